Source: an optimization exercise on an open RTL-to-GDS flow (aim: small area). Production flows keep margins and buffers that such runs may drop. Where RTL was checked, it was by simulation tests only, not by an equivalence proof against the original. Order is by start time. A run may have started before the one above it ended, and the first run may already hold edits. The series may have gaps, and a smaller design here may also do less where the tests do not look. No functional check of the RTL was part of runs 1, 3 to 5, 7 and 10. No activity file was given, so power comes from the tool's default toggle rates. The clock port is modelled as an ideal driver; clocking choices that lean on that would not hold on a real chip.

[flow/run.sh]
#!/bin/bash
# synth_recipe.tcl (not shown) runs the flow's synth.tcl, then flattens the netlist and writes it again
# the make line also repeats each setting of config.mk as NAME=value (left out here)
make -C /OpenROAD-flow-scripts/flow DESIGN_CONFIG=/design/flow/config.mk WORK_HOME=/design/flow/orfs CLKGATE_MAP_FILE= SYNTH_SCRIPT=/design/flow/synth_recipe.tcl finish
[flow/design.v]
module cic_integrator #(
	parameter WIDTH = 64
) (	
	input logic clk_i,
	input logic rstn_i,
	input  logic en_i,
	input  logic clr_i,
	input  logic [1:0] sel_i,
	input  logic [WIDTH-1:0] data_i,
	output logic [WIDTH-1:0] data_o
);
	logic [3:0] [WIDTH-1:0] r_accumulator;
	logic       [WIDTH-1:0] s_sum;
	logic       [WIDTH-1:0] s_mux;
	assign s_mux = r_accumulator[sel_i];
	assign s_sum = s_mux + data_i;
	assign data_o = s_mux;
	always_ff @(posedge clk_i or negedge rstn_i)
	begin
		if (~rstn_i)
		begin
			r_accumulator[0] <= 'h0;
			r_accumulator[1] <= 'h0;
			r_accumulator[2] <= 'h0;
			r_accumulator[3] <= 'h0;
		end
		else
		begin
			if (clr_i)
			begin
				r_accumulator[0] <= 'h0;
				r_accumulator[1] <= 'h0;
				r_accumulator[2] <= 'h0;
				r_accumulator[3] <= 'h0;
			end
  			else if (en_i) 
  				r_accumulator[sel_i] <= s_sum;
  		end
	end
endmodule
module cic_comb #(
	parameter WIDTH = 64
) (	
	input logic clk_i,
	input logic rstn_i,
	input  logic en_i,
	input  logic clr_i,
	input  logic [1:0] sel_i,
	input  logic [WIDTH-1:0] data_i,
	output logic [WIDTH-1:0] data_o
);
	logic [3:0] [WIDTH-1:0] r_previousdata;
	logic [3:0] [WIDTH-1:0] r_data;
	logic       [WIDTH-1:0] s_sum;
	assign s_sum = data_i - r_previousdata[sel_i];
	assign data_o = r_data[sel_i];
	always_ff @(posedge clk_i or negedge rstn_i)
	begin
		if (~rstn_i)
		begin
			r_previousdata[0] <= 'h0;
			r_previousdata[1] <= 'h0;
			r_previousdata[2] <= 'h0;
			r_previousdata[3] <= 'h0;
			r_data[0]         <= 'h0;
			r_data[1]         <= 'h0;
			r_data[2]         <= 'h0;
			r_data[3]         <= 'h0;
		end
		else
		begin
			if (clr_i)
			begin
				r_previousdata[0] <= 'h0;
				r_previousdata[1] <= 'h0;
				r_previousdata[2] <= 'h0;
				r_previousdata[3] <= 'h0;
				r_data[0]         <= 'h0;
				r_data[1]         <= 'h0;
				r_data[2]         <= 'h0;
				r_data[3]         <= 'h0;
				end
  			else if (en_i) 
    		begin
    			r_data[sel_i]     <= s_sum;
    			r_previousdata[sel_i] <= data_i;
    		end
    	end
    end
endmodule
module varcic #( 
  parameter STAGES = 5,
  parameter ACC_WIDTH = 51
) (
  input  logic             clk_i,
  input  logic             rstn_i,
  input  logic             cfg_en_i,
  input  logic  [1:0]      cfg_ch_num_i,
  input  logic  [9:0]      cfg_decimation_i,
  input  logic  [2:0]      cfg_shift_i,
  input  logic             data_i,
  input  logic             data_valid_i,
  output logic [15:0]      data_o,
  output logic             data_valid_o
);
logic [ACC_WIDTH-1:0] integrator_data [0:STAGES];
logic [ACC_WIDTH-1:0] comb_data [0:STAGES];
logic [9:0] r_sample_nr;
logic [1:0] r_ch_nr;
logic       r_en;
logic       s_clr;
assign s_clr = cfg_en_i & !r_en;
always_ff @(posedge clk_i or negedge rstn_i)
begin
  if(~rstn_i)
    r_en <= 'h0;
  else
    r_en <= cfg_en_i;
end
always_ff @(posedge clk_i or negedge rstn_i)
begin
  if(~rstn_i)
  begin
    r_sample_nr  <=  'h0;
    r_ch_nr      <=  'h0;
  end
  else
  begin
    if (s_clr)
    begin
      r_sample_nr  <= 0;
      r_ch_nr      <= 0;
    end
    else if (data_valid_i)
    begin
      if(r_ch_nr == cfg_ch_num_i)
      begin
        r_ch_nr <= 'h0;
        if (r_sample_nr == cfg_decimation_i)
          r_sample_nr  <= 0;
        else
          r_sample_nr  <= r_sample_nr + 1;
      end
      else
        r_ch_nr <= r_ch_nr + 1;
      end
  end
end
logic  s_out_data_valid;
assign s_out_data_valid = data_valid_i & (r_sample_nr == cfg_decimation_i);
assign data_valid_o     = s_out_data_valid;
assign integrator_data[0] = data_i ? 'h1 : {ACC_WIDTH{1'b1}};
assign comb_data[0] = integrator_data[STAGES];
genvar i;
generate
  for (i=0; i<STAGES; i=i+1)
    begin : cic_stages
    cic_integrator #(ACC_WIDTH) cic_integrator_inst(
      .clk_i(clk_i),
      .rstn_i(rstn_i),
      .clr_i(s_clr),
      .sel_i(r_ch_nr),
      .en_i(data_valid_i),
      .data_i(integrator_data[i]),
      .data_o(integrator_data[i+1])
      );
    cic_comb #(ACC_WIDTH) cic_comb_inst(
      .clk_i(clk_i),
      .rstn_i(rstn_i),
      .clr_i(s_clr),
      .sel_i(r_ch_nr),
      .en_i(s_out_data_valid),
      .data_i(comb_data[i]),
      .data_o(comb_data[i+1])
      );
    end
endgenerate
always_comb begin : proc_data_o
  data_o = 'h0;
  case(cfg_shift_i)
    0:
      data_o = comb_data[STAGES][ACC_WIDTH-1:ACC_WIDTH-16];
    1:
      data_o = comb_data[STAGES][ACC_WIDTH-6:ACC_WIDTH-21];
    2:
      data_o = comb_data[STAGES][ACC_WIDTH-11:ACC_WIDTH-26];
    3:
      data_o = comb_data[STAGES][ACC_WIDTH-16:ACC_WIDTH-31];
    4:
      data_o = comb_data[STAGES][ACC_WIDTH-21:ACC_WIDTH-36];
    5:
      data_o = comb_data[STAGES][ACC_WIDTH-26:ACC_WIDTH-41];
    6:
      data_o = comb_data[STAGES][ACC_WIDTH-31:ACC_WIDTH-46];
    7:
      data_o = comb_data[STAGES][ACC_WIDTH-36:ACC_WIDTH-51];
    default:
      data_o = comb_data[STAGES][ACC_WIDTH-1:ACC_WIDTH-16];
    endcase  
end
endmodule
module pdm_top (
	input  logic          clk_i,
	input  logic          rstn_i,
	output logic          pdm_clk_o,
    input  logic  [1:0]   cfg_pdm_ch_mode_i,
    input  logic  [9:0]   cfg_pdm_decimation_i,
    input  logic  [2:0]   cfg_pdm_shift_i,
    input  logic          cfg_pdm_en_i,
	input  logic          pdm_ch0_i,
	input  logic          pdm_ch1_i,
	output logic   [15:0] pcm_data_o,
	output logic          pcm_data_valid_o,
	input  logic          pcm_data_ready_i
);
	logic [1:0] s_ch_target;
	logic       s_data;
	logic       s_data_valid;
	logic       r_store_ch0;
	logic       r_store_ch1;
	logic       r_store_ch2;
	logic       r_store_ch3;
	logic       r_send_ch0;
	logic       r_send_ch1;
	logic       r_send_ch2;
	logic       r_send_ch3;
	logic       r_data_ch0;
	logic       r_data_ch1;
	logic       r_data_ch2;
	logic       r_data_ch3;
	logic       r_clk;
	logic       r_clk_dly;
	assign pdm_clk_o = r_clk;
	varcic #( 
  		.STAGES(5),
  		.ACC_WIDTH(51)
	) i_varcic (
  		.clk_i            ( clk_i                ),
  		.rstn_i           ( rstn_i               ),
  		.cfg_en_i         ( cfg_pdm_en_i         ),
  		.cfg_ch_num_i     ( s_ch_target          ),
  		.cfg_decimation_i ( cfg_pdm_decimation_i ),
  		.cfg_shift_i      ( cfg_pdm_shift_i      ),
  		.data_i           ( s_data               ),
  		.data_valid_i     ( s_data_valid         ),
  		.data_o           ( pcm_data_o           ),
  		.data_valid_o     ( pcm_data_valid_o     )
	);
	always_comb begin : proc_s_ch_target
		s_ch_target = 0;
		case(cfg_pdm_ch_mode_i)
			2'b00:
				s_ch_target = 0;
			2'b01:
				s_ch_target = 1;
			2'b10:
				s_ch_target = 1;
			2'b11:
				s_ch_target = 3;
		endcase  
	end
	always_ff @(posedge clk_i or negedge rstn_i) begin : proc_r_store
		if(~rstn_i) begin
			r_store_ch0 <= 1;
			r_store_ch1 <= 0;
			r_store_ch2 <= 0;
			r_store_ch3 <= 0;
			r_send_ch0  <= 0;
			r_send_ch1  <= 0;
			r_send_ch2  <= 0;
			r_send_ch3  <= 0;
			r_data_ch0  <= 0;
			r_data_ch1  <= 0;
			r_data_ch2  <= 0;
			r_data_ch3  <= 0;
			r_clk       <= 0;
			r_clk_dly   <= 0;
		end else begin
	  		if(cfg_pdm_en_i)
	  		begin
	        case(cfg_pdm_ch_mode_i)
	        	2'b00:
	        	begin
	        		r_store_ch0 <= ~r_store_ch0;
	        		r_send_ch0  <= ~r_send_ch0;
	        		if(r_store_ch0)
	        			r_data_ch0 <= pdm_ch0_i;
	        		r_clk <= ~r_clk;
	        	end
	        	2'b01:
	        	begin
	        		r_store_ch0 <= ~r_store_ch0;
	        		r_send_ch0  <= ~r_send_ch0;
	        		r_store_ch1 <= ~r_store_ch1;
	        		r_send_ch1  <=  r_send_ch0;
	        		if(r_store_ch0)
	        			r_data_ch0 <= pdm_ch0_i;
	        		if(r_store_ch1)
	        			r_data_ch1 <= pdm_ch0_i;
	        		r_clk <= ~r_clk;
	        	end
	        	2'b10:
	        	begin
	        		r_store_ch0 <= ~r_store_ch0;
	        		r_send_ch0  <= ~r_send_ch0;
	        		r_send_ch1  <=  r_send_ch0;
	        		if(r_store_ch0)
	        		begin
	        			r_data_ch0 <= pdm_ch0_i;
	        			r_data_ch1 <= pdm_ch1_i;
	        		end
	        		r_clk <= ~r_clk;
	        	end
	        	2'b11:
	        	begin
	        		r_store_ch0 <=  r_clk_dly & ~r_clk;
	        		r_store_ch2 <= ~r_clk_dly &  r_clk;
	        		r_send_ch0 <= r_store_ch0;
	        		r_send_ch1 <= r_send_ch0;
	        		r_send_ch2 <= r_send_ch1;
	        		r_send_ch3 <= r_send_ch2;
	        		if(r_store_ch0)
	        		begin
	        			r_data_ch0 <= pdm_ch0_i;
	        			r_data_ch1 <= pdm_ch1_i;
	        		end
	        		if(r_store_ch2)
	        		begin
	        			r_data_ch2 <= pdm_ch0_i;
	        			r_data_ch3 <= pdm_ch1_i;
	        		end
	        		r_clk      <= ~r_clk_dly;
	        		r_clk_dly  <= r_clk;
	        	end
	        endcase  
			end	
			else
			begin
				r_store_ch0 <= 1'b1;
				r_store_ch1 <= 0;
				r_store_ch2 <= 0;
				r_store_ch3 <= 0;
				r_send_ch0  <= 0;
				r_send_ch1  <= 0;
				r_send_ch2  <= 0;
				r_send_ch3  <= 0;
				r_clk       <= 0;
				r_clk_dly   <= 0;
			end
		end
	end
	always_comb begin : proc_s_data
		if(r_send_ch0)
		begin
				s_data = r_data_ch0;
		end
		else if(r_send_ch1)
		begin
				s_data = r_data_ch1;
		end
		else if(r_send_ch2)
		begin
				s_data = r_data_ch2;
		end
		else
		begin
				s_data = r_data_ch3;
		end
	end
	assign s_data_valid = r_send_ch0 | r_send_ch1 | r_send_ch2 | r_send_ch3;
endmodule
[flow/constraint.sdc]
create_clock -name core_clock -period 10.0 [get_ports {clk_i}]
set_input_delay 2.0000 -clock core_clock [delete_from_list [all_inputs] [get_ports {clk_i}]]
set_output_delay 2.0000 -clock core_clock [all_outputs]
set_load 0.01 [all_outputs]
[flow/config.mk]
export PLATFORM = sky130hd
export DESIGN_NAME = pdm_top
export DESIGN_NICKNAME = pdm_top
export VERILOG_FILES = /design/flow/design.v
export SDC_FILE = /design/flow/constraint.sdc
export NUM_CORES = 4
export LEC_CHECK = 0
export CAP_MARGIN = 20
export CORE_MARGIN = 2
export CORE_UTILIZATION = 40
export SLEW_MARGIN = 20
==> results_dict.tcl, run 1 <==
set metrics [dict create \
    globalRouteOverflowTotal 0 \
    clk_path_buf_depth 4 \
    maxSlewHeadroom_pct 22.7 \
    grt_pass1_vias 111000 \
    drc 0 \
    critical_path.max_fanout 69 \
    worst_path_max_delay_cell "sky130_fd_sc_hd__dfrtp_4" \
    timing.rr.start "i_varcic.r_ch_nr[1]$_DFFE_PN0P_" \
    num-fill-cells 35500 \
    tightest_slew_ps 1160 \
    grt_first_pass_wirelength_mm 689 \
    min_delay_path_depth 2 \
    worst-setup-path-type "flip-flop to output port" \
    yosysTopAreaCell "sky130_fd_sc_hd__dfrtp_1" \
    postSynthRegisterBits 3086 \
    die_area_sq_um 395000 \
    tns_ps 0 \
    detail_route.wirelength_mm 437 \
    cp_cell_sequence "buf_12, buf_4, buf_4, mux4_2, mux4_2, mux2_2, clkdlybuf4s50_1" \
    drive_gt1_share_pct 12.3 \
    buffer_ports.inserted 37 \
    multi_input_area_sq_um 73500 \
    final_hold_viol_count 0 \
    yosysSeqAreaShare_pct 49.6 \
    post_cts_resize_count 0 \
    drt_pass1_iterations 6 \
    clock_pin_slew_of_the_registers_on_the_worst_case_setup_and_hold_paths_ps 60 \
    fp.coreArea_sq_um 389000 \
    synth-warning-count 8 \
    detailedPlacementHpwl_mm 250 \
    detail_route.wl_per_cell_um 23.9 \
    average_cell_area_after_synthesis_sq_um 11.8 \
    vdd.ir_drop.worst_uv 159 \
    critical_path.startpoint_type "flip-flop" \
    areaGrowthSynthToFinish_pct 10.8 \
    path_category_of_the_worst_min_delay_check "flip-flop to flip-flop" \
    cts_hold_buffers 0 \
    timing.clock.skew_ps 47.0 \
    finalWorstSetupSlack_ps 2320 \
    hold_path.startpoint "i_varcic.cic_stages[4].cic_comb_inst.r_data[92]$_DFFE_PN0P_" \
    die_h_um 628 \
    cts_root_buffer "sky130_fd_sc_hd__clkbuf_16" \
    placement.setup.worst_slack_ps 2960 \
    top_cell_types_by_occurrence_after_synthesis "sky130_fd_sc_hd__dfrtp_1 (3085), sky130_fd_sc_hd__a22o_1 (2266), sky130_fd_sc_hd__nand2_1 (1101), sky130_fd_sc_hd__clkbuf_1 (893), sky130_fd_sc_hd__mux4_2 (782)" \
    final.period_utilization_pct 76.8 \
    synth_cells 13200 \
    setup_violations 0 \
    yosys.cell_types.count 94 \
    final_cells 18300 \
    cp_slowest_stage_delay_ps 960 \
    fmax_ghz 0.130 \
    mappedNetlistArea_sq_um 156000 \
    vias 112000 \
    status "timing/DRC/antenna clean" \
    tritoncts "yes" \
    first_iter_violations 9900 \
    worst_hold_path.endpoint "i_varcic.cic_stages[4].cic_comb_inst.r_data[92]$_DFFE_PN0P_" \
    netlist.area_leader.share_pct 49.6 \
    synth.net_count 13800 \
    p_per_area_nw_per_um2 191 \
    dp_cells 17700 \
    slew_viol_final 0 \
    rows 229 \
    asyncSetResetFlopFracSynth_pct 100 \
    antenna_found_initial 9 \
    io_pins 39 \
    tritoncts_num_sinks 3086 \
    p_leak_nw 79.0 \
    critPathRequiredTime_ps 8000 \
    num-nets-final 13300 \
    clk_latency_ps 940 \
    cts_bufs_inserted 340 \
    worst_r2r_path_cells 15 \
    antenna_violating_nets_post_route 0 \
    critical_path_arrival_ps 5680 \
    final-seq-area_sq_um 77200 \
    cts_setup_buffers 0 \
    gpl.final_weighted_congestion 0.838 \
    initial_core_util_pct 40.1 \
    end_kind "output port" \
    setup_repair_after_global_routing_missed_its_margin "no" \
    synth_flop_cell "sky130_fd_sc_hd__dfrtp_1" \
    detail_route.vias_per_cell 6.12 \
    synth-edff-count 0 \
    clock_tree.htree_level_count 5 \
    r2r_setup_slack_ps 2660 \
    grt_start_max_net_pins 173 \
    groute.usage.overall_pct 21.6 \
    die_width_um 628 \
    maxCapViolCount 0 \
    worst_r2r_endpoint "i_varcic.cic_stages[3].cic_comb_inst.r_data[151]$_DFFE_PN0P_" \
    yosysMostFrequentCell "sky130_fd_sc_hd__dfrtp_1" \
    final.min_clock_period_ps 7680 \
    synth_top_cells_by_area "sky130_fd_sc_hd__dfrtp_1 (50%), sky130_fd_sc_hd__a22o_1 (13%), sky130_fd_sc_hd__mux4_2 (11%)" \
]
==> state kept, by name, indices dropped and copies added (netlist names), 2 cells and up <==
signal / cells
i_varcic.r_sample_nr: 10
i_varcic.cic_stages.cic_integrator_inst.r_accumulator: 1020
i_varcic.cic_stages.cic_comb_inst.r_previousdata: 1020
i_varcic.cic_stages.cic_comb_inst.r_data: 1020
i_varcic.r_ch_nr: 2
==> cells in the final DEF (no fill, tap or decap), drive strengths merged, types with 79 or more instances in the layout <==
cell / count
clkbuf: 501
a21oi: 764
xor2: 176
dfrtp: 3085
o21ai: 781
a21o: 322
xnor2: 281
nor2: 314
nor2b: 88
o21bai: 82
buf: 198
nand3: 369
o21a: 96
mux4: 786
nand2: 1101
ha: 503
nor3: 83
a22o: 2266
nand2b: 79
inv: 381
==> power breakdown <==
part           internal, W  switching (W)
clock network      0.00778        0.00535
registers           0.0129       0.000280
logic              0.00222        0.00445
total               0.0229         0.0101
==> worst max-delay path by stage <==
stage | start | end | slack (ps) | cells past startpoint
global route | i_varcic.r_ch_nr[1]$_DFFE_PN0P_ | pcm_data_o[11] | 2160 | 7
CTS | i_varcic.r_ch_nr[1]$_DFFE_PN0P_ | pcm_data_o[11] | 2220 | 7
finish | i_varcic.r_ch_nr[1]$_DFFE_PN0P_ | pcm_data_o[11] | 2320 | 7
floorplan | i_varcic.r_ch_nr[0]$_DFFE_PN0P_ | i_varcic.cic_stages[4].cic_comb_inst.r_data[197]$_DFFE_PN0P_ | 3610 | 22
detailed placement | i_varcic.r_ch_nr[0]$_DFFE_PN0P_ | flip-flop | 2960 | 15
global placement | i_varcic.r_ch_nr[1]$_DFFE_PN0P_ | i_varcic.cic_stages[3].cic_comb_inst.r_data[202]$_DFFE_PN0P_ | 2950 | 15
==> cell families (layout without fill, tap and decap cells) <==
| family | Yosys count | after routing | synth area share, % |
|---|---|---|---|
| compound gates | 4677 | 4677 | 22.0 |
| flops | 3086 | 3086 | 49.6 |
| simple gates | 2302 | 2302 | 6.68 |
| buf+inv | 1388 | 1210 | 3.38 |
| mux | 817 | 817 | 11.6 |
| fa+ha+maj | 514 | 514 | 4.17 |
| xor+xnor | 457 | 457 | 2.57 |
| other cells | 0 | 3 | 0 |
==> cell type report <==
class	count	area share (%)
Antenna cell	3	0.00435
Clock buffer	501	5.81
Clock inverter	108	0.884
Inverter	367	0.798
Multi-Input combinational cell	8767	42.6
Sequential cell	3086	44.7
Tap cell	5197	3.77
Timing Repair Buffer	234	1.40
==> worst max-delay path: cells and delay by family (launching register included) <==
| kind | cells | cell delay [ps] |
|---|---|---|
| muxes | 3 | 1280 |
| buffers and inverters | 4 | 2380 |
| DFF | 1 | 960 |
==> layer usage <==
metal / track usage [%] / up-vias / routed length, um
met5: 0 / - / 0
met4: 4.44 / 0 / 7810
met3: 3.03 / 495 / 27100
met2: 32.9 / 3569 / 197000
met1: 32.8 / 58400 / 204000
li1: - / 49300 / -
==> through the flow <==
step | power [W] | cell area [sq um] | util [%] | hold slack, ps
after floorplan | 0.0179 | 156000 | - | 444
after global placement | 0.0201 | 161000 | 41.4 | 455
after detailed placement | 0.0201 | 161000 | 41.4 | 465
after CTS | 0.0333 | 173000 | 44.4 | 477
after global routing | 0.0343 | 173000 | 44.4 | 494
final | 0.0330 | 173000 | 44.4 | 473
==> run 2, diff against run 1 <==
--- a/flow/design.v
+++ b/flow/design.v
@@ -1,92 +1,141 @@
 module cic_integrator #(
-	parameter WIDTH = 64
-) (	
-	input logic clk_i,
-	input logic rstn_i,
-	input  logic en_i,
-	input  logic clr_i,
-	input  logic [1:0] sel_i,
-	input  logic [WIDTH-1:0] data_i,
-	output logic [WIDTH-1:0] data_o
+  parameter WIDTH  = 51,
+  parameter STAGES = 5
+) (
+  input  logic             clk_i,
+  input  logic             long_i,
+  input  logic             clr_i,
+  input  logic             data_i,
+  output logic [WIDTH-1:0] data_o
 );
-	logic [3:0] [WIDTH-1:0] r_accumulator;
-	logic       [WIDTH-1:0] s_sum;
-	logic       [WIDTH-1:0] s_mux;
-	assign s_mux = r_accumulator[sel_i];
-	assign s_sum = s_mux + data_i;
-	assign data_o = s_mux;
-	always_ff @(posedge clk_i or negedge rstn_i)
-	begin
-		if (~rstn_i)
-		begin
-			r_accumulator[0] <= 'h0;
-			r_accumulator[1] <= 'h0;
-			r_accumulator[2] <= 'h0;
-			r_accumulator[3] <= 'h0;
-		end
-		else
-		begin
-			if (clr_i)
-			begin
-				r_accumulator[0] <= 'h0;
-				r_accumulator[1] <= 'h0;
-				r_accumulator[2] <= 'h0;
-				r_accumulator[3] <= 'h0;
-			end
-  			else if (en_i) 
-  				r_accumulator[sel_i] <= s_sum;
-  		end
-	end
+  logic [WIDTH-1:0] r_s0 [STAGES];
+  logic [WIDTH-1:0] r_s1 [STAGES];
+  logic [WIDTH-1:0] r_s2 [STAGES];
+  logic [WIDTH-1:0] r_s3 [STAGES];
+  logic [WIDTH-1:0] s_tap [STAGES];
+  logic [WIDTH-1:0] s_in  [STAGES];
+  logic             s_sel3, s_sel1;
+  assign s_sel3 = ~clr_i &  long_i;
+  assign s_sel1 = ~clr_i & ~long_i;
+  genvar i;
+  generate
+    for (i = 0; i < STAGES; i++) begin : g_st
+      assign s_tap[i] = ({WIDTH{s_sel3}} & r_s3[i]) | ({WIDTH{s_sel1}} & r_s1[i]);
+      if (i == 0) begin : g_in0
+        assign s_in[i] = data_i ? {{(WIDTH-1){1'b0}}, 1'b1} : {WIDTH{1'b1}};
+      end else begin : g_in
+        assign s_in[i] = s_tap[i-1];
+      end
+      always_ff @(posedge clk_i) begin
+        r_s0[i] <= s_tap[i] + s_in[i];
+        r_s1[i] <= r_s0[i];
+        r_s2[i] <= r_s1[i];
+        r_s3[i] <= r_s2[i];
+      end
+    end
+  endgenerate
+  assign data_o = s_tap[STAGES-1];
 endmodule
 module cic_comb #(
-	parameter WIDTH = 64
-) (	
-	input logic clk_i,
-	input logic rstn_i,
-	input  logic en_i,
-	input  logic clr_i,
-	input  logic [1:0] sel_i,
-	input  logic [WIDTH-1:0] data_i,
-	output logic [WIDTH-1:0] data_o
+  parameter WIDTH  = 51,
+  parameter STAGES = 5,
+  parameter NF     = 3
+) (
+  input  logic             clk_i,
+  input  logic             long_i,
+  input  logic             clr_i,
+  input  logic             en_i,
+  input  logic [2:0]       shift_i,
+  input  logic [WIDTH-1:0] data_i,
+  output logic [15:0]      data_o
 );
-	logic [3:0] [WIDTH-1:0] r_previousdata;
-	logic [3:0] [WIDTH-1:0] r_data;
-	logic       [WIDTH-1:0] s_sum;
-	assign s_sum = data_i - r_previousdata[sel_i];
-	assign data_o = r_data[sel_i];
-	always_ff @(posedge clk_i or negedge rstn_i)
-	begin
-		if (~rstn_i)
-		begin
-			r_previousdata[0] <= 'h0;
-			r_previousdata[1] <= 'h0;
-			r_previousdata[2] <= 'h0;
-			r_previousdata[3] <= 'h0;
-			r_data[0]         <= 'h0;
-			r_data[1]         <= 'h0;
-			r_data[2]         <= 'h0;
-			r_data[3]         <= 'h0;
-		end
-		else
-		begin
-			if (clr_i)
-			begin
-				r_previousdata[0] <= 'h0;
-				r_previousdata[1] <= 'h0;
-				r_previousdata[2] <= 'h0;
-				r_previousdata[3] <= 'h0;
-				r_data[0]         <= 'h0;
-				r_data[1]         <= 'h0;
-				r_data[2]         <= 'h0;
-				r_data[3]         <= 'h0;
-				end
-  			else if (en_i) 
-    		begin
-    			r_data[sel_i]     <= s_sum;
-    			r_previousdata[sel_i] <= data_i;
-    		end
-    	end
+  logic [WIDTH-1:0] r_c0 [STAGES];
+  logic [WIDTH-1:0] r_c1 [STAGES];
+  logic [WIDTH-1:0] r_c2 [STAGES];
+  logic [WIDTH-1:0] r_c3 [STAGES];
+  logic [15:0]      r_q0 [STAGES];
+  logic [15:0]      r_q1 [STAGES];
+  logic [15:0]      r_q2 [STAGES];
+  logic [15:0]      r_q3 [STAGES];
+  logic [WIDTH-1:0] r_e;
+  logic             r_en;
+  logic [WIDTH-1:0] s_p [STAGES];
+  logic [15:0]      s_q [STAGES];
+  logic [WIDTH-1:0] s_t [STAGES+1];
+  logic [15:0]      s_win;
+  logic             s_sel3, s_sel1;
+  assign s_sel3 = ~clr_i &  long_i;
+  assign s_sel1 = ~clr_i & ~long_i;
+  genvar i;
+  generate
+    for (i = 0; i < STAGES; i++) begin : g_tap
+      assign s_p[i] = ({WIDTH{s_sel3}} & r_c3[i]) | ({WIDTH{s_sel1}} & r_c1[i]);
+      assign s_q[i] = ({16{s_sel3}} & r_q3[i]) | ({16{s_sel1}} & r_q1[i]);
+    end
+  endgenerate
+  assign s_t[0] = data_i;
+  generate
+    for (i = 0; i < NF; i++) begin : g_f
+      assign s_t[i+1] = s_t[i] - s_p[i];
+      always_ff @(posedge clk_i)
+        r_c0[i] <= en_i ? s_t[i] : s_p[i];
     end
+    for (i = NF; i < STAGES; i++) begin : g_fp
+      always_ff @(posedge clk_i)
+        r_c0[i] <= s_p[i];
+    end
+    for (i = 0; i < STAGES; i++) begin : g_fq
+      always_ff @(posedge clk_i)
+        r_q0[i] <= s_q[i];
+    end
+  endgenerate
+  always_ff @(posedge clk_i) begin
+    r_e  <= s_t[NF];
+    r_en <= en_i;
+  end
+  generate
+    for (i = NF; i < STAGES; i++) begin : g_g
+      if (i == NF) begin : g_g0
+        assign s_t[i+1] = r_e - r_c0[i];
+        always_ff @(posedge clk_i)
+          r_c1[i] <= r_en ? r_e : r_c0[i];
+      end else begin : g_gn
+        assign s_t[i+1] = s_t[i] - r_c0[i];
+        always_ff @(posedge clk_i)
+          r_c1[i] <= r_en ? s_t[i] : r_c0[i];
+      end
+    end
+    for (i = 0; i < NF; i++) begin : g_gp
+      always_ff @(posedge clk_i)
+        r_c1[i] <= r_c0[i];
+    end
+  endgenerate
+  always_comb begin
+    case (shift_i)
+      3'd0: s_win = s_t[STAGES][50:35];
+      3'd1: s_win = s_t[STAGES][45:30];
+      3'd2: s_win = s_t[STAGES][40:25];
+      3'd3: s_win = s_t[STAGES][35:20];
+      3'd4: s_win = s_t[STAGES][30:15];
+      3'd5: s_win = s_t[STAGES][25:10];
+      3'd6: s_win = s_t[STAGES][20:5];
+      default: s_win = s_t[STAGES][15:0];
+    endcase
+  end
+  always_ff @(posedge clk_i) begin
+    r_q1[0] <= r_en ? s_win : r_q0[0];
+    for (int k = 1; k < STAGES; k++)
+      r_q1[k] <= r_en ? r_q0[k-1] : r_q0[k];
+  end
+  always_ff @(posedge clk_i) begin
+    for (int k = 0; k < STAGES; k++) begin
+      r_c2[k] <= r_c1[k];
+      r_c3[k] <= r_c2[k];
+      r_q2[k] <= r_q1[k];
+      r_q3[k] <= r_q2[k];
+    end
+  end
+  assign data_o = s_q[STAGES-1];
 endmodule
-module varcic #( 
+module varcic #(
   parameter STAGES = 5,
@@ -105,4 +154,2 @@
 );
-logic [ACC_WIDTH-1:0] integrator_data [0:STAGES];
-logic [ACC_WIDTH-1:0] comb_data [0:STAGES];
 logic [9:0] r_sample_nr;
@@ -111,3 +158,11 @@
 logic       s_clr;
-assign s_clr = cfg_en_i & !r_en;
+logic       r_int_first;    
+logic       r_comb_first;   
+logic       s_last_ch;
+logic       s_out_data_valid;
+logic       s_long;
+logic [ACC_WIDTH-1:0] s_int_out;
+assign s_clr     = cfg_en_i & !r_en;
+assign s_last_ch = (r_ch_nr == cfg_ch_num_i);
+assign s_long    = (cfg_ch_num_i == 2'd3);
 always_ff @(posedge clk_i or negedge rstn_i)
@@ -125,2 +180,4 @@
     r_ch_nr      <=  'h0;
+    r_int_first  <= 1'b1;
+    r_comb_first <= 1'b1;
   end
@@ -132,2 +189,4 @@
       r_ch_nr      <= 0;
+      r_int_first  <= 1'b1;
+      r_comb_first <= 1'b1;
     end
@@ -135,7 +194,11 @@
     begin
-      if(r_ch_nr == cfg_ch_num_i)
+      if(s_last_ch)
       begin
         r_ch_nr <= 'h0;
+        r_int_first <= 1'b0;
         if (r_sample_nr == cfg_decimation_i)
+        begin
           r_sample_nr  <= 0;
+          r_comb_first <= 1'b0;
+        end
         else
@@ -145,57 +208,23 @@
         r_ch_nr <= r_ch_nr + 1;
-      end
+    end
   end
 end
-logic  s_out_data_valid;
 assign s_out_data_valid = data_valid_i & (r_sample_nr == cfg_decimation_i);
 assign data_valid_o     = s_out_data_valid;
-assign integrator_data[0] = data_i ? 'h1 : {ACC_WIDTH{1'b1}};
-assign comb_data[0] = integrator_data[STAGES];
-genvar i;
-generate
-  for (i=0; i<STAGES; i=i+1)
-    begin : cic_stages
-    cic_integrator #(ACC_WIDTH) cic_integrator_inst(
-      .clk_i(clk_i),
-      .rstn_i(rstn_i),
-      .clr_i(s_clr),
-      .sel_i(r_ch_nr),
-      .en_i(data_valid_i),
-      .data_i(integrator_data[i]),
-      .data_o(integrator_data[i+1])
-      );
-    cic_comb #(ACC_WIDTH) cic_comb_inst(
-      .clk_i(clk_i),
-      .rstn_i(rstn_i),
-      .clr_i(s_clr),
-      .sel_i(r_ch_nr),
-      .en_i(s_out_data_valid),
-      .data_i(comb_data[i]),
-      .data_o(comb_data[i+1])
-      );
-    end
-endgenerate
-always_comb begin : proc_data_o
-  data_o = 'h0;
-  case(cfg_shift_i)
-    0:
-      data_o = comb_data[STAGES][ACC_WIDTH-1:ACC_WIDTH-16];
-    1:
-      data_o = comb_data[STAGES][ACC_WIDTH-6:ACC_WIDTH-21];
-    2:
-      data_o = comb_data[STAGES][ACC_WIDTH-11:ACC_WIDTH-26];
-    3:
-      data_o = comb_data[STAGES][ACC_WIDTH-16:ACC_WIDTH-31];
-    4:
-      data_o = comb_data[STAGES][ACC_WIDTH-21:ACC_WIDTH-36];
-    5:
-      data_o = comb_data[STAGES][ACC_WIDTH-26:ACC_WIDTH-41];
-    6:
-      data_o = comb_data[STAGES][ACC_WIDTH-31:ACC_WIDTH-46];
-    7:
-      data_o = comb_data[STAGES][ACC_WIDTH-36:ACC_WIDTH-51];
-    default:
-      data_o = comb_data[STAGES][ACC_WIDTH-1:ACC_WIDTH-16];
-    endcase  
-end
+cic_integrator #(.WIDTH(ACC_WIDTH), .STAGES(STAGES)) i_int (
+  .clk_i   ( clk_i       ),
+  .long_i  ( s_long      ),
+  .clr_i   ( r_int_first ),
+  .data_i  ( data_i      ),
+  .data_o  ( s_int_out   )
+);
+cic_comb #(.WIDTH(ACC_WIDTH), .STAGES(STAGES)) i_comb (
+  .clk_i   ( clk_i            ),
+  .long_i  ( s_long           ),
+  .clr_i   ( r_comb_first     ),
+  .en_i    ( s_out_data_valid ),
+  .shift_i ( cfg_shift_i      ),
+  .data_i  ( s_int_out        ),
+  .data_o  ( data_o           )
+);
 endmodule
==> run 2 against run 1 <==
Sequential share of layout area grew 2.4 points; routed wire length shrank 58%; utilization is 2.9 points higher; critical path type is now input port to flip-flop.
==> results_dict.tcl, run 2 <==
set metrics [dict create \
    setup_repair_after_global_routing_missed_its_margin "no" \
    final.period_utilization_pct 94.5 \
    timing.rr.start "i_varcic.r_comb_first$_DFFE_PN1P_" \
    drc 0 \
    groute.usage.overall_pct 16.4 \
    cts_root_buffer "sky130_fd_sc_hd__clkbuf_16" \
    xor_xnor_portion_of_the_synthesized_cell_area_pct 5.27 \
    synth_mux_area_share_pct 1.39 \
    num-nets-final 10100 \
    synth_cells 9064 \
    grt_pass1_vias 62000 \
    timing.clock.skew_ps 106 \
    detailedPlacementHpwl_mm 127 \
    crit_family "compound AO/OA/AOI/OAI gates" \
    antenna_violating_nets_post_route 0 \
    rows 172 \
    setup_violations 0 \
    synth_simple_gate_area_share_pct 13.5 \
    path_category_of_the_worst_min_delay_check "flip-flop to flip-flop" \
    tritoncts_num_sinks 2440 \
    detail_route.wl_per_cell_um 14.7 \
    drive_gt1_share_pct 12.0 \
    worst_path_max_delay_cell "sky130_fd_sc_hd__or4_1" \
    drt_pass1_iterations 5 \
    globalRouteOverflowTotal 0 \
    yosysSeqAreaShare_pct 55.5 \
    critical_path.max_fanout 19 \
    maxSlewHeadroom_pct 27.7 \
    tritoncts "yes" \
    critical_path.startpoint_type "input port" \
    end_kind "flip-flop" \
    mappedNetlistArea_sq_um 88300 \
    synth_flop_cell "sky130_fd_sc_hd__dfxtp_1" \
    clock_pin_slew_of_the_registers_on_the_worst_case_setup_and_hold_paths_ps 60 \
    postSynthRegisterBits 2440 \
    worst-setup-path-type "input port to flip-flop" \
    insertedDiodeCount 0 \
    placed_area_sq_um 95200 \
    average_cell_area_after_synthesis_sq_um 9.74 \
    yosys.cell_types.count 126 \
    first_iter_violations 2827 \
    dominant_combinational_cell_family_by_area_after_synthesis "compound AO/OA/AOI/OAI gates" \
    final.min_clock_period_ps 9450 \
    fmax_ghz 0.106 \
    die_width_um 474 \
    status "timing/DRC/antenna clean" \
    clk_latency_ps 890 \
    dp_cells 12200 \
    mostFrequentLayoutCell "sky130_fd_sc_hd__dfxtp_1" \
    critical_path_arrival_ps 10210 \
    antenna_found_initial 3 \
    slew_viol_final 0 \
    yosysTopAreaCell "sky130_fd_sc_hd__dfxtp_1" \
    gpl.final_weighted_congestion 0.826 \
    fp.coreArea_sq_um 220000 \
    hold_path.startpoint "i_varcic.i_comb.r_c2[3][10]$_DFF_P_" \
    synth-compound-area-share_pct 14.7 \
    cts_hold_buffers 0 \
    cp_slowest_stage_delay_ps 510 \
    grt_first_pass_wirelength_mm 306 \
    num-fill-cells 20200 \
    detail_route.vias_per_cell 4.86 \
    path_common_cell "sky130_fd_sc_hd__buf_4" \
    buffer_ports.inserted 37 \
    clock_tree.htree_level_count 4 \
    detail_route.wirelength_mm 185 \
    cp_num_buf_inv 6 \
    critPathRequiredTime_ps 10760 \
    layout_common_cells "sky130_fd_sc_hd__dfxtp_1 (2411), sky130_fd_sc_hd__nand2_1 (1901), sky130_fd_sc_hd__a21oi_1 (815)" \
    synth-edff-count 0 \
    vias 61400 \
    die_area_sq_um 225000 \
    yosysMostFrequentCell "sky130_fd_sc_hd__dfxtp_1" \
    die_h_um 474 \
    top_cell_types_by_occurrence_after_synthesis "sky130_fd_sc_hd__dfxtp_1 (2412), sky130_fd_sc_hd__nand2_1 (1902), sky130_fd_sc_hd__a21oi_1 (830), sky130_fd_sc_hd__o21ai_0 (496), sky130_fd_sc_hd__ha_1 (471)" \
    io_pins 39 \
    asyncSetResetFlopFracSynth_pct 1.15 \
    final_area_sq_um 104000 \
    initial_core_util_pct 40.2 \
    startpoint_of_the_most_critical_setup_path "cfg_pdm_ch_mode_i[1]" \
    synth.net_count 9566 \
    tightest_slew_ps 1080 \
    areaGrowthSynthToFinish_pct 17.7 \
    synth_top_cells_by_area "sky130_fd_sc_hd__dfxtp_1 (55%), sky130_fd_sc_hd__nand2_1 (8.1%), sky130_fd_sc_hd__ha_1 (6.7%)" \
    synth-warning-count 21 \
    grt_start_max_net_pins 194 \
    netlist.area_leader.share_pct 54.7 \
    cts_bufs_inserted 237 \
    final_hold_viol_count 0 \
    final_cells 12600 \
    area_share_of_fa_ha_maj_cells_after_synthesis_pct 7.08 \
    maxCapViolCount 0 \
    clk_path_buf_depth 3 \
    hold_slack_final_ps 237 \
]
run 2: changes by cell type in the layout (fill, tap and decap cells not counted), moves of 64 or more:
cell                        delta
sky130_fd_sc_hd__a21o_1      -125
sky130_fd_sc_hd__a22o_1     -2263
sky130_fd_sc_hd__buf_4       +368
sky130_fd_sc_hd__clkbuf_16   -111
sky130_fd_sc_hd__dfrtp_1    -3058
sky130_fd_sc_hd__dfxtp_1    +2411
sky130_fd_sc_hd__inv_1        -88
sky130_fd_sc_hd__mux2_2       +71
sky130_fd_sc_hd__mux4_2      -782
sky130_fd_sc_hd__nand2_1     +804
sky130_fd_sc_hd__nand3_1     -264
sky130_fd_sc_hd__o21ai_0     -273
sky130_fd_sc_hd__xnor2_1      +64
run 2: path summary, 6_finish.rpt:
| kind | end | slack, ps | cells past startpoint |
|---|---|---|---|
| setup / recovery | i_varcic.i_comb.r_e[50]$_DFF_P_ | 550 | 40 |
| hold / removal | i_varcic.i_comb.r_c3[3][10]$_DFF_P_ | 240 | 0 |
| setup reg to reg | i_varcic.i_comb.r_e[50]$_DFF_P_ | 1190 | 37 |
| hold reg to reg | i_varcic.i_comb.r_c3[3][10]$_DFF_P_ | 240 | 0 |
| max in group asynchronous | r_clk$_DFF_PN0_ | 8360 | 1 |
| min in group asynchronous | i_varcic.r_sample_nr[5]$_DFFE_PN0P_ | 1190 | 1 |
run 2: repair_timing:
action,in CTS,in global routing
gates resized for setup,0,23
setup endpoints to repair,0,7
setup buffers,0,4
run 2: routing by layer:
metal,vias up,share of wire [%],GRT usage (%)
li1,31800,-,-
met2,703,47,28.3
met1,28500,47,21.0
met3,308,2.9,2.35
met4,0,2.6,5.12
met5,-,0,0
run 2: logic make-up after synthesis:
group                      Yosys count
AOI/OAI and AO/OA                 2106
xor gates and xnor gates           512
adders and majority gates          496
buffers and inverters              602
DFF                               2440
muxes                              112
and+or+nand+nor                   2796
run 2: area by class of cell:
| class | count | area, sq um | share of cell area, % |
|---|---|---|---|
| repair buffers | 564 | 4380 | 4.22 |
| well taps | 2871 | 3590 | 3.46 |
| multi-input cells | 6023 | 37300 | 35.9 |
| clock inverters | 105 | 1710 | 1.65 |
| clock buffers | 339 | 6840 | 6.59 |
| inverters | 282 | 1070 | 1.03 |
| flip-flops and latches | 2440 | 49000 | 47.2 |
run 2: stage by stage:
stage	setup slack (ps)	utilization, %	setup TNS, ps
after floorplan	-624	-	-2470
after global placement	-757	43.4	-4140
after detailed placement	-800	43.4	-4920
after CTS	129	47.3	0
after global routing	129	47.3	0
final	545	47.3	0
Power of run 2 is not shown: default switching activity piles up to over one toggle a cycle in this logic, so the estimate is an artifact.
==> run 3, diff against run 2 <==
--- a/flow/design.v
+++ b/flow/design.v
@@ -1,4 +1,68 @@
+module cic_add #(
+  parameter W    = 51,
+  parameter ARCH = 1,
+  parameter K    = 13
+) (
+  input  logic [W-1:0] a,
+  input  logic [W-1:0] b,
+  input  logic         ci,
+  output logic [W-1:0] s
+);
+  generate
+    if (ARCH == 0) begin : g_plain
+      assign s = a + b + W'(ci);
+    end else if (ARCH == 1) begin : g_chunk
+      localparam NC = (W + K - 1) / K;
+      logic [NC:0] c;
+      assign c[0] = ci;
+      for (genvar j = 0; j < NC; j++) begin : g_c
+        localparam LO = j * K;
+        localparam HI = (j * K + K > W) ? W - 1 : j * K + K - 1;
+        assign {c[j+1], s[HI:LO]} = {1'b0, a[HI:LO]} + {1'b0, b[HI:LO]} + (HI-LO+2)'(c[j]);
+      end
+    end else begin : g_bk
+      localparam L = $clog2(W);
+      logic [W-1:0] g [2*L];
+      logic [W-1:0] p [2*L];
+      logic [W-1:0] gf, pf;
+      logic [W:0]   c;
+      assign g[0] = a & b;
+      assign p[0] = a ^ b;
+      for (genvar d = 0; d < L; d++) begin : g_up
+        for (genvar i = 0; i < W; i++) begin : g_b
+          if ((i % (2 << d)) == (2 << d) - 1) begin : g_op
+            assign g[d+1][i] = g[d][i] | (p[d][i] & g[d][i - (1 << d)]);
+            assign p[d+1][i] = p[d][i] & p[d][i - (1 << d)];
+          end else begin : g_pass
+            assign g[d+1][i] = g[d][i];
+            assign p[d+1][i] = p[d][i];
+          end
+        end
+      end
+      for (genvar d = L - 2; d >= 0; d--) begin : g_dn
+        for (genvar i = 0; i < W; i++) begin : g_b
+          if (i >= (3 << d) - 1 && ((i + 1 - (1 << d)) % (2 << d)) == 0) begin : g_op
+            assign g[2*L-1-d][i] = g[2*L-2-d][i] | (p[2*L-2-d][i] & g[2*L-2-d][i - (1 << d)]);
+            assign p[2*L-1-d][i] = p[2*L-2-d][i] & p[2*L-2-d][i - (1 << d)];
+          end else begin : g_pass
+            assign g[2*L-1-d][i] = g[2*L-2-d][i];
+            assign p[2*L-1-d][i] = p[2*L-2-d][i];
+          end
+        end
+      end
+      assign gf = g[2*L-1];
+      assign pf = p[2*L-1];
+      assign c[0] = ci;
+      for (genvar i = 0; i < W; i++) begin : g_cc
+        assign c[i+1] = gf[i] | (pf[i] & ci);
+      end
+      assign s = p[0] ^ c[W-1:0];
+    end
+  endgenerate
+endmodule
 module cic_integrator #(
   parameter WIDTH  = 51,
-  parameter STAGES = 5
+  parameter STAGES = 5,
+  parameter ARCH   = 1,
+  parameter K      = 13
 ) (
@@ -16,2 +80,3 @@
   logic [WIDTH-1:0] s_in  [STAGES];
+  logic [WIDTH-1:0] s_sum [STAGES];
   logic             s_sel3, s_sel1;
@@ -24,3 +89,3 @@
       if (i == 0) begin : g_in0
-        assign s_in[i] = data_i ? {{(WIDTH-1){1'b0}}, 1'b1} : {WIDTH{1'b1}};
+        assign s_in[i] = {{(WIDTH-1){~data_i}}, 1'b1};
       end else begin : g_in
@@ -28,4 +93,6 @@
       end
+      cic_add #(.W(WIDTH), .ARCH(ARCH), .K(K)) i_add (
+        .a(s_tap[i]), .b(s_in[i]), .ci(1'b0), .s(s_sum[i]));
       always_ff @(posedge clk_i) begin
-        r_s0[i] <= s_tap[i] + s_in[i];
+        r_s0[i] <= s_sum[i];
         r_s1[i] <= r_s0[i];
@@ -41,3 +108,5 @@
   parameter STAGES = 5,
-  parameter NF     = 3
+  parameter NF     = 3,
+  parameter ARCH   = 1,
+  parameter K      = 13
 ) (
@@ -78,3 +147,4 @@
     for (i = 0; i < NF; i++) begin : g_f
-      assign s_t[i+1] = s_t[i] - s_p[i];
+      cic_add #(.W(WIDTH), .ARCH(ARCH), .K(K)) i_sub (
+        .a(s_t[i]), .b(~s_p[i]), .ci(1'b1), .s(s_t[i+1]));
       always_ff @(posedge clk_i)
@@ -98,3 +168,4 @@
       if (i == NF) begin : g_g0
-        assign s_t[i+1] = r_e - r_c0[i];
+        cic_add #(.W(WIDTH), .ARCH(ARCH), .K(K)) i_sub (
+          .a(r_e), .b(~r_c0[i]), .ci(1'b1), .s(s_t[i+1]));
         always_ff @(posedge clk_i)
@@ -102,3 +173,4 @@
       end else begin : g_gn
-        assign s_t[i+1] = s_t[i] - r_c0[i];
+        cic_add #(.W(WIDTH), .ARCH(ARCH), .K(K)) i_sub (
+          .a(s_t[i]), .b(~r_c0[i]), .ci(1'b1), .s(s_t[i+1]));
         always_ff @(posedge clk_i)
@@ -141,3 +213,5 @@
   parameter STAGES = 5,
-  parameter ACC_WIDTH = 51
+  parameter ACC_WIDTH = 51,
+  parameter ARCH = 2,
+  parameter K = 13
 ) (
@@ -155,3 +229,5 @@
 logic [9:0] r_sample_nr;
+logic [9:0] s_sample_nr;
 logic [1:0] r_ch_nr;
+logic [1:0] s_ch_nr;
 logic       r_en;
@@ -160,9 +236,15 @@
 logic       r_comb_first;   
+logic       r_hit;          
+logic       r_long;         
+logic [2:0] r_shift;
 logic       s_last_ch;
 logic       s_out_data_valid;
-logic       s_long;
 logic [ACC_WIDTH-1:0] s_int_out;
+always_ff @(posedge clk_i)
+begin
+  r_long  <= (cfg_ch_num_i == 2'd3);
+  r_shift <= cfg_shift_i;
+end
 assign s_clr     = cfg_en_i & !r_en;
 assign s_last_ch = (r_ch_nr == cfg_ch_num_i);
-assign s_long    = (cfg_ch_num_i == 2'd3);
 always_ff @(posedge clk_i or negedge rstn_i)
@@ -174,2 +256,40 @@
 end
+always_comb
+begin
+  s_sample_nr = r_sample_nr;
+  s_ch_nr     = r_ch_nr;
+  if (s_clr)
+  begin
+    s_sample_nr = 0;
+    s_ch_nr     = 0;
+  end
+  else if (data_valid_i)
+  begin
+    if (s_last_ch)
+    begin
+      s_ch_nr = 'h0;
+      if (r_hit)
+        s_sample_nr = 0;
+      else
+        s_sample_nr = r_sample_nr + 1;
+    end
+    else
+      s_ch_nr = r_ch_nr + 1;
+  end
+end
+always_ff @(posedge clk_i or negedge rstn_i)
+begin
+  if(~rstn_i)
+  begin
+    r_sample_nr  <= 'h0;
+    r_ch_nr      <= 'h0;
+  end
+  else
+  begin
+    r_sample_nr  <= s_sample_nr;
+    r_ch_nr      <= s_ch_nr;
+  end
+end
+always_ff @(posedge clk_i)
+  r_hit <= (s_sample_nr == cfg_decimation_i);
 always_ff @(posedge clk_i or negedge rstn_i)
@@ -178,4 +298,2 @@
   begin
-    r_sample_nr  <=  'h0;
-    r_ch_nr      <=  'h0;
     r_int_first  <= 1'b1;
@@ -187,4 +305,2 @@
     begin
-      r_sample_nr  <= 0;
-      r_ch_nr      <= 0;
       r_int_first  <= 1'b1;
@@ -192,18 +308,7 @@
     end
-    else if (data_valid_i)
+    else if (data_valid_i & s_last_ch)
     begin
-      if(s_last_ch)
-      begin
-        r_ch_nr <= 'h0;
-        r_int_first <= 1'b0;
-        if (r_sample_nr == cfg_decimation_i)
-        begin
-          r_sample_nr  <= 0;
-          r_comb_first <= 1'b0;
-        end
-        else
-          r_sample_nr  <= r_sample_nr + 1;
-      end
-      else
-        r_ch_nr <= r_ch_nr + 1;
+      r_int_first <= 1'b0;
+      if (r_hit)
+        r_comb_first <= 1'b0;
     end
@@ -211,7 +316,7 @@
 end
-assign s_out_data_valid = data_valid_i & (r_sample_nr == cfg_decimation_i);
+assign s_out_data_valid = data_valid_i & r_hit;
 assign data_valid_o     = s_out_data_valid;
-cic_integrator #(.WIDTH(ACC_WIDTH), .STAGES(STAGES)) i_int (
+cic_integrator #(.WIDTH(ACC_WIDTH), .STAGES(STAGES), .ARCH(ARCH), .K(K)) i_int (
   .clk_i   ( clk_i       ),
-  .long_i  ( s_long      ),
+  .long_i  ( r_long      ),
   .clr_i   ( r_int_first ),
@@ -220,8 +325,8 @@
 );
-cic_comb #(.WIDTH(ACC_WIDTH), .STAGES(STAGES)) i_comb (
+cic_comb #(.WIDTH(ACC_WIDTH), .STAGES(STAGES), .ARCH(ARCH), .K(K)) i_comb (
   .clk_i   ( clk_i            ),
-  .long_i  ( s_long           ),
+  .long_i  ( r_long           ),
   .clr_i   ( r_comb_first     ),
   .en_i    ( s_out_data_valid ),
-  .shift_i ( cfg_shift_i      ),
+  .shift_i ( r_shift          ),
   .data_i  ( s_int_out        ),
--- a/flow/config.mk
+++ b/flow/config.mk
@@ -9,3 +9,7 @@
 export CORE_MARGIN = 2
-export CORE_UTILIZATION = 40
+export CORE_UTILIZATION = 65
+export CTS_BUF_LIST = sky130_fd_sc_hd__clkbuf_8
+export CTS_CLUSTER_DIAMETER = 60
+export CTS_CLUSTER_SIZE = 18
+export PLACE_DENSITY = 0.75
 export SLEW_MARGIN = 20
==> run 3 against run 2 <==
Clock skew fell by 55 ps; sequential share of layout area rose by 8.3 points; via count fell by 21%; cell area fell by 15%; utilization rose by 22 points; largest cell class unchanged.
==> results_dict.tcl, run 3 <==
set metrics [dict create \
    r2r_setup_slack_ps 970 \
    drive_gt1_share_pct 7.19 \
    critPathRequiredTime_ps 10820 \
    path_category_of_the_worst_min_delay_check "flip-flop to flip-flop" \
    tritoncts_num_sinks 2445 \
    layout_common_cells "sky130_fd_sc_hd__dfxtp_1 (2415), sky130_fd_sc_hd__nor2_1 (695), sky130_fd_sc_hd__mux2i_1 (593)" \
    cts_hold_buffers 0 \
    grt_pass1_vias 48900 \
    die_area_sq_um 131000 \
    worst-setup-path-type "flip-flop to flip-flop" \
    critical_path.startpoint_type "flip-flop" \
    cts_bufs_inserted 161 \
    post-route-util_pct 69.4 \
    drt_pass1_iterations 5 \
    num-nets-final 7913 \
    cp_num_buf_inv 1 \
    clk_latency_ps 910 \
    grt_start_max_net_pins 183 \
    final.min_clock_period_ps 9030 \
    placement.setup.worst_slack_ps 1000 \
    mappedNetlistArea_sq_um 83600 \
    yosysTopAreaCell "sky130_fd_sc_hd__dfxtp_1" \
    tightest_slew_ps 1090 \
    detailedPlacementHpwl_mm 96.6 \
    drc 0 \
    synth_cells 7242 \
    detail_route.wl_per_cell_um 15.6 \
    setup_violations 0 \
    first_iter_violations 2398 \
    final.period_utilization_pct 90.3 \
    fp.coreArea_sq_um 128000 \
    timing.clock.skew_ps 51.5 \
    yosys.cell_types.count 90 \
    critical_path_arrival_ps 9850 \
    cp_slowest_stage_delay_ps 660 \
    final_area_sq_um 88500 \
    maxSlewHeadroom_pct 27.4 \
    worst_r2r_path_cells 35 \
    yosysSeqAreaShare_pct 58.7 \
    cts_setup_buffers 0 \
    grt_first_pass_wirelength_mm 237 \
    cts_root_buffer "sky130_fd_sc_hd__clkbuf_8" \
    rows 131 \
    tns_ps 0 \
    startpoint_of_the_most_critical_setup_path "i_varcic.r_long$_DFF_P_" \
    tritoncts "yes" \
    worst_path_max_delay_cell "sky130_fd_sc_hd__dfxtp_4" \
    crit_family "compound AO/OA/AOI/OAI gates" \
    postSynthRegisterBits 2445 \
    die_width_um 363 \
    netlist.area_leader.share_pct 57.9 \
    timing.rr.start "i_varcic.r_long$_DFF_P_" \
    clock_tree.htree_level_count 4 \
    average_cell_area_after_synthesis_sq_um 11.5 \
    num-fill-cells 9490 \
    fmax_ghz 0.111 \
    end_kind "flip-flop" \
    setup_repair_after_global_routing_missed_its_margin "no" \
    final_hold_viol_count 0 \
    clk_path_buf_depth 3 \
    worst_hold_path.endpoint "i_varcic.i_int.r_s3[3][39]$_DFF_P_" \
    yosysMostFrequentCell "sky130_fd_sc_hd__dfxtp_1" \
    maxCapViolCount 0 \
    slew_viol_final 0 \
    post_cts_resize_count 0 \
    critical_path.max_fanout 29 \
    initial_core_util_pct 65.5 \
    synth_flop_cell "sky130_fd_sc_hd__dfxtp_1" \
    die_h_um 363 \
    placed_area_sq_um 85600 \
    groute.usage.overall_pct 21.7 \
    synth_top_cells_by_area "sky130_fd_sc_hd__dfxtp_1 (58%), sky130_fd_sc_hd__ha_1 (7.5%), sky130_fd_sc_hd__mux2i_1 (7.1%)" \
    globalRouteOverflowTotal 0 \
    io_pins 39 \
    worst_r2r_endpoint "i_varcic.i_comb.r_e[50]$_DFF_P_" \
    asyncSetResetFlopFracSynth_pct 1.15 \
    top_cell_types_by_occurrence_after_synthesis "sky130_fd_sc_hd__dfxtp_1 (2417), sky130_fd_sc_hd__nor2_1 (695), sky130_fd_sc_hd__mux2i_1 (593), sky130_fd_sc_hd__ha_1 (500), sky130_fd_sc_hd__nand2_1 (415)" \
    clock_pin_slew_of_the_registers_on_the_worst_case_setup_and_hold_paths_ps 100 \
    detail_route.wirelength_mm 140 \
    synth-edff-count 0 \
    gpl.final_weighted_congestion 0.885 \
    mostFrequentLayoutCell "sky130_fd_sc_hd__dfxtp_1" \
    synth.net_count 7888 \
    finalWorstSetupSlack_ps 974 \
    min_delay_path_depth 0 \
    detail_route.vias_per_cell 5.38 \
    vias 48300 \
    hold_path.startpoint "i_varcic.i_int.r_s2[3][39]$_DFF_P_" \
    antenna_found_initial 2 \
    buffer_ports.inserted 37 \
    antenna_violating_nets_post_route 0 \
    status "timing/DRC/antenna clean" \
    areaGrowthSynthToFinish_pct 5.83 \
    synth-warning-count 42 \
]
==> run 3: area by class of cell <==
type / count / area [sq um] / area share [%]
multi-input cells: 4384 / 33000 / 37.3
flip-flops and latches: 2445 / 49100 / 55.5
inverters: 196 / 743 / 0.840
clock inverters: 38 / 389 / 0.440
repair buffers: 79 / 748 / 0.846
diodes: 1 / 2.50 / 0.00283
well taps: 1662 / 2080 / 2.35
clock buffers: 177 / 2440 / 2.75
==> run 3: stage by stage <==
step,hold WS (ps),std cells
after floorplan,310,7242
after global placement,310,8766
after detailed placement,312,8766
after CTS,304,8981
after global routing,309,8982
final,308,8982
==> run 3: logic make-up after synthesis <==
family,Yosys count,synth area share (%)
compound gates,1109,8.40
xor+xnor,329,3.45
fa+ha+maj,625,10.5
buf+inv,413,1.86
flops,2445,58.7
mux,674,8.19
simple gates,1647,8.89
==> run 3: layer usage <==
metal  track usage [%]  vias to the layer above  routed length, um
li1                  -                    24600                  -
met1              29.2                    23000              67500
met2              36.3                      528              65300
met3              3.05                      233               3960
met4              6.69                        0               3450
met5                 0                        -                  0
==> run 3: worst max path at each step <==
| stage | to | slack, ps | cells past startpoint |
|---|---|---|---|
| after floorplan | i_varcic.i_int.r_s0[0][49]$_DFF_P_ | 870 | 19 |
| after global placement | i_varcic.i_comb.r_e[50]$_DFF_P_ | 1190 | 35 |
| after detailed placement | i_varcic.i_comb.r_e[50]$_DFF_P_ | 1000 | 35 |
| after CTS | i_varcic.i_comb.r_e[50]$_DFF_P_ | 920 | 35 |
| after global routing | i_varcic.i_comb.r_e[50]$_DFF_P_ | 200 | 35 |
| final | i_varcic.i_comb.r_e[50]$_DFF_P_ | 970 | 35 |
==> run 3: worst register-to-register path, delay by kind of cell, from the launching register on <==
kind	cells	cell delay (ps)
buffers and inverters	1	310
DFF	1	660
xor gates and xnor gates	4	710
adders and majority gates	3	950
AOI/OAI and AO/OA	21	5260
and+or+nand+nor	5	960
muxes	1	120
Power of run 3 is not shown: the default activity estimate is doubtful for this run.
==> run 4, diff against run 3 <==
--- a/flow/design.v
+++ b/flow/design.v
@@ -23,3 +23,3 @@
     end else begin : g_bk
-      localparam L = $clog2(W);
+      localparam L = (W > 64) ? 7 : (W > 32) ? 6 : (W > 16) ? 5 : (W > 8) ? 4 : (W > 4) ? 3 : (W > 2) ? 2 : 1;
       logic [W-1:0] g [2*L];
@@ -69,4 +69,4 @@
   input  logic             clk_i,
-  input  logic             long_i,
-  input  logic             clr_i,
+  input  logic             sel3_i,
+  input  logic             sel1_i,
   input  logic             data_i,
@@ -81,5 +81,2 @@
   logic [WIDTH-1:0] s_sum [STAGES];
-  logic             s_sel3, s_sel1;
-  assign s_sel3 = ~clr_i &  long_i;
-  assign s_sel1 = ~clr_i & ~long_i;
   genvar i;
@@ -87,3 +84,3 @@
     for (i = 0; i < STAGES; i++) begin : g_st
-      assign s_tap[i] = ({WIDTH{s_sel3}} & r_s3[i]) | ({WIDTH{s_sel1}} & r_s1[i]);
+      assign s_tap[i] = ({WIDTH{sel3_i}} & r_s3[i]) | ({WIDTH{sel1_i}} & r_s1[i]);
       if (i == 0) begin : g_in0
@@ -113,4 +110,4 @@
   input  logic             clk_i,
-  input  logic             long_i,
-  input  logic             clr_i,
+  input  logic             sel3_i,
+  input  logic             sel1_i,
   input  logic             en_i,
@@ -134,5 +131,2 @@
   logic [15:0]      s_win;
-  logic             s_sel3, s_sel1;
-  assign s_sel3 = ~clr_i &  long_i;
-  assign s_sel1 = ~clr_i & ~long_i;
   genvar i;
@@ -140,4 +134,4 @@
     for (i = 0; i < STAGES; i++) begin : g_tap
-      assign s_p[i] = ({WIDTH{s_sel3}} & r_c3[i]) | ({WIDTH{s_sel1}} & r_c1[i]);
-      assign s_q[i] = ({16{s_sel3}} & r_q3[i]) | ({16{s_sel1}} & r_q1[i]);
+      assign s_p[i] = ({WIDTH{sel3_i}} & r_c3[i]) | ({WIDTH{sel1_i}} & r_c1[i]);
+      assign s_q[i] = ({16{sel3_i}} & r_q3[i]) | ({16{sel1_i}} & r_q1[i]);
     end
@@ -234,6 +228,9 @@
 logic       s_clr;
-logic       r_int_first;    
-logic       r_comb_first;   
+logic       s_int_first;    
+logic       s_comb_first;   
+logic       s_int_first_nxt, s_comb_first_nxt;
+logic       r_int_sel3, r_int_sel1;     
+logic       r_comb_sel3, r_comb_sel1;   
+logic       s_long;         
 logic       r_hit;          
-logic       r_long;         
 logic [2:0] r_shift;
@@ -243,6 +240,4 @@
 always_ff @(posedge clk_i)
-begin
-  r_long  <= (cfg_ch_num_i == 2'd3);
   r_shift <= cfg_shift_i;
-end
+assign s_long = (cfg_ch_num_i == 2'd3);
 assign s_clr     = cfg_en_i & !r_en;
@@ -294,2 +289,20 @@
   r_hit <= (s_sample_nr == cfg_decimation_i);
+assign s_int_first  = ~(r_int_sel3 | r_int_sel1);
+assign s_comb_first = ~(r_comb_sel3 | r_comb_sel1);
+always_comb
+begin
+  s_int_first_nxt  = s_int_first;
+  s_comb_first_nxt = s_comb_first;
+  if (s_clr)
+  begin
+    s_int_first_nxt  = 1'b1;
+    s_comb_first_nxt = 1'b1;
+  end
+  else if (data_valid_i & s_last_ch)
+  begin
+    s_int_first_nxt = 1'b0;
+    if (r_hit)
+      s_comb_first_nxt = 1'b0;
+  end
+end
 always_ff @(posedge clk_i or negedge rstn_i)
@@ -298,4 +311,6 @@
   begin
-    r_int_first  <= 1'b1;
-    r_comb_first <= 1'b1;
+    r_int_sel3  <= 1'b0;
+    r_int_sel1  <= 1'b0;
+    r_comb_sel3 <= 1'b0;
+    r_comb_sel1 <= 1'b0;
   end
@@ -303,13 +318,6 @@
   begin
-    if (s_clr)
-    begin
-      r_int_first  <= 1'b1;
-      r_comb_first <= 1'b1;
-    end
-    else if (data_valid_i & s_last_ch)
-    begin
-      r_int_first <= 1'b0;
-      if (r_hit)
-        r_comb_first <= 1'b0;
-    end
+    r_int_sel3  <= ~s_int_first_nxt  &  s_long;
+    r_int_sel1  <= ~s_int_first_nxt  & ~s_long;
+    r_comb_sel3 <= ~s_comb_first_nxt &  s_long;
+    r_comb_sel1 <= ~s_comb_first_nxt & ~s_long;
   end
@@ -320,4 +328,4 @@
   .clk_i   ( clk_i       ),
-  .long_i  ( r_long      ),
-  .clr_i   ( r_int_first ),
+  .sel3_i  ( r_int_sel3  ),
+  .sel1_i  ( r_int_sel1  ),
   .data_i  ( data_i      ),
@@ -327,4 +335,4 @@
   .clk_i   ( clk_i            ),
-  .long_i  ( r_long           ),
-  .clr_i   ( r_comb_first     ),
+  .sel3_i  ( r_comb_sel3      ),
+  .sel1_i  ( r_comb_sel1      ),
   .en_i    ( s_out_data_valid ),
==> run 4 against run 3 <==
Non-clock buffer count shrank 18; maximum frequency grew 2.6%; worst setup slack gained 220 ps; critical path depth shrank 2; count of clock-buffer cells in the layout shrank 11; highest routed layer unchanged; final cell count shrank 7.6%; utilization shrank 0.11 points; still clean.
==> results_dict.tcl, run 4 <==
set metrics [dict create \
    initial_core_util_pct 65.6 \
    yosysMostFrequentCell "sky130_fd_sc_hd__dfxtp_1" \
    asyncSetResetFlopFracSynth_pct 1.23 \
    critical_path.max_fanout 74 \
    critical_path.startpoint_type "flip-flop" \
    synth_top_cells_by_area "sky130_fd_sc_hd__dfxtp_1 (60%), sky130_fd_sc_hd__ha_1 (7.8%), sky130_fd_sc_hd__a22o_1 (4.8%)" \
    tritoncts "yes" \
    num-fill-cells 8796 \
    yosysSeqAreaShare_pct 61.3 \
    grt_first_pass_wirelength_mm 228 \
    final-seq-area_sq_um 49100 \
    postSynthRegisterBits 2446 \
    setup_violations 0 \
    die_h_um 355 \
    worst_path_max_delay_cell "sky130_fd_sc_hd__dfrtp_4" \
    maxSlewHeadroom_pct 28.5 \
    status "timing/DRC/antenna clean" \
    groute.usage.overall_pct 21.7 \
    startpoint_of_the_most_critical_setup_path "i_varcic.r_comb_sel3$_DFF_PN0_" \
    fmax_ghz 0.114 \
    buffer_ports.inserted 37 \
    final.min_clock_period_ps 8800 \
    netlist.area_leader.share_pct 60.4 \
    synth.net_count 7272 \
    setup_repair_after_global_routing_missed_its_margin "no" \
    clock_tree.htree_level_count 4 \
    drt_pass1_iterations 7 \
    yosys.cell_types.count 82 \
    rows 128 \
    maxCapViolCount 0 \
    detail_route.vias_per_cell 5.55 \
    vias 46100 \
    detailedPlacementHpwl_mm 92.2 \
    path_category_of_the_worst_min_delay_check "flip-flop to flip-flop" \
    top_cell_types_by_occurrence_after_synthesis "sky130_fd_sc_hd__dfxtp_1 (2416), sky130_fd_sc_hd__ha_1 (500), sky130_fd_sc_hd__a22o_1 (442), sky130_fd_sc_hd__a21oi_1 (383), sky130_fd_sc_hd__nor2_1 (352)" \
    areaGrowthSynthToFinish_pct 5.54 \
    clock_pin_slew_of_the_registers_on_the_worst_case_setup_and_hold_paths_ps 110 \
    antenna_found_initial 1 \
    post-route-util_pct 69.3 \
    antenna_violating_nets_post_route 0 \
    tritoncts_num_sinks 2446 \
    path_common_cell "sky130_fd_sc_hd__a21oi_1" \
    detail_route.wl_per_cell_um 16.2 \
    globalRouteOverflowTotal 0 \
    gpl.final_weighted_congestion 0.889 \
    grt_pass1_vias 46500 \
    dp_cells 8093 \
    synth_flop_cell "sky130_fd_sc_hd__dfxtp_1" \
    critPathRequiredTime_ps 10770 \
    cts_hold_buffers 0 \
    synth-edff-count 0 \
    final_hold_viol_count 0 \
    worst-setup-path-type "flip-flop to flip-flop" \
    drc 0 \
    tightest_slew_ps 1070 \
    r2r_setup_slack_ps 1200 \
    fp.coreArea_sq_um 122000 \
    layout_common_cells "sky130_fd_sc_hd__dfxtp_1 (2414), sky130_fd_sc_hd__ha_1 (500), sky130_fd_sc_hd__a22o_1 (442)" \
    post_cts_resize_count 0 \
    cts_setup_buffers 0 \
    critical_path_arrival_ps 9580 \
    final.period_utilization_pct 88.0 \
    multi_input_area_sq_um 29400 \
    clk_latency_ps 900 \
    num-nets-final 7276 \
    final_cells 8303 \
    die_width_um 355 \
    grt_start_max_net_pins 226 \
    tns_ps 0 \
    placed_area_sq_um 81900 \
    cts_root_buffer "sky130_fd_sc_hd__clkbuf_8" \
    end_kind "flip-flop" \
    die_area_sq_um 126000 \
    cp_slowest_stage_delay_ps 1040 \
    timing.clock.skew_ps 39.3 \
    cts_bufs_inserted 160 \
    io_pins 39 \
    drive_gt1_share_pct 5.29 \
    yosysTopAreaCell "sky130_fd_sc_hd__dfxtp_1" \
    slew_viol_final 0 \
    hold_path.startpoint "i_varcic.i_int.r_s2[2][12]$_DFF_P_" \
    average_cell_area_after_synthesis_sq_um 12.1 \
    synth_cells 6626 \
    synth-warning-count 42 \
    mappedNetlistArea_sq_um 80100 \
    final_area_sq_um 84500 \
    timing.rr.start "i_varcic.r_comb_sel3$_DFF_PN0_" \
    detail_route.wirelength_mm 135 \
    first_iter_violations 2286 \
    mostFrequentLayoutCell "sky130_fd_sc_hd__dfxtp_1" \
    clk_path_buf_depth 3 \
]
[run 4: through the flow]
stage                     setup WS (ps)  hold WS [ps]
after floorplan                     919           310
after global placement             1340           309
after detailed placement           1230           312
after CTS                          1170           301
after global routing                487           308
final                              1200           303
[run 4: critical path: cells and delay by family (launching register included)]
| family | cells | cell delay [ps] |
|---|---|---|
| AO/OA/AOI/OAI | 18 | 4440 |
| AND/OR/NAND/NOR | 10 | 1850 |
| adder cells (fa/ha/maj) | 3 | 1060 |
| flip-flops | 1 | 1040 |
| XOR/XNOR | 2 | 270 |
[run 4: area by class of cell]
| class | instances | area share (%) |
|---|---|---|
| multi-input combinational | 3752 | 34.8 |
| clock buffer | 166 | 2.70 |
| sequential | 2446 | 58.1 |
| clock inverter | 43 | 0.354 |
| tap | 1625 | 2.41 |
| timing repair buffer | 61 | 0.696 |
| inverter | 209 | 0.928 |
| antenna | 1 | 0.00296 |
[run 4: final timing paths]
kind | to | cells past startpoint
max | i_varcic.i_comb.r_e[49]$_DFF_P_ | 33
max in group asynchronous | r_store_ch0$_DFF_PN1_ | 2
min in group asynchronous | r_data_ch1$_DFFE_PN0P_ | 2
min reg2reg | i_varcic.i_int.r_s3[2][12]$_DFF_P_ | 0
min | i_varcic.i_int.r_s3[2][12]$_DFF_P_ | 0
max reg2reg | i_varcic.i_comb.r_e[49]$_DFF_P_ | 33
[run 4: metal layers]
layer | global-route usage [%] | up-vias | part of all wire, %
met5 | 0 | - | 0
met4 | 8.40 | 0 | 3.4
li1 | - | 23300 | -
met3 | 3.03 | 248 | 2.9
met1 | 28.9 | 22000 | 47
met2 | 35.8 | 578 | 46
[run 4: kinds of logic (layout without fill, tap and decap cells)]
group,count (synthesis),after routing,synth area share (%)
flip-flops,2446,2446,61.3
AO/OA/AOI/OAI,1709,1709,15.0
adder cells (fa/ha/maj),625,625,10.9
other,0,1,0
buffers and inverters,428,479,2.01
AND/OR/NAND/NOR,991,991,5.73
XOR/XNOR,338,338,3.73
multiplexers,89,89,1.24
Power of run 4 is not shown: the default activity estimate is doubtful for this run.
==> run 5, diff against run 4 <==
--- a/flow/design.v
+++ b/flow/design.v
@@ -71,2 +71,3 @@
   input  logic             sel1_i,
+  input  logic             dump_i,
   input  logic             data_i,
@@ -81,2 +82,3 @@
   logic [WIDTH-1:0] s_sum [STAGES];
+  logic [WIDTH-1:0] s_acc [STAGES];
   genvar i;
@@ -90,4 +92,9 @@
       end
+      if (i == STAGES-1) begin : g_dump
+        assign s_acc[i] = s_tap[i] & {WIDTH{~dump_i}};
+      end else begin : g_keep
+        assign s_acc[i] = s_tap[i];
+      end
       cic_add #(.W(WIDTH), .ARCH(ARCH), .K(K)) i_add (
-        .a(s_tap[i]), .b(s_in[i]), .ci(1'b0), .s(s_sum[i]));
+        .a(s_acc[i]), .b(s_in[i]), .ci(1'b0), .s(s_sum[i]));
       always_ff @(posedge clk_i) begin
@@ -105,3 +112,2 @@
   parameter STAGES = 5,
-  parameter NF     = 3,
   parameter ARCH   = 1,
@@ -117,6 +123,7 @@
 );
-  logic [WIDTH-1:0] r_c0 [STAGES];
-  logic [WIDTH-1:0] r_c1 [STAGES];
-  logic [WIDTH-1:0] r_c2 [STAGES];
-  logic [WIDTH-1:0] r_c3 [STAGES];
+  localparam NP = STAGES - 1;   
+  logic [WIDTH-1:0] r_c0 [NP];
+  logic [WIDTH-1:0] r_c1 [NP];
+  logic [WIDTH-1:0] r_c2 [NP];
+  logic [WIDTH-1:0] r_c3 [NP];
   logic [15:0]      r_q0 [STAGES];
@@ -125,7 +132,5 @@
   logic [15:0]      r_q3 [STAGES];
-  logic [WIDTH-1:0] r_e;
-  logic             r_en;
-  logic [WIDTH-1:0] s_p [STAGES];
+  logic [WIDTH-1:0] s_p [NP];
   logic [15:0]      s_q [STAGES];
-  logic [WIDTH-1:0] s_t [STAGES+1];
+  logic [WIDTH-1:0] s_t [NP+1];
   logic [15:0]      s_win;
@@ -133,4 +138,6 @@
   generate
-    for (i = 0; i < STAGES; i++) begin : g_tap
+    for (i = 0; i < NP; i++) begin : g_tap
       assign s_p[i] = ({WIDTH{sel3_i}} & r_c3[i]) | ({WIDTH{sel1_i}} & r_c1[i]);
+    end
+    for (i = 0; i < STAGES; i++) begin : g_tapq
       assign s_q[i] = ({16{sel3_i}} & r_q3[i]) | ({16{sel1_i}} & r_q1[i]);
@@ -140,3 +147,3 @@
   generate
-    for (i = 0; i < NF; i++) begin : g_f
+    for (i = 0; i < NP; i++) begin : g_f
       cic_add #(.W(WIDTH), .ARCH(ARCH), .K(K)) i_sub (
@@ -146,33 +153,2 @@
     end
-    for (i = NF; i < STAGES; i++) begin : g_fp
-      always_ff @(posedge clk_i)
-        r_c0[i] <= s_p[i];
-    end
-    for (i = 0; i < STAGES; i++) begin : g_fq
-      always_ff @(posedge clk_i)
-        r_q0[i] <= s_q[i];
-    end
-  endgenerate
-  always_ff @(posedge clk_i) begin
-    r_e  <= s_t[NF];
-    r_en <= en_i;
-  end
-  generate
-    for (i = NF; i < STAGES; i++) begin : g_g
-      if (i == NF) begin : g_g0
-        cic_add #(.W(WIDTH), .ARCH(ARCH), .K(K)) i_sub (
-          .a(r_e), .b(~r_c0[i]), .ci(1'b1), .s(s_t[i+1]));
-        always_ff @(posedge clk_i)
-          r_c1[i] <= r_en ? r_e : r_c0[i];
-      end else begin : g_gn
-        cic_add #(.W(WIDTH), .ARCH(ARCH), .K(K)) i_sub (
-          .a(s_t[i]), .b(~r_c0[i]), .ci(1'b1), .s(s_t[i+1]));
-        always_ff @(posedge clk_i)
-          r_c1[i] <= r_en ? s_t[i] : r_c0[i];
-      end
-    end
-    for (i = 0; i < NF; i++) begin : g_gp
-      always_ff @(posedge clk_i)
-        r_c1[i] <= r_c0[i];
-    end
   endgenerate
@@ -180,10 +156,10 @@
     case (shift_i)
-      3'd0: s_win = s_t[STAGES][50:35];
-      3'd1: s_win = s_t[STAGES][45:30];
-      3'd2: s_win = s_t[STAGES][40:25];
-      3'd3: s_win = s_t[STAGES][35:20];
-      3'd4: s_win = s_t[STAGES][30:15];
-      3'd5: s_win = s_t[STAGES][25:10];
-      3'd6: s_win = s_t[STAGES][20:5];
-      default: s_win = s_t[STAGES][15:0];
+      3'd0: s_win = s_t[NP][50:35];
+      3'd1: s_win = s_t[NP][45:30];
+      3'd2: s_win = s_t[NP][40:25];
+      3'd3: s_win = s_t[NP][35:20];
+      3'd4: s_win = s_t[NP][30:15];
+      3'd5: s_win = s_t[NP][25:10];
+      3'd6: s_win = s_t[NP][20:5];
+      default: s_win = s_t[NP][15:0];
     endcase
@@ -191,14 +167,26 @@
   always_ff @(posedge clk_i) begin
-    r_q1[0] <= r_en ? s_win : r_q0[0];
-    for (int k = 1; k < STAGES; k++)
-      r_q1[k] <= r_en ? r_q0[k-1] : r_q0[k];
+    r_q0[0] <= en_i ? s_win : s_q[0];
   end
-  always_ff @(posedge clk_i) begin
-    for (int k = 0; k < STAGES; k++) begin
-      r_c2[k] <= r_c1[k];
-      r_c3[k] <= r_c2[k];
-      r_q2[k] <= r_q1[k];
-      r_q3[k] <= r_q2[k];
+  generate
+    for (i = 1; i < STAGES; i++) begin : g_fq
+      always_ff @(posedge clk_i)
+        r_q0[i] <= en_i ? s_q[i-1] : s_q[i];
     end
-  end
+  endgenerate
+  generate
+    for (i = 0; i < NP; i++) begin : g_rc
+      always_ff @(posedge clk_i) begin
+        r_c1[i] <= r_c0[i];
+        r_c2[i] <= r_c1[i];
+        r_c3[i] <= r_c2[i];
+      end
+    end
+    for (i = 0; i < STAGES; i++) begin : g_rq
+      always_ff @(posedge clk_i) begin
+        r_q1[i] <= r_q0[i];
+        r_q2[i] <= r_q1[i];
+        r_q3[i] <= r_q2[i];
+      end
+    end
+  endgenerate
   assign data_o = s_q[STAGES-1];
@@ -330,2 +318,3 @@
   .sel1_i  ( r_int_sel1  ),
+  .dump_i  ( s_out_data_valid ),
   .data_i  ( data_i      ),
==> run 5 against run 4 <==
Sequential share of layout area fell by 1.9 points; worst setup slack got worse by 1100 ps; cell area is 7.4% lower; final cell count decreased by 7.0%; still clean on timing, DRC and antenna.
==> results_dict.tcl, run 5 <==
set metrics [dict create \
    cts_bufs_inserted 146 \
    rows 121 \
    areaGrowthSynthToFinish_pct 9.03 \
    fmax_ghz 0.101 \
    first_iter_violations 2020 \
    antenna_violating_nets_post_route 0 \
    tns_ps 0 \
    maxSlewHeadroom_pct 28.9 \
    slew_viol_final 0 \
    tightest_slew_ps 1070 \
    final.period_utilization_pct 98.5 \
    groute.layer.met1.usage_pct 29.4 \
    final.min_clock_period_ps 9850 \
    mappedNetlistArea_sq_um 71800 \
    critical_path.max_fanout 5 \
    worst_r2r_path_cells 51 \
    worst_r2r_endpoint "i_varcic.i_comb.r_q0[0][15]$_DFF_P_" \
    setup_violations 0 \
    tritoncts_num_sinks 2190 \
    groute.layer.met2.usage_pct 36.2 \
    critical_path_arrival_ps 10580 \
    die_width_um 336 \
    die_h_um 336 \
    top_cell_types_by_occurrence_after_synthesis "sky130_fd_sc_hd__dfxtp_1 (2160), sky130_fd_sc_hd__a21oi_1 (453), sky130_fd_sc_hd__ha_1 (449), sky130_fd_sc_hd__nor2_1 (423), sky130_fd_sc_hd__a22o_1 (283)" \
    detailedPlacementHpwl_mm 82.5 \
    end_kind "flip-flop" \
    asyncSetResetFlopFracSynth_pct 1.37 \
    r2r_setup_slack_ps 150 \
    cp_slowest_stage_delay_ps 520 \
    initial_core_util_pct 65.8 \
    gpl.final_weighted_congestion 0.857 \
    maxCapViolCount 0 \
    synth_cells 5983 \
    grt.busiest_layer "met2" \
    num-nets-final 6781 \
    synth-warning-count 44 \
    fp.coreArea_sq_um 109000 \
    detail_route.wirelength_mm 123 \
    grt_first_pass_wirelength_mm 205 \
    drc 0 \
    buffer_ports.inserted 37 \
    timing.clock.skew_ps 39.5 \
    tritoncts "yes" \
    groute.usage.overall_pct 21.8 \
    cts_root_buffer "sky130_fd_sc_hd__clkbuf_8" \
    yosysSeqAreaShare_pct 61.3 \
    netlist.area_leader.share_pct 60.2 \
    worst_hold_path.endpoint "i_varcic.i_comb.r_c3[1][10]$_DFF_P_" \
    path_category_of_the_worst_min_delay_check "flip-flop to flip-flop" \
    cts_hold_buffers 0 \
    final_hold_viol_count 0 \
    globalRouteOverflowTotal 0 \
    timing.rr.start "i_varcic.r_int_sel3$_DFF_PN0_" \
    placement.setup.worst_slack_ps -275 \
    critPathRequiredTime_ps 10720 \
    yosysMostFrequentCell "sky130_fd_sc_hd__dfxtp_1" \
    clock_pin_slew_of_the_registers_on_the_worst_case_setup_and_hold_paths_ps 110 \
    io_pins 39 \
    status "timing/DRC/antenna clean" \
    synth-edff-count 0 \
    yosysTopAreaCell "sky130_fd_sc_hd__dfxtp_1" \
    antenna_found_initial 1 \
    drt_pass1_iterations 7 \
    drive_gt1_share_pct 9.36 \
    worst-setup-path-type "flip-flop to flip-flop" \
    path_common_cell "sky130_fd_sc_hd__o21a_1" \
    clk_latency_ps 870 \
    die_area_sq_um 113000 \
    finalWorstSetupSlack_ps 146 \
    globalRouteMet3Util_pct 2.99 \
    yosys.cell_types.count 84 \
    postSynthRegisterBits 2190 \
    synth.net_count 6578 \
    multi_input_area_sq_um 27200 \
    synth_flop_cell "sky130_fd_sc_hd__dfxtp_1" \
    hold_path.startpoint "i_varcic.i_comb.r_c2[1][10]$_DFF_P_" \
    synth_top_cells_by_area "sky130_fd_sc_hd__dfxtp_1 (60%), sky130_fd_sc_hd__ha_1 (7.8%), sky130_fd_sc_hd__fa_1 (3.5%)" \
    critical_path.startpoint_type "flip-flop" \
    vias 42400 \
    min_delay_path_depth 0 \
    average_cell_area_after_synthesis_sq_um 12.0 \
    grt_pass1_vias 42300 \
    clock_tree.htree_level_count 4 \
    setup_repair_after_global_routing_missed_its_margin "yes" \
    layout_common_cells "sky130_fd_sc_hd__dfxtp_1 (2160), sky130_fd_sc_hd__ha_1 (442), sky130_fd_sc_hd__a21oi_1 (424)" \
    mostFrequentLayoutCell "sky130_fd_sc_hd__dfxtp_1" \
    detail_route.vias_per_cell 5.50 \
    num-fill-cells 7611 \
    final-seq-area_sq_um 44000 \
    detail_route.wl_per_cell_um 15.9 \
    grt_start_max_net_pins 218 \
    clk_path_buf_depth 3 \
    worst_path_max_delay_cell "sky130_fd_sc_hd__dfrtp_4" \
]
==> run 5: cell types whose count changed in the layout (fill, tap and decap cells not counted), sizes merged, moves of 71 or more <==
cell,previous run,this run
mux2,79,8
nor2,352,423
o21ai,229,133
a22oi,160,260
a21oi,383,455
a22o,442,283
buf,24,225
dfxtp,2416,2160
nand2,265,156
==> run 5: cell type report <==
| type | count | share of cell area [%] |
|---|---|---|
| Clock inverter | 48 | 0.479 |
| Multi-Input combinational cell | 3423 | 34.7 |
| Timing Repair Buffer | 262 | 2.80 |
| Inverter | 163 | 0.785 |
| Antenna cell | 5 | 0.0160 |
| Tap cell | 1476 | 2.36 |
| Clock buffer | 151 | 2.65 |
| Sequential cell | 2190 | 56.2 |
==> run 5: kinds of logic (layout without fill, tap and decap cells) <==
| logic type | Yosys count | after routing | share of synthesized area [%] |
|---|---|---|---|
| adders and majority gates | 574 | 574 | 11.3 |
| and+or+nand+nor | 941 | 941 | 6.08 |
| DFF | 2190 | 2190 | 61.3 |
| buffers and inverters | 370 | 624 | 1.93 |
| other | 0 | 5 | 0 |
| AOI/OAI and AO/OA | 1568 | 1568 | 15.1 |
| muxes | 54 | 54 | 0.784 |
| xor gates and xnor gates | 286 | 286 | 3.52 |
==> run 5: metal layers <==
| layer | part of all wire [%] | up-vias |
|---|---|---|
| met3 | 2.6 | 216 |
| met2 | 47 | 496 |
| met5 | 0 | - |
| met1 | 48 | 20300 |
| li1 | - | 21400 |
| met4 | 2.8 | 0 |
==> run 5: worst max path at each step <==
stage | start | endpoint | cells after the start
floorplan | i_varcic.r_int_sel1$_DFF_PN0_ | i_varcic.i_comb.r_q0[0][15]$_DFF_P_ | 56
global placement | i_varcic.r_int_sel3$_DFF_PN0_ | i_varcic.i_comb.r_q0[0][15]$_DFF_P_ | 54
detailed placement | i_varcic.r_int_sel3$_DFF_PN0_ | i_varcic.i_comb.r_q0[0][15]$_DFF_P_ | 54
CTS | i_varcic.r_int_sel3$_DFF_PN0_ | i_varcic.i_comb.r_q0[0][15]$_DFF_P_ | 55
global route | i_varcic.r_comb_sel3$_DFF_PN0_ | i_varcic.i_comb.r_q0[0][15]$_DFF_P_ | 54
finish | i_varcic.r_int_sel3$_DFF_PN0_ | i_varcic.i_comb.r_q0[0][15]$_DFF_P_ | 51
==> run 5: worst max-delay path, delay by kind of cell, from the launching register on <==
family / cells / cell delay, ps
muxes: 2 / 360
DFF: 1 / 520
adders and majority gates: 4 / 1190
AOI/OAI and AO/OA: 25 / 4290
and+or+nand+nor: 15 / 2710
xor gates and xnor gates: 3 / 430
buffers and inverters: 2 / 210
==> run 5: stage by stage <==
step	cell area, sq um	instances	util (%)	hold slack, ps
4_1_cts	77500	7693	71.0	308
6_report	78300	7718	71.7	307
3_5_place_dp	74900	7490	68.6	312
3_3_place_gp	74900	7490	68.6	309
2_1_floorplan	71900	5983	-	310
5_1_grt	78300	7718	71.7	308
==> run 5: what timing repair did <==
action | 4_1_cts | 5_1_grt
pin swaps | 16 | 81
resized for setup | 21 | 136
endpoints found under the setup margin | 10 | 16
setup buffers | 4 | 23
Power of run 5 is not shown: default switching activity piles up to over one toggle a cycle in this logic, so the estimate is an artifact.
==> run 6, diff against run 5 <==
--- a/flow/design.v
+++ b/flow/design.v
@@ -112,2 +112,3 @@
   parameter STAGES = 5,
+  parameter NF     = 2,
   parameter ARCH   = 1,
@@ -132,2 +133,4 @@
   logic [15:0]      r_q3 [STAGES];
+  logic [WIDTH-1:0] r_e;
+  logic             r_en;
   logic [WIDTH-1:0] s_p [NP];
@@ -147,3 +150,3 @@
   generate
-    for (i = 0; i < NP; i++) begin : g_f
+    for (i = 0; i < NF; i++) begin : g_f
       cic_add #(.W(WIDTH), .ARCH(ARCH), .K(K)) i_sub (
@@ -153,2 +156,33 @@
     end
+    for (i = NF; i < NP; i++) begin : g_fp
+      always_ff @(posedge clk_i)
+        r_c0[i] <= s_p[i];
+    end
+    for (i = 0; i < STAGES; i++) begin : g_fq
+      always_ff @(posedge clk_i)
+        r_q0[i] <= s_q[i];
+    end
+  endgenerate
+  always_ff @(posedge clk_i) begin
+    r_e  <= s_t[NF];
+    r_en <= en_i;
+  end
+  generate
+    for (i = NF; i < NP; i++) begin : g_g
+      if (i == NF) begin : g_g0
+        cic_add #(.W(WIDTH), .ARCH(ARCH), .K(K)) i_sub (
+          .a(r_e), .b(~r_c0[i]), .ci(1'b1), .s(s_t[i+1]));
+        always_ff @(posedge clk_i)
+          r_c1[i] <= r_en ? r_e : r_c0[i];
+      end else begin : g_gn
+        cic_add #(.W(WIDTH), .ARCH(ARCH), .K(K)) i_sub (
+          .a(s_t[i]), .b(~r_c0[i]), .ci(1'b1), .s(s_t[i+1]));
+        always_ff @(posedge clk_i)
+          r_c1[i] <= r_en ? s_t[i] : r_c0[i];
+      end
+    end
+    for (i = 0; i < NF; i++) begin : g_gp
+      always_ff @(posedge clk_i)
+        r_c1[i] <= r_c0[i];
+    end
   endgenerate
@@ -167,14 +201,9 @@
   always_ff @(posedge clk_i) begin
-    r_q0[0] <= en_i ? s_win : s_q[0];
+    r_q1[0] <= r_en ? s_win : r_q0[0];
+    for (int k = 1; k < STAGES; k++)
+      r_q1[k] <= r_en ? r_q0[k-1] : r_q0[k];
   end
   generate
-    for (i = 1; i < STAGES; i++) begin : g_fq
-      always_ff @(posedge clk_i)
-        r_q0[i] <= en_i ? s_q[i-1] : s_q[i];
-    end
-  endgenerate
-  generate
     for (i = 0; i < NP; i++) begin : g_rc
       always_ff @(posedge clk_i) begin
-        r_c1[i] <= r_c0[i];
         r_c2[i] <= r_c1[i];
@@ -185,3 +214,2 @@
       always_ff @(posedge clk_i) begin
-        r_q1[i] <= r_q0[i];
         r_q2[i] <= r_q1[i];
==> run 6 against run 5 <==
Still clean; via count fell by 1.2%; die area is 2.4% higher; critical path depth is 26 lower; synthesized area up 2.4%; synthesized cell count increased by 1.6%; count of clock-buffer cells in the layout is 4 higher; first-iteration DRC count shrank 0.20%; largest cell class unchanged; highest routed layer unchanged.
==> results_dict.tcl, run 6 <==
set metrics [dict create \
    final_hold_viol_count 0 \
    num-nets-final 6676 \
    areaGrowthSynthToFinish_pct 5.64 \
    top_cell_types_by_occurrence_after_synthesis "sky130_fd_sc_hd__dfxtp_1 (2212), sky130_fd_sc_hd__ha_1 (449), sky130_fd_sc_hd__a22o_1 (441), sky130_fd_sc_hd__a21oi_1 (305), sky130_fd_sc_hd__nor2_1 (272)" \
    groute.layer.met2.usage_pct 34.6 \
    num-fill-cells 8236 \
    mostFrequentLayoutCell "sky130_fd_sc_hd__dfxtp_1" \
    antenna_violating_nets_post_route 0 \
    grt_start_max_net_pins 230 \
    average_cell_area_after_synthesis_sq_um 12.1 \
    postSynthRegisterBits 2242 \
    grt_pass1_vias 42000 \
    path_category_of_the_worst_min_delay_check "flip-flop to flip-flop" \
    fmax_ghz 0.136 \
    antenna_found_initial 2 \
    hold_path.startpoint "i_varcic.i_comb.r_c2[3][49]$_DFF_P_" \
    cts_setup_buffers 0 \
    synth.net_count 6671 \
    vias 41900 \
    asyncSetResetFlopFracSynth_pct 1.34 \
    critical_path.startpoint_type "flip-flop" \
    slew_viol_final 0 \
    p_per_area_nw_per_um2 285 \
    tightest_slew_ps 1060 \
    io_pins 39 \
    synth_flop_cell "sky130_fd_sc_hd__dfxtp_1" \
    drive_gt1_share_pct 5.36 \
    synth_cells 6076 \
    timing.rr.start "i_varcic.r_int_sel3$_DFF_PN0_" \
    yosys.cell_types.count 81 \
    maxSlewHeadroom_pct 29.5 \
    status "timing/DRC/antenna clean" \
    critPathRequiredTime_ps 10800 \
    groute.usage.overall_pct 21.1 \
    rows 123 \
    critical_path.max_fanout 94 \
    die_width_um 340 \
    grt.busiest_layer "met2" \
    layout_common_cells "sky130_fd_sc_hd__dfxtp_1 (2211), sky130_fd_sc_hd__ha_1 (449), sky130_fd_sc_hd__a22o_1 (441)" \
    finalWorstSetupSlack_ps 2660 \
    tritoncts "yes" \
    fp.coreArea_sq_um 112000 \
    worst-setup-path-type "flip-flop to flip-flop" \
    end_kind "flip-flop" \
    detail_route.vias_per_cell 5.50 \
    die_h_um 340 \
    yosysTopAreaCell "sky130_fd_sc_hd__dfxtp_1" \
    globalRouteMet3Util_pct 3.04 \
    mappedNetlistArea_sq_um 73500 \
    initial_core_util_pct 65.5 \
    netlist.area_leader.share_pct 60.2 \
    first_iter_violations 2016 \
    detail_route.wl_per_cell_um 15.9 \
    globalRouteOverflowTotal 0 \
    detailedPlacementHpwl_mm 83.7 \
    yosysMostFrequentCell "sky130_fd_sc_hd__dfxtp_1" \
    post_cts_resize_count 0 \
    startpoint_of_the_most_critical_setup_path "i_varcic.r_int_sel3$_DFF_PN0_" \
    drc 0 \
    yosysSeqAreaShare_pct 61.2 \
    final.period_utilization_pct 73.4 \
    clk_latency_ps 880 \
    gpl.final_weighted_congestion 0.874 \
    p_leak_nw 34.2 \
    critical_path_arrival_ps 8130 \
    drt_pass1_iterations 5 \
    detail_route.wirelength_mm 121 \
    tritoncts_num_sinks 2242 \
    placement.setup.worst_slack_ps 2660 \
    clock_tree.htree_level_count 4 \
    cts_hold_buffers 0 \
    maxCapViolCount 0 \
    synth_top_cells_by_area "sky130_fd_sc_hd__dfxtp_1 (60%), sky130_fd_sc_hd__ha_1 (7.6%), sky130_fd_sc_hd__a22o_1 (5.3%)" \
    die_area_sq_um 116000 \
    tns_ps 0 \
    clock_pin_slew_of_the_registers_on_the_worst_case_setup_and_hold_paths_ps 100 \
    vdd.ir_drop.worst_uv 197 \
    cts_root_buffer "sky130_fd_sc_hd__clkbuf_8" \
    grt_first_pass_wirelength_mm 205 \
    groute.layer.met1.usage_pct 28.7 \
    buffer_ports.inserted 37 \
    setup_violations 0 \
    setup_repair_after_global_routing_missed_its_margin "no" \
    synth-warning-count 44 \
    clk_path_buf_depth 3 \
    cts_bufs_inserted 146 \
    synth-edff-count 0 \
    final.min_clock_period_ps 7340 \
    timing.clock.skew_ps 24.9 \
]
run 6: area by class of cell:
class / count / area (sq um) / area share [%]
sequential: 2242 / 45100 / 58.0
multi-input combinational: 3380 / 26800 / 34.5
clock buffer: 155 / 2130 / 2.75
tap: 1500 / 1880 / 2.42
inverter: 251 / 942 / 1.21
timing repair buffer: 60 / 568 / 0.731
clock inverter: 33 / 289 / 0.372
antenna: 3 / 7.51 / 0.00966
run 6: path summary, 6_finish.rpt:
| kind | slack, ps | depth (start not counted) | to |
|---|---|---|---|
| worst max register to register | 2660 | 25 | i_varcic.i_comb.r_e[50]$_DFF_P_ |
| worst min register to register | 320 | 0 | i_varcic.i_comb.r_c3[3][49]$_DFF_P_ |
| min in group asynchronous | 1500 | 2 | r_clk$_DFF_PN0_ |
| worst min-delay path | 320 | 0 | i_varcic.i_comb.r_c3[3][49]$_DFF_P_ |
| max in group asynchronous | 8160 | 2 | i_varcic.r_comb_sel3$_DFF_PN0_ |
| worst max-delay path | 2660 | 25 | i_varcic.i_comb.r_e[50]$_DFF_P_ |
run 6: cell families after synthesis:
family | Yosys count | synth area share [%]
adders and majority gates | 574 | 11.0
xor gates and xnor gates | 300 | 3.57
muxes | 84 | 1.27
and+or+nand+nor | 882 | 5.59
DFF | 2242 | 61.2
AOI/OAI and AO/OA | 1540 | 15.0
buffers and inverters | 454 | 2.32
run 6: through the flow:
stage / std cells / total power, W / hold WS [ps] / instance area [sq um] / utilization (%)
global placement: 7433 / 0.0179 / 309 / 75300 / 67.0
floorplan: 6076 / 0.0163 / 310 / 73500 / -
CTS: 7621 / 0.0222 / 313 / 77700 / 69.2
global route: 7624 / 0.0235 / 321 / 77700 / 69.2
detailed placement: 7433 / 0.0182 / 312 / 75300 / 67.0
finish: 7624 / 0.0221 / 319 / 77700 / 69.2
run 6: critical path, stage by stage, from the launching register on:
cell,delay (ps)
sky130_fd_sc_hd__dfrtp_4,1120
sky130_fd_sc_hd__a22o_1,350
sky130_fd_sc_hd__ha_1,310
sky130_fd_sc_hd__o21ai_0,380
sky130_fd_sc_hd__a221oi_2,160
sky130_fd_sc_hd__a22oi_1,320
sky130_fd_sc_hd__a211oi_1,180
sky130_fd_sc_hd__o2111a_1,330
sky130_fd_sc_hd__o21ai_0,330
sky130_fd_sc_hd__nand2_1,200
sky130_fd_sc_hd__a22o_1,270
sky130_fd_sc_hd__o21a_1,190
sky130_fd_sc_hd__o21bai_1,130
sky130_fd_sc_hd__a21oi_1,120
sky130_fd_sc_hd__ha_1,370
sky130_fd_sc_hd__o21a_1,130
sky130_fd_sc_hd__o211ai_1,150
sky130_fd_sc_hd__a21oi_1,60
sky130_fd_sc_hd__a2111o_1,440
sky130_fd_sc_hd__a2111oi_2,350
sky130_fd_sc_hd__nor2_1,160
sky130_fd_sc_hd__a41o_1,310
sky130_fd_sc_hd__a41o_1,300
sky130_fd_sc_hd__o41ai_2,240
sky130_fd_sc_hd__xor2_1,200
sky130_fd_sc_hd__xnor2_1,130
run 6: metal layers:
layer	up-vias	wire, um
met5	-	0
met4	0	3780
met3	226	3130
met2	445	55500
met1	20000	59000
li1	21300	-
run 6: where the power goes:
part	internal (W)	total (W)	switching, W	leakage [nW]
Combinational	0.00293	0.00734	0.00441	14.6
Sequential	0.0102	0.0107	0.000437	18.4
Clock	0.00151	0.00409	0.00259	1.25
==> run 7, diff against run 6 <==
--- a/flow/design.v
+++ b/flow/design.v
@@ -1,5 +1,4 @@
 module cic_add #(
-  parameter W    = 51,
-  parameter ARCH = 1,
-  parameter K    = 13
+  parameter W    = 26,
+  parameter ARCH = 2
 ) (
@@ -8,3 +7,4 @@
   input  logic         ci,
-  output logic [W-1:0] s
+  output logic [W-1:0] s,
+  output logic         co
 );
@@ -12,12 +12,3 @@
     if (ARCH == 0) begin : g_plain
-      assign s = a + b + W'(ci);
-    end else if (ARCH == 1) begin : g_chunk
-      localparam NC = (W + K - 1) / K;
-      logic [NC:0] c;
-      assign c[0] = ci;
-      for (genvar j = 0; j < NC; j++) begin : g_c
-        localparam LO = j * K;
-        localparam HI = (j * K + K > W) ? W - 1 : j * K + K - 1;
-        assign {c[j+1], s[HI:LO]} = {1'b0, a[HI:LO]} + {1'b0, b[HI:LO]} + (HI-LO+2)'(c[j]);
-      end
+      assign {co, s} = {1'b0, a} + {1'b0, b} + {{W{1'b0}}, ci};
     end else begin : g_bk
@@ -58,3 +49,4 @@
       end
-      assign s = p[0] ^ c[W-1:0];
+      assign s  = p[0] ^ c[W-1:0];
+      assign co = c[W];
     end
@@ -64,13 +56,15 @@
   parameter WIDTH  = 51,
+  parameter LO     = 26,
   parameter STAGES = 5,
-  parameter ARCH   = 1,
-  parameter K      = 13
+  parameter ARCH   = 2
 ) (
-  input  logic             clk_i,
-  input  logic             sel3_i,
-  input  logic             sel1_i,
-  input  logic             dump_i,
-  input  logic             data_i,
-  output logic [WIDTH-1:0] data_o
+  input  logic                  clk_i,
+  input  logic                  sel3_i,
+  input  logic                  sel1_i,
+  input  logic                  dump_i,
+  input  logic                  data_i,
+  output logic [LO-1:0]         lo_o,    
+  output logic [WIDTH-LO-1:0]   hi_o     
 );
+  localparam HI = WIDTH - LO;
   logic [WIDTH-1:0] r_s0 [STAGES];
@@ -79,6 +73,10 @@
   logic [WIDTH-1:0] r_s3 [STAGES];
+  logic             r_c  [STAGES];
+  logic             r_dump;
+  logic             r_data;
   logic [WIDTH-1:0] s_tap [STAGES];
-  logic [WIDTH-1:0] s_in  [STAGES];
-  logic [WIDTH-1:0] s_sum [STAGES];
-  logic [WIDTH-1:0] s_acc [STAGES];
+  always_ff @(posedge clk_i) begin
+    r_dump <= dump_i;
+    r_data <= data_i;
+  end
   genvar i;
@@ -86,18 +84,28 @@
     for (i = 0; i < STAGES; i++) begin : g_st
+      logic [LO-1:0] s_acc_lo, s_in_lo, s_sum_lo;
+      logic [HI-1:0] s_acc_hi, s_in_hi, s_sum_hi;
+      logic          s_co, s_co_hi;
       assign s_tap[i] = ({WIDTH{sel3_i}} & r_s3[i]) | ({WIDTH{sel1_i}} & r_s1[i]);
       if (i == 0) begin : g_in0
-        assign s_in[i] = {{(WIDTH-1){~data_i}}, 1'b1};
+        assign s_in_lo = {{(LO-1){~data_i}}, 1'b1};
+        assign s_in_hi = {HI{~r_data}};
       end else begin : g_in
-        assign s_in[i] = s_tap[i-1];
+        assign s_in_lo = s_tap[i-1][LO-1:0];
+        assign s_in_hi = r_s0[i-1][WIDTH-1:LO];
       end
       if (i == STAGES-1) begin : g_dump
-        assign s_acc[i] = s_tap[i] & {WIDTH{~dump_i}};
+        assign s_acc_lo = s_tap[i][LO-1:0] & {LO{~dump_i}};
+        assign s_acc_hi = r_s0[i][WIDTH-1:LO] & {HI{~r_dump}};
       end else begin : g_keep
-        assign s_acc[i] = s_tap[i];
+        assign s_acc_lo = s_tap[i][LO-1:0];
+        assign s_acc_hi = r_s0[i][WIDTH-1:LO];
       end
-      cic_add #(.W(WIDTH), .ARCH(ARCH), .K(K)) i_add (
-        .a(s_acc[i]), .b(s_in[i]), .ci(1'b0), .s(s_sum[i]));
+      cic_add #(.W(LO), .ARCH(ARCH)) i_add_lo (
+        .a(s_acc_lo), .b(s_in_lo), .ci(1'b0), .s(s_sum_lo), .co(s_co));
+      cic_add #(.W(HI), .ARCH(ARCH)) i_add_hi (
+        .a(s_acc_hi), .b(s_in_hi), .ci(r_c[i]), .s(s_sum_hi), .co(s_co_hi));
       always_ff @(posedge clk_i) begin
-        r_s0[i] <= s_sum[i];
-        r_s1[i] <= r_s0[i];
+        r_s0[i] <= {s_tap[i][WIDTH-1:LO], s_sum_lo};
+        r_c[i]  <= s_co;
+        r_s1[i] <= {s_sum_hi, r_s0[i][LO-1:0]};
         r_s2[i] <= r_s1[i];
@@ -107,3 +115,4 @@
   endgenerate
-  assign data_o = s_tap[STAGES-1];
+  assign lo_o = s_tap[STAGES-1][LO-1:0];
+  assign hi_o = r_s0[STAGES-1][WIDTH-1:LO];
 endmodule
@@ -111,15 +120,16 @@
   parameter WIDTH  = 51,
+  parameter LO     = 26,
   parameter STAGES = 5,
-  parameter NF     = 2,
-  parameter ARCH   = 1,
-  parameter K      = 13
+  parameter ARCH   = 2
 ) (
-  input  logic             clk_i,
-  input  logic             sel3_i,
-  input  logic             sel1_i,
-  input  logic             en_i,
-  input  logic [2:0]       shift_i,
-  input  logic [WIDTH-1:0] data_i,
-  output logic [15:0]      data_o
+  input  logic                clk_i,
+  input  logic                sel3_i,
+  input  logic                sel1_i,
+  input  logic                en_i,
+  input  logic [2:0]          shift_i,
+  input  logic [LO-1:0]       lo_i,
+  input  logic [WIDTH-LO-1:0] hi_i,
+  output logic [15:0]         data_o
 );
+  localparam HI = WIDTH - LO;
   localparam NP = STAGES - 1;   
@@ -133,3 +143,3 @@
   logic [15:0]      r_q3 [STAGES];
-  logic [WIDTH-1:0] r_e;
+  logic             r_b  [NP];
   logic             r_en;
@@ -137,4 +147,5 @@
   logic [15:0]      s_q [STAGES];
-  logic [WIDTH-1:0] s_t [NP+1];
-  logic [15:0]      s_win;
+  logic [LO-1:0]    s_tlo [NP+1];
+  logic [HI-1:0]    s_thi [NP+1];
+  logic [15:0]      s_win_lo, s_win_hi, s_hi_mask;
   genvar i;
@@ -148,60 +159,61 @@
   endgenerate
-  assign s_t[0] = data_i;
+  function automatic logic [15:0] window(input logic [WIDTH-1:0] v, input logic [2:0] s);
+    case (s)
+      3'd0: window = v[50:35];
+      3'd1: window = v[45:30];
+      3'd2: window = v[40:25];
+      3'd3: window = v[35:20];
+      3'd4: window = v[30:15];
+      3'd5: window = v[25:10];
+      3'd6: window = v[20:5];
+      default: window = v[15:0];
+    endcase
+  endfunction
   generate
-    for (i = 0; i < NF; i++) begin : g_f
-      cic_add #(.W(WIDTH), .ARCH(ARCH), .K(K)) i_sub (
-        .a(s_t[i]), .b(~s_p[i]), .ci(1'b1), .s(s_t[i+1]));
-      always_ff @(posedge clk_i)
-        r_c0[i] <= en_i ? s_t[i] : s_p[i];
-    end
-    for (i = NF; i < NP; i++) begin : g_fp
-      always_ff @(posedge clk_i)
-        r_c0[i] <= s_p[i];
+    for (i = 0; i < 16; i++) begin : g_mask
+      assign s_hi_mask[i] = (35 + i) >= (5 * shift_i + LO);
     end
-    for (i = 0; i < STAGES; i++) begin : g_fq
-      always_ff @(posedge clk_i)
-        r_q0[i] <= s_q[i];
+  endgenerate
+  assign s_tlo[0] = lo_i;
+  generate
+    for (i = 0; i < NP; i++) begin : g_f
+      logic s_b;
+      cic_add #(.W(LO), .ARCH(ARCH)) i_sub_lo (
+        .a(s_tlo[i]), .b(~s_p[i][LO-1:0]), .ci(1'b1), .s(s_tlo[i+1]), .co(s_b));
+      always_ff @(posedge clk_i) begin
+        r_c0[i] <= {s_p[i][WIDTH-1:LO], en_i ? s_tlo[i] : s_p[i][LO-1:0]};
+        r_b[i]  <= s_b;
+      end
     end
   endgenerate
+  assign s_win_lo = window({{HI{1'b0}}, s_tlo[NP]}, shift_i);
   always_ff @(posedge clk_i) begin
-    r_e  <= s_t[NF];
-    r_en <= en_i;
+    r_en    <= en_i;
+    r_q0[0] <= en_i ? s_win_lo : s_q[0];
   end
   generate
-    for (i = NF; i < NP; i++) begin : g_g
-      if (i == NF) begin : g_g0
-        cic_add #(.W(WIDTH), .ARCH(ARCH), .K(K)) i_sub (
-          .a(r_e), .b(~r_c0[i]), .ci(1'b1), .s(s_t[i+1]));
-        always_ff @(posedge clk_i)
-          r_c1[i] <= r_en ? r_e : r_c0[i];
-      end else begin : g_gn
-        cic_add #(.W(WIDTH), .ARCH(ARCH), .K(K)) i_sub (
-          .a(s_t[i]), .b(~r_c0[i]), .ci(1'b1), .s(s_t[i+1]));
-        always_ff @(posedge clk_i)
-          r_c1[i] <= r_en ? s_t[i] : r_c0[i];
-      end
+    for (i = 1; i < STAGES; i++) begin : g_fq
+      always_ff @(posedge clk_i)
+        r_q0[i] <= en_i ? s_q[i-1] : s_q[i];
     end
-    for (i = 0; i < NF; i++) begin : g_gp
+  endgenerate
+  assign s_thi[0] = hi_i;
+  generate
+    for (i = 0; i < NP; i++) begin : g_g
+      logic s_b_hi;
+      cic_add #(.W(HI), .ARCH(ARCH)) i_sub_hi (
+        .a(s_thi[i]), .b(~r_c0[i][WIDTH-1:LO]), .ci(r_b[i]), .s(s_thi[i+1]), .co(s_b_hi));
       always_ff @(posedge clk_i)
-        r_c1[i] <= r_c0[i];
+        r_c1[i] <= {r_en ? s_thi[i] : r_c0[i][WIDTH-1:LO], r_c0[i][LO-1:0]};
     end
   endgenerate
-  always_comb begin
-    case (shift_i)
-      3'd0: s_win = s_t[NP][50:35];
-      3'd1: s_win = s_t[NP][45:30];
-      3'd2: s_win = s_t[NP][40:25];
-      3'd3: s_win = s_t[NP][35:20];
-      3'd4: s_win = s_t[NP][30:15];
-      3'd5: s_win = s_t[NP][25:10];
-      3'd6: s_win = s_t[NP][20:5];
-      default: s_win = s_t[NP][15:0];
-    endcase
-  end
+  assign s_win_hi = window({s_thi[NP], {LO{1'b0}}}, shift_i);
   always_ff @(posedge clk_i) begin
-    r_q1[0] <= r_en ? s_win : r_q0[0];
-    for (int k = 1; k < STAGES; k++)
-      r_q1[k] <= r_en ? r_q0[k-1] : r_q0[k];
+    r_q1[0] <= (r_en ? (s_hi_mask & s_win_hi) | (~s_hi_mask & r_q0[0]) : r_q0[0]);
   end
   generate
+    for (i = 1; i < STAGES; i++) begin : g_gq
+      always_ff @(posedge clk_i)
+        r_q1[i] <= r_q0[i];
+    end
     for (i = 0; i < NP; i++) begin : g_rc
@@ -224,4 +236,4 @@
   parameter ACC_WIDTH = 51,
-  parameter ARCH = 2,
-  parameter K = 13
+  parameter LO = 26,
+  parameter ARCH = 2
 ) (
@@ -254,3 +266,4 @@
 logic       s_out_data_valid;
-logic [ACC_WIDTH-1:0] s_int_out;
+logic [LO-1:0] s_int_lo;
+logic [ACC_WIDTH-LO-1:0] s_int_hi;
 always_ff @(posedge clk_i)
@@ -342,11 +355,12 @@
 assign data_valid_o     = s_out_data_valid;
-cic_integrator #(.WIDTH(ACC_WIDTH), .STAGES(STAGES), .ARCH(ARCH), .K(K)) i_int (
-  .clk_i   ( clk_i       ),
-  .sel3_i  ( r_int_sel3  ),
-  .sel1_i  ( r_int_sel1  ),
+cic_integrator #(.WIDTH(ACC_WIDTH), .LO(LO), .STAGES(STAGES), .ARCH(ARCH)) i_int (
+  .clk_i   ( clk_i            ),
+  .sel3_i  ( r_int_sel3       ),
+  .sel1_i  ( r_int_sel1       ),
   .dump_i  ( s_out_data_valid ),
-  .data_i  ( data_i      ),
-  .data_o  ( s_int_out   )
+  .data_i  ( data_i           ),
+  .lo_o    ( s_int_lo         ),
+  .hi_o    ( s_int_hi         )
 );
-cic_comb #(.WIDTH(ACC_WIDTH), .STAGES(STAGES), .ARCH(ARCH), .K(K)) i_comb (
+cic_comb #(.WIDTH(ACC_WIDTH), .LO(LO), .STAGES(STAGES), .ARCH(ARCH)) i_comb (
   .clk_i   ( clk_i            ),
@@ -356,3 +370,4 @@
   .shift_i ( r_shift          ),
-  .data_i  ( s_int_out        ),
+  .lo_i    ( s_int_lo         ),
+  .hi_i    ( s_int_hi         ),
   .data_o  ( data_o           )
==> run 7 against run 6 <==
Worst setup slack got worse by 1500 ps; sequential cell count decreased by 41; clock skew increased by 6.1 ps; die area decreased by 2.0%; count of clock-buffer cells in the layout increased by 3; final cell count increased by 0.16%; critical endpoint is now i_varcic.i_comb.r_q0[0][15]$_DFF_P_; largest cell class unchanged.
==> results_dict.tcl, run 7 <==
set metrics [dict create \
    vias 41700 \
    antenna_violating_nets_post_route 0 \
    yosysSeqAreaShare_pct 61.3 \
    io_pins 39 \
    drc 0 \
    final_hold_viol_count 0 \
    tritoncts "yes" \
    path_category_of_the_worst_min_delay_check "flip-flop to flip-flop" \
    cts_bufs_inserted 147 \
    drive_gt1_share_pct 4.52 \
    yosys.cell_types.count 84 \
    crit_family "compound AO/OA/AOI/OAI gates" \
    worstSetupEndpoint "i_varcic.i_comb.r_q0[0][15]$_DFF_P_" \
    fp.coreArea_sq_um 110000 \
    timing.rr.start "i_varcic.r_int_sel3$_DFF_PN0_" \
    cts_setup_buffers 0 \
    num-nets-final 6656 \
    placed_area_sq_um 73800 \
    setup_repair_after_global_routing_missed_its_margin "no" \
    path_common_cell "sky130_fd_sc_hd__a21oi_1" \
    drt_pass1_iterations 5 \
    tritoncts_num_sinks 2201 \
    synth-warning-count 48 \
    cp_num_buf_inv 0 \
    detail_route.wirelength_mm 119 \
    die_h_um 337 \
    status "timing/DRC/antenna clean" \
    die_width_um 337 \
    grt_pass1_vias 41600 \
    detail_route.vias_per_cell 5.46 \
    yosysTopAreaCell "sky130_fd_sc_hd__dfxtp_1" \
    groute.usage.overall_pct 21.1 \
    initial_core_util_pct 65.3 \
    clk_latency_ps 850 \
    clock_tree.htree_level_count 4 \
    met2_wirelength_mm 54.3 \
    setup_violations 0 \
    end_kind "flip-flop" \
    critical_path_arrival_ps 9500 \
    antenna_found_initial 1 \
    mostFrequentLayoutCell "sky130_fd_sc_hd__dfxtp_1" \
    post_cts_resize_count 0 \
    layout_common_cells "sky130_fd_sc_hd__dfxtp_1 (2170), sky130_fd_sc_hd__ha_1 (458), sky130_fd_sc_hd__a22o_1 (383)" \
    slew_viol_final 0 \
    worst_path_max_delay_cell "sky130_fd_sc_hd__dfrtp_4" \
    synth_flop_cell "sky130_fd_sc_hd__dfxtp_1" \
    timing.clock.skew_ps 31.0 \
    asyncSetResetFlopFracSynth_pct 1.36 \
    tns_ps 0 \
    average_cell_area_after_synthesis_sq_um 11.8 \
    grt_first_pass_wirelength_mm 200 \
    areaGrowthSynthToFinish_pct 5.86 \
    detail_route.wirelength.met1_mm 58.4 \
    gpl.final_weighted_congestion 0.868 \
    critical_path.startpoint_type "flip-flop" \
    synth-edff-count 0 \
    worst-path-stages 36 \
    cts_hold_buffers 0 \
    clock_pin_slew_of_the_registers_on_the_worst_case_setup_and_hold_paths_ps 100 \
    final.period_utilization_pct 88.2 \
    yosysMostFrequentCell "sky130_fd_sc_hd__dfxtp_1" \
    grt_start_max_net_pins 162 \
    tightest_slew_ps 1160 \
    r2r_setup_slack_ps 1180 \
    final_area_sq_um 76300 \
    fmax_ghz 0.113 \
    top_cell_types_by_occurrence_after_synthesis "sky130_fd_sc_hd__dfxtp_1 (2171), sky130_fd_sc_hd__ha_1 (458), sky130_fd_sc_hd__a22o_1 (383), sky130_fd_sc_hd__nor2_1 (363), sky130_fd_sc_hd__a21oi_1 (309)" \
    placement.setup.worst_slack_ps 1300 \
    min_delay_path_depth 0 \
    synth_top_cells_by_area "sky130_fd_sc_hd__dfxtp_1 (60%), sky130_fd_sc_hd__ha_1 (7.9%), sky130_fd_sc_hd__a22o_1 (4.7%)" \
    critical_path.max_fanout 43 \
    cp_slowest_stage_delay_ps 710 \
    die_area_sq_um 114000 \
    postSynthRegisterBits 2201 \
    synth.net_count 6652 \
    worst_r2r_path_cells 36 \
    clk_path_buf_depth 3 \
    globalRouteOverflowTotal 0 \
    first_iter_violations 1947 \
    hold_slack_final_ps 315 \
    maxSlewHeadroom_pct 22.8 \
    synth_cells 6098 \
    final.min_clock_period_ps 8820 \
    cts_root_buffer "sky130_fd_sc_hd__clkbuf_8" \
    rows 122 \
    worst_r2r_endpoint "i_varcic.i_comb.r_q0[0][15]$_DFF_P_" \
    startpoint_of_the_most_critical_setup_path "i_varcic.r_int_sel3$_DFF_PN0_" \
    wl_met3_mm 3.22 \
    detailedPlacementHpwl_mm 80.6 \
    critPathRequiredTime_ps 10680 \
    detail_route.wl_per_cell_um 15.5 \
    netlist.area_leader.share_pct 60.3 \
    top_layer "met4" \
    maxCapViolCount 0 \
    mappedNetlistArea_sq_um 72100 \
    hold_path.startpoint "i_varcic.i_int.r_s0[1][5]$_DFF_P_" \
    buffer_ports.inserted 37 \
    worst-setup-path-type "flip-flop to flip-flop" \
    finalWorstSetupSlack_ps 1180 \
]
run 7: changes by cell type after synthesis, sizes merged, moves of 38 or more:
cell | previous run | this run
nor2 | 272 | 363
a22o | 441 | 383
mux2 | 76 | 20
a21o | 194 | 140
a22oi | 118 | 171
fa | 125 | 75
xnor2 | 138 | 188
nor3 | 66 | 110
dfxtp | 2212 | 2171
mux2i | 8 | 46
run 7: worst min-delay path by stage:
| stage | endpoint |
|---|---|
| 6_report | i_varcic.i_int.r_s1[1][5]$_DFF_P_ |
| 5_1_grt | i_varcic.i_int.r_s1[1][5]$_DFF_P_ |
| 4_1_cts | i_varcic.i_comb.r_c3[3][50]$_DFF_P_ |
| 3_5_place_dp | i_varcic.i_comb.r_c3[0][17]$_DFF_P_ |
| 3_3_place_gp | i_varcic.i_int.r_s1[3][23]$_DFF_P_ |
| 2_1_floorplan | i_varcic.i_comb.r_c1[0][0]$_DFF_P_ |
run 7: cell families (layout without fill, tap and decap cells):
group / after synthesis / count (layout) / share of synthesized area, %
AO/OA/AOI/OAI: 1503 / 1503 / 14.8
other: 0 / 1 / 0
multiplexers: 69 / 69 / 1.04
buffers and inverters: 454 / 503 / 2.37
XOR/XNOR: 316 / 316 / 3.88
AND/OR/NAND/NOR: 1021 / 1021 / 6.52
adder cells (fa/ha/maj): 534 / 534 / 10.0
flip-flops: 2201 / 2201 / 61.3
run 7: metal layers:
layer | vias to the layer above | GRT usage (%)
li1 | 21300 | -
met1 | 19800 | 28.9
met2 | 449 | 34.8
met3 | 190 | 3.02
met4 | 0 | 6.54
met5 | - | 0
run 7: worst reg2reg max path, delay by kind of cell, from the launching register on:
kind	cells	cell delay (ps)
flip-flops	1	710
AO/OA/AOI/OAI	20	4100
adder cells (fa/ha/maj)	5	1700
XOR/XNOR	3	770
AND/OR/NAND/NOR	8	1380
run 7: cell type report:
class / instances / area [sq um]
inverter: 248 / 933
clock buffer: 158 / 2170
timing repair buffer: 61 / 563
tap: 1488 / 1860
multi-input combinational: 3443 / 26200
fill: 8021 / 34100
antenna: 1 / 2.50
sequential: 2201 / 44200
clock inverter: 36 / 365
run 7: per-stage QoR:
step | instances | utilization, %
finish | 7636 | 69.1
global route | 7636 | 69.1
CTS | 7635 | 69.1
detailed placement | 7441 | 66.8
global placement | 7441 | 66.8
floorplan | 6098 | -
Power of run 7 is not shown: default switching activity piles up to over one toggle a cycle in this logic, so the estimate is an artifact.
==> run 8, diff against run 7 <==
--- a/flow/design.v
+++ b/flow/design.v
@@ -13,2 +13,26 @@
       assign {co, s} = {1'b0, a} + {1'b0, b} + {{W{1'b0}}, ci};
+    end else if (ARCH == 3) begin : g_cinc
+      localparam K  = 9;
+      localparam NB = (W + K - 1) / K;
+      logic [W-1:0] r;
+      logic [W-1:0] s0;
+      logic [W-1:0] k;
+      logic [NB:0] c;
+      assign c[0] = ci;
+      for (genvar j = 0; j < NB; j++) begin : g_blk
+        localparam BL = j * K;
+        localparam BH = (j * K + K > W) ? W - 1 : j * K + K - 1;
+        assign r[BL] = 1'b0;
+        assign k[BL] = c[j];
+        for (genvar i = BL; i <= BH; i++) begin : g_bt
+          assign s0[i] = a[i] ^ b[i] ^ r[i];
+          if (i < BH) begin : g_k
+            assign r[i+1] = (a[i] & b[i]) | (r[i] & (a[i] ^ b[i]));
+            assign k[i+1] = s0[i] & k[i];
+          end
+          assign s[i] = s0[i] ^ k[i];
+        end
+        assign c[j+1] = (a[BH] & b[BH]) | (r[BH] & (a[BH] ^ b[BH])) | (&s0[BH:BL] & c[j]);
+      end
+      assign co = c[NB];
     end else begin : g_bk
@@ -237,3 +261,3 @@
   parameter LO = 26,
-  parameter ARCH = 2
+  parameter ARCH = 3
 ) (
@@ -364,3 +388,3 @@
 );
-cic_comb #(.WIDTH(ACC_WIDTH), .LO(LO), .STAGES(STAGES), .ARCH(ARCH)) i_comb (
+cic_comb #(.WIDTH(ACC_WIDTH), .LO(LO), .STAGES(STAGES), .ARCH(2)) i_comb (
   .clk_i   ( clk_i            ),
==> run 8 against run 7 <==
Register-to-register slack gained 170 ps; worst setup slack gained 170 ps; final cell count shrank 4.8%; cell area shrank 0.94%; highest routed layer unchanged.
==> results_dict.tcl, run 8 <==
set metrics [dict create \
    status "timing/DRC/antenna clean" \
    dp_cells 7080 \
    xor_xnor_portion_of_the_synthesized_cell_area_pct 2.32 \
    final_cells 7269 \
    detailedPlacementHpwl_mm 78.8 \
    setup_repair_after_global_routing_missed_its_margin "no" \
    maxCapViolCount 0 \
    netlist.area_leader.share_pct 60.8 \
    end_kind "flip-flop" \
    gpl.final_weighted_congestion 0.883 \
    initial_core_util_pct 65.6 \
    timing.rr.start "i_varcic.r_int_sel1$_DFF_PN0_" \
    clk_path_buf_depth 3 \
    drt_pass1_iterations 5 \
    rows 121 \
    grt_start_max_net_pins 192 \
    clock_pin_slew_of_the_registers_on_the_worst_case_setup_and_hold_paths_ps 110 \
    mostFrequentLayoutCell "sky130_fd_sc_hd__dfxtp_1" \
    tritoncts "yes" \
    yosys.cell_types.count 88 \
    final.period_utilization_pct 86.5 \
    synth_top_cells_by_area "sky130_fd_sc_hd__dfxtp_1 (61%), sky130_fd_sc_hd__ha_1 (7.5%), sky130_fd_sc_hd__fa_1 (6.3%)" \
    yosysMostFrequentCell "sky130_fd_sc_hd__dfxtp_1" \
    cts_setup_buffers 0 \
    synth-edff-count 0 \
    yosysTopAreaCell "sky130_fd_sc_hd__dfxtp_1" \
    worst-setup-path-type "flip-flop to flip-flop" \
    cts_hold_buffers 0 \
    postSynthRegisterBits 2201 \
    detail_route.vias_per_cell 5.46 \
    layout_common_cells "sky130_fd_sc_hd__dfxtp_1 (2170), sky130_fd_sc_hd__ha_1 (428), sky130_fd_sc_hd__inv_1 (409)" \
    slew_viol_final 0 \
    final.min_clock_period_ps 8650 \
    critical_path_arrival_ps 9420 \
    area_share_of_fa_ha_maj_cells_after_synthesis_pct 13.8 \
    die_width_um 336 \
    die_h_um 336 \
    detail_route.wl_per_cell_um 16.1 \
    path_category_of_the_worst_min_delay_check "flip-flop to flip-flop" \
    synth-warning-count 48 \
    fp.coreArea_sq_um 109000 \
    clk_latency_ps 870 \
    critical_path.max_fanout 48 \
    synth_mux_area_share_pct 0.902 \
    fmax_ghz 0.116 \
    clock_tree.htree_level_count 4 \
    groute.usage.overall_pct 21.3 \
    cts_bufs_inserted 146 \
    top_cell_types_by_occurrence_after_synthesis "sky130_fd_sc_hd__dfxtp_1 (2171), sky130_fd_sc_hd__ha_1 (428), sky130_fd_sc_hd__inv_1 (404), sky130_fd_sc_hd__a22o_1 (364), sky130_fd_sc_hd__nor2_1 (288)" \
    average_cell_area_after_synthesis_sq_um 12.3 \
    synth_simple_gate_area_share_pct 5.37 \
    vias 39700 \
    antenna_violating_nets_post_route 0 \
    die_area_sq_um 113000 \
    synth.net_count 6483 \
    detail_route.wirelength_mm 117 \
    antenna_found_initial 2 \
    mappedNetlistArea_sq_um 71500 \
    num-nets-final 6488 \
    tightest_slew_ps 1070 \
    grt_first_pass_wirelength_mm 199 \
    areaGrowthSynthToFinish_pct 5.66 \
    drive_gt1_share_pct 4.48 \
    dominant_combinational_cell_family_by_area_after_synthesis "adder cells" \
    drc 0 \
    synth_flop_cell "sky130_fd_sc_hd__dfxtp_1" \
    critPathRequiredTime_ps 10770 \
    placed_area_sq_um 73200 \
    first_iter_violations 2016 \
    r2r_setup_slack_ps 1350 \
    worst_path_max_delay_cell "sky130_fd_sc_hd__dfrtp_4" \
    cts_root_buffer "sky130_fd_sc_hd__clkbuf_8" \
    cp_slowest_stage_delay_ps 710 \
    synth-compound-area-share_pct 12.6 \
    hold_path.startpoint "i_varcic.i_int.r_s2[0][9]$_DFF_P_" \
    grt_pass1_vias 40800 \
    post_cts_resize_count 0 \
    critical_path.startpoint_type "flip-flop" \
    final_hold_viol_count 0 \
    synth_cells 5809 \
    io_pins 39 \
    asyncSetResetFlopFracSynth_pct 1.36 \
    globalRouteOverflowTotal 0 \
    final_area_sq_um 75600 \
    tritoncts_num_sinks 2201 \
    tns_ps 0 \
    timing.clock.skew_ps 43.7 \
    yosysSeqAreaShare_pct 61.8 \
    setup_violations 0 \
    startpoint_of_the_most_critical_setup_path "i_varcic.r_int_sel1$_DFF_PN0_" \
    buffer_ports.inserted 37 \
    maxSlewHeadroom_pct 28.8 \
]
## run 8: final timing paths
| path | end | cells past startpoint |
|---|---|---|
| max | i_varcic.i_comb.r_q0[0][10]$_DFF_P_ | 37 |
| min | i_varcic.i_int.r_s3[0][9]$_DFF_P_ | 0 |
| max reg2reg | i_varcic.i_comb.r_q0[0][10]$_DFF_P_ | 37 |
| min reg2reg | i_varcic.i_int.r_s3[0][9]$_DFF_P_ | 0 |
| max in group asynchronous | i_varcic.r_comb_sel1$_DFF_PN0_ | 2 |
| min in group asynchronous | i_varcic.r_sample_nr[1]$_DFF_PN0_ | 2 |
## run 8: cells by family after synthesis
family,Yosys count
xor gates and xnor gates,189
and+or+nand+nor,837
muxes,62
AOI/OAI and AO/OA,1254
adders and majority gates,654
buffers and inverters,612
DFF,2201
## run 8: metal layers
layer / vias up / part of all wire [%] / track usage, %
met5: - / 0 / 0
met4: 0 / 2.5 / 6.63
met3: 193 / 3.0 / 3.06
met2: 484 / 47 / 36.0
met1: 19100 / 48 / 28.6
li1: 19900 / - / -
## run 8: per-stage QoR
step           worst slack (ps)  utilization [%]  hold slack [ps]
2_1_floorplan              2470                -              310
3_3_place_gp               1570             67.1              310
3_5_place_dp               1400             67.1              312
4_1_cts                    1330             69.3              312
5_1_grt                     672             69.3              301
6_report                   1350             69.3              308
## run 8: layout make-up
type | count | area [sq um]
diodes | 2 | 5.00
inverters | 404 | 1520
well taps | 1414 | 1770
clock inverters | 36 | 343
multi-input cells | 2996 | 25000
clock buffers | 151 | 2080
flip-flops and latches | 2201 | 44200
repair buffers | 65 | 606
fillers | 7823 | 33400
## run 8: worst max-delay path: cells and delay by family (launching register included)
family / cells / cell delay, ps
flip-flops: 1 / 710
adder cells (fa/ha/maj): 5 / 1800
AND/OR/NAND/NOR: 8 / 1020
XOR/XNOR: 4 / 880
AO/OA/AOI/OAI: 20 / 4140
Power of run 8 is left out for the same reason.
==> run 9, diff against run 8 <==
--- a/flow/config.mk
+++ b/flow/config.mk
@@ -10,5 +10,5 @@
 export CORE_UTILIZATION = 65
-export CTS_BUF_LIST = sky130_fd_sc_hd__clkbuf_8
-export CTS_CLUSTER_DIAMETER = 60
-export CTS_CLUSTER_SIZE = 18
+export CTS_BUF_LIST = sky130_fd_sc_hd__clkbuf_4
+export CTS_CLUSTER_DIAMETER = 40
+export CTS_CLUSTER_SIZE = 10
 export PLACE_DENSITY = 0.75
==> run 9 against run 8 <==
Critical path depth unchanged; global-route usage up 0.38 points; cell area up 0.16%; final cell count increased by 2.1%; hold slack worse by 36 ps; die area unchanged; sequential share of layout area down 0.096 points; critical path type unchanged; count of clock-buffer cells in the layout increased by 152; sequential cell count is the same; via count is 2.3% higher; worst setup slack got worse by 50 ps; highest routed layer unchanged; first-iteration DRC count is 6.9% lower.
==> results_dict.tcl, run 9 <==
set metrics [dict create \
    rows 121 \
    yosys.cell_types.count 88 \
    fp.coreArea_sq_um 109000 \
    hold_slack_final_ps 272 \
    setup_violations 0 \
    hold_path.startpoint "i_varcic.i_int.r_s2[0][22]$_DFF_P_" \
    initial_core_util_pct 65.6 \
    synth.net_count 6483 \
    finalWorstSetupSlack_ps 1300 \
    yosysSeqAreaShare_pct 61.8 \
    tightest_slew_ps 1060 \
    vias 40600 \
    drt_pass1_iterations 7 \
    average_cell_area_after_synthesis_sq_um 12.3 \
    globalRouteOverflowTotal 0 \
    clock_tree.htree_level_count 5 \
    antenna_found_initial 2 \
    placement.setup.worst_slack_ps 1400 \
    critPathRequiredTime_ps 11040 \
    first_iter_violations 1877 \
    worst_r2r_path_cells 37 \
    grt_pass1_vias 42000 \
    worst_r2r_endpoint "i_varcic.i_comb.r_q0[0][10]$_DFF_P_" \
    worstSetupEndpoint "i_varcic.i_comb.r_q0[0][10]$_DFF_P_" \
    asyncSetResetFlopFracSynth_pct 1.36 \
    yosysTopAreaCell "sky130_fd_sc_hd__dfxtp_1" \
    final.period_utilization_pct 87.0 \
    die_h_um 336 \
    clk_latency_ps 1200 \
    cts_root_buffer "sky130_fd_sc_hd__clkbuf_4" \
    dp_cells 7080 \
    cts_bufs_inserted 279 \
    tritoncts "yes" \
    die_area_sq_um 113000 \
    synth_flop_cell "sky130_fd_sc_hd__dfxtp_1" \
    antenna_violating_nets_post_route 0 \
    maxCapViolCount 0 \
    yosysMostFrequentCell "sky130_fd_sc_hd__dfxtp_1" \
    detail_route.wirelength_mm 119 \
    post_cts_resize_count 0 \
    drive_gt1_share_pct 6.85 \
    die_width_um 336 \
    buffer_ports.inserted 37 \
    path_category_of_the_worst_min_delay_check "flip-flop to flip-flop" \
    cp_slowest_stage_delay_ps 710 \
    final.min_clock_period_ps 8700 \
    maxSlewHeadroom_pct 29.0 \
    postSynthRegisterBits 2201 \
    setup_repair_after_global_routing_missed_its_margin "no" \
    synth_cells 5809 \
    layout_common_cells "sky130_fd_sc_hd__dfxtp_1 (2170), sky130_fd_sc_hd__ha_1 (428), sky130_fd_sc_hd__inv_1 (403)" \
    drc 0 \
    grt_start_max_net_pins 192 \
    critical_path.max_fanout 48 \
    io_pins 39 \
    tns_ps 0 \
    worst_path_max_delay_cell "sky130_fd_sc_hd__dfrtp_4" \
    end_kind "flip-flop" \
    status "timing/DRC/antenna clean" \
    gpl.final_weighted_congestion 0.883 \
    final_hold_viol_count 0 \
    detail_route.vias_per_cell 5.47 \
    clk_path_buf_depth 4 \
    areaGrowthSynthToFinish_pct 5.83 \
    critical_path_arrival_ps 9740 \
    mostFrequentLayoutCell "sky130_fd_sc_hd__dfxtp_1" \
    cts_setup_buffers 0 \
    grt_first_pass_wirelength_mm 203 \
    worst-setup-path-type "flip-flop to flip-flop" \
    num-nets-final 6621 \
    synth-warning-count 48 \
    critical_path.startpoint_type "flip-flop" \
    top_cell_types_by_occurrence_after_synthesis "sky130_fd_sc_hd__dfxtp_1 (2171), sky130_fd_sc_hd__ha_1 (428), sky130_fd_sc_hd__inv_1 (404), sky130_fd_sc_hd__a22o_1 (364), sky130_fd_sc_hd__nor2_1 (288)" \
    netlist.area_leader.share_pct 60.8 \
    synth_top_cells_by_area "sky130_fd_sc_hd__dfxtp_1 (61%), sky130_fd_sc_hd__ha_1 (7.5%), sky130_fd_sc_hd__fa_1 (6.3%)" \
    synth-edff-count 0 \
    groute.usage.overall_pct 21.7 \
    timing.clock.skew_ps 81.4 \
    clock_pin_slew_of_the_registers_on_the_worst_case_setup_and_hold_paths_ps 100 \
    slew_viol_final 0 \
    timing.rr.start "i_varcic.r_int_sel1$_DFF_PN0_" \
    mappedNetlistArea_sq_um 71500 \
    r2r_setup_slack_ps 1300 \
    startpoint_of_the_most_critical_setup_path "i_varcic.r_int_sel1$_DFF_PN0_" \
    cts_hold_buffers 0 \
    final_cells 7422 \
    detail_route.wl_per_cell_um 16.0 \
    tritoncts_num_sinks 2201 \
    fmax_ghz 0.115 \
    detailedPlacementHpwl_mm 78.8 \
]
-- run 9: layer usage --
layer | vias to the layer above | part of all wire (%) | global-route usage, %
li1 | 20200 | - | -
met5 | - | 0 | 0
met4 | 0 | 2.8 | 8.14
met3 | 245 | 3.1 | 3.28
met1 | 19500 | 47 | 28.6
met2 | 602 | 47 | 36.4
-- run 9: worst min-delay path by stage --
stage | end | slack [ps] | cells past startpoint
detailed placement | i_varcic.i_comb.r_c1[1][0]$_DFF_P_ | 310 | 0
global placement | i_varcic.i_int.r_s1[2][10]$_DFF_P_ | 310 | 0
CTS | i_varcic.i_int.r_s3[0][22]$_DFF_P_ | 270 | 0
floorplan | i_varcic.i_comb.r_c1[0][0]$_DFF_P_ | 310 | 0
global route | i_varcic.i_int.r_s3[0][22]$_DFF_P_ | 270 | 0
finish | i_varcic.i_int.r_s3[0][22]$_DFF_P_ | 270 | 0
-- run 9: cell families (layout without fill, tap and decap cells) --
logic type	Yosys count	count (layout)	synth area share, %
flip-flops	2201	2201	61.8
AO/OA/AOI/OAI	1254	1254	12.6
AND/OR/NAND/NOR	837	837	5.37
adder cells (fa/ha/maj)	654	654	13.8
buffers and inverters	612	805	3.21
XOR/XNOR	189	189	2.32
multiplexers	62	62	0.902
other	0	6	0
-- run 9: area by class of cell --
class | instances | area [sq um]
well taps | 1414 | 1770
multi-input cells | 2996 | 25000
inverters | 404 | 1520
clock inverters | 33 | 260
diodes | 6 | 15.0
clock buffers | 303 | 2270
flip-flops and latches | 2201 | 44200
repair buffers | 65 | 606
fillers | 7912 | 33300
-- run 9: worst max-delay path: cells and delay by family, from the launching register on --
family | cells | cell delay, ps
compound gates | 20 | 4150
xor+xnor | 4 | 880
fa+ha+maj | 5 | 1800
flops | 1 | 710
simple gates | 8 | 1020
-- run 9: per-stage QoR --
stage               util (%)  cell area, sq um
floorplan                  -             71500
global placement        67.1             73200
detailed placement      67.1             73200
CTS                     69.4             75700
global route            69.5             75700
finish                  69.5             75700
Power of run 9 is left out for the same reason.
==> run 10, diff against run 9 <==
--- a/flow/design.v
+++ b/flow/design.v
@@ -327,14 +327,6 @@
 end
-always_ff @(posedge clk_i or negedge rstn_i)
+always_ff @(posedge clk_i)
 begin
-  if(~rstn_i)
-  begin
-    r_sample_nr  <= 'h0;
-    r_ch_nr      <= 'h0;
-  end
-  else
-  begin
-    r_sample_nr  <= s_sample_nr;
-    r_ch_nr      <= s_ch_nr;
-  end
+  r_sample_nr  <= s_sample_nr;
+  r_ch_nr      <= s_ch_nr;
 end
@@ -360,18 +352,8 @@
 end
-always_ff @(posedge clk_i or negedge rstn_i)
+always_ff @(posedge clk_i)
 begin
-  if(~rstn_i)
-  begin
-    r_int_sel3  <= 1'b0;
-    r_int_sel1  <= 1'b0;
-    r_comb_sel3 <= 1'b0;
-    r_comb_sel1 <= 1'b0;
-  end
-  else
-  begin
-    r_int_sel3  <= ~s_int_first_nxt  &  s_long;
-    r_int_sel1  <= ~s_int_first_nxt  & ~s_long;
-    r_comb_sel3 <= ~s_comb_first_nxt &  s_long;
-    r_comb_sel1 <= ~s_comb_first_nxt & ~s_long;
-  end
+  r_int_sel3  <= ~s_int_first_nxt  &  s_long;
+  r_int_sel1  <= ~s_int_first_nxt  & ~s_long;
+  r_comb_sel3 <= ~s_comb_first_nxt &  s_long;
+  r_comb_sel1 <= ~s_comb_first_nxt & ~s_long;
 end
@@ -469,6 +451,2 @@
 			r_send_ch3  <= 0;
-			r_data_ch0  <= 0;
-			r_data_ch1  <= 0;
-			r_data_ch2  <= 0;
-			r_data_ch3  <= 0;
 			r_clk       <= 0;
@@ -483,4 +461,2 @@
 	        		r_send_ch0  <= ~r_send_ch0;
-	        		if(r_store_ch0)
-	        			r_data_ch0 <= pdm_ch0_i;
 	        		r_clk <= ~r_clk;
@@ -493,6 +469,2 @@
 	        		r_send_ch1  <=  r_send_ch0;
-	        		if(r_store_ch0)
-	        			r_data_ch0 <= pdm_ch0_i;
-	        		if(r_store_ch1)
-	        			r_data_ch1 <= pdm_ch0_i;
 	        		r_clk <= ~r_clk;
@@ -504,7 +476,2 @@
 	        		r_send_ch1  <=  r_send_ch0;
-	        		if(r_store_ch0)
-	        		begin
-	        			r_data_ch0 <= pdm_ch0_i;
-	        			r_data_ch1 <= pdm_ch1_i;
-	        		end
 	        		r_clk <= ~r_clk;
@@ -519,12 +486,2 @@
 	        		r_send_ch3 <= r_send_ch2;
-	        		if(r_store_ch0)
-	        		begin
-	        			r_data_ch0 <= pdm_ch0_i;
-	        			r_data_ch1 <= pdm_ch1_i;
-	        		end
-	        		if(r_store_ch2)
-	        		begin
-	        			r_data_ch2 <= pdm_ch0_i;
-	        			r_data_ch3 <= pdm_ch1_i;
-	        		end
 	        		r_clk      <= ~r_clk_dly;
@@ -548,2 +505,38 @@
 		end
+	end
+	always_ff @(posedge clk_i) begin : proc_r_data
+		if(cfg_pdm_en_i)
+		begin
+			case(cfg_pdm_ch_mode_i)
+				2'b00:
+					if(r_store_ch0)
+						r_data_ch0 <= pdm_ch0_i;
+				2'b01:
+				begin
+					if(r_store_ch0)
+						r_data_ch0 <= pdm_ch0_i;
+					if(r_store_ch1)
+						r_data_ch1 <= pdm_ch0_i;
+				end
+				2'b10:
+					if(r_store_ch0)
+					begin
+						r_data_ch0 <= pdm_ch0_i;
+						r_data_ch1 <= pdm_ch1_i;
+					end
+				2'b11:
+				begin
+					if(r_store_ch0)
+					begin
+						r_data_ch0 <= pdm_ch0_i;
+						r_data_ch1 <= pdm_ch1_i;
+					end
+					if(r_store_ch2)
+					begin
+						r_data_ch2 <= pdm_ch0_i;
+						r_data_ch3 <= pdm_ch1_i;
+					end
+				end
+			endcase
+		end
 	end
--- a/flow/config.mk
+++ b/flow/config.mk
@@ -12,3 +12,3 @@
 export CTS_CLUSTER_DIAMETER = 40
-export CTS_CLUSTER_SIZE = 10
+export CTS_CLUSTER_SIZE = 12
 export PLACE_DENSITY = 0.75
==> run 10 against run 9 <==
Still clean on timing, DRC and antenna; sequential share of layout area decreased by 0.23 points; synthesized cell count barely moved; final cell count fell by 0.20%; worst setup slack got worse by 270 ps; critical endpoint is now i_varcic.i_comb.r_q0[0][5]$_DFF_P_; highest routed layer is now met5.
==> results_dict.tcl, run 10 <==
set metrics [dict create \
    final.min_clock_period_ps 8970 \
    critical_path_arrival_ps 10100 \
    grt_start_max_net_pins 152 \
    asyncSetResetFlopFracSynth_pct 0.454 \
    layout_common_cells "sky130_fd_sc_hd__dfxtp_1 (2182), sky130_fd_sc_hd__ha_1 (426), sky130_fd_sc_hd__inv_1 (411)" \
    clk_path_buf_depth 3 \
    timing.clock.skew_ps 72.0 \
    synth_flop_cell "sky130_fd_sc_hd__dfxtp_1" \
    detail_route.vias_per_cell 5.41 \
    cp_slowest_stage_delay_ps 480 \
    antenna_violating_nets_post_route 0 \
    first_iter_violations 2082 \
    detail_route.wl_per_cell_um 16.2 \
    worst_r2r_path_cells 39 \
    critPathRequiredTime_ps 11130 \
    vias 40100 \
    synth-edff-count 4 \
    die_width_um 336 \
    netlist.area_leader.share_pct 61.2 \
    r2r_setup_slack_ps 1030 \
    fp.coreArea_sq_um 109000 \
    hold_slack_final_ps 280 \
    die_h_um 336 \
    cp_num_buf_inv 1 \
    cts_hold_buffers 0 \
    path_category_of_the_worst_min_delay_check "flip-flop to flip-flop" \
    multi_input_area_sq_um 25000 \
    synth_top_cells_by_area "sky130_fd_sc_hd__dfxtp_1 (61%), sky130_fd_sc_hd__ha_1 (7.5%), sky130_fd_sc_hd__fa_1 (6.3%)" \
    clk_latency_ps 1210 \
    worst-setup-path-type "flip-flop to flip-flop" \
    die_area_sq_um 113000 \
    crit_family "compound AO/OA/AOI/OAI gates" \
    maxCapViolCount 0 \
    num-nets-final 6560 \
    globalRouteOverflowTotal 0 \
    num-fill-cells 7823 \
    worst_path_max_delay_cell "sky130_fd_sc_hd__dfxtp_4" \
    clock_pin_slew_of_the_registers_on_the_worst_case_setup_and_hold_paths_ps 120 \
    groute.usage.overall_pct 21.8 \
    clock_tree.htree_level_count 4 \
    yosysTopAreaCell "sky130_fd_sc_hd__dfxtp_1" \
    synth_cells 5808 \
    io_pins 39 \
    cts_setup_buffers 0 \
    drive_gt1_share_pct 6.50 \
    gpl.final_weighted_congestion 0.897 \
    post_cts_resize_count 0 \
    postSynthRegisterBits 2201 \
    initial_core_util_pct 65.6 \
    grt_first_pass_wirelength_mm 201 \
    synth.net_count 6480 \
    yosys.cell_types.count 85 \
    min_delay_path_depth 0 \
    detail_route.wirelength_mm 120 \
    rows 121 \
    drt_pass1_iterations 5 \
    end_kind "flip-flop" \
    slew_viol_final 0 \
    average_cell_area_after_synthesis_sq_um 12.3 \
    maxSlewHeadroom_pct 27.8 \
    startpoint_of_the_most_critical_setup_path "i_varcic.r_int_sel1$_DFF_P_" \
    tritoncts "yes" \
    mappedNetlistArea_sq_um 71500 \
    cts_root_buffer "sky130_fd_sc_hd__clkbuf_4" \
    critical_path.max_fanout 37 \
    top_cell_types_by_occurrence_after_synthesis "sky130_fd_sc_hd__dfxtp_1 (2187), sky130_fd_sc_hd__ha_1 (426), sky130_fd_sc_hd__inv_1 (412), sky130_fd_sc_hd__a22o_1 (374), sky130_fd_sc_hd__nor2_1 (289)" \
    timing.rr.start "i_varcic.r_int_sel1$_DFF_P_" \
    tightest_slew_ps 1070 \
    tns_ps 0 \
    yosysSeqAreaShare_pct 61.7 \
    cts_bufs_inserted 221 \
    final.period_utilization_pct 89.7 \
    drc 0 \
    worst_r2r_endpoint "i_varcic.i_comb.r_q0[0][5]$_DFF_P_" \
    hold_path.startpoint "i_varcic.i_comb.r_c0[3][15]$_DFF_P_" \
    worst_hold_path.endpoint "i_varcic.i_comb.r_c1[3][15]$_DFF_P_" \
    buffer_ports.inserted 37 \
    areaGrowthSynthToFinish_pct 6.11 \
    critical_path.startpoint_type "flip-flop" \
    setup_repair_after_global_routing_missed_its_margin "no" \
    setup_violations 0 \
    antenna_found_initial 7 \
    yosysMostFrequentCell "sky130_fd_sc_hd__dfxtp_1" \
    fmax_ghz 0.111 \
    synth-warning-count 48 \
    final-seq-area_sq_um 44200 \
    status "timing/DRC/antenna clean" \
    post-route-util_pct 69.6 \
    tritoncts_num_sinks 2201 \
    finalWorstSetupSlack_ps 1030 \
    final_hold_viol_count 0 \
    detailedPlacementHpwl_mm 80.9 \
    mostFrequentLayoutCell "sky130_fd_sc_hd__dfxtp_1" \
    grt_pass1_vias 40900 \
    placement.setup.worst_slack_ps 1150 \
]
## run 10: layer usage
metal  track usage (%)  wire, um  up-vias
met5                 0        23        -
met4              7.80      3440        4
met3              3.79      4570      256
met2              35.4     55000      614
met1              29.4     57100    19100
li1                  -         -    20100
## run 10: logic make-up after synthesis
kind of cell	Yosys count	share of synthesized area (%)
AO/OA/AOI/OAI	1223	12.3
XOR/XNOR	220	2.71
adder cells (fa/ha/maj)	652	13.8
buffers and inverters	622	3.27
flip-flops	2201	61.7
multiplexers	57	0.876
AND/OR/NAND/NOR	833	5.39
## run 10: final cells by class
type | count | share of cell area [%]
antenna | 10 | 0.0330
clock buffer | 254 | 2.51
clock inverter | 64 | 1.03
inverter | 413 | 2.05
multi-input combinational | 2985 | 33.0
sequential | 2201 | 58.2
tap | 1414 | 2.33
timing repair buffer | 66 | 0.857
## run 10: through the flow
stage                     instances  area (sq um)
after floorplan                5808         71500
after detailed placement       7079         73200
after global placement         7079         73200
after CTS                      7397         75900
after global routing           7402         75900
final                          7407         75900
## run 10: worst max path at each step
stage                     cells after the start  slack (ps)                                  to
final                                        39        1030  i_varcic.i_comb.r_q0[0][5]$_DFF_P_
after global routing                         39         270  i_varcic.i_comb.r_q0[0][5]$_DFF_P_
after CTS                                    39        1070  i_varcic.i_comb.r_q0[0][5]$_DFF_P_
after detailed placement                     39        1150  i_varcic.i_comb.r_q0[0][5]$_DFF_P_
after global placement                       39        1270  i_varcic.i_comb.r_q0[0][5]$_DFF_P_
after floorplan                              40        1930  i_varcic.i_comb.r_q0[0][5]$_DFF_P_
## run 10: worst register-to-register path: cells and delay by family, from the launching register on
kind / cells / cell delay, ps
compound gates: 21 / 4620
simple gates: 10 / 1680
fa+ha+maj: 5 / 1640
flops: 1 / 480
xor+xnor: 2 / 360
buf+inv: 1 / 110
Power of run 10 is left out for the same reason.
==> run 11, diff against run 10 <==
--- a/flow/design.v
+++ b/flow/design.v
@@ -89,2 +89,3 @@
   input  logic                  data_i,
+  input  logic [STAGES-1:0]     lsb_i,   
   output logic [LO-1:0]         lo_o,    
@@ -111,3 +112,4 @@
       logic          s_co, s_co_hi;
-      assign s_tap[i] = ({WIDTH{sel3_i}} & r_s3[i]) | ({WIDTH{sel1_i}} & r_s1[i]);
+      assign s_tap[i] = {({(WIDTH-1){sel3_i}} & r_s3[i][WIDTH-1:1]) | ({(WIDTH-1){sel1_i}} & r_s1[i][WIDTH-1:1]),
+                         lsb_i[i]};
       if (i == 0) begin : g_in0
@@ -153,2 +155,3 @@
   input  logic [2:0]          shift_i,
+  input  logic [STAGES-2:0]   lsb_i,    
   input  logic [LO-1:0]       lo_i,
@@ -177,3 +180,4 @@
     for (i = 0; i < NP; i++) begin : g_tap
-      assign s_p[i] = ({WIDTH{sel3_i}} & r_c3[i]) | ({WIDTH{sel1_i}} & r_c1[i]);
+      assign s_p[i] = {({(WIDTH-1){sel3_i}} & r_c3[i][WIDTH-1:1]) | ({(WIDTH-1){sel1_i}} & r_c1[i][WIDTH-1:1]),
+                       lsb_i[i]};
     end
@@ -288,2 +292,5 @@
 logic [2:0] r_shift;
+logic [STAGES-1:0] r_int_lsb;    
+logic [STAGES-2:0] r_comb_lsb;   
+logic [STAGES-1:0] s_comb_t0;    
 logic       s_last_ch;
@@ -359,2 +366,25 @@
 end
+assign s_comb_t0[0] = r_int_lsb[STAGES-1];
+generate
+  for (genvar j = 0; j < STAGES-1; j++) begin : g_comb_t0
+    assign s_comb_t0[j+1] = s_comb_t0[j] ^ r_comb_lsb[j];
+  end
+endgenerate
+always_ff @(posedge clk_i)
+begin
+  if (s_clr)
+  begin
+    r_int_lsb  <= '0;
+    r_comb_lsb <= '0;
+  end
+  else if (data_valid_i & s_last_ch)
+  begin
+    r_int_lsb[0] <= ~r_int_lsb[0];
+    for (int j = 1; j < STAGES-1; j++)
+      r_int_lsb[j] <= r_int_lsb[j] ^ r_int_lsb[j-1];
+    r_int_lsb[STAGES-1] <= (r_int_lsb[STAGES-1] & ~r_hit) ^ r_int_lsb[STAGES-2];
+    if (r_hit)
+      r_comb_lsb <= s_comb_t0[STAGES-2:0];
+  end
+end
 assign s_out_data_valid = data_valid_i & r_hit;
@@ -367,2 +397,3 @@
   .data_i  ( data_i           ),
+  .lsb_i   ( r_int_lsb        ),
   .lo_o    ( s_int_lo         ),
@@ -376,2 +407,3 @@
   .shift_i ( r_shift          ),
+  .lsb_i   ( r_comb_lsb       ),
   .lo_i    ( s_int_lo         ),
--- a/flow/config.mk
+++ b/flow/config.mk
@@ -11,4 +11,4 @@
 export CTS_BUF_LIST = sky130_fd_sc_hd__clkbuf_4
-export CTS_CLUSTER_DIAMETER = 40
-export CTS_CLUSTER_SIZE = 12
+export CTS_CLUSTER_DIAMETER = 50
+export CTS_CLUSTER_SIZE = 11
 export PLACE_DENSITY = 0.75
==> run 11 against run 10 <==
Clock skew is 20 ps lower; hold slack better by 14 ps; utilization fell by 1.0 points; cell area fell by 1.9%; synthesized cell count decreased by 0.48%; final cell count decreased by 1.2%; via count down 0.46%; non-clock buffer count increased by 6; critical path type unchanged; highest routed layer is now met4.
==> results_dict.tcl, run 11 <==
set metrics [dict create \
    status "timing/DRC/antenna clean" \
    mappedNetlistArea_sq_um 70900 \
    final.period_utilization_pct 84.9 \
    grt_first_pass_wirelength_mm 202 \
    final_hold_viol_count 0 \
    fp.coreArea_sq_um 109000 \
    io_pins 39 \
    top_cell_types_by_occurrence_after_synthesis "sky130_fd_sc_hd__dfxtp_1 (2160), sky130_fd_sc_hd__ha_1 (427), sky130_fd_sc_hd__inv_1 (400), sky130_fd_sc_hd__a22o_1 (358), sky130_fd_sc_hd__nor2_1 (311)" \
    yosys.cell_types.count 88 \
    final.min_clock_period_ps 8490 \
    vias 39900 \
    netlist.area_leader.share_pct 61.0 \
    maxSlewHeadroom_pct 34.4 \
    grt_start_max_net_pins 146 \
    synth_top_cells_by_area "sky130_fd_sc_hd__dfxtp_1 (61%), sky130_fd_sc_hd__ha_1 (7.5%), sky130_fd_sc_hd__fa_1 (6.4%)" \
    path_category_of_the_worst_min_delay_check "flip-flop to flip-flop" \
    final-seq-area_sq_um 43600 \
    asyncSetResetFlopFracSynth_pct 0.460 \
    path_common_cell "sky130_fd_sc_hd__a21o_1" \
    tns_ps 0 \
    first_iter_violations 1809 \
    fmax_ghz 0.118 \
    average_cell_area_after_synthesis_sq_um 12.3 \
    antenna_violating_nets_post_route 0 \
    tritoncts_num_sinks 2174 \
    layout_common_cells "sky130_fd_sc_hd__dfxtp_1 (2155), sky130_fd_sc_hd__ha_1 (427), sky130_fd_sc_hd__inv_1 (399)" \
    detailedPlacementHpwl_mm 82.5 \
    slew_viol_final 0 \
    detail_route.wl_per_cell_um 16.5 \
    hold_slack_final_ps 293 \
    buffer_ports.inserted 37 \
    drt_pass1_iterations 5 \
    areaGrowthSynthToFinish_pct 5.07 \
    synth_cells 5780 \
    detail_route.wirelength_mm 121 \
    worst-setup-path-type "flip-flop to flip-flop" \
    tightest_slew_ps 983 \
    detail_route.vias_per_cell 5.45 \
    critical_path.startpoint_type "flip-flop" \
    groute.usage.overall_pct 22.0 \
    critPathRequiredTime_ps 11010 \
    grt_pass1_vias 40500 \
    clock_tree.htree_level_count 4 \
    setup_repair_after_global_routing_missed_its_margin "no" \
    critical_path_arrival_ps 9490 \
    initial_core_util_pct 65.3 \
    die_width_um 334 \
    clk_latency_ps 1160 \
    cp_slowest_stage_delay_ps 660 \
    multi_input_area_sq_um 25000 \
    synth.net_count 6453 \
    postSynthRegisterBits 2174 \
    yosysMostFrequentCell "sky130_fd_sc_hd__dfxtp_1" \
    die_area_sq_um 112000 \
    clock_pin_slew_of_the_registers_on_the_worst_case_setup_and_hold_paths_ps 120 \
    die_h_um 334 \
    globalRouteOverflowTotal 0 \
    cts_hold_buffers 0 \
    cts_setup_buffers 0 \
    mostFrequentLayoutCell "sky130_fd_sc_hd__dfxtp_1" \
    yosysSeqAreaShare_pct 61.5 \
    critical_path.max_fanout 36 \
    timing.clock.skew_ps 52.5 \
    num-fill-cells 7951 \
    gpl.final_weighted_congestion 0.903 \
    post_cts_resize_count 0 \
    worst_path_max_delay_cell "sky130_fd_sc_hd__dfxtp_4" \
    synth_flop_cell "sky130_fd_sc_hd__dfxtp_1" \
    yosysTopAreaCell "sky130_fd_sc_hd__dfxtp_1" \
    antenna_found_initial 3 \
    num-nets-final 6538 \
    cts_root_buffer "sky130_fd_sc_hd__clkbuf_4" \
    clk_path_buf_depth 3 \
    maxCapViolCount 0 \
    drive_gt1_share_pct 5.85 \
    synth-warning-count 48 \
    rows 121 \
    end_kind "flip-flop" \
    synth-edff-count 4 \
    cts_bufs_inserted 219 \
    setup_violations 0 \
    tritoncts "yes" \
    drc 0 \
]
## run 11: changes by cell type after synthesis, moves of 11 or more
cell,before,now
sky130_fd_sc_hd__a221oi_1,32,12
sky130_fd_sc_hd__a22oi_1,166,179
sky130_fd_sc_hd__a21oi_1,271,257
sky130_fd_sc_hd__nor2_1,289,311
sky130_fd_sc_hd__dfxtp_1,2187,2160
sky130_fd_sc_hd__xnor2_1,135,120
sky130_fd_sc_hd__a22o_1,374,358
sky130_fd_sc_hd__nor2b_1,35,24
sky130_fd_sc_hd__nand2b_1,42,19
sky130_fd_sc_hd__inv_1,412,400
sky130_fd_sc_hd__mux2i_1,33,52
sky130_fd_sc_hd__o21a_1,35,54
## run 11: path summary, 6_finish.rpt
kind	startpoint	to	slack, ps	cells after the start
worst max-delay path	i_varcic.r_comb_sel1$_DFF_P_	i_varcic.i_comb.r_q0[0][14]$_DFF_P_	1510	39
worst min-delay path	i_varcic.i_comb.r_c0[0][1]$_DFF_P_	i_varcic.i_comb.r_c1[0][1]$_DFF_P_	290	0
worst max register to register	i_varcic.r_comb_sel1$_DFF_P_	i_varcic.i_comb.r_q0[0][14]$_DFF_P_	1510	39
worst min register to register	i_varcic.i_comb.r_c0[0][1]$_DFF_P_	i_varcic.i_comb.r_c1[0][1]$_DFF_P_	290	0
max in group asynchronous	rstn_i	r_store_ch0$_DFF_PN1_	8450	1
min in group asynchronous	rstn_i	i_varcic.r_en$_DFF_PN0_	1190	1
## run 11: per-layer routing
layer / global-route usage, % / share of wire, %
met3: 3.40 / 3.3
met4: 7.18 / 2.5
met2: 35.7 / 46
met5: 0 / 0
met1: 30.5 / 49
## run 11: area by class of cell
type	count	area share, %
Sequential cell	2174	58.6
Tap cell	1414	2.38
Multi-Input combinational cell	2996	33.6
Timing Repair Buffer	72	0.867
Clock buffer	233	2.35
Inverter	402	2.03
Antenna cell	8	0.0269
Clock inverter	17	0.223
## run 11: cell families (layout without fill, tap and decap cells)
kind of cell | count (synthesis) | after routing | synth area share [%]
other cells | 0 | 8 | 0
xor+xnor | 200 | 200 | 2.49
simple gates | 852 | 852 | 5.47
buf+inv | 610 | 724 | 3.24
compound gates | 1224 | 1224 | 12.4
fa+ha+maj | 653 | 653 | 13.9
flops | 2174 | 2174 | 61.5
mux | 67 | 67 | 0.972
## run 11: critical path, delay by kind of cell (launching register included)
family,cells,cell delay [ps]
AO/OA/AOI/OAI,20,3800
XOR/XNOR,4,780
adder cells (fa/ha/maj),4,1370
buffers and inverters,2,160
flip-flops,1,660
multiplexers,1,280
AND/OR/NAND/NOR,8,1290
## run 11: stage by stage
step	cells	util [%]	setup WS, ps	instance area, sq um
finish	7316	68.6	1510	74500
global route	7314	68.6	697	74500
CTS	7308	68.6	1510	74500
detailed placement	7058	66.8	1600	72600
global placement	7058	66.8	1710	72600
floorplan	5780	-	2440	70900
Power of run 11 is left out for the same reason.
==> run 12, diff against run 11 <==
--- a/flow/config.mk
+++ b/flow/config.mk
@@ -10,5 +10,5 @@
 export CORE_UTILIZATION = 65
-export CTS_BUF_LIST = sky130_fd_sc_hd__clkbuf_4
-export CTS_CLUSTER_DIAMETER = 50
-export CTS_CLUSTER_SIZE = 11
+export CTS_BUF_LIST = sky130_fd_sc_hd__clkbuf_8
+export CTS_CLUSTER_DIAMETER = 60
+export CTS_CLUSTER_SIZE = 18
 export PLACE_DENSITY = 0.75
==> run 12 against run 11 <==
Non-clock buffer count stayed put; synthesized area stayed put; cell area is 0.69% higher; routed wire length is 0.58% lower; hold slack better by 25 ps; register-to-register slack worse by 20 ps; critical path depth stayed put; synthesized cell count stayed put; clock skew is 20 ps lower; maximum frequency is 0.26% lower; final cell count is 0.90% lower.
==> results_dict.tcl, run 12 <==
set metrics [dict create \
    yosysTopAreaCell "sky130_fd_sc_hd__dfxtp_1" \
    layout_common_cells "sky130_fd_sc_hd__dfxtp_1 (2155), sky130_fd_sc_hd__ha_1 (427), sky130_fd_sc_hd__inv_1 (407)" \
    worst-path-stages 39 \
    areaGrowthSynthToFinish_pct 5.80 \
    netlist.area_leader.share_pct 61.0 \
    worst-setup-path-type "flip-flop to flip-flop" \
    synth.net_count 6453 \
    top_cell_types_by_occurrence_after_synthesis "sky130_fd_sc_hd__dfxtp_1 (2160), sky130_fd_sc_hd__ha_1 (427), sky130_fd_sc_hd__inv_1 (400), sky130_fd_sc_hd__a22o_1 (358), sky130_fd_sc_hd__nor2_1 (311)" \
    synth-warning-count 48 \
    clk_path_buf_depth 3 \
    setup_repair_after_global_routing_missed_its_margin "no" \
    fmax_ghz 0.118 \
    critical_path.max_fanout 36 \
    detailedPlacementHpwl_mm 82.5 \
    mappedNetlistArea_sq_um 70900 \
    vias 39400 \
    slew_viol_final 0 \
    buffer_ports.inserted 37 \
    startpoint_of_the_most_critical_setup_path "i_varcic.r_comb_sel1$_DFF_P_" \
    final_hold_viol_count 0 \
    final.min_clock_period_ps 8510 \
    status "timing/DRC/antenna clean" \
    crit_family "compound AO/OA/AOI/OAI gates" \
    synth-edff-count 4 \
    timing.clock.skew_ps 32.3 \
    critical_path_arrival_ps 9230 \
    clock_tree.htree_level_count 4 \
    min_delay_path_depth 0 \
    worst_r2r_path_cells 39 \
    first_iter_violations 1834 \
    detail_route.wl_per_cell_um 16.5 \
    finalWorstSetupSlack_ps 1490 \
    die_width_um 334 \
    placement.setup.worst_slack_ps 1600 \
    detail_route.wirelength_mm 120 \
    tritoncts_num_sinks 2174 \
    grt_first_pass_wirelength_mm 199 \
    detail_route.vias_per_cell 5.44 \
    average_cell_area_after_synthesis_sq_um 12.3 \
    synth_cells 5780 \
    grt_start_max_net_pins 146 \
    initial_core_util_pct 65.3 \
    clk_latency_ps 860 \
    cts_bufs_inserted 144 \
    cp_slowest_stage_delay_ps 640 \
    num-nets-final 6463 \
    mostFrequentLayoutCell "sky130_fd_sc_hd__dfxtp_1" \
    timing.rr.start "i_varcic.r_comb_sel1$_DFF_P_" \
    end_kind "flip-flop" \
    clock_pin_slew_of_the_registers_on_the_worst_case_setup_and_hold_paths_ps 100 \
    maxSlewHeadroom_pct 34.0 \
    asyncSetResetFlopFracSynth_pct 0.460 \
    postSynthRegisterBits 2174 \
    antenna_found_initial 3 \
    setup_violations 0 \
    antenna_violating_nets_post_route 0 \
    critical_path.startpoint_type "flip-flop" \
    groute.usage.overall_pct 21.8 \
    final.period_utilization_pct 85.1 \
    yosys.cell_types.count 88 \
    tightest_slew_ps 991 \
    grt_pass1_vias 39800 \
    tns_ps 0 \
    cp_num_buf_inv 2 \
    hold_path.startpoint "i_varcic.i_int.r_s2[0][47]$_DFF_P_" \
    drt_pass1_iterations 5 \
    cts_setup_buffers 0 \
    rows 121 \
    io_pins 39 \
    post-route-util_pct 69.1 \
    fp.coreArea_sq_um 109000 \
    cts_hold_buffers 0 \
    die_area_sq_um 112000 \
    num-fill-cells 7815 \
    post_cts_resize_count 0 \
    drive_gt1_share_pct 4.78 \
    critPathRequiredTime_ps 10720 \
    yosysMostFrequentCell "sky130_fd_sc_hd__dfxtp_1" \
    worst_path_max_delay_cell "sky130_fd_sc_hd__dfxtp_4" \
    die_h_um 334 \
    path_category_of_the_worst_min_delay_check "flip-flop to flip-flop" \
    globalRouteOverflowTotal 0 \
    gpl.final_weighted_congestion 0.903 \
    synth_flop_cell "sky130_fd_sc_hd__dfxtp_1" \
    yosysSeqAreaShare_pct 61.5 \
    path_common_cell "sky130_fd_sc_hd__a21o_1" \
    synth_top_cells_by_area "sky130_fd_sc_hd__dfxtp_1 (61%), sky130_fd_sc_hd__ha_1 (7.5%), sky130_fd_sc_hd__fa_1 (6.4%)" \
    tritoncts "yes" \
    hold_slack_final_ps 318 \
    cts_root_buffer "sky130_fd_sc_hd__clkbuf_8" \
    drc 0 \
    maxCapViolCount 0 \
]
==> run 12: cell type report <==
class	instances	area (sq um)	share of cell area [%]
well taps	1414	1770	2.36
clock buffers	154	2120	2.83
diodes	2	5.00	0.00667
flip-flops and latches	2174	43600	58.2
repair buffers	72	646	0.861
inverters	402	1510	2.02
clock inverters	36	324	0.432
multi-input cells	2996	25000	33.3
==> run 12: cells by family after synthesis <==
| logic type | count (synthesis) | synth area share (%) |
|---|---|---|
| muxes | 67 | 0.972 |
| buffers and inverters | 610 | 3.24 |
| and+or+nand+nor | 852 | 5.47 |
| adders and majority gates | 653 | 13.9 |
| xor gates and xnor gates | 200 | 2.49 |
| AOI/OAI and AO/OA | 1224 | 12.4 |
| DFF | 2174 | 61.5 |
==> run 12: per-stage QoR <==
step	std cells	area, sq um
after global placement	7058	72600
after CTS	7248	75000
final	7250	75000
after detailed placement	7058	72600
after floorplan	5780	70900
after global routing	7250	75000
==> run 12: layer usage <==
| metal | share of wire (%) | wire (um) | global-route usage, % | up-vias |
|---|---|---|---|---|
| met2 | 46 | 54900 | 35.4 | 545 |
| met1 | 48 | 58200 | 30.5 | 18900 |
| met4 | 2.5 | 2990 | 6.91 | 0 |
| li1 | - | - | - | 19800 |
| met5 | 0 | 0 | 0 | - |
| met3 | 3.3 | 3900 | 3.02 | 194 |
==> run 12: final timing paths <==
path / slack (ps) / to
max: 1490 / i_varcic.i_comb.r_q0[0][14]$_DFF_P_
min: 320 / i_varcic.i_int.r_s3[0][47]$_DFF_P_
max reg2reg: 1490 / i_varcic.i_comb.r_q0[0][14]$_DFF_P_
min reg2reg: 320 / i_varcic.i_int.r_s3[0][47]$_DFF_P_
max in group asynchronous: 8180 / r_store_ch0$_DFF_PN1_
min in group asynchronous: 1470 / i_varcic.r_en$_DFF_PN0_
Power of run 12 is left out for the same reason.
==> run 13, diff against run 12 <==
--- a/flow/design.v
+++ b/flow/design.v
@@ -13,2 +13,10 @@
       assign {co, s} = {1'b0, a} + {1'b0, b} + {{W{1'b0}}, ci};
+    end else if (ARCH == 1) begin : g_ripple
+      logic [W:0] c;
+      assign c[0] = ci;
+      for (genvar i = 0; i < W; i++) begin : g_b
+        assign s[i]   = a[i] ^ b[i] ^ c[i];
+        assign c[i+1] = (a[i] & b[i]) | (c[i] & (a[i] ^ b[i]));
+      end
+      assign co = c[W];
     end else if (ARCH == 3) begin : g_cinc
@@ -82,3 +90,4 @@
   parameter STAGES = 5,
-  parameter ARCH   = 2
+  parameter ARCH   = 2,
+  parameter HARCH  = 1
 ) (
@@ -130,3 +139,3 @@
         .a(s_acc_lo), .b(s_in_lo), .ci(1'b0), .s(s_sum_lo), .co(s_co));
-      cic_add #(.W(HI), .ARCH(ARCH)) i_add_hi (
+      cic_add #(.W(HI), .ARCH(HARCH)) i_add_hi (
         .a(s_acc_hi), .b(s_in_hi), .ci(r_c[i]), .s(s_sum_hi), .co(s_co_hi));
@@ -231,3 +240,3 @@
       logic s_b_hi;
-      cic_add #(.W(HI), .ARCH(ARCH)) i_sub_hi (
+      cic_add #(.W(HI), .ARCH(1)) i_sub_hi (
         .a(s_thi[i]), .b(~r_c0[i][WIDTH-1:LO]), .ci(r_b[i]), .s(s_thi[i+1]), .co(s_b_hi));
@@ -264,3 +273,3 @@
   parameter ACC_WIDTH = 51,
-  parameter LO = 26,
+  parameter LO = 38,
   parameter ARCH = 3
==> run 13 against run 12 <==
Still clean; sequential cell count stayed put; utilization is 0.50 points higher; global-route usage is 0.71 points higher; first-iteration DRC count is 2.7% lower; non-clock buffer count is 6 higher; maximum frequency is 8.9% lower; die area is 2.9% lower; critical path depth is 5 higher; synthesized area is 3.0% lower; critical endpoint is now i_varcic.i_comb.r_q0[0][6]$_DFF_P_.
==> results_dict.tcl, run 13 <==
set metrics [dict create \
    status "timing/DRC/antenna clean" \
    yosysTopAreaCell "sky130_fd_sc_hd__dfxtp_1" \
    drc 0 \
    multi_input_area_sq_um 23500 \
    startpoint_of_the_most_critical_setup_path "i_varcic.r_int_sel1$_DFF_P_" \
    synth-edff-count 4 \
    layout_common_cells "sky130_fd_sc_hd__dfxtp_1 (2155), sky130_fd_sc_hd__nor2_1 (346), sky130_fd_sc_hd__ha_1 (313)" \
    fmax_ghz 0.107 \
    end_kind "flip-flop" \
    detail_route.wirelength_mm 119 \
    hold_path.startpoint "i_varcic.i_comb.r_c0[3][37]$_DFF_P_" \
    first_iter_violations 1784 \
    synth.net_count 5999 \
    average_cell_area_after_synthesis_sq_um 12.8 \
    detailedPlacementHpwl_mm 82.7 \
    drt_pass1_iterations 6 \
    die_width_um 329 \
    initial_core_util_pct 65.4 \
    final_hold_viol_count 0 \
    maxCapViolCount 0 \
    slew_viol_final 0 \
    drive_gt1_share_pct 5.29 \
    num-nets-final 6022 \
    tritoncts "yes" \
    globalRouteMet3Util_pct 3.11 \
    mostFrequentLayoutCell "sky130_fd_sc_hd__dfxtp_1" \
    antenna_found_initial 1 \
    netlist.area_leader.share_pct 62.9 \
    worst_r2r_endpoint "i_varcic.i_comb.r_q0[0][6]$_DFF_P_" \
    grt_pass1_vias 38000 \
    synth-warning-count 45 \
    buffer_ports.inserted 37 \
    setup_repair_after_global_routing_missed_its_margin "no" \
    io_pins 39 \
    worst_r2r_path_cells 44 \
    synth_cells 5390 \
    critical_path_arrival_ps 10060 \
    synth_top_cells_by_area "sky130_fd_sc_hd__dfxtp_1 (63%), sky130_fd_sc_hd__fa_1 (8.0%), sky130_fd_sc_hd__ha_1 (5.7%)" \
    asyncSetResetFlopFracSynth_pct 0.460 \
    areaGrowthSynthToFinish_pct 6.35 \
    synth_flop_cell "sky130_fd_sc_hd__dfxtp_1" \
    final-seq-area_sq_um 43600 \
    postSynthRegisterBits 2174 \
    critPathRequiredTime_ps 10720 \
    gpl.final_weighted_congestion 0.880 \
    rows 119 \
    worst_path_max_delay_cell "sky130_fd_sc_hd__dfxtp_4" \
    timing.rr.start "i_varcic.r_int_sel1$_DFF_P_" \
    final.period_utilization_pct 93.4 \
    yosysMostFrequentCell "sky130_fd_sc_hd__dfxtp_1" \
    final.min_clock_period_ps 9340 \
    clk_path_buf_depth 3 \
    cp_slowest_stage_delay_ps 540 \
    groute.usage.overall_pct 22.5 \
    worst-setup-path-type "flip-flop to flip-flop" \
    grt.busiest_layer "met2" \
    r2r_setup_slack_ps 660 \
    antenna_violating_nets_post_route 0 \
    globalRouteOverflowTotal 0 \
    path_category_of_the_worst_min_delay_check "flip-flop to flip-flop" \
    critical_path.max_fanout 26 \
    yosys.cell_types.count 88 \
    cts_root_buffer "sky130_fd_sc_hd__clkbuf_8" \
    grt_start_max_net_pins 194 \
    clk_latency_ps 870 \
    tns_ps 0 \
    fp.coreArea_sq_um 105000 \
    tritoncts_num_sinks 2174 \
    yosysSeqAreaShare_pct 63.4 \
    critical_path.startpoint_type "flip-flop" \
    mappedNetlistArea_sq_um 68800 \
    num-fill-cells 7508 \
    tightest_slew_ps 1060 \
    vias 37300 \
    cts_bufs_inserted 145 \
    setup_violations 0 \
    detail_route.vias_per_cell 5.44 \
    worstSetupEndpoint "i_varcic.i_comb.r_q0[0][6]$_DFF_P_" \
    die_h_um 329 \
    timing.clock.skew_ps 38.3 \
    clock_pin_slew_of_the_registers_on_the_worst_case_setup_and_hold_paths_ps 120 \
    die_area_sq_um 108000 \
    detail_route.wl_per_cell_um 17.4 \
    grt_first_pass_wirelength_mm 197 \
    groute.layer.met1.usage_pct 30.8 \
    top_cell_types_by_occurrence_after_synthesis "sky130_fd_sc_hd__dfxtp_1 (2160), sky130_fd_sc_hd__nor2_1 (347), sky130_fd_sc_hd__ha_1 (313), sky130_fd_sc_hd__a22o_1 (303), sky130_fd_sc_hd__a21oi_1 (302)" \
    maxSlewHeadroom_pct 28.6 \
    clock_tree.htree_level_count 4 \
    groute.layer.met2.usage_pct 36.6 \
]
## run 13: cell types whose count changed after synthesis, moves of 19 or more
cell / before / now
sky130_fd_sc_hd__a21oi_1: 257 / 302
sky130_fd_sc_hd__a22o_1: 358 / 303
sky130_fd_sc_hd__a22oi_1: 179 / 231
sky130_fd_sc_hd__fa_1: 225 / 275
sky130_fd_sc_hd__ha_1: 427 / 313
sky130_fd_sc_hd__inv_1: 400 / 269
sky130_fd_sc_hd__nand2_1: 239 / 141
sky130_fd_sc_hd__nand3_1: 45 / 26
sky130_fd_sc_hd__nor2_1: 311 / 347
sky130_fd_sc_hd__o21ai_0: 155 / 56
sky130_fd_sc_hd__xor2_1: 79 / 60
## run 13: worst min-delay path by stage
| stage | to | depth (start not counted) | slack [ps] |
|---|---|---|---|
| after floorplan | i_varcic.i_comb.r_c1[0][10]$_DFF_P_ | 0 | 310 |
| after global placement | i_varcic.i_int.r_s1[3][32]$_DFF_P_ | 0 | 310 |
| after detailed placement | i_varcic.i_comb.r_q1[4][13]$_DFF_P_ | 0 | 310 |
| after CTS | i_varcic.i_comb.r_c1[3][37]$_DFF_P_ | 0 | 310 |
| after global routing | i_varcic.i_comb.r_c3[3][16]$_DFF_P_ | 0 | 310 |
| final | i_varcic.i_comb.r_c1[3][37]$_DFF_P_ | 0 | 310 |
## run 13: worst max-delay path: cells and delay by family (launching register included)
| family | cells | cell delay (ps) |
|---|---|---|
| compound gates | 23 | 4460 |
| simple gates | 13 | 2250 |
| fa+ha+maj | 4 | 1250 |
| xor+xnor | 4 | 650 |
| flops | 1 | 540 |
## run 13: through the flow
stage	cell area, sq um	std cells	util (%)	hold WS [ps]	setup slack (ps)
after floorplan	68800	5390	-	310	1270
after global routing	73200	6850	69.6	314	22.5
after detailed placement	70500	6656	67.1	312	541
final	73200	6850	69.6	308	656
after CTS	73100	6848	69.5	306	462
after global placement	70500	6656	67.1	309	678
## run 13: logic make-up after synthesis
family          after synthesis  synth area share, %
simple gates                758                 5.08
buf+inv                     473                 2.59
flops                      2174                 63.4
fa+ha+maj                   588                 13.7
mux                          60                0.900
xor+xnor                    165                 2.10
compound gates             1172                 12.2
## run 13: per-layer routing
metal / vias to the layer above / routed length, um / part of all wire [%]
met1: 18000 / 56000 / 47
met2: 522 / 55100 / 46
met3: 203 / 3700 / 3.1
met5: - / 0 / 0
li1: 18500 / - / -
met4: 0 / 4480 / 3.8
## run 13: layout make-up
type | count | share of cell area (%)
Antenna cell | 1 | 0.00342
Clock buffer | 154 | 2.90
Clock inverter | 38 | 0.602
Inverter | 271 | 1.39
Multi-Input combinational cell | 2743 | 32.1
Sequential cell | 2174 | 59.6
Tap cell | 1391 | 2.38
Timing Repair Buffer | 78 | 0.983
## run 13: repair_timing
item                                    in CTS  in global routing
resized for setup                            0                 14
setup buffers                                0                  1
hold buffers                                 0                  0
endpoints found under the setup margin       0                 12
Power of run 13 is left out for the same reason.
==> run 14, diff against run 13 <==
--- a/flow/design.v
+++ b/flow/design.v
@@ -273,3 +273,3 @@
   parameter ACC_WIDTH = 51,
-  parameter LO = 38,
+  parameter LO = 35,
   parameter ARCH = 3
==> run 14 against run 13 <==
Still clean on timing, DRC and antenna; sequential share of layout area grew 0.41 points; utilization down 0.37 points; die area down 0.40%; routed wire length decreased by 6.5%; cell area is 0.68% lower; count of clock-buffer cells in the layout is 1 lower; worst setup slack better by 21 ps; critical path depth down 19; final cell count fell by 1.5%; synthesized cell count is 1.9% lower; synthesized area is 0.40% lower; global-route usage decreased by 1.3 points; critical path type unchanged.
==> results_dict.tcl, run 14 <==
set metrics [dict create \
    status "timing/DRC/antenna clean" \
    num-fill-cells 7373 \
    synth-warning-count 45 \
    antenna_violating_nets_post_route 0 \
    grt_first_pass_wirelength_mm 187 \
    asyncSetResetFlopFracSynth_pct 0.460 \
    critical_path.startpoint_type "flip-flop" \
    grt_start_max_net_pins 142 \
    final_hold_viol_count 0 \
    dominant_combinational_cell_family_by_area_after_synthesis "adder cells" \
    fp.coreArea_sq_um 105000 \
    area_share_of_fa_ha_maj_cells_after_synthesis_pct 13.8 \
    grt_pass1_vias 37200 \
    worst-setup-path-type "flip-flop to flip-flop" \
    synth_simple_gate_area_share_pct 4.47 \
    tritoncts "yes" \
    final_area_sq_um 72700 \
    yosysSeqAreaShare_pct 63.7 \
    timing.clock.skew_ps 44.0 \
    mostFrequentLayoutCell "sky130_fd_sc_hd__dfxtp_1" \
    final.min_clock_period_ps 9320 \
    die_width_um 329 \
    globalRouteMet3Util_pct 3.65 \
    detail_route.vias_per_cell 5.39 \
    synth_mux_area_share_pct 1.25 \
    multi_input_area_sq_um 23000 \
    layout_common_cells "sky130_fd_sc_hd__dfxtp_1 (2155), sky130_fd_sc_hd__a22o_1 (318), sky130_fd_sc_hd__inv_1 (308)" \
    io_pins 39 \
    tritoncts_num_sinks 2174 \
    setup_violations 0 \
    fmax_ghz 0.107 \
    groute.layer.met1.usage_pct 30.1 \
    rows 119 \
    synth-edff-count 4 \
    grt.busiest_layer "met2" \
    r2r_setup_slack_ps 680 \
    synth.net_count 5887 \
    synth_cells 5286 \
    synth-compound-area-share_pct 12.1 \
    postSynthRegisterBits 2174 \
    vias 36400 \
    tns_ps 0 \
    cp_slowest_stage_delay_ps 580 \
    slew_viol_final 0 \
    clock_tree.htree_level_count 4 \
    drc 0 \
    timing.rr.start "i_varcic.i_int.r_s0[4][35]$_DFF_P_" \
    synth_top_cells_by_area "sky130_fd_sc_hd__dfxtp_1 (63%), sky130_fd_sc_hd__fa_1 (8.5%), sky130_fd_sc_hd__ha_1 (5.3%)" \
    drt_pass1_iterations 5 \
    buffer_ports.inserted 37 \
    detail_route.wl_per_cell_um 16.5 \
    critPathRequiredTime_ps 10770 \
    die_h_um 329 \
    gpl.final_weighted_congestion 0.862 \
    mappedNetlistArea_sq_um 68500 \
    drive_gt1_share_pct 5.23 \
    yosys.cell_types.count 83 \
    globalRouteOverflowTotal 0 \
    worst_path_max_delay_cell "sky130_fd_sc_hd__fa_1" \
    final.period_utilization_pct 93.2 \
    yosysMostFrequentCell "sky130_fd_sc_hd__dfxtp_1" \
    critical_path_arrival_ps 10090 \
    worst_r2r_path_cells 25 \
    detail_route.wirelength_mm 112 \
    worst_hold_path.endpoint "i_varcic.i_comb.r_c3[1][30]$_DFF_P_" \
    worst_r2r_endpoint "i_varcic.i_comb.r_q1[0][14]$_DFF_P_" \
    xor_xnor_portion_of_the_synthesized_cell_area_pct 1.99 \
    clk_path_buf_depth 3 \
    first_iter_violations 1892 \
    maxSlewHeadroom_pct 20.5 \
    placed_area_sq_um 70100 \
    clock_pin_slew_of_the_registers_on_the_worst_case_setup_and_hold_paths_ps 100 \
    yosysTopAreaCell "sky130_fd_sc_hd__dfxtp_1" \
    detailedPlacementHpwl_mm 75.8 \
    startpoint_of_the_most_critical_setup_path "i_varcic.i_int.r_s0[4][35]$_DFF_P_" \
    path_category_of_the_worst_min_delay_check "flip-flop to flip-flop" \
    setup_repair_after_global_routing_missed_its_margin "no" \
    num-nets-final 5901 \
    min_delay_path_depth 0 \
    end_kind "flip-flop" \
    netlist.area_leader.share_pct 63.1 \
    areaGrowthSynthToFinish_pct 6.06 \
    tightest_slew_ps 1190 \
    top_cell_types_by_occurrence_after_synthesis "sky130_fd_sc_hd__dfxtp_1 (2160), sky130_fd_sc_hd__a22o_1 (318), sky130_fd_sc_hd__inv_1 (297), sky130_fd_sc_hd__fa_1 (290), sky130_fd_sc_hd__ha_1 (290)" \
    initial_core_util_pct 65.3 \
    final-seq-area_sq_um 43600 \
    cts_root_buffer "sky130_fd_sc_hd__clkbuf_8" \
    groute.usage.overall_pct 21.3 \
    die_area_sq_um 108000 \
    synth_flop_cell "sky130_fd_sc_hd__dfxtp_1" \
    antenna_found_initial 2 \
    hold_path.startpoint "i_varcic.i_comb.r_c2[1][30]$_DFF_P_" \
    path_common_cell "sky130_fd_sc_hd__fa_1" \
    cts_bufs_inserted 145 \
    clk_latency_ps 880 \
    groute.layer.met2.usage_pct 34.0 \
    maxCapViolCount 0 \
    critical_path.max_fanout 3 \
    average_cell_area_after_synthesis_sq_um 13.0 \
]
## run 14: cell types whose count changed after synthesis, sizes merged, moves of 15 or more
cell / before / now
nor2: 348 / 280
ha: 313 / 290
inv: 270 / 298
fa: 275 / 290
a22o: 303 / 318
mux2i: 45 / 62
a21oi: 308 / 252
nand2: 141 / 126
## run 14: worst max path at each step
stage / slack (ps) / to / cells after the start
finish: 680 / i_varcic.i_comb.r_q1[0][14]$_DFF_P_ / 25
global route: 60 / i_varcic.i_comb.r_q0[0][14]$_DFF_P_ / 38
CTS: 460 / i_varcic.i_comb.r_q0[0][14]$_DFF_P_ / 38
detailed placement: 550 / i_varcic.i_comb.r_q0[0][14]$_DFF_P_ / 38
global placement: 680 / i_varcic.i_comb.r_q1[0][14]$_DFF_P_ / 27
floorplan: 1160 / i_varcic.i_comb.r_q1[0][14]$_DFF_P_ / 27
## run 14: worst max-delay path: cells and delay by family (launching register included)
family / cells / cell delay (ps)
adder cells (fa/ha/maj): 18 / 7990
buffers and inverters: 4 / 280
AO/OA/AOI/OAI: 3 / 620
flip-flops: 1 / 340
## run 14: cell families (layout without fill, tap and decap cells)
logic type,after synthesis,count (layout)
muxes,83,83
AOI/OAI and AO/OA,1138,1138
other,0,8
DFF,2174,2174
and+or+nand+nor,659,659
buffers and inverters,497,561
xor gates and xnor gates,155,155
adders and majority gates,580,580
## run 14: final cells by class
class,count,area share (%)
inverters,298,1.54
well taps,1391,2.40
clock buffers,153,2.90
diodes,8,0.0276
multi-input cells,2615,31.7
clock inverters,44,0.536
flip-flops and latches,2174,60.0
repair buffers,66,0.864
## run 14: metrics by stage
stage,cells,hold slack (ps),utilization (%),setup slack (ps)
2_1_floorplan,5286,310,-,1160
3_3_place_gp,6542,309,66.8,683
3_5_place_dp,6542,312,66.8,546
4_1_cts,6739,303,69.2,461
5_1_grt,6747,306,69.2,63.3
6_report,6749,306,69.2,677
## run 14: layer usage
layer  part of all wire (%)  vias to the layer above  routed length [um]
met5                      0                        -                   0
met4                    2.3                        0                2520
met3                    3.4                      183                3780
met2                     45                      463               50600
met1                     49                    17600               54800
li1                       -                    18100                   -
## run 14: timing repair
item / 4_1_cts / 5_1_grt
resized for setup: 0 / 1
endpoints found under the setup margin: 0 / 11
buffers inserted: 0 / 2
hold buffers: 0 / 0
Power of run 14 is left out for the same reason.
==> run 15, diff against run 14 <==
--- a/flow/config.mk
+++ b/flow/config.mk
@@ -10,5 +10,5 @@
 export CORE_UTILIZATION = 65
-export CTS_BUF_LIST = sky130_fd_sc_hd__clkbuf_8
+export CTS_BUF_LIST = sky130_fd_sc_hd__clkbuf_4
 export CTS_CLUSTER_DIAMETER = 60
-export CTS_CLUSTER_SIZE = 18
+export CTS_CLUSTER_SIZE = 10
 export PLACE_DENSITY = 0.75
==> run 15 against run 14 <==
Sequential share of layout area rose by 0.39 points; final cell count rose by 0.99%; routed wire length rose by 1.1%; still clean; via count rose by 1.3%; first-iteration DRC count rose by 0.63%; non-clock buffer count did not move; synthesized cell count did not move; critical endpoint unchanged; highest routed layer unchanged; critical path type unchanged; hold slack got worse by 18 ps; clock skew rose by 21 ps; count of clock-buffer cells in the layout rose by 92.
==> results_dict.tcl, run 15 <==
set metrics [dict create \
    initial_core_util_pct 65.3 \
    clk_path_buf_depth 3 \
    final_hold_viol_count 0 \
    globalRouteOverflowTotal 0 \
    maxCapViolCount 0 \
    drive_gt1_share_pct 6.54 \
    yosys.cell_types.count 83 \
    first_iter_violations 1904 \
    die_h_um 329 \
    timing.clock.skew_ps 64.5 \
    clock_tree.htree_level_count 4 \
    grt_first_pass_wirelength_mm 190 \
    num-nets-final 5991 \
    critical_path_arrival_ps 10400 \
    synth-warning-count 45 \
    tritoncts "yes" \
    buffer_ports.inserted 37 \
    setup_repair_after_global_routing_missed_its_margin "no" \
    worst_path_max_delay_cell "sky130_fd_sc_hd__fa_1" \
    path_category_of_the_worst_min_delay_check "flip-flop to flip-flop" \
    mostFrequentLayoutCell "sky130_fd_sc_hd__dfxtp_1" \
    yosysMostFrequentCell "sky130_fd_sc_hd__dfxtp_1" \
    final.period_utilization_pct 93.2 \
    synth.net_count 5887 \
    antenna_found_initial 2 \
    gpl.final_weighted_congestion 0.862 \
    rows 119 \
    top_cell_types_by_occurrence_after_synthesis "sky130_fd_sc_hd__dfxtp_1 (2160), sky130_fd_sc_hd__a22o_1 (318), sky130_fd_sc_hd__inv_1 (297), sky130_fd_sc_hd__fa_1 (290), sky130_fd_sc_hd__ha_1 (290)" \
    final.min_clock_period_ps 9320 \
    setup_violations 0 \
    cp_slowest_stage_delay_ps 580 \
    synth-edff-count 4 \
    grt_start_max_net_pins 142 \
    synth_cells 5286 \
    end_kind "flip-flop" \
    asyncSetResetFlopFracSynth_pct 0.460 \
    vias 36800 \
    die_area_sq_um 108000 \
    critical_path.max_fanout 3 \
    synth_flop_cell "sky130_fd_sc_hd__dfxtp_1" \
    worst-setup-path-type "flip-flop to flip-flop" \
    clock_pin_slew_of_the_registers_on_the_worst_case_setup_and_hold_paths_ps 120 \
    synth_simple_gate_area_share_pct 4.47 \
    final_area_sq_um 72200 \
    critical_path.startpoint_type "flip-flop" \
    fmax_ghz 0.107 \
    drc 0 \
    xor_xnor_portion_of_the_synthesized_cell_area_pct 1.99 \
    placed_area_sq_um 70100 \
    synth_top_cells_by_area "sky130_fd_sc_hd__dfxtp_1 (63%), sky130_fd_sc_hd__fa_1 (8.5%), sky130_fd_sc_hd__ha_1 (5.3%)" \
    critPathRequiredTime_ps 11080 \
    cts_hold_buffers 0 \
    detail_route.wl_per_cell_um 16.6 \
    dominant_combinational_cell_family_by_area_after_synthesis "adder cells" \
    clk_latency_ps 1190 \
    tns_ps 0 \
    groute.usage.overall_pct 21.5 \
    detailedPlacementHpwl_mm 75.8 \
    areaGrowthSynthToFinish_pct 5.37 \
    drt_pass1_iterations 5 \
    netlist.area_leader.share_pct 63.1 \
    cts_root_buffer "sky130_fd_sc_hd__clkbuf_4" \
    cts_bufs_inserted 235 \
    path_common_cell "sky130_fd_sc_hd__fa_1" \
    mappedNetlistArea_sq_um 68500 \
    grt_pass1_vias 38000 \
    detail_route.wirelength_mm 113 \
    tritoncts_num_sinks 2174 \
    detail_route.vias_per_cell 5.40 \
    status "timing/DRC/antenna clean" \
    layout_common_cells "sky130_fd_sc_hd__dfxtp_1 (2155), sky130_fd_sc_hd__a22o_1 (318), sky130_fd_sc_hd__inv_1 (297)" \
    maxSlewHeadroom_pct 21.4 \
    slew_viol_final 0 \
    synth_mux_area_share_pct 1.25 \
    yosysTopAreaCell "sky130_fd_sc_hd__dfxtp_1" \
    die_width_um 329 \
    synth-compound-area-share_pct 12.1 \
    postSynthRegisterBits 2174 \
    yosysSeqAreaShare_pct 63.7 \
    tightest_slew_ps 1180 \
    average_cell_area_after_synthesis_sq_um 13.0 \
    area_share_of_fa_ha_maj_cells_after_synthesis_pct 13.8 \
    antenna_violating_nets_post_route 0 \
    fp.coreArea_sq_um 105000 \
    io_pins 39 \
]
## run 15: cell count changes in the layout (fill, tap and decap cells not counted), moves of 2 or more
cell                         before  now
sky130_fd_sc_hd__inv_1          308  297
sky130_fd_sc_hd__inv_2            0    3
sky130_fd_sc_hd__inv_6            6    1
sky130_fd_sc_hd__clkinv_2         8    2
sky130_fd_sc_hd__inv_8            2    0
sky130_fd_sc_hd__clkbuf_8       153    0
sky130_fd_sc_hd__diode_2          8   12
sky130_fd_sc_hd__clkinvlp_4       8    3
sky130_fd_sc_hd__clkbuf_4         0  245
## run 15: final timing paths
check / from / cells after the start / slack, ps / to
worst max-delay path: i_varcic.i_int.r_s0[4][35]$_DFF_P_ / 25 / 680 / i_varcic.i_comb.r_q1[0][14]$_DFF_P_
worst min-delay path: i_varcic.i_comb.r_c2[3][20]$_DFF_P_ / 0 / 290 / i_varcic.i_comb.r_c3[3][20]$_DFF_P_
worst max register to register: i_varcic.i_int.r_s0[4][35]$_DFF_P_ / 25 / 680 / i_varcic.i_comb.r_q1[0][14]$_DFF_P_
worst min register to register: i_varcic.i_comb.r_c2[3][20]$_DFF_P_ / 0 / 290 / i_varcic.i_comb.r_c3[3][20]$_DFF_P_
max in group asynchronous: rstn_i / 1 / 8510 / r_store_ch0$_DFF_PN1_
min in group asynchronous: rstn_i / 1 / 1150 / r_send_ch1$_DFFE_PN0P_
## run 15: metrics by stage
step	std cells	utilization [%]	setup WS, ps	hold slack (ps)
6_report	6816	68.8	682	288
5_1_grt	6814	68.8	92.9	277
4_1_cts	6802	68.7	490	285
3_5_place_dp	6542	66.8	546	312
3_3_place_gp	6542	66.8	683	309
2_1_floorplan	5286	-	1160	310
## run 15: worst max-delay path: cells and delay by family (launching register included)
| family | cells | cell delay, ps |
|---|---|---|
| buf+inv | 4 | 280 |
| flops | 1 | 340 |
| fa+ha+maj | 18 | 7980 |
| compound gates | 3 | 620 |
## run 15: what timing repair did
| item | 4_1_cts | 5_1_grt |
|---|---|---|
| resized for setup | 0 | 1 |
| buffers inserted | 0 | 2 |
| endpoints found under the setup margin | 0 | 13 |
## run 15: cell families (layout without fill, tap and decap cells)
group                    Yosys count  in the layout
AO/OA/AOI/OAI                   1138           1138
flip-flops                      2174           2174
multiplexers                      83             83
XOR/XNOR                         155            155
other                              0             12
buffers and inverters            497            624
AND/OR/NAND/NOR                  659            659
adder cells (fa/ha/maj)          580            580
## run 15: layout make-up
type | count | area [sq um]
diodes | 12 | 30.0
fillers | 7459 | 32800
flip-flops and latches | 2174 | 43600
inverters | 298 | 1120
repair buffers | 66 | 628
well taps | 1391 | 1740
clock inverters | 15 | 173
multi-input cells | 2615 | 23000
clock buffers | 245 | 1840
## run 15: layer usage
| metal | wire, um | GRT usage [%] | up-vias | part of all wire [%] |
|---|---|---|---|---|
| met5 | 0 | 0 | - | 0 |
| met4 | 2590 | 6.99 | 0 | 2.3 |
| met3 | 4170 | 3.74 | 199 | 3.7 |
| met2 | 51400 | 34.3 | 556 | 46 |
| met1 | 54700 | 30.1 | 17700 | 48 |
| li1 | - | - | 18300 | - |
Power of run 15 is left out for the same reason.
==> run 16, diff against run 15 <==
--- a/flow/design.v
+++ b/flow/design.v
@@ -220,3 +220,3 @@
       always_ff @(posedge clk_i) begin
-        r_c0[i] <= {s_p[i][WIDTH-1:LO], en_i ? s_tlo[i] : s_p[i][LO-1:0]};
+        r_c0[i] <= {~s_p[i][WIDTH-1:LO], en_i ? s_tlo[i] : s_p[i][LO-1:0]};
         r_b[i]  <= s_b;
@@ -241,5 +241,5 @@
       cic_add #(.W(HI), .ARCH(1)) i_sub_hi (
-        .a(s_thi[i]), .b(~r_c0[i][WIDTH-1:LO]), .ci(r_b[i]), .s(s_thi[i+1]), .co(s_b_hi));
+        .a(s_thi[i]), .b(r_c0[i][WIDTH-1:LO]), .ci(r_b[i]), .s(s_thi[i+1]), .co(s_b_hi));
       always_ff @(posedge clk_i)
-        r_c1[i] <= {r_en ? s_thi[i] : r_c0[i][WIDTH-1:LO], r_c0[i][LO-1:0]};
+        r_c1[i] <= {r_en ? s_thi[i] : ~r_c0[i][WIDTH-1:LO], r_c0[i][LO-1:0]};
     end
==> run 16 against run 15 <==
Sequential share of layout area about the same; synthesized cell count is essentially flat; critical path depth stayed put; utilization up 0.15 points; via count about the same; die area fell by 0.13%; cell area about the same; largest cell class unchanged.
==> results_dict.tcl, run 16 <==
set metrics [dict create \
    synth-warning-count 45 \
    synth_flop_cell "sky130_fd_sc_hd__dfxtp_1" \
    slew_viol_final 0 \
    antenna_found_initial 2 \
    multi_input_area_sq_um 22900 \
    critical_path_arrival_ps 10350 \
    r2r_setup_slack_ps 700 \
    groute.usage.overall_pct 21.1 \
    clock_tree.htree_level_count 4 \
    yosysTopAreaCell "sky130_fd_sc_hd__dfxtp_1" \
    die_area_sq_um 108000 \
    end_kind "flip-flop" \
    path_common_cell "sky130_fd_sc_hd__fa_1" \
    clk_latency_ps 1180 \
    num-fill-cells 7432 \
    postSynthRegisterBits 2174 \
    maxSlewHeadroom_pct 29.5 \
    initial_core_util_pct 65.3 \
    detail_route.vias_per_cell 5.41 \
    globalRouteOverflowTotal 0 \
    grt_start_max_net_pins 172 \
    gpl.final_weighted_congestion 0.870 \
    io_pins 39 \
    cts_hold_buffers 0 \
    asyncSetResetFlopFracSynth_pct 0.460 \
    layout_common_cells "sky130_fd_sc_hd__dfxtp_1 (2155), sky130_fd_sc_hd__inv_1 (313), sky130_fd_sc_hd__fa_1 (290), sky130_fd_sc_hd__ha_1 (290), sky130_fd_sc_hd__nor2_1 (287)" \
    yosysMostFrequentCell "sky130_fd_sc_hd__dfxtp_1" \
    hold_slack_final_ps 291 \
    detail_route.wirelength_mm 110 \
    die_width_um 328 \
    timing.rr.start "i_varcic.i_comb.r_b[0]$_DFF_P_" \
    critPathRequiredTime_ps 11050 \
    worst_path_max_delay_cell "sky130_fd_sc_hd__fa_1" \
    areaGrowthSynthToFinish_pct 5.59 \
    buffer_ports.inserted 37 \
    cts_setup_buffers 0 \
    die_h_um 328 \
    grt_pass1_vias 38100 \
    crit_family "adder cells" \
    final-seq-area_sq_um 43600 \
    cts_root_buffer "sky130_fd_sc_hd__clkbuf_4" \
    fmax_ghz 0.108 \
    top_cell_types_by_occurrence_after_synthesis "sky130_fd_sc_hd__dfxtp_1 (2160), sky130_fd_sc_hd__inv_1 (314), sky130_fd_sc_hd__fa_1 (290), sky130_fd_sc_hd__ha_1 (290), sky130_fd_sc_hd__nor2_1 (287)" \
    cp_slowest_stage_delay_ps 560 \
    average_cell_area_after_synthesis_sq_um 13.0 \
    first_iter_violations 1616 \
    final.period_utilization_pct 93.0 \
    yosysSeqAreaShare_pct 63.7 \
    yosys.cell_types.count 80 \
    startpoint_of_the_most_critical_setup_path "i_varcic.i_comb.r_b[0]$_DFF_P_" \
    path_category_of_the_worst_min_delay_check "flip-flop to flip-flop" \
    grt_first_pass_wirelength_mm 187 \
    mostFrequentLayoutCell "sky130_fd_sc_hd__dfxtp_1" \
    worst-setup-path-type "flip-flop to flip-flop" \
    final.min_clock_period_ps 9300 \
    clock_pin_slew_of_the_registers_on_the_worst_case_setup_and_hold_paths_ps 100 \
    hold_path.startpoint "i_varcic.i_comb.r_q0[4][14]$_DFF_P_" \
    tritoncts_num_sinks 2174 \
    final_hold_viol_count 0 \
    cts_bufs_inserted 236 \
    synth.net_count 5883 \
    num-nets-final 5995 \
    timing.clock.skew_ps 62.8 \
    status "timing/DRC/antenna clean" \
    clk_path_buf_depth 3 \
    detailedPlacementHpwl_mm 74.9 \
    antenna_violating_nets_post_route 0 \
    rows 119 \
    netlist.area_leader.share_pct 63.2 \
    synth_top_cells_by_area "sky130_fd_sc_hd__dfxtp_1 (63%), sky130_fd_sc_hd__fa_1 (8.5%), sky130_fd_sc_hd__ha_1 (5.3%)" \
    drt_pass1_iterations 5 \
    fp.coreArea_sq_um 105000 \
    cp_num_buf_inv 3 \
    detail_route.wl_per_cell_um 16.2 \
    vias 36900 \
    post_cts_resize_count 0 \
    critical_path.startpoint_type "flip-flop" \
    mappedNetlistArea_sq_um 68400 \
    drive_gt1_share_pct 6.18 \
    tritoncts "yes" \
    synth_cells 5282 \
    setup_violations 0 \
    drc 0 \
    tightest_slew_ps 1060 \
    synth-edff-count 4 \
    maxCapViolCount 0 \
    critical_path.max_fanout 2 \
]
-- run 16: changes by cell type in the layout (fill, tap and decap cells not counted), moves of 16 or more --
cell | before | now
sky130_fd_sc_hd__nor2b_1 | 44 | 20
sky130_fd_sc_hd__mux2_2 | 21 | 2
sky130_fd_sc_hd__o21ai_0 | 75 | 57
sky130_fd_sc_hd__a22oi_1 | 216 | 283
sky130_fd_sc_hd__mux2i_1 | 62 | 93
sky130_fd_sc_hd__a22o_1 | 318 | 257
sky130_fd_sc_hd__inv_1 | 297 | 313
-- run 16: metal layers --
metal	routed length (um)	GRT usage [%]	part of all wire, %	up-vias
met4	2480	6.87	2.2	0
met5	0	0	0	-
met2	52600	35.3	48	459
met3	3520	3.47	3.2	207
li1	-	-	-	18300
met1	51700	28.1	47	17900
-- run 16: final timing paths --
path | end | cells past startpoint
setup / recovery | i_varcic.i_comb.r_q1[0][15]$_DFF_P_ | 25
min in group asynchronous | r_store_ch1$_DFFE_PN0P_ | 1
hold reg to reg | i_varcic.i_comb.r_q1[4][14]$_DFF_P_ | 0
setup reg to reg | i_varcic.i_comb.r_q1[0][15]$_DFF_P_ | 25
hold / removal | i_varcic.i_comb.r_q1[4][14]$_DFF_P_ | 0
max in group asynchronous | r_store_ch0$_DFF_PN1_ | 1
-- run 16: kinds of logic (layout without fill, tap and decap cells) --
logic type | Yosys count | count (layout) | share of synthesized area [%]
DFF | 2174 | 2174 | 63.7
AOI/OAI and AO/OA | 1124 | 1124 | 12.0
and+or+nand+nor | 641 | 641 | 4.30
adders and majority gates | 580 | 580 | 13.8
buffers and inverters | 511 | 647 | 2.81
xor gates and xnor gates | 157 | 157 | 2.01
muxes | 95 | 95 | 1.39
other | 0 | 7 | 0
-- run 16: worst reg2reg max path, cell delays in order (launching register included) --
cell and delay [ps]:
sky130_fd_sc_hd__dfxtp_1 330, sky130_fd_sc_hd__fa_1 450, sky130_fd_sc_hd__fa_1 560, sky130_fd_sc_hd__inv_1 70
sky130_fd_sc_hd__fa_1 410, sky130_fd_sc_hd__inv_1 80, sky130_fd_sc_hd__fa_1 470, sky130_fd_sc_hd__fa_1 470
sky130_fd_sc_hd__fa_1 430, sky130_fd_sc_hd__fa_1 430, sky130_fd_sc_hd__fa_1 430, sky130_fd_sc_hd__fa_1 430
sky130_fd_sc_hd__fa_1 420, sky130_fd_sc_hd__fa_1 440, sky130_fd_sc_hd__fa_1 440, sky130_fd_sc_hd__fa_1 430
sky130_fd_sc_hd__fa_1 430, sky130_fd_sc_hd__fa_1 450, sky130_fd_sc_hd__inv_1 100, sky130_fd_sc_hd__fa_1 460
sky130_fd_sc_hd__fa_1 460, sky130_fd_sc_hd__fa_1 420, sky130_fd_sc_hd__xnor2_1 180, sky130_fd_sc_hd__xnor2_1 150
sky130_fd_sc_hd__nand2_1 70, sky130_fd_sc_hd__a31oi_1 190
-- run 16: final cells by class --
cell class | instances | area share [%]
inverter | 314 | 1.63
timing repair buffer | 71 | 0.888
tap | 1391 | 2.41
clock inverter | 19 | 0.423
multi-input combinational | 2597 | 31.7
sequential | 2174 | 60.4
clock buffer | 243 | 2.53
antenna | 7 | 0.0242
-- run 16: through the flow --
step / setup slack [ps] / utilization (%) / setup TNS (ps) / std cells / instance area [sq um]
3_3_place_gp: 724 / 66.9 / 0 / 6547 / 70100
6_report: 699 / 68.9 / 0 / 6816 / 72200
4_1_cts: 590 / 68.9 / 0 / 6809 / 72200
2_1_floorplan: 1160 / - / 0 / 5282 / 68400
5_1_grt: -15.7 / 68.9 / -15.7 / 6813 / 72200
3_5_place_dp: 665 / 66.9 / 0 / 6547 / 70100
Power of run 16 is left out for the same reason.
==> run 17, diff against run 16 <==
--- a/flow/config.mk
+++ b/flow/config.mk
@@ -11,3 +11,3 @@
 export CTS_BUF_LIST = sky130_fd_sc_hd__clkbuf_4
-export CTS_CLUSTER_DIAMETER = 60
+export CTS_CLUSTER_DIAMETER = 90
 export CTS_CLUSTER_SIZE = 10
==> run 17 against run 16 <==
Routed wire length about the same; critical path depth increased by 9; still clean; utilization decreased by 0.13 points; register-to-register slack about the same; non-clock buffer count unchanged.
==> results_dict.tcl, run 17 <==
set metrics [dict create \
    status "timing/DRC/antenna clean" \
    synth_flop_cell "sky130_fd_sc_hd__dfxtp_1" \
    top_cell_types_by_occurrence_after_synthesis "sky130_fd_sc_hd__dfxtp_1 (2160), sky130_fd_sc_hd__inv_1 (314), sky130_fd_sc_hd__fa_1 (290), sky130_fd_sc_hd__ha_1 (290), sky130_fd_sc_hd__nor2_1 (287)" \
    critical_path_arrival_ps 10310 \
    num-nets-final 5994 \
    die_area_sq_um 108000 \
    synth_cells 5282 \
    critical_path.startpoint_type "flip-flop" \
    mappedNetlistArea_sq_um 68400 \
    grt_start_max_net_pins 172 \
    critical_path.max_fanout 57 \
    cts_setup_buffers 0 \
    vias 36800 \
    yosysSeqAreaShare_pct 63.7 \
    clk_path_buf_depth 3 \
    yosysMostFrequentCell "sky130_fd_sc_hd__dfxtp_1" \
    clock_tree.htree_level_count 4 \
    grt_first_pass_wirelength_mm 187 \
    grt_pass1_vias 38200 \
    layout_common_cells "sky130_fd_sc_hd__dfxtp_1 (2155), sky130_fd_sc_hd__inv_1 (313), sky130_fd_sc_hd__fa_1 (290), sky130_fd_sc_hd__ha_1 (290), sky130_fd_sc_hd__nor2_1 (287)" \
    clk_latency_ps 1170 \
    final.period_utilization_pct 93.0 \
    detail_route.wirelength_mm 110 \
    groute.usage.overall_pct 21.1 \
    maxCapViolCount 0 \
    finalWorstSetupSlack_ps 704 \
    die_h_um 328 \
    postSynthRegisterBits 2174 \
    tightest_slew_ps 1050 \
    fmax_ghz 0.108 \
    gpl.final_weighted_congestion 0.870 \
    cts_hold_buffers 0 \
    first_iter_violations 1632 \
    worst_path_max_delay_cell "sky130_fd_sc_hd__dfxtp_4" \
    dp_cells 6547 \
    synth.net_count 5883 \
    setup_violations 0 \
    cp_slowest_stage_delay_ps 570 \
    min_delay_path_depth 0 \
    final_hold_viol_count 0 \
    synth-warning-count 45 \
    drc 0 \
    yosysTopAreaCell "sky130_fd_sc_hd__dfxtp_1" \
    globalRouteOverflowTotal 0 \
    path_category_of_the_worst_min_delay_check "flip-flop to flip-flop" \
    post-route-util_pct 68.8 \
    clock_pin_slew_of_the_registers_on_the_worst_case_setup_and_hold_paths_ps 100 \
    io_pins 39 \
    tritoncts_num_sinks 2174 \
    worst_r2r_path_cells 34 \
    critPathRequiredTime_ps 11020 \
    setup_repair_after_global_routing_missed_its_margin "no" \
    drt_pass1_iterations 6 \
    antenna_violating_nets_post_route 0 \
    detailedPlacementHpwl_mm 74.9 \
    synth_top_cells_by_area "sky130_fd_sc_hd__dfxtp_1 (63%), sky130_fd_sc_hd__fa_1 (8.5%), sky130_fd_sc_hd__ha_1 (5.3%)" \
    mostFrequentLayoutCell "sky130_fd_sc_hd__dfxtp_1" \
    timing.clock.skew_ps 72.9 \
    buffer_ports.inserted 37 \
    tritoncts "yes" \
    detail_route.wl_per_cell_um 16.2 \
    final_cells 6804 \
    antenna_found_initial 1 \
    final.min_clock_period_ps 9300 \
    rows 119 \
    synth-edff-count 4 \
    maxSlewHeadroom_pct 29.7 \
    slew_viol_final 0 \
    asyncSetResetFlopFracSynth_pct 0.460 \
    cts_root_buffer "sky130_fd_sc_hd__clkbuf_4" \
    areaGrowthSynthToFinish_pct 5.38 \
    cts_bufs_inserted 235 \
    detail_route.vias_per_cell 5.40 \
    worst-setup-path-type "flip-flop to flip-flop" \
    fp.coreArea_sq_um 105000 \
    end_kind "flip-flop" \
    drive_gt1_share_pct 6.10 \
    placement.setup.worst_slack_ps 665 \
    die_width_um 328 \
    tns_ps 0 \
    netlist.area_leader.share_pct 63.2 \
    initial_core_util_pct 65.3 \
    yosys.cell_types.count 80 \
    average_cell_area_after_synthesis_sq_um 13.0 \
]
-- run 17: cell counts after synthesis --
No cell type changed its count.
-- run 17: critical path, delay by kind of cell (launching register included) --
kind / cells / cell delay, ps
adders and majority gates: 4 / 1320
buffers and inverters: 1 / 560
AOI/OAI and AO/OA: 21 / 5230
xor gates and xnor gates: 4 / 780
DFF: 1 / 570
and+or+nand+nor: 4 / 690
-- run 17: worst paths after layout --
| path | endpoint | slack (ps) | startpoint |
|---|---|---|---|
| max in group asynchronous | r_store_ch0$_DFF_PN1_ | 8480 | rstn_i |
| setup / recovery | i_varcic.i_comb.r_q0[0][4]$_DFF_P_ | 700 | i_varcic.r_int_sel1$_DFF_P_ |
| hold / removal | i_varcic.i_int.r_s1[0][5]$_DFF_P_ | 280 | i_varcic.i_int.r_s0[0][5]$_DFF_P_ |
| setup reg to reg | i_varcic.i_comb.r_q0[0][4]$_DFF_P_ | 700 | i_varcic.r_int_sel1$_DFF_P_ |
| min in group asynchronous | r_clk_dly$_DFFE_PN0P_ | 1190 | rstn_i |
| hold reg to reg | i_varcic.i_int.r_s1[0][5]$_DFF_P_ | 280 | i_varcic.i_int.r_s0[0][5]$_DFF_P_ |
-- run 17: final cells by class --
| cell class | count | area, sq um |
|---|---|---|
| Antenna cell | 1 | 2.50 |
| Sequential cell | 2174 | 43600 |
| Clock inverter | 16 | 204 |
| Clock buffer | 240 | 1800 |
| Timing Repair Buffer | 71 | 642 |
| Inverter | 314 | 1180 |
| Tap cell | 1391 | 1740 |
| Fill cell | 7450 | 32700 |
| Multi-Input combinational cell | 2597 | 22900 |
-- run 17: kinds of logic after synthesis --
| kind of cell | count (synthesis) | share of synthesized area (%) |
|---|---|---|
| flip-flops | 2174 | 63.7 |
| AO/OA/AOI/OAI | 1124 | 12.0 |
| AND/OR/NAND/NOR | 641 | 4.30 |
| adder cells (fa/ha/maj) | 580 | 13.8 |
| buffers and inverters | 511 | 2.81 |
| XOR/XNOR | 157 | 2.01 |
| multiplexers | 95 | 1.39 |
-- run 17: what timing repair did --
action | in CTS | in global routing
gates resized for setup | 0 | 3
endpoints found under the hold margin | 0 | 0
endpoints found under the setup margin | 0 | 7
-- run 17: routing by layer --
layer	vias to the layer above	share of wire, %	global-route usage (%)
li1	18300	-	-
met1	17800	47	28.0
met2	501	48	35.1
met3	200	3.2	3.59
met4	0	2.5	7.24
met5	-	0	0
-- run 17: metrics by stage --
step,hold slack (ps),area (sq um)
floorplan,310,68400
finish,278,72100
global placement,310,70100
global route,295,72100
CTS,286,72100
detailed placement,312,70100
Power of run 17 is left out for the same reason.
==> run 18, diff against run 17 <==
--- a/flow/config.mk
+++ b/flow/config.mk
@@ -10,5 +10,5 @@
 export CORE_UTILIZATION = 65
-export CTS_BUF_LIST = sky130_fd_sc_hd__clkbuf_4
-export CTS_CLUSTER_DIAMETER = 90
-export CTS_CLUSTER_SIZE = 10
+export CTS_BUF_LIST = sky130_fd_sc_hd__clkbuf_16
+export CTS_CLUSTER_DIAMETER = 100
+export CTS_CLUSTER_SIZE = 33
 export PLACE_DENSITY = 0.75
==> run 18 against run 17 <==
Cell area up 0.10%; still clean; sequential share of layout area down 0.063 points; synthesized area stayed put.
==> results_dict.tcl, run 18 <==
set metrics [dict create \
    final.period_utilization_pct 93.1 \
    yosysMostFrequentCell "sky130_fd_sc_hd__dfxtp_1" \
    asyncSetResetFlopFracSynth_pct 0.460 \
    insertedDiodeCount 0 \
    cp_slowest_stage_delay_ps 560 \
    drt_pass1_iterations 5 \
    clk_latency_ps 700 \
    io_pins 39 \
    detail_route.wirelength_mm 109 \
    grt_pass1_vias 36600 \
    clock_pin_slew_of_the_registers_on_the_worst_case_setup_and_hold_paths_ps 120 \
    end_kind "flip-flop" \
    clock_tree.htree_level_count 3 \
    cts_root_buffer "sky130_fd_sc_hd__clkbuf_16" \
    synth-edff-count 4 \
    maxSlewHeadroom_pct 29.5 \
    die_width_um 328 \
    yosysTopAreaCell "sky130_fd_sc_hd__dfxtp_1" \
    critical_path_arrival_ps 9900 \
    yosysSeqAreaShare_pct 63.7 \
    detail_route.vias_per_cell 5.40 \
    die_h_um 328 \
    worst-setup-path-type "flip-flop to flip-flop" \
    cts_bufs_inserted 76 \
    status "timing/DRC/antenna clean" \
    average_cell_area_after_synthesis_sq_um 13.0 \
    synth_top_cells_by_area "sky130_fd_sc_hd__dfxtp_1 (63%), sky130_fd_sc_hd__fa_1 (8.5%), sky130_fd_sc_hd__ha_1 (5.3%)" \
    path_category_of_the_worst_min_delay_check "flip-flop to flip-flop" \
    globalRouteOverflowTotal 0 \
    critPathRequiredTime_ps 10590 \
    synth-warning-count 45 \
    synth_flop_cell "sky130_fd_sc_hd__dfxtp_1" \
    die_area_sq_um 108000 \
    rows 119 \
    postSynthRegisterBits 2174 \
    detailedPlacementHpwl_mm 74.9 \
    cts_setup_buffers 0 \
    layout_common_cells "sky130_fd_sc_hd__dfxtp_1 (2155), sky130_fd_sc_hd__inv_1 (317), sky130_fd_sc_hd__fa_1 (290), sky130_fd_sc_hd__ha_1 (290), sky130_fd_sc_hd__nor2_1 (287)" \
    fmax_ghz 0.107 \
    areaGrowthSynthToFinish_pct 5.49 \
    vias 35900 \
    grt_start_max_net_pins 172 \
    top_cell_types_by_occurrence_after_synthesis "sky130_fd_sc_hd__dfxtp_1 (2160), sky130_fd_sc_hd__inv_1 (314), sky130_fd_sc_hd__fa_1 (290), sky130_fd_sc_hd__ha_1 (290), sky130_fd_sc_hd__nor2_1 (287)" \
    antenna_found_initial 0 \
    final_hold_viol_count 0 \
    drive_gt1_share_pct 3.05 \
    worst_path_max_delay_cell "sky130_fd_sc_hd__a221oi_2" \
    num-nets-final 5835 \
    final.min_clock_period_ps 9310 \
    detail_route.wl_per_cell_um 16.4 \
    gpl.final_weighted_congestion 0.870 \
    tritoncts "yes" \
    initial_core_util_pct 65.3 \
    tightest_slew_ps 1050 \
    grt_first_pass_wirelength_mm 183 \
    first_iter_violations 1727 \
    dp_cells 6547 \
    fp.coreArea_sq_um 105000 \
    groute.usage.overall_pct 20.5 \
    slew_viol_final 0 \
    synth_cells 5282 \
    drc 0 \
    maxCapViolCount 0 \
    setup_violations 0 \
    yosys.cell_types.count 80 \
    netlist.area_leader.share_pct 63.2 \
    tritoncts_num_sinks 2174 \
    buffer_ports.inserted 37 \
    final_cells 6637 \
    antenna_violating_nets_post_route 0 \
    mostFrequentLayoutCell "sky130_fd_sc_hd__dfxtp_1" \
    critical_path.max_fanout 32 \
    synth.net_count 5883 \
    clk_path_buf_depth 3 \
    timing.clock.skew_ps 33.3 \
    critical_path.startpoint_type "flip-flop" \
    mappedNetlistArea_sq_um 68400 \
]
-- run 18: cell count changes in the layout (fill, tap and decap cells not counted), sizes merged --
cell      before  now
inv          317  321
clkinvlp       5    0
clkbuf       240   79
bufinv         4    0
diode          1    0
-- run 18: worst max-delay path: cells and delay by family, from the launching register on --
family | cells | cell delay (ps)
compound gates | 20 | 4970
simple gates | 10 | 1430
fa+ha+maj | 4 | 1410
xor+xnor | 4 | 890
flops | 1 | 490
-- run 18: layout make-up --
| cell class | count | area (sq um) |
|---|---|---|
| flip-flops and latches | 2174 | 43600 |
| fillers | 7357 | 32600 |
| multi-input cells | 2597 | 22900 |
| clock buffers | 79 | 1980 |
| well taps | 1391 | 1740 |
| inverters | 314 | 1180 |
| repair buffers | 71 | 642 |
| clock inverters | 11 | 106 |
-- run 18: repair_timing --
| action | 4_1_cts | 5_1_grt |
|---|---|---|
| setup endpoints to repair | 0 | 6 |
| resized for setup | 0 | 2 |
| hold buffers | 0 | 0 |
-- run 18: worst paths after layout --
path                       slack [ps]                               from                            endpoint  cells after the start
min                               310  i_varcic.i_int.r_s0[0][9]$_DFF_P_   i_varcic.i_int.r_s1[0][9]$_DFF_P_                      0
min in group asynchronous        1610                             rstn_i             r_store_ch1$_DFFE_PN0P_                      1
max reg2reg                       690        i_varcic.r_int_sel3$_DFF_P_  i_varcic.i_comb.r_q0[0][4]$_DFF_P_                     38
min reg2reg                       310  i_varcic.i_int.r_s0[0][9]$_DFF_P_   i_varcic.i_int.r_s1[0][9]$_DFF_P_                      0
max in group asynchronous        8050                             rstn_i               r_store_ch0$_DFF_PN1_                      1
max                               690        i_varcic.r_int_sel3$_DFF_P_  i_varcic.i_comb.r_q0[0][4]$_DFF_P_                     38
-- run 18: kinds of logic after synthesis --
logic type                 after synthesis  share of synthesized area (%)
DFF                                   2174                           63.7
xor gates and xnor gates               157                           2.01
muxes                                   95                           1.39
AOI/OAI and AO/OA                     1124                           12.0
adders and majority gates              580                           13.8
buffers and inverters                  511                           2.81
and+or+nand+nor                        641                           4.30
-- run 18: metrics by stage --
step / area [sq um] / TNS [ps] / hold WS [ps] / worst slack, ps / util, %
5_1_grt: 72200 / -28.4 / 323 / -28.4 / 68.9
3_3_place_gp: 70100 / 0 / 310 / 724 / 66.9
2_1_floorplan: 68400 / 0 / 310 / 1160 / -
3_5_place_dp: 70100 / 0 / 312 / 665 / 66.9
6_report: 72200 / 0 / 313 / 685 / 68.9
4_1_cts: 72200 / 0 / 315 / 604 / 68.9
-- run 18: routing by layer --
| layer | GRT usage [%] | share of wire (%) |
|---|---|---|
| met1 | 28.0 | 48 |
| met2 | 35.0 | 48 |
| met3 | 2.46 | 2.3 |
| met4 | 5.12 | 2.3 |
| met5 | 0 | 0 |
Power of run 18 is left out for the same reason.
==> run 19, diff against run 18 <==
--- a/flow/config.mk
+++ b/flow/config.mk
@@ -12,3 +12,3 @@
 export CTS_CLUSTER_DIAMETER = 100
-export CTS_CLUSTER_SIZE = 33
+export CTS_CLUSTER_SIZE = 36
 export PLACE_DENSITY = 0.75
==> run 19 against run 18 <==
Maximum frequency rose by 0.49%; via count barely moved; routed wire length up 0.18%; hold slack gained 16 ps; count of clock-buffer cells in the layout shrank 5; synthesized area is the same; synthesized cell count unchanged; non-clock buffer count is the same.
==> results_dict.tcl, run 19 <==
set metrics [dict create \
    layout_common_cells "sky130_fd_sc_hd__dfxtp_1 (2155), sky130_fd_sc_hd__inv_1 (317), sky130_fd_sc_hd__fa_1 (290), sky130_fd_sc_hd__ha_1 (290), sky130_fd_sc_hd__nor2_1 (287)" \
    final.period_utilization_pct 92.7 \
    min_delay_path_depth 0 \
    top_cell_types_by_occurrence_after_synthesis "sky130_fd_sc_hd__dfxtp_1 (2160), sky130_fd_sc_hd__inv_1 (314), sky130_fd_sc_hd__fa_1 (290), sky130_fd_sc_hd__ha_1 (290), sky130_fd_sc_hd__nor2_1 (287)" \
    path_common_cell "sky130_fd_sc_hd__ha_1" \
    dp_cells 6547 \
    timing.rr.start "i_varcic.r_int_sel1$_DFF_P_" \
    final_hold_viol_count 0 \
    vias 35800 \
    drt_pass1_iterations 5 \
    detail_route.wl_per_cell_um 16.4 \
    grt_start_max_net_pins 172 \
    clock_pin_slew_of_the_registers_on_the_worst_case_setup_and_hold_paths_ps 120 \
    worst_path_max_delay_cell "sky130_fd_sc_hd__dfxtp_4" \
    yosysMostFrequentCell "sky130_fd_sc_hd__dfxtp_1" \
    r2r_setup_slack_ps 730 \
    path_category_of_the_worst_min_delay_check "flip-flop to flip-flop" \
    gpl.final_weighted_congestion 0.870 \
    setup_repair_after_global_routing_missed_its_margin "no" \
    areaGrowthSynthToFinish_pct 5.27 \
    critPathRequiredTime_ps 10590 \
    first_iter_violations 1771 \
    antenna_found_initial 0 \
    mostFrequentLayoutCell "sky130_fd_sc_hd__dfxtp_1" \
    asyncSetResetFlopFracSynth_pct 0.460 \
    insertedDiodeCount 0 \
    hold_slack_final_ps 328 \
    drive_gt1_share_pct 2.94 \
    synth_simple_gate_area_share_pct 4.30 \
    area_share_of_fa_ha_maj_cells_after_synthesis_pct 13.8 \
    tightest_slew_ps 1060 \
    synth_mux_area_share_pct 1.39 \
    synth_flop_cell "sky130_fd_sc_hd__dfxtp_1" \
    final_area_sq_um 72000 \
    dominant_combinational_cell_family_by_area_after_synthesis "adder cells" \
    maxSlewHeadroom_pct 29.4 \
    crit_family "compound AO/OA/AOI/OAI gates" \
    critical_path.max_fanout 57 \
    final_cells 6632 \
    drc 0 \
    rows 119 \
    detail_route.wirelength_mm 109 \
    netlist.area_leader.share_pct 63.2 \
    timing.clock.skew_ps 23.3 \
    synth_cells 5282 \
    synth-warning-count 45 \
    cp_slowest_stage_delay_ps 580 \
    critical_path_arrival_ps 9860 \
    final.min_clock_period_ps 9270 \
    grt_first_pass_wirelength_mm 182 \
    num-fill-cells 7403 \
    synth-edff-count 4 \
    worst_r2r_path_cells 34 \
    groute.usage.overall_pct 20.5 \
    initial_core_util_pct 65.3 \
    tritoncts_num_sinks 2174 \
    tns_ps 0 \
    fmax_ghz 0.108 \
    io_pins 39 \
    final-seq-area_sq_um 43600 \
    fp.coreArea_sq_um 105000 \
    die_h_um 328 \
    setup_violations 0 \
    synth_top_cells_by_area "sky130_fd_sc_hd__dfxtp_1 (63%), sky130_fd_sc_hd__fa_1 (8.5%), sky130_fd_sc_hd__ha_1 (5.3%)" \
    grt_pass1_vias 36500 \
    globalRouteMet3Util_pct 2.39 \
    tritoncts "yes" \
    cts_hold_buffers 0 \
    clk_latency_ps 690 \
    maxCapViolCount 0 \
    multi_input_area_sq_um 22900 \
    clock_tree.htree_level_count 3 \
    buffer_ports.inserted 37 \
    yosys.cell_types.count 80 \
    placed_area_sq_um 70100 \
    status "timing/DRC/antenna clean" \
    synth-compound-area-share_pct 12.0 \
    synth.net_count 5883 \
    antenna_violating_nets_post_route 0 \
    post_cts_resize_count 0 \
    clk_path_buf_depth 3 \
    mappedNetlistArea_sq_um 68400 \
    postSynthRegisterBits 2174 \
    groute.layer.met2.usage_pct 35.0 \
    die_area_sq_um 108000 \
    globalRouteOverflowTotal 0 \
    detail_route.vias_per_cell 5.40 \
    xor_xnor_portion_of_the_synthesized_cell_area_pct 2.01 \
    yosysTopAreaCell "sky130_fd_sc_hd__dfxtp_1" \
    cts_root_buffer "sky130_fd_sc_hd__clkbuf_16" \
    cts_bufs_inserted 70 \
    cp_num_buf_inv 2 \
    slew_viol_final 0 \
    grt.busiest_layer "met2" \
    worst_hold_path.endpoint "i_varcic.i_comb.r_c3[2][45]$_DFF_P_" \
    critical_path.startpoint_type "flip-flop" \
    groute.layer.met1.usage_pct 28.0 \
    end_kind "flip-flop" \
    hold_path.startpoint "i_varcic.i_comb.r_c2[2][45]$_DFF_P_" \
    detailedPlacementHpwl_mm 74.9 \
    worst-setup-path-type "flip-flop to flip-flop" \
    cts_setup_buffers 0 \
    average_cell_area_after_synthesis_sq_um 13.0 \
    die_width_um 328 \
    yosysSeqAreaShare_pct 63.7 \
    num-nets-final 5829 \
    worst_r2r_endpoint "i_varcic.i_comb.r_q0[0][4]$_DFF_P_" \
]
run 19: kinds of logic after synthesis:
group                      after synthesis
and+or+nand+nor                        641
buffers and inverters                  511
muxes                                   95
AOI/OAI and AO/OA                     1124
adders and majority gates              580
DFF                                   2174
xor gates and xnor gates               157
run 19: worst register-to-register path: cells and delay by family (launching register included):
family	cells	cell delay [ps]
and+or+nand+nor	5	900
buffers and inverters	2	640
xor gates and xnor gates	4	770
DFF	1	580
adders and majority gates	4	1330
AOI/OAI and AO/OA	19	4970
run 19: layout make-up:
| class | instances | share of cell area (%) |
|---|---|---|
| well taps | 1391 | 2.42 |
| flip-flops and latches | 2174 | 60.6 |
| inverters | 314 | 1.64 |
| clock buffers | 74 | 2.57 |
| multi-input cells | 2597 | 31.8 |
| repair buffers | 71 | 0.891 |
| clock inverters | 11 | 0.108 |
run 19: how the worst max path moves through the flow:
stage | from | endpoint | slack (ps) | cells after the start
after global placement | i_varcic.i_comb.r_b[0]$_DFF_P_ | i_varcic.i_comb.r_q1[0][15]$_DFF_P_ | 720 | 25
after floorplan | i_varcic.i_comb.r_b[0]$_DFF_P_ | i_varcic.i_comb.r_q1[0][15]$_DFF_P_ | 1160 | 25
after global routing | i_varcic.r_int_sel1$_DFF_P_ | i_varcic.i_comb.r_q0[0][4]$_DFF_P_ | 60 | 36
after detailed placement | i_varcic.i_comb.r_b[0]$_DFF_P_ | i_varcic.i_comb.r_q1[0][15]$_DFF_P_ | 660 | 25
after CTS | i_varcic.r_int_sel3$_DFF_P_ | i_varcic.i_comb.r_q0[0][4]$_DFF_P_ | 620 | 34
final | i_varcic.r_int_sel1$_DFF_P_ | i_varcic.i_comb.r_q0[0][4]$_DFF_P_ | 730 | 34
run 19: stage by stage:
stage | worst slack [ps] | utilization (%)
floorplan | 1160 | -
global placement | 724 | 66.9
detailed placement | 665 | 66.9
CTS | 616 | 68.7
global route | 58.8 | 68.7
finish | 730 | 68.7
run 19: layer usage:
layer  share of wire, %  up-vias
met5                  0        -
met4                2.4        0
met3                2.3      143
li1                   -    17900
met2                 48      343
met1                 48    17500
Power of run 19 is left out for the same reason.

[what the ideal ports hide]
How much do the figures lean on ideal ports? The routed layouts below were timed once more, with nothing changed but the port constraints. Step 1 sets driving cells, clkbuf_16 on the clock port and buf_2 on the other inputs (assumed; they add their load-dependent delay and slew). Step 2 times the ports against the registers' clock, not the clock port: input delays grow and output delays shrink by t, the midpoint of the rising clock arrivals with the driver on. Slacks: ideal / step 1 / step 2; pairs: ideal / step 1.
run	shift t [ns]	slack for setup (ns)	worst register clock-pin slew, ns	pins driven straight from the clock port
run 1	1.010	2.322 / 2.226 / 2.661	0.07 / 0.07	1
run 2	0.928	0.545 / 0.596 / -0.332	0.07 / 0.07	1
run 3	0.959	0.974 / 0.974 / 0.974	0.11 / 0.11	1
run 4	0.951	1.199 / 1.199 / 1.199	0.11 / 0.11	1
run 5	0.919	0.146 / 0.146 / 0.146	0.11 / 0.11	1
run 6	0.933	2.664 / 2.664 / 2.664	0.12 / 0.12	1
run 7	0.899	1.175 / 1.175 / 1.175	0.11 / 0.11	1
run 8	0.913	1.350 / 1.350 / 1.350	0.11 / 0.11	1
run 9	1.220	1.300 / 1.300 / 1.300	0.11 / 0.11	1
run 10	1.243	1.028 / 1.028 / 1.028	0.12 / 0.12	1
run 11	1.192	1.513 / 1.513 / 1.513	0.12 / 0.12	1
run 12	0.911	1.491 / 1.491 / 1.491	0.11 / 0.11	1
run 13	0.911	0.656 / 0.656 / 0.656	0.12 / 0.12	1
run 14	0.928	0.677 / 0.677 / 0.677	0.11 / 0.11	1
run 15	1.221	0.682 / 0.682 / 0.682	0.12 / 0.12	1
run 16	1.206	0.699 / 0.699 / 0.699	0.12 / 0.12	1
run 17	1.186	0.704 / 0.704 / 0.704	0.12 / 0.12	1
run 18	0.745	0.685 / 0.685 / 0.685	0.12 / 0.12	1
run 19	0.740	0.730 / 0.730 / 0.730	0.12 / 0.12	1
With both steps, setup timing fails in run 2, where it was met with ideal ports. For run 2, which loses most, drivers alone change the setup slack by +0.051 ns; drivers and shift together by -0.877 ns.
